Source: an optimization exercise on an open RTL-to-GDS flow (aim: small area, a short achievable clock period and few clock cycles per item). Production flows keep margins and buffers that such runs may drop. At most, simulation tests tie the RTL to the original design; equivalence was not proved. The runs stand in the order in which they began. Some may have run side by side, so a run need not build on the results above it, and the first need not be the original design. Some runs may be left out. An edit can pass the tests and still lose a function that they never use. No functional check of the RTL was part of runs 3 to 9, 14 and 15. Power is estimated from default activity; no workload was simulated.

--- flow/config.mk ---
export PLATFORM = sky130hd
export DESIGN_NAME = smash_noc
export DESIGN_NICKNAME = smash_noc
export VERILOG_FILES = /design/flow/design.v
export SDC_FILE = /design/flow/constraint.sdc
export NUM_CORES = 4
export LEC_CHECK = 0
export CAP_MARGIN = 20
export CORE_MARGIN = 2
export CORE_UTILIZATION = 30
export PLACE_DENSITY = 0.5
export SLEW_MARGIN = 20
--- flow/constraint.sdc ---
create_clock -name core_clock -period 6.0 [get_ports {i_clk}]
set_input_delay 1.2000 -clock core_clock [delete_from_list [all_inputs] [get_ports {i_clk}]]
set_output_delay 1.2000 -clock core_clock [all_outputs]
set_load 0.01 [all_outputs]
--- flow/design.v ---
`timescale 1 ns / 1 ps
module smash_fifo #(
	parameter ADDR_SIZE = 1,
	parameter DATA_SIZE = 32
) (
	input i_clk, i_rst,
	input  [DATA_SIZE - 1:0] i_data,
	output [DATA_SIZE - 1:0] o_data,
	input                    i_read,
	input                    i_write,
	output                   o_full,
	output                   o_empty
);
	reg [DATA_SIZE - 1:0] mem[0:2 ** ADDR_SIZE - 1];
	reg [ADDR_SIZE - 1:0] read_ptr;
	reg [ADDR_SIZE - 1:0] write_ptr;
	reg empty;
	wire do_write = i_write && !o_full;
	wire do_read  = i_read && !empty;
	wire [ADDR_SIZE - 1:0] read_next = read_ptr + 'd1;
	assign o_empty = empty;
	assign o_full  = !empty && (read_ptr == write_ptr);
	assign o_data  = mem[read_ptr];
	always @(posedge i_clk) begin
		if (do_write) begin
			mem[write_ptr] <= i_data;
		end
	end
	always @(posedge i_clk) begin
		if (i_rst) begin
			read_ptr  <= 'd0;
			write_ptr <= 'd0;
			empty     <= 'b1;
		end else begin
			if (do_write) begin
				write_ptr <= write_ptr + 'd1;
			end
			if (do_read) begin
				read_ptr <= read_ptr + 'd1;
			end
			if (do_write) begin
				empty <= 'b0;
			end else if (do_read && (read_next == write_ptr)) begin
				empty <= 'b1;
			end
		end
	end
endmodule
`timescale 1 ns / 1 ps
module smash_noc #(
	parameter ADDR_SIZE       = 4,
	parameter DATA_SIZE       = 32,
	parameter NUM_ROWS        = 16,
	parameter NUM_COLUMNS     = 16,
	parameter ROUTER_ROW_ADDR = 6,
	parameter ROUTER_COL_ADDR = 9
) (
	input 					 i_clk, i_rst,
	input 					 i_ready_up,
	input [ADDR_SIZE - 1:0]  i_addr_row_up,
	input [ADDR_SIZE - 1:0]  i_addr_col_up,
	input [DATA_SIZE - 1:0]  i_data_up,
	input 					 i_valid_up,
	output reg 				 o_ready_up,
	output 					 o_valid_up,
	output [ADDR_SIZE - 1:0] o_addr_row_up,
	output [ADDR_SIZE - 1:0] o_addr_col_up,
	output [DATA_SIZE - 1:0] o_data_up,
	input 					 i_ready_down,
	input [ADDR_SIZE - 1:0]  i_addr_row_down,
	input [ADDR_SIZE - 1:0]  i_addr_col_down,
	input [DATA_SIZE - 1:0]  i_data_down,
	input 					 i_valid_down,
	output reg 				 o_ready_down,
	output 					 o_valid_down,
	output [ADDR_SIZE - 1:0] o_addr_row_down,
	output [ADDR_SIZE - 1:0] o_addr_col_down,
	output [DATA_SIZE - 1:0] o_data_down,
	input 					 i_ready_left,
	input [ADDR_SIZE - 1:0]  i_addr_row_left,
	input [ADDR_SIZE - 1:0]  i_addr_col_left,
	input [DATA_SIZE - 1:0]  i_data_left,
	input 					 i_valid_left,
	output reg 				 o_ready_left,
	output 					 o_valid_left,
	output [ADDR_SIZE - 1:0] o_addr_row_left,
	output [ADDR_SIZE - 1:0] o_addr_col_left,
	output [DATA_SIZE - 1:0] o_data_left,
	input 					 i_ready_right,
	input [ADDR_SIZE - 1:0]  i_addr_row_right,
	input [ADDR_SIZE - 1:0]  i_addr_col_right,
	input [DATA_SIZE - 1:0]  i_data_right,
	input 					 i_valid_right,
	output reg 				 o_ready_right,
	output 					 o_valid_right,
	output [ADDR_SIZE - 1:0] o_addr_row_right,
	output [ADDR_SIZE - 1:0] o_addr_col_right,
	output [DATA_SIZE - 1:0] o_data_right,
	input 					 pcpi_valid,
	input [31:0] 			 pcpi_insn,
	input [31:0] 			 pcpi_rs1,
	input [31:0] 			 pcpi_rs2,
	output reg 				 pcpi_wr,
	output [31:0] 			 pcpi_rd,
	output 					 pcpi_wait,
	output reg				 pcpi_ready
);
	localparam [2:0] DIR_UP     = 3'd0;
	localparam [2:0] DIR_RIGHT  = 3'd1;
	localparam [2:0] DIR_DOWN   = 3'd2;
	localparam [2:0] DIR_LEFT   = 3'd3;
	localparam [2:0] DIR_CENTER = 3'd4;
	localparam FIFO_WIDTH = 2 * ADDR_SIZE + DATA_SIZE;
	reg  [2:0] lane_direction;
	wire [FIFO_WIDTH - 1:0] o_fifo_data_up;
	wire [FIFO_WIDTH - 1:0] o_fifo_data_down;
	wire [FIFO_WIDTH - 1:0] o_fifo_data_right;
	wire [FIFO_WIDTH - 1:0] o_fifo_data_left;
	wire [FIFO_WIDTH - 1:0] o_fifo_data_center;
	wire full_up, full_down, full_left, full_right, full_center;
	wire empty_up, empty_down, empty_left, empty_right, empty_center;
	assign o_valid_up    = ~empty_up;
	assign o_valid_right = ~empty_right;
	assign o_valid_down  = ~empty_down;
	assign o_valid_left  = ~empty_left;
	assign o_data_up    = o_fifo_data_up[DATA_SIZE - 1:0];
	assign o_data_right = o_fifo_data_right[DATA_SIZE - 1:0];
	assign o_data_down  = o_fifo_data_down[DATA_SIZE - 1:0];
	assign o_data_left  = o_fifo_data_left[DATA_SIZE - 1:0];
	assign pcpi_rd      = o_fifo_data_center[DATA_SIZE - 1:0];
	assign o_addr_row_up    = o_fifo_data_up[ADDR_SIZE + DATA_SIZE - 1:DATA_SIZE];
	assign o_addr_row_right = o_fifo_data_right[ADDR_SIZE + DATA_SIZE - 1:DATA_SIZE];
	assign o_addr_row_down  = o_fifo_data_down[ADDR_SIZE + DATA_SIZE - 1:DATA_SIZE];
	assign o_addr_row_left  = o_fifo_data_left[ADDR_SIZE + DATA_SIZE - 1:DATA_SIZE];
	assign o_addr_col_up    = o_fifo_data_up[FIFO_WIDTH - 1:ADDR_SIZE + DATA_SIZE];
	assign o_addr_col_right = o_fifo_data_right[FIFO_WIDTH - 1:ADDR_SIZE + DATA_SIZE];
	assign o_addr_col_down  = o_fifo_data_down[FIFO_WIDTH - 1:ADDR_SIZE + DATA_SIZE];
	assign o_addr_col_left  = o_fifo_data_left[FIFO_WIDTH - 1:ADDR_SIZE + DATA_SIZE];
	assign pcpi_wait = pcpi_valid && !pcpi_ready;
	wire read_up     = i_ready_up;
	wire read_down   = i_ready_down;
	wire read_left   = i_ready_left;
	wire read_right  = i_ready_right;
	reg  read_center;
	reg write_up, write_down, write_left, write_right, write_center;
	wire [ADDR_SIZE - 1:0] row_addr = pcpi_rs2[ADDR_SIZE - 1:0];
	wire [ADDR_SIZE - 1:0] col_addr = pcpi_rs2[2 * ADDR_SIZE - 1:ADDR_SIZE];
	always @(posedge i_clk) begin
		if (i_rst) begin
			lane_direction <= DIR_UP;
		end else begin
			case (lane_direction)
				DIR_UP:     lane_direction <= DIR_RIGHT;
				DIR_RIGHT:  lane_direction <= DIR_DOWN;
				DIR_DOWN:   lane_direction <= DIR_LEFT;
				DIR_LEFT:   lane_direction <= DIR_CENTER;
				default:    lane_direction <= DIR_UP;
			endcase
		end
	end
	reg                    sel_valid;
	reg [ADDR_SIZE - 1:0]  sel_row;
	reg [ADDR_SIZE - 1:0]  sel_col;
	reg [DATA_SIZE - 1:0]  sel_data;
	always @(*) begin
		sel_valid = 1'b0;
		sel_row   = i_addr_row_up;
		sel_col   = i_addr_col_up;
		sel_data  = i_data_up;
		case (lane_direction)
			DIR_UP: begin
				sel_valid = i_valid_up;
			end
			DIR_RIGHT: begin
				sel_valid = i_valid_right;
				sel_row   = i_addr_row_right;
				sel_col   = i_addr_col_right;
				sel_data  = i_data_right;
			end
			DIR_DOWN: begin
				sel_valid = i_valid_down;
				sel_row   = i_addr_row_down;
				sel_col   = i_addr_col_down;
				sel_data  = i_data_down;
			end
			DIR_LEFT: begin
				sel_valid = i_valid_left;
				sel_row   = i_addr_row_left;
				sel_col   = i_addr_col_left;
				sel_data  = i_data_left;
			end
			DIR_CENTER: begin
				sel_valid = pcpi_valid && pcpi_insn[31];
				sel_row   = row_addr;
				sel_col   = col_addr;
				sel_data  = pcpi_rs1;
			end
			default: begin
			end
		endcase
	end
	wire [FIFO_WIDTH - 1:0] i_fifo_data = {sel_col, sel_row, sel_data};
	reg accept;
	always @(*) begin
		write_up     = 1'b0;
		write_down   = 1'b0;
		write_left   = 1'b0;
		write_right  = 1'b0;
		write_center = 1'b0;
		accept       = 1'b0;
		if (sel_valid) begin
			if (sel_col > ROUTER_COL_ADDR) begin
				write_right = 1'b1;
				accept      = !full_right;
			end else if (sel_col < ROUTER_COL_ADDR) begin
				write_left = 1'b1;
				accept     = !full_left;
			end else if (sel_row > ROUTER_ROW_ADDR) begin
				write_up = 1'b1;
				accept   = !full_up;
			end else if (sel_row < ROUTER_ROW_ADDR) begin
				write_down = 1'b1;
				accept     = !full_down;
			end else if (lane_direction != DIR_CENTER) begin
				write_center = 1'b1;
				accept       = !full_center;
			end else begin
				accept = 1'b1;
			end
		end
	end
	always @(*) begin
		o_ready_up    = 1'b0;
		o_ready_right = 1'b0;
		o_ready_down  = 1'b0;
		o_ready_left  = 1'b0;
		pcpi_ready    = 1'b0;
		pcpi_wr       = 1'b0;
		read_center   = 1'b0;
		case (lane_direction)
			DIR_UP:    o_ready_up    = accept;
			DIR_RIGHT: o_ready_right = accept;
			DIR_DOWN:  o_ready_down  = accept;
			DIR_LEFT:  o_ready_left  = accept;
			DIR_CENTER: begin
				if (pcpi_valid) begin
					if (pcpi_insn[31]) begin
						pcpi_ready = accept;
					end else if (!empty_center) begin
						pcpi_ready  = 1'b1;
						pcpi_wr     = 1'b1;
						read_center = 1'b1;
					end
				end
			end
			default: begin
			end
		endcase
	end
	smash_fifo #(1, FIFO_WIDTH) lane_fifo_up (
		.i_clk   (i_clk),
		.i_rst   (i_rst),
		.i_write (write_up),
		.i_read  (read_up),
		.i_data  (i_fifo_data),
		.o_data  (o_fifo_data_up),
		.o_full  (full_up),
		.o_empty (empty_up)
	);
	smash_fifo #(1, FIFO_WIDTH) lane_fifo_down (
		.i_clk   (i_clk),
		.i_rst   (i_rst),
		.i_write (write_down),
		.i_read  (read_down),
		.i_data  (i_fifo_data),
		.o_data  (o_fifo_data_down),
		.o_full  (full_down),
		.o_empty (empty_down)
	);
	smash_fifo #(1, FIFO_WIDTH) lane_fifo_left (
		.i_clk   (i_clk),
		.i_rst   (i_rst),
		.i_write (write_left),
		.i_read  (read_left),
		.i_data  (i_fifo_data),
		.o_data  (o_fifo_data_left),
		.o_full  (full_left),
		.o_empty (empty_left)
	);
	smash_fifo #(1, FIFO_WIDTH) lane_fifo_right (
		.i_clk   (i_clk),
		.i_rst   (i_rst),
		.i_write (write_right),
		.i_read  (read_right),
		.i_data  (i_fifo_data),
		.o_data  (o_fifo_data_right),
		.o_full  (full_right),
		.o_empty (empty_right)
	);
	smash_fifo #(1, FIFO_WIDTH) lane_fifo_center (
		.i_clk   (i_clk),
		.i_rst   (i_rst),
		.i_write (write_center),
		.i_read  (read_center),
		.i_data  (i_fifo_data),
		.o_data  (o_fifo_data_center),
		.o_full  (full_center),
		.o_empty (empty_center)
	);
endmodule
--- flow/run.sh ---
#!/bin/bash
# synth_recipe.tcl (not shown) runs the flow's synth.tcl, then flattens the netlist and writes it again
# the make line also repeats each setting of config.mk as NAME=value (left out here)
make -C /OpenROAD-flow-scripts/flow DESIGN_CONFIG=/design/flow/config.mk WORK_HOME=/design/flow/orfs CLKGATE_MAP_FILE= SYNTH_SCRIPT=/design/flow/synth_recipe.tcl finish
==> summary.txt, run 1 <==
Routed vias/inst: 4.69
Core ar.: 55,400 um^2
Placed Instances: 2,144
Fmax: 182 MHz
Global Route Usage Sum: 0.184
IO buf count: 414
Row count: 86
Yosys cell types: 60
Slew @ Worst Pin: 1070 ps
Synth area leader: edfxtp_1
Initial antenna violation count: 2
Slowest-stage cell, CP: dfxtp_4
Hold_buf cts: 0
H-Tree Depth: 2
Syn avg cell area: 17.0 um^2
Largest net degree at the start of global routing: 53
Critical path class: flop to primary output
Vias in the first global route: 10,600
Min-delay worst type: flop to flop
Final ANT Viol Nets: 0
Worst slew margin: 0.285
CP max stage delay: 890 ps
# clock sinks: 407
Commonest cells post-synth: 384 x edfxtp_1, 204 x mux2_2, 76 x nor2_1
Maximum fanout along the worst path: 45
#FFs+latches synth: 407
Drt wl/cell: 24.7 um
CTS tree: done
Post CTS Setup Buffer Count: 0
Worst Setup End Kind: primary output
WP data required: 4800 ps
Share of total power in combinational logic: 0.147
Post-layout util: 0.424
Seq pwr share: 0.482
Area of the die: 58,200 um^2
Hold Fails Final Rpt: 0
Final Max Slew Viols: 0
DRT Pass-1 Iters: 4
Switching power: 1.68 mW
Residual DRC: 0
Hold path startpoint: lane_fifo_up.empty
Synthesized area: 16,900 um^2
Critical Path Source: lane_direction[1]
Yosys Warn Count: 2
Post-CTS Resized: 0
EDFF count, synth: 384
Async S/R FF share, synth: 0
Total of max-cap violations: 0
Hpwl dp: 37.2 mm
Die X: 241 um
Mapped Nets: 1,261
Antenna diodes: 0
Min Tclk post-route: 5510 ps
Share of the synthesized area in the top cell type: 0.683
# IOs: 470
Clock transition at the registers of the reported paths: 60 ps
Total number of vias: 10,400
Final-stage net count: 1,710
Final period utilization: 0.918
Clock latency on the worst-skew pair: 560 ps
Setup violations, final: 0
Startpoint Class: flop
Pint: 5.36 mW
Status: finished clean
Post-synthesis cell count: 994
CTS Buf Count: 44
Layout Skew: 15.6 ps
Setup_tns: 0 ps
Lkg Pwr: 7.81 nW
Top post-synthesis cells by area: edfxtp_1 68%, mux2_2 14%, dfxtp_1 2.7%, mux2i_1 2.7%, mux4_2 2.0%
WL final: 54.9 mm
Cell Count, Final, Fillers Out: 2,222
Layout cells sized above 1: 0.234
Initial Util: 0.305
Pwr/cell area: 299 nW/um^2
Initial DRC count: 498
Die height: 241 um
Placer Congestion: 0.748
First-pass GRT wire length: 75.1 mm
Fill count: 5,063
Sequential fraction of the synthesis area: 0.710
Grt ovf: 0
Count leader, synth: edfxtp_1
Net Sw Frac: 0.239
Worst path arrival time: 4310 ps
P&R area growth vs syn: 39.3%
Root Driver: clkbuf_16
Unrepaired setup endpoints after global routing: no
Max clock buf depth: 3
Worst r2r src: lane_direction[1]
Power share of the clock group: 0.371
Top FF cell, synth: edfxtp_1
Peak supply drop: 0.188 mV
Worst-path cell chain: or3b_1 > nor2_1 > o22a_1 > or4_4 > o221a_1 > o21ai_1 > nor3_1 > clkdlybuf4s50_1
-- flip-flops by register name, indices dropped and copies added (netlist names), named ones only --
| name | count |
|---|---|
| lane_fifo_up.write_ptr | 1 |
| lane_fifo_center.read_ptr | 1 |
| lane_fifo_down.read_ptr | 1 |
| lane_fifo_up.empty | 1 |
| lane_fifo_left.write_ptr | 1 |
| lane_fifo_center.empty | 1 |
| lane_fifo_left.empty | 1 |
| lane_fifo_up.read_ptr | 1 |
| lane_fifo_down.write_ptr | 1 |
| lane_fifo_right.empty | 1 |
| lane_fifo_left.read_ptr | 1 |
| lane_fifo_left.mem | 80 |
| lane_fifo_right.read_ptr | 1 |
| lane_fifo_right.write_ptr | 1 |
| lane_direction | 3 |
| lane_fifo_right.mem | 80 |
| lane_fifo_center.write_ptr | 1 |
| lane_fifo_up.mem | 80 |
| lane_fifo_down.mem | 80 |
| lane_fifo_center.mem | 64 |
| lane_fifo_down.empty | 1 |
-- worst max-delay path: cells and delay by family (launching register included) --
kind / cells / cell delay [ps]
compound gates: 3 / 970
flops: 1 / 890
buf+inv: 1 / 590
simple gates: 4 / 1260
-- final timing paths --
check                                  to  slack, ps  cells after the start
setup / recovery               o_ready_up        490                      8
hold / removal         lane_fifo_up.empty        560                      2
setup reg to reg  lane_fifo_up.mem[0][25]       1790                      8
hold reg to reg        lane_fifo_up.empty        560                      2
-- cells by family after synthesis --
family                    synth area share
and+or+nand+nor                     0.0402
DFF                                  0.710
muxes                                0.185
buffers and inverters               0.0152
xor gates and xnor gates           0.00875
AOI/OAI and AO/OA                   0.0408
-- per-layer routing --
| layer | vias to the layer above | track usage | wire length [um] |
|---|---|---|---|
| li1 | 4756 | - | - |
| met2 | 295 | 0.311 | 26700 |
| met1 | 5312 | 0.241 | 23900 |
| met3 | 58 | 0.0420 | 3280 |
| met5 | - | 0 | 0 |
| met4 | 0 | 0.0395 | 962 |
-- power groups by stage --
stage / Sequential, mW / Clock (mW) / Combinational (mW)
3_3_place_gp: 3.45 / 0 / 1.04
3_5_place_dp: 3.45 / 0 / 1.05
4_1_cts: 3.39 / 2.69 / 1.06
2_1_floorplan: 3.40 / 0 / 0.480
5_1_grt: 3.40 / 2.78 / 1.11
6_report: 3.39 / 2.61 / 1.03
-- per-stage QoR --
step	power [mW]	cell area, um^2	worst slack, ps	hold WS [ps]
floorplan	3.88	16900	1040	510
global placement	4.49	22100	547	533
detailed placement	4.50	22100	533	547
CTS	7.14	23500	408	556
global route	7.30	23500	277	593
finish	7.03	23500	491	556
-- cell type report --
type	instances	area, um^2	area share
repair buffers	454	4470	0.190
inverters	10	37.5	0.00160
multi-input cells	526	4690	0.199
clock inverters	23	213	0.00905
flip-flops and latches	407	12000	0.511
clock buffers	54	1160	0.0493
well taps	748	936	0.0398
-- cell usage in the layout (no fill, tap or decap), types with 7 or more instances in the layout --
cell type	netlist	layout
a21oi_1	45	45
a22oi_1	13	13
buf_4	2	37
clkbuf_1	20	9
clkbuf_16	0	45
clkdlybuf4s50_1	0	414
clkinv_1	0	12
dfxtp_1	23	15
edfxtp_1	384	384
inv_1	10	9
mux2_2	204	204
mux2i_1	46	46
mux4_2	15	15
nand2_1	10	10
nor2_1	76	74
o21ai_0	12	7
o22ai_1	7	7
xnor2_1	10	10
Testbench counts, summed over its fixed seeds: cycles 10,289, items 8,000.
==> inputs of run 2 (changes only) <==
==> flow/design.v (replaced) <==
`timescale 1 ns / 1 ps
module smash_fifo #(
	parameter ADDR_SIZE = 0,
	parameter DATA_SIZE = 32
) (
	input i_clk, i_rst,
	input  [DATA_SIZE - 1:0] i_data,
	output [DATA_SIZE - 1:0] o_data,
	input                    i_read,
	input                    i_write,
	output                   o_full,
	output                   o_empty
);
	reg [DATA_SIZE - 1:0] mem;
	reg full;
	assign o_data  = mem;
	assign o_full  = full;
	assign o_empty = !full;
	always @(posedge i_clk) begin
		if (i_write && !full) begin
			mem <= i_data;
		end
	end
	always @(posedge i_clk) begin
		if (i_rst) begin
			full <= 1'b0;
		end else if (i_write && !full) begin
			full <= 1'b1;
		end else if (i_read) begin
			full <= 1'b0;
		end
	end
endmodule
`timescale 1 ns / 1 ps
module smash_noc #(
	parameter ADDR_SIZE       = 4,
	parameter DATA_SIZE       = 32,
	parameter NUM_ROWS        = 16,
	parameter NUM_COLUMNS     = 16,
	parameter ROUTER_ROW_ADDR = 6,
	parameter ROUTER_COL_ADDR = 9
) (
	input 					 i_clk, i_rst,
	input 					 i_ready_up,
	input [ADDR_SIZE - 1:0]  i_addr_row_up,
	input [ADDR_SIZE - 1:0]  i_addr_col_up,
	input [DATA_SIZE - 1:0]  i_data_up,
	input 					 i_valid_up,
	output 	 				 o_ready_up,
	output 					 o_valid_up,
	output [ADDR_SIZE - 1:0] o_addr_row_up,
	output [ADDR_SIZE - 1:0] o_addr_col_up,
	output [DATA_SIZE - 1:0] o_data_up,
	input 					 i_ready_down,
	input [ADDR_SIZE - 1:0]  i_addr_row_down,
	input [ADDR_SIZE - 1:0]  i_addr_col_down,
	input [DATA_SIZE - 1:0]  i_data_down,
	input 					 i_valid_down,
	output 	 				 o_ready_down,
	output 					 o_valid_down,
	output [ADDR_SIZE - 1:0] o_addr_row_down,
	output [ADDR_SIZE - 1:0] o_addr_col_down,
	output [DATA_SIZE - 1:0] o_data_down,
	input 					 i_ready_left,
	input [ADDR_SIZE - 1:0]  i_addr_row_left,
	input [ADDR_SIZE - 1:0]  i_addr_col_left,
	input [DATA_SIZE - 1:0]  i_data_left,
	input 					 i_valid_left,
	output 	 				 o_ready_left,
	output 					 o_valid_left,
	output [ADDR_SIZE - 1:0] o_addr_row_left,
	output [ADDR_SIZE - 1:0] o_addr_col_left,
	output [DATA_SIZE - 1:0] o_data_left,
	input 					 i_ready_right,
	input [ADDR_SIZE - 1:0]  i_addr_row_right,
	input [ADDR_SIZE - 1:0]  i_addr_col_right,
	input [DATA_SIZE - 1:0]  i_data_right,
	input 					 i_valid_right,
	output 	 				 o_ready_right,
	output 					 o_valid_right,
	output [ADDR_SIZE - 1:0] o_addr_row_right,
	output [ADDR_SIZE - 1:0] o_addr_col_right,
	output [DATA_SIZE - 1:0] o_data_right,
	input 					 pcpi_valid,
	input [31:0] 			 pcpi_insn,
	input [31:0] 			 pcpi_rs1,
	input [31:0] 			 pcpi_rs2,
	output 	 				 pcpi_wr,
	output [31:0] 			 pcpi_rd,
	output 					 pcpi_wait,
	output 	 				 pcpi_ready
);
	localparam FW = 2 * ADDR_SIZE + DATA_SIZE;
	wire [4:0] src_valid;
	wire [ADDR_SIZE - 1:0] src_row [0:4];
	wire [ADDR_SIZE - 1:0] src_col [0:4];
	wire [FW - 1:0] src_flit [0:4];
	assign src_valid = {pcpi_valid && pcpi_insn[31], i_valid_left, i_valid_down,
	                    i_valid_right, i_valid_up};
	assign src_row[0] = i_addr_row_up;    assign src_col[0] = i_addr_col_up;
	assign src_row[1] = i_addr_row_right; assign src_col[1] = i_addr_col_right;
	assign src_row[2] = i_addr_row_down;  assign src_col[2] = i_addr_col_down;
	assign src_row[3] = i_addr_row_left;  assign src_col[3] = i_addr_col_left;
	assign src_row[4] = pcpi_rs2[ADDR_SIZE - 1:0];
	assign src_col[4] = pcpi_rs2[2 * ADDR_SIZE - 1:ADDR_SIZE];
	assign src_flit[0] = {i_addr_col_up,    i_addr_row_up,    i_data_up};
	assign src_flit[1] = {i_addr_col_right, i_addr_row_right, i_data_right};
	assign src_flit[2] = {i_addr_col_down,  i_addr_row_down,  i_data_down};
	assign src_flit[3] = {i_addr_col_left,  i_addr_row_left,  i_data_left};
	assign src_flit[4] = {src_col[4], src_row[4], pcpi_rs1};
	reg [4:0] req [0:3];
	reg [4:0] req_loc;
	integer s;
	always @(*) begin
		for (s = 0; s < 5; s = s + 1) begin
			req[0][s]  = src_valid[s] && src_col[s] == ROUTER_COL_ADDR && src_row[s] > ROUTER_ROW_ADDR;
			req[1][s]  = src_valid[s] && src_col[s] > ROUTER_COL_ADDR;
			req[2][s]  = src_valid[s] && src_col[s] == ROUTER_COL_ADDR && src_row[s] < ROUTER_ROW_ADDR;
			req[3][s]  = src_valid[s] && src_col[s] < ROUTER_COL_ADDR;
			req_loc[s] = src_valid[s] && src_col[s] == ROUTER_COL_ADDR && src_row[s] == ROUTER_ROW_ADDR;
		end
	end
	wire [4:0]  gnt [0:3];
	reg  [4:0]  lock [0:3];
	wire [3:0]  out_ready = {i_ready_left, i_ready_down, i_ready_right, i_ready_up};
	wire [3:0]  out_valid;
	wire [FW - 1:0] out_flit [0:3];
	genvar o;
	generate
		for (o = 0; o < 4; o = o + 1) begin : g_out
			wire [4:0] r = req[o];
			wire [4:0] rr = {r[0],r[1],r[2],r[3],r[4]};
			wire [4:0] pr = rr & ~(rr - 5'd1);
			wire [4:0] pri = {pr[0],pr[1],pr[2],pr[3],pr[4]};
			assign gnt[o] = (|lock[o]) ? lock[o] : pri;
			assign out_valid[o] = |r;
			reg [FW - 1:0] f;
			integer k;
			always @(*) begin
				f = {FW{1'b0}};
				for (k = 0; k < 5; k = k + 1)
					f = f | ({FW{gnt[o][k]}} & src_flit[k]);
			end
			assign out_flit[o] = f;
			always @(posedge i_clk) begin
				if (i_rst || out_ready[o])
					lock[o] <= 5'd0;
				else
					lock[o] <= gnt[o];
			end
		end
	endgenerate
	assign o_valid_up    = out_valid[0];
	assign o_valid_right = out_valid[1];
	assign o_valid_down  = out_valid[2];
	assign o_valid_left  = out_valid[3];
	assign {o_addr_col_up,    o_addr_row_up,    o_data_up}    = out_flit[0];
	assign {o_addr_col_right, o_addr_row_right, o_data_right} = out_flit[1];
	assign {o_addr_col_down,  o_addr_row_down,  o_data_down}  = out_flit[2];
	assign {o_addr_col_left,  o_addr_row_left,  o_data_left}  = out_flit[3];
	wire loc_full, loc_empty;
	wire [DATA_SIZE - 1:0] loc_data;
	wire [3:0] gnt_loc = req_loc[3:0] & ~(req_loc[3:0] - 4'd1);
	wire loc_take = !loc_full;
	wire pcpi_recv = pcpi_valid && !pcpi_insn[31];
	reg  [DATA_SIZE - 1:0] loc_in;
	integer m;
	always @(*) begin
		loc_in = {DATA_SIZE{1'b0}};
		for (m = 0; m < 4; m = m + 1)
			loc_in = loc_in | ({DATA_SIZE{gnt_loc[m]}} & src_flit[m][DATA_SIZE - 1:0]);
	end
	smash_fifo #(0, DATA_SIZE) lane_fifo_center (
		.i_clk   (i_clk),
		.i_rst   (i_rst),
		.i_write (|req_loc[3:0]),
		.i_read  (pcpi_recv),
		.i_data  (loc_in),
		.o_data  (loc_data),
		.o_full  (loc_full),
		.o_empty (loc_empty)
	);
	wire [4:0] taken = (gnt[0] & {5{i_ready_up}}) | (gnt[1] & {5{i_ready_right}})
	                 | (gnt[2] & {5{i_ready_down}}) | (gnt[3] & {5{i_ready_left}})
	                 | ({1'b0, gnt_loc} & {5{loc_take}});
	assign o_ready_up    = taken[0];
	assign o_ready_right = taken[1];
	assign o_ready_down  = taken[2];
	assign o_ready_left  = taken[3];
	assign pcpi_ready = pcpi_valid && (pcpi_insn[31] ? (taken[4] || req_loc[4]) : loc_full);
	assign pcpi_wr    = !pcpi_insn[31];
	assign pcpi_rd    = loc_data;
	assign pcpi_wait  = pcpi_valid && !pcpi_ready;
endmodule
==> run 2 against run 1 <==
  * Combinational power about the same
  * Synthesized area shrank 43%
  * Design area fell by 39%
  * Power shrank 74%
  * Largest power group is now combinational cells
==> summary.txt, run 2 <==
Status: finished clean
WP data required: 4800 ps
Initial antenna violation count: 3
Top flop regs: lane_fifo_center.mem: 32 flops, lock: 20 flops, lane_fifo_center.full: 1 flops
# IOs: 470
Post-route cell area: 14,300 um^2
Vias in the first global route: 13,700
Root Driver: clkbuf_16
Commonest non-fill, non-tap cell in the layout: clkdlybuf4s50_1
Most frequent cells in the layout: 414 x clkdlybuf4s50_1, 171 x a22oi_1, 163 x nand2_1
Min-Delay Endpoint: lock[1][4]
Placed Instances: 1,930
First-pass GRT wire length: 93.4 mm
Min Tclk post-route: 5670 ps
Share of the synthesized area in the top cell type: 0.149
Total of max-cap violations: 0
Unrepaired setup endpoints after global routing: no
Largest net degree at the start of global routing: 43
Critical path class: primary input to primary output
Drt wl/cell: 33.6 um
Synth area leader: a222oi_1
Yosys cell types: 69
CTS tree: done
Hold path startpoint: lock[1][4]
Layout cells sized above 1: 0.104
Post-synthesis cell count: 1,267
Die X: 183 um
Cell Count, Final, Fillers Out: 1,940
Routed vias/inst: 7.32
IO buf count: 414
Final Max Slew Viols: 0
Placer Congestion: 0.928
Post CTS Setup Buffer Count: 0
Startpoint Class: primary input
Synthesized area: 9560 um^2
Layout Skew: 10.9 ps
DRT Pass-1 Iters: 13
Clock transition at the registers of the reported paths: 100 ps
Lkg Pwr: 4.90 nW
FF/Latch Area: 1390 um^2
Async S/R FF share, synth: 0
Area of the die: 33,300 um^2
WL final: 65.2 mm
#FFs+latches synth: 53
R2r worst-path depth: 6
Yosys Warn Count: 4
Min-delay worst type: flop to flop
Sequential fraction of the synthesis area: 0.144
Pwr/cell area: 126 nW/um^2
Top FF cell, synth: edfxtp_1
P&R area growth vs syn: 49.3%
Hold_buf cts: 0
Total Power: 1.80 mW
Reg2reg setup slack: 3110 ps
Worst r2r src: lock[2][0]
Core ar.: 31,500 um^2
Final worst setup slack: 327 ps
Fill count: 3,162
Pre-CTS setup slack: 370 ps
Worst slew margin: 0.239
Post-CTS Resized: 0
Clock latency on the worst-skew pair: 320 ps
Setup violations, final: 0
CTS Buf Count: 5
Final period utilization: 0.946
H-Tree Depth: 2
Hpwl dp: 41.4 mm
Slew @ Worst Pin: 1140 ps
Total number of vias: 14,200
DP Area: 14,100 um^2
Global Route Usage Sum: 0.370
Post-layout util: 0.454
Max clock buf depth: 2
Worst path arrival time: 4470 ps
Maximum fanout along the worst path: 19
Final ANT Viol Nets: 0
Die height: 183 um
Reg2reg end: lock[2][0]
Commonest cells post-synth: 171 x a22oi_1, 163 x nand2_1, 160 x clkbuf_1
Fmax: 176 MHz
Peak supply drop: 0.118 mV
Residual DRC: 0
# clock sinks: 53
Row count: 65
Syn avg cell area: 7.55 um^2
Hold_ws: 571 ps
EDFF count, synth: 32
Grt ovf: 0
Hold Fails Final Rpt: 0
Initial Util: 0.304
Count leader, synth: a22oi_1
Initial DRC count: 2,909
Top post-synthesis cells by area: a222oi_1 15%, a22oi_1 13%, edfxtp_1 10%, nand2_1 6.4%, clkbuf_1 6.3%
Hold-critical path depth: 2
Register name with the most flops: lane_fifo_center.mem
Mapped Nets: 1,534
Area of the multi-input gates: 7150 um^2
Setup_tns: 0 ps
Worst Setup End Kind: primary output
Max reg flops: 32
Final-stage net count: 1,802
==> run 2: where the power goes <==
| group | switching [mW] | internal, mW | leakage, nW |
|---|---|---|---|
| registers | 0.00282 | 0.386 | 0.402 |
| clock network | 0.195 | 0.161 | 0.0752 |
| logic | 0.567 | 0.484 | 4.43 |
| total | 0.765 | 1.03 | 4.90 |
==> run 2: kinds of logic after synthesis <==
kind of cell           Yosys count  share of synthesized area
buffers and inverters          278                      0.122
DFF                             53                      0.144
AOI/OAI and AO/OA              584                      0.542
and+or+nand+nor                352                      0.191
==> run 2: final cells by class <==
| class | instances | area share |
|---|---|---|
| multi-input combinational | 936 | 0.500 |
| timing repair buffer | 491 | 0.344 |
| sequential | 53 | 0.0973 |
| tap | 402 | 0.0352 |
| inverter | 48 | 0.0126 |
| clock buffer | 5 | 0.00876 |
| clock inverter | 3 | 0.00166 |
| antenna | 2 | 0.000350 |
==> run 2: worst max-delay path, stage by stage <==
cell and delay [ps]:
clkdlybuf4s50_1 600, a31oi_1 370, and4b_1 320, or4b_2 730
buf_4 290, o211ai_1 350, clkdlybuf4s50_1 610
==> run 2: how the worst max path moves through the flow <==
stage	from	to	slack, ps	cells after the start
floorplan	i_addr_col_up[2]	lane_fifo_center.mem[0]	1490	5
global placement	i_addr_row_left[2]	o_data_up[12]	340	7
detailed placement	i_addr_row_left[2]	o_data_up[12]	370	7
CTS	i_addr_row_left[2]	o_data_up[12]	360	7
global route	i_addr_col_down[2]	o_data_down[21]	210	7
finish	i_addr_row_left[2]	o_data_up[12]	330	7
==> run 2: layer usage <==
metal / wire length [um] / vias up / global-route usage
met2: 29500 / 1317 / 0.594
met1: 24800 / 6837 / 0.465
met4: 2690 / 2 / 0.165
met5: 13 / - / 0
met3: 8170 / 174 / 0.0948
li1: - / 5878 / -
Testbench counts for the RTL of run 2, summed over its fixed seeds: cycles 3,518, items 8,000.
==> inputs of run 3 (changes only) <==
--- a/flow/design.v
+++ b/flow/design.v
@@ -123,3 +123,3 @@
 	wire [4:0]  gnt [0:3];
-	reg  [4:0]  lock [0:3];
+	reg  [4:0]  grant [0:3];
 	wire [3:0]  out_ready = {i_ready_left, i_ready_down, i_ready_right, i_ready_up};
@@ -131,7 +131,9 @@
 			wire [4:0] r = req[o];
-			wire [4:0] rr = {r[0],r[1],r[2],r[3],r[4]};
-			wire [4:0] pr = rr & ~(rr - 5'd1);
-			wire [4:0] pri = {pr[0],pr[1],pr[2],pr[3],pr[4]};
-			assign gnt[o] = (|lock[o]) ? lock[o] : pri;
-			assign out_valid[o] = |r;
+			wire [4:0] cur = grant[o] & r;
+			wire [4:0] oth = r & ~grant[o];
+			wire [4:0] ro = {oth[0],oth[1],oth[2],oth[3],oth[4]};
+			wire [4:0] po = ro & ~(ro - 5'd1);
+			wire [4:0] pri = {po[0],po[1],po[2],po[3],po[4]};
+			assign gnt[o] = cur;
+			assign out_valid[o] = |cur;
 			reg [FW - 1:0] f;
@@ -141,3 +143,3 @@
 				for (k = 0; k < 5; k = k + 1)
-					f = f | ({FW{gnt[o][k]}} & src_flit[k]);
+					f = f | ({FW{grant[o][k]}} & src_flit[k]);
 			end
@@ -145,6 +147,8 @@
 			always @(posedge i_clk) begin
-				if (i_rst || out_ready[o])
-					lock[o] <= 5'd0;
+				if (i_rst)
+					grant[o] <= 5'b10000;
+				else if ((|cur && !out_ready[o]) || !(|oth))
+					grant[o] <= grant[o];
 				else
-					lock[o] <= gnt[o];
+					grant[o] <= pri;
 			end
==> flow/flow/run.sh (new file) <==
#!/bin/bash
# Standard ORFS flow, with small buffers on the ports instead of the
# delay cells buffer_ports picks by default.
set -o pipefail
bash standard.sh BUFFER_PORTS_ARGS="-buffer_cell sky130_fd_sc_hd__buf_1" finish > flow.log 2>&1
==> flow/standard.sh (new file) <==
#!/bin/bash
# synth_recipe.tcl (not shown) runs the flow's synth.tcl, then flattens the netlist and writes it again
# the make line also repeats each setting of config.mk as NAME=value (left out here)
make -C /OpenROAD-flow-scripts/flow DESIGN_CONFIG=/design/flow/config.mk WORK_HOME=/design/flow/orfs CLKGATE_MAP_FILE= SYNTH_SCRIPT=/design/flow/synth_recipe.tcl "${@:-finish}"
removed: flow/run.sh
==> run 3 against run 2 <==
  * Critical endpoint is now o_ready_left
  * Utilization shrank 7.0 points
  * Hold slack gained 88 ps
  * Sequential cell count did not move
  * Highest routed layer is now met4
  * Synthesized cell count is 25% lower
  * Final cell count fell by 18%
  * Sequential power rose by 15%
  * Clock power is 14% lower
  * Synthesized area shrank 24%
  * Power shrank 23%
  * Clock skew rose by 1.4 ps
  * Combinational power shrank about 40%
==> summary.txt, run 3 <==
Status: finished clean
Min-Delay Endpoint: lane_fifo_center.full
Most frequent cells in the layout: 414 x buf_1, 216 x nand2_1, 175 x a222oi_1
CTS tree: done
Maximum fanout along the worst path: 8
Die height: 159 um
IO buf count: 414
Post-layout util: 0.384
Setup violations, final: 0
Max clock buf depth: 2
Grt ovf: 0
Share of the synthesized area in the top cell type: 0.242
Lkg Pwr: 3.23 nW
Unrepaired setup endpoints after global routing: no
Top flop regs: lane_fifo_center.mem: 32 flops, grant: 20 flops, lane_fifo_center.full: 1 flops
Mapped Nets: 1,220
Global Route Usage Sum: 0.324
Final worst setup slack: 1590 ps
Row count: 56
Layout cells sized above 1: 0.0538
Layout Skew: 12.4 ps
Yosys Warn Count: 4
Commonest cells post-synth: 216 x nand2_1, 175 x a222oi_1, 161 x a22oi_1
Clock transition at the registers of the reported paths: 70 ps
Cell Count, Final, Fillers Out: 1,585
# clock sinks: 53
Total of max-cap violations: 0
Initial DRC count: 2,469
Routed vias/inst: 7.04
Hold path startpoint: lane_fifo_center.full
Final Max Slew Viols: 0
Critical path class: primary input to primary output
Worst slew margin: 0.187
Register name with the most flops: lane_fifo_center.mem
# IOs: 470
Top post-synthesis cells by area: a222oi_1 24%, a22oi_1 17%, edfxtp_1 13%, nand2_1 11%, clkbuf_1 6.2%
Initial Util: 0.307
Residual DRC: 0
Slew @ Worst Pin: 1220 ps
Hold_ws: 659 ps
Min-delay worst type: flop to flop
Fmax: 227 MHz
Sequential fraction of the synthesis area: 0.191
Drt wl/cell: 28.0 um
Startpoint Class: primary input
EDFF count, synth: 32
Seq pwr share: 0.323
FF/Latch Area: 1410 um^2
#FFs+latches synth: 53
Share of total power in combinational logic: 0.455
Post-route cell area: 9070 um^2
Largest net degree at the start of global routing: 45
Switching power: 0.626 mW
Synth area leader: a222oi_1
Min Tclk post-route: 4410 ps
Yosys cell types: 66
Reg2reg end: grant[3][3]
Pint: 0.753 mW
Pre-CTS setup slack: 1620 ps
Post CTS Setup Buffer Count: 0
Syn avg cell area: 7.60 um^2
Top FF cell, synth: edfxtp_1
CTS Buf Count: 5
Count leader, synth: nand2_1
R2r worst-path depth: 6
H-Tree Depth: 2
Area of the die: 25,400 um^2
DRT Pass-1 Iters: 11
Vias in the first global route: 10,500
P&R area growth vs syn: 25.1%
Worst path arrival time: 3210 ps
Pwr/cell area: 152 nW/um^2
Worst Setup End Kind: primary output
Hold Fails Final Rpt: 0
Hold_buf cts: 0
Net Sw Frac: 0.454
Setup_tns: 0 ps
First-pass GRT wire length: 65.6 mm
Die X: 159 um
Async S/R FF share, synth: 0
Hpwl dp: 29.5 mm
Total Power: 1.38 mW
Placed Instances: 1,575
Hold-critical path depth: 2
Post-CTS Resized: 0
Root Driver: clkbuf_16
Placer Congestion: 0.935
Fill count: 2,561
Max reg flops: 32
Total number of vias: 11,200
Area of the multi-input gates: 5330 um^2
DP Area: 8890 um^2
Worst r2r src: grant[3][3]
WP data required: 4800 ps
Final period utilization: 0.736
Initial antenna violation count: 1
Clock latency on the worst-skew pair: 310 ps
Synthesized area: 7240 um^2
Final-stage net count: 1,531
Post-synthesis cell count: 953
Peak supply drop: 0.102 mV
WL final: 44.4 mm
Reg2reg setup slack: 3500 ps
Commonest non-fill, non-tap cell in the layout: buf_1
Final ANT Viol Nets: 0
Power share of the clock group: 0.222
Core ar.: 23,600 um^2
==> run 3: worst max-delay path by stage <==
stage	end	from	depth (start not counted)
2_1_floorplan	lane_fifo_center.mem[0]	i_addr_col_up[1]	6
4_1_cts	o_ready_left	i_addr_col_left[3]	7
5_1_grt	o_ready_left	i_addr_col_left[3]	7
3_5_place_dp	o_ready_left	i_addr_col_up[3]	8
3_3_place_gp	o_ready_left	i_addr_col_up[3]	8
6_report	o_ready_left	i_addr_col_left[3]	7
==> run 3: critical path, cell delays in order <==
cell and delay [ps]:
buf_1 270, and4bb_2 350, nand3b_1 130, or3_1 500
nor4_4 340, a221o_1 250, buf_1 170
==> run 3: logic make-up after synthesis <==
group	after synthesis	synth area share
flip-flops	53	0.191
AO/OA/AOI/OAI	435	0.518
multiplexers	6	0.00829
AND/OR/NAND/NOR	315	0.206
buffers and inverters	144	0.0774
==> run 3: power groups by stage <==
| stage | Combinational, mW | Sequential (mW) | Clock, mW |
|---|---|---|---|
| floorplan | 0.343 | 0.400 | 0 |
| global placement | 0.599 | 0.459 | 0 |
| detailed placement | 0.599 | 0.459 | 0 |
| CTS | 0.601 | 0.450 | 0.318 |
| global route | 0.674 | 0.446 | 0.327 |
| finish | 0.628 | 0.446 | 0.306 |
==> run 3: area by class of cell <==
type / instances / share of cell area
Inverter: 12 / 0.00497
Antenna cell: 1 / 0.000276
Clock inverter: 3 / 0.00235
Clock buffer: 5 / 0.0138
Tap cell: 319 / 0.0440
Multi-Input combinational cell: 756 / 0.588
Sequential cell: 53 / 0.156
Timing Repair Buffer: 436 / 0.191
==> run 3: metal layers <==
layer	wire length [um]	share of wire	vias to the layer above	global-route usage
met3	5370	0.12	152	0.0638
met5	0	0	-	0
met1	17000	0.38	5223	0.414
met2	20400	0.46	1054	0.529
met4	1670	0.038	0	0.148
li1	-	-	4724	-
==> inputs of run 4 (changes only) <==
--- a/flow/design.v
+++ b/flow/design.v
@@ -93,3 +93,4 @@
 	localparam FW = 2 * ADDR_SIZE + DATA_SIZE;
-	wire [4:0] src_valid;
+	wire [4:0] src_valid = {pcpi_valid && pcpi_insn[31], i_valid_left, i_valid_down,
+	                        i_valid_right, i_valid_up};
 	wire [ADDR_SIZE - 1:0] src_row [0:4];
@@ -97,4 +98,2 @@
 	wire [FW - 1:0] src_flit [0:4];
-	assign src_valid = {pcpi_valid && pcpi_insn[31], i_valid_left, i_valid_down,
-	                    i_valid_right, i_valid_up};
 	assign src_row[0] = i_addr_row_up;    assign src_col[0] = i_addr_col_up;
@@ -110,4 +109,3 @@
 	assign src_flit[4] = {src_col[4], src_row[4], pcpi_rs1};
-	reg [4:0] req [0:3];
-	reg [4:0] req_loc;
+	reg [4:0] dir [0:4];
 	integer s;
@@ -115,40 +113,41 @@
 		for (s = 0; s < 5; s = s + 1) begin
-			req[0][s]  = src_valid[s] && src_col[s] == ROUTER_COL_ADDR && src_row[s] > ROUTER_ROW_ADDR;
-			req[1][s]  = src_valid[s] && src_col[s] > ROUTER_COL_ADDR;
-			req[2][s]  = src_valid[s] && src_col[s] == ROUTER_COL_ADDR && src_row[s] < ROUTER_ROW_ADDR;
-			req[3][s]  = src_valid[s] && src_col[s] < ROUTER_COL_ADDR;
-			req_loc[s] = src_valid[s] && src_col[s] == ROUTER_COL_ADDR && src_row[s] == ROUTER_ROW_ADDR;
-		end
-	end
-	wire [4:0]  gnt [0:3];
-	reg  [4:0]  grant [0:3];
-	wire [3:0]  out_ready = {i_ready_left, i_ready_down, i_ready_right, i_ready_up};
-	wire [3:0]  out_valid;
-	wire [FW - 1:0] out_flit [0:3];
+			dir[s][0] = src_col[s] == ROUTER_COL_ADDR && src_row[s] > ROUTER_ROW_ADDR;
+			dir[s][1] = src_col[s] > ROUTER_COL_ADDR;
+			dir[s][2] = src_col[s] == ROUTER_COL_ADDR && src_row[s] < ROUTER_ROW_ADDR;
+			dir[s][3] = src_col[s] < ROUTER_COL_ADDR;
+			dir[s][4] = src_col[s] == ROUTER_COL_ADDR && src_row[s] == ROUTER_ROW_ADDR;
+		end
+	end
+	reg [4:0] req [0:4];
+	integer a, b;
+	always @(*) begin
+		for (a = 0; a < 5; a = a + 1)
+			for (b = 0; b < 5; b = b + 1)
+				req[a][b] = src_valid[b] && dir[b][a];
+		req[4][4] = 1'b0;
+	end
+	wire [4:0] out_ready;
+	reg  [4:0] grant [0:4];
+	wire [4:0] out_valid;
+	wire [4:0] out_take;
+	wire loc_full, loc_empty;
+	wire pcpi_recv = pcpi_valid && !pcpi_insn[31];
+	assign out_ready = {!loc_full, i_ready_left, i_ready_down, i_ready_right, i_ready_up};
 	genvar o;
 	generate
-		for (o = 0; o < 4; o = o + 1) begin : g_out
-			wire [4:0] r = req[o];
-			wire [4:0] cur = grant[o] & r;
-			wire [4:0] oth = r & ~grant[o];
-			wire [4:0] ro = {oth[0],oth[1],oth[2],oth[3],oth[4]};
-			wire [4:0] po = ro & ~(ro - 5'd1);
-			wire [4:0] pri = {po[0],po[1],po[2],po[3],po[4]};
-			assign gnt[o] = cur;
-			assign out_valid[o] = |cur;
-			reg [FW - 1:0] f;
-			integer k;
-			always @(*) begin
-				f = {FW{1'b0}};
-				for (k = 0; k < 5; k = k + 1)
-					f = f | ({FW{grant[o][k]}} & src_flit[k]);
-			end
-			assign out_flit[o] = f;
+		for (o = 0; o < 5; o = o + 1) begin : g_out
+			wire [4:0] oth = req[o] & ~grant[o];
+			wire [4:0] pick;
+			assign pick[4] = oth[4];
+			assign pick[3] = oth[3] && !oth[4];
+			assign pick[2] = oth[2] && !(|oth[4:3]);
+			assign pick[1] = oth[1] && !(|oth[4:2]);
+			assign pick[0] = oth[0] && !(|oth[4:1]);
+			assign out_valid[o] = |(grant[o] & req[o]);
+			assign out_take[o]  = out_valid[o] && out_ready[o];
 			always @(posedge i_clk) begin
 				if (i_rst)
-					grant[o] <= 5'b10000;
-				else if ((|cur && !out_ready[o]) || !(|oth))
-					grant[o] <= grant[o];
-				else
-					grant[o] <= pri;
+					grant[o] <= 5'd1 << (o == 4 ? 0 : (o + 2) % 4);
+				else if (!(out_valid[o] && !out_ready[o]) && |oth)
+					grant[o] <= pick;
 			end
@@ -156,2 +155,28 @@
 	endgenerate
+	reg [FW - 1:0] out_flit [0:3];
+	integer x, k;
+	always @(*) begin
+		for (x = 0; x < 4; x = x + 1) begin
+			out_flit[x] = {FW{1'b0}};
+			for (k = 0; k < 5; k = k + 1)
+				out_flit[x] = out_flit[x] | ({FW{grant[x][k]}} & src_flit[k]);
+		end
+	end
+	reg [DATA_SIZE - 1:0] loc_in;
+	integer m;
+	always @(*) begin
+		loc_in = {DATA_SIZE{1'b0}};
+		for (m = 0; m < 4; m = m + 1)
+			loc_in = loc_in | ({DATA_SIZE{grant[4][m]}} & src_flit[m][DATA_SIZE - 1:0]);
+	end
+	smash_fifo #(0, DATA_SIZE) lane_fifo_center (
+		.i_clk   (i_clk),
+		.i_rst   (i_rst),
+		.i_write (out_valid[4]),
+		.i_read  (pcpi_recv),
+		.i_data  (loc_in),
+		.o_data  (pcpi_rd),
+		.o_full  (loc_full),
+		.o_empty (loc_empty)
+	);
 	assign o_valid_up    = out_valid[0];
@@ -164,34 +189,17 @@
 	assign {o_addr_col_left,  o_addr_row_left,  o_data_left}  = out_flit[3];
-	wire loc_full, loc_empty;
-	wire [DATA_SIZE - 1:0] loc_data;
-	wire [3:0] gnt_loc = req_loc[3:0] & ~(req_loc[3:0] - 4'd1);
-	wire loc_take = !loc_full;
-	wire pcpi_recv = pcpi_valid && !pcpi_insn[31];
-	reg  [DATA_SIZE - 1:0] loc_in;
-	integer m;
-	always @(*) begin
-		loc_in = {DATA_SIZE{1'b0}};
-		for (m = 0; m < 4; m = m + 1)
-			loc_in = loc_in | ({DATA_SIZE{gnt_loc[m]}} & src_flit[m][DATA_SIZE - 1:0]);
-	end
-	smash_fifo #(0, DATA_SIZE) lane_fifo_center (
-		.i_clk   (i_clk),
-		.i_rst   (i_rst),
-		.i_write (|req_loc[3:0]),
-		.i_read  (pcpi_recv),
-		.i_data  (loc_in),
-		.o_data  (loc_data),
-		.o_full  (loc_full),
-		.o_empty (loc_empty)
-	);
-	wire [4:0] taken = (gnt[0] & {5{i_ready_up}}) | (gnt[1] & {5{i_ready_right}})
-	                 | (gnt[2] & {5{i_ready_down}}) | (gnt[3] & {5{i_ready_left}})
-	                 | ({1'b0, gnt_loc} & {5{loc_take}});
-	assign o_ready_up    = taken[0];
-	assign o_ready_right = taken[1];
-	assign o_ready_down  = taken[2];
-	assign o_ready_left  = taken[3];
-	assign pcpi_ready = pcpi_valid && (pcpi_insn[31] ? (taken[4] || req_loc[4]) : loc_full);
+	reg [4:0] src_take;
+	integer y, z;
+	always @(*) begin
+		for (y = 0; y < 5; y = y + 1) begin
+			src_take[y] = 1'b0;
+			for (z = 0; z < 5; z = z + 1)
+				src_take[y] = src_take[y] | (dir[y][z] && grant[z][y] && out_ready[z]);
+		end
+	end
+	assign o_ready_up    = src_take[0];
+	assign o_ready_right = src_take[1];
+	assign o_ready_down  = src_take[2];
+	assign o_ready_left  = src_take[3];
+	assign pcpi_ready = pcpi_insn[31] ? (src_take[4] || dir[4][4]) : loc_full;
 	assign pcpi_wr    = !pcpi_insn[31];
-	assign pcpi_rd    = loc_data;
 	assign pcpi_wait  = pcpi_valid && !pcpi_ready;
==> run 4 against run 3 <==
  * Still clean on timing, DRC and antenna
  * Sequential power is 14% higher
  * Die area rose by 3.8%
  * First-iteration DRC count rose by 13%
  * Combinational power shrank 2%
  * Setup slack better by 260 ps
  * Global-route usage down 1.9 points
  * Power grew 20%
  * Count of clock-buffer cells in the layout increased by 11
  * Synthesized cell count is 6.3% higher
  * Critical endpoint is now o_ready_right
==> summary.txt, run 4 <==
DP Area: 9120 um^2
Synth area leader: a22oi_1
Commonest cells post-synth: 224 x a22oi_1, 220 x nand2_1, 159 x a222oi_1
Fmax: 241 MHz
Post-route cell area: 9470 um^2
#FFs+latches synth: 57
Crit-path leading delay family: simple AND/OR/NAND/NOR gates
Top post-synthesis cells by area: a22oi_1 22%, a222oi_1 21%, edfxtp_1 13%, nand2_1 11%, dfxtp_1 6.6%
Global Route Usage Sum: 0.306
CP max stage delay: 710 ps
Final worst setup slack: 1840 ps
Met3 WL: 5.51 mm
Post-CTS Resized: 0
Share of the synthesized area in the top cell type: 0.223
Routed vias/inst: 6.96
Post CTS Setup Buffer Count: 0
CTS tree: done
Hold_buf cts: 0
Startpoint Class: primary input
Placed Instances: 1,633
Yosys Warn Count: 6
Status: finished clean
Core ar.: 24,500 um^2
Fill count: 2,634
First-pass GRT wire length: 63.3 mm
Placer Congestion: 0.922
Clock latency on the worst-skew pair: 330 ps
# clock sinks: 57
Register name with the most flops: lane_fifo_center.mem
WL final: 43.8 mm
Maximum fanout along the worst path: 7
Drt wl/cell: 26.5 um
Lkg Pwr: 3.16 nW
Final period utilization: 0.693
Synthesized area: 7530 um^2
Root Driver: clkbuf_16
Hpwl dp: 28.0 mm
Die X: 162 um
Worst path arrival time: 2960 ps
Async S/R FF share, synth: 0
Cell Count, Final, Fillers Out: 1,652
Clock transition at the registers of the reported paths: 50 ps
Top Metal Used: met4
Sequential fraction of the synthesis area: 0.194
Layout cells sized above 1: 0.0475
Post-synthesis cell count: 1,013
Grt ovf: 0
Count leader, synth: a22oi_1
Top flop regs: lane_fifo_center.mem: 32 flops, grant: 24 flops, lane_fifo_center.full: 1 flops
Top FF cell, synth: edfxtp_1
Peak supply drop: 0.107 mV
Unrepaired setup endpoints after global routing: no
Hold Fails Final Rpt: 0
Syn avg cell area: 7.43 um^2
Pre-CTS setup slack: 1790 ps
Initial DRC count: 2,779
Die height: 162 um
Commonest non-fill, non-tap cell in the layout: buf_1
Slew @ Worst Pin: 1270 ps
DRT Pass-1 Iters: 11
Mapped Nets: 1,280
Largest net degree at the start of global routing: 46
Total length of routed met2 wires: 20.1 mm
M1 WL: 16.8 mm
Most frequent cells in the layout: 414 x buf_1, 224 x a22oi_1, 220 x nand2_1
Pwr/cell area: 175 nW/um^2
# IOs: 470
Final ANT Viol Nets: 0
EDFF count, synth: 32
Worst slew margin: 0.152
Total number of vias: 11,500
Hold_ws: 517 ps
Slowest-stage cell, CP: nor4bb_1
Total of max-cap violations: 0
H-Tree Depth: 3
Min Tclk post-route: 4160 ps
P&R area growth vs syn: 25.8%
Worst Setup End Kind: primary output
Final Max Slew Viols: 0
IO buf count: 414
Yosys cell types: 65
CTS Buf Count: 9
Min-delay worst type: flop to flop
Critical path buffer and inverter count: 2
Residual DRC: 0
Vias in the first global route: 10,500
Max clock buf depth: 2
Setup violations, final: 0
WP data required: 4800 ps
Critical path class: primary input to primary output
Setup_tns: 0 ps
Max reg flops: 32
Initial antenna violation count: 2
Final-stage net count: 1,588
Initial Util: 0.308
Row count: 57
Layout Skew: 11.4 ps
Area of the die: 26,400 um^2
Worst-path cell chain: buf_1 > nor4bb_1 > nand2_1 > o21ai_0 > o21ai_0 > o311ai_0 > buf_1
-- run 4: cell types whose count changed after synthesis, sizes merged, moves of 7 or more --
cell	change
nor2	+7
o21ai	+14
a222oi	-16
a21oi	+7
a22o	-16
a221o	-18
a22oi	+63
nand3	+9
a31oi	+7
-- run 4: path summary, 6_finish.rpt --
kind,startpoint,endpoint,slack (ps),depth (start not counted)
worst min register to register,grant[2][3],grant[2][3],520,2
worst max-delay path,i_addr_row_right[1],o_ready_right,1840,7
worst min-delay path,grant[2][3],grant[2][3],520,2
worst max register to register,grant[4][3],lane_fifo_center.mem[18],3020,5
-- run 4: metrics by stage --
stage,total power [mW],util
after floorplan,0.801,-
after global placement,1.11,0.373
after detailed placement,1.11,0.373
after CTS,1.66,0.386
after global routing,1.74,0.387
final,1.66,0.387
-- run 4: report_power, final --
part	switching, mW	internal, mW
Combinational	0.386	0.228
Sequential	0.0905	0.419
Clock	0.185	0.353
-- run 4: kinds of logic (layout without fill, tap and decap cells) --
logic type | after synthesis | after routing | synth area share
other cells | 0 | 2 | 0
compound gates | 469 | 469 | 0.513
buf+inv | 138 | 451 | 0.0698
flops | 57 | 57 | 0.194
mux | 1 | 1 | 0.00133
simple gates | 348 | 348 | 0.222
-- run 4: worst reg2reg max path, stage by stage (launching register included) --
cell and delay [ps]:
dfxtp_2 1000, nand4b_1 200, or3_1 370, o2111ai_1 220
nor2b_4 610, buf_16 250
-- run 4: layer usage --
metal,GRT usage,vias up
li1,-,4925
met1,0.401,5428
met2,0.498,1024
met3,0.0519,125
met4,0.126,0
met5,0,-
-- run 4: final cells by class --
class,instances,area [um^2],share of cell area
Tap cell,324,405,0.0428
Inverter,9,33.8,0.00357
Antenna cell,2,5.00,0.000529
Timing Repair Buffer,426,1660,0.176
Multi-Input combinational cell,818,5550,0.586
Clock buffer,16,314,0.0332
Sequential cell,57,1500,0.158
==> inputs of run 5 (changes only) <==
--- a/flow/config.mk
+++ b/flow/config.mk
@@ -11,2 +11,3 @@
 export PLACE_DENSITY = 0.5
+export SETUP_SLACK_MARGIN = 2.6
 export SLEW_MARGIN = 20
==> run 5 against run 4 <==
  * Highest routed layer unchanged
  * Clock skew is 4.5 ps lower
  * Sequential share of layout area fell by 1.4 points
  * Design area rose by 11%
  * Power up 7.3%
  * Sequential power is 2% lower
  * Utilization is 4.2 points higher
  * Clock power is about 10% higher
  * Critical path depth shrank 1
  * Global-route usage grew 0.87 points
  * Via count rose by 1.2%
  * Die area did not move
  * Critical path type unchanged
  * Hold slack gained 150 ps
==> summary.txt, run 5 <==
Post-synthesis cell count: 1,013
Critical path class: primary input to primary output
Final ANT Viol Nets: 0
# IOs: 470
Layout Skew: 6.95 ps
Fill count: 2,598
Final-stage net count: 1,624
Worst slew margin: 0.205
First-pass GRT wire length: 64.5 mm
Setup violations, final: 0
Core ar.: 24,500 um^2
DRT Pass-1 Iters: 14
Grt ovf: 0
Drt wl/cell: 26.4 um
Maximum fanout along the worst path: 6
Final Max Slew Viols: 0
Syn avg cell area: 7.43 um^2
GRT busiest layer: met2
Slowest-stage cell, CP: o311ai_2
Commonest non-fill, non-tap cell in the layout: buf_1
Yosys cell types: 65
Status: finished clean
Worst-path cell chain: buf_12 > nand4bb_4 > o311ai_2 > o32a_1 > nor2b_1 > buf_2
Startpoint Class: primary input
Worst path arrival time: 2360 ps
Total of max-cap violations: 0
Top FF cell, synth: edfxtp_1
Row count: 57
Residual DRC: 0
CTS tree: done
Final period utilization: 0.593
Hold_buf cts: 0
Mapped Nets: 1,280
Pwr/cell area: 170 nW/um^2
Worst r2r src: grant[4][0]
Unrepaired setup endpoints after global routing: yes
EDFF count, synth: 32
Largest net degree at the start of global routing: 45
Met2 Usage GRT: 0.512
Clock latency on the worst-skew pair: 340 ps
Initial DRC count: 2,473
Critical path buffer and inverter count: 2
H-Tree Depth: 3
Root Driver: clkbuf_16
Global Route Usage Sum: 0.314
Die X: 162 um
Routed vias/inst: 6.89
Min-delay worst type: flop to flop
Max clock buf depth: 2
Register name with the most flops: lane_fifo_center.mem
Async S/R FF share, synth: 0
Die height: 162 um
Hpwl dp: 28.2 mm
Layout cells sized above 1: 0.141
CP max stage delay: 300 ps
Cell Count, Final, Fillers Out: 1,690
Fmax: 281 MHz
P&R area growth vs syn: 39.4%
Commonest cells post-synth: 224 x a22oi_1, 220 x nand2_1, 159 x a222oi_1
Slew @ Worst Pin: 1190 ps
Most frequent cells in the layout: 360 x buf_1, 224 x a22oi_1, 215 x nand2_1
IO buf count: 414
Total Power: 1.78 mW
Post-route cell area: 10,500 um^2
WP data required: 4800 ps
Count leader, synth: a22oi_1
Critical Path Source: pcpi_rs2[5]
Synth area leader: a22oi_1
Yosys Warn Count: 6
Post-layout util: 0.429
Crit-path leading delay family: compound AO/OA/AOI/OAI gates
Setup_tns: 0 ps
Placed Instances: 1,636
DP Area: 9140 um^2
GR Layer Usage met1: 0.403
Met3 usage: 0.0634
Top flop regs: lane_fifo_center.mem: 32 flops, grant: 24 flops, lane_fifo_center.full: 1 flops
Synthesized area: 7530 um^2
Worst Setup End Kind: primary output
Hold Fails Final Rpt: 0
CTS Buf Count: 9
#FFs+latches synth: 57
Top post-synthesis cells by area: a22oi_1 22%, a222oi_1 21%, edfxtp_1 13%, nand2_1 11%, dfxtp_1 6.6%
Share of the synthesized area in the top cell type: 0.223
Initial Util: 0.308
Min Tclk post-route: 3560 ps
Hold path startpoint: grant[2][4]
Area of the die: 26,400 um^2
Sequential fraction of the synthesis area: 0.194
Clock transition at the registers of the reported paths: 60 ps
Initial antenna violation count: 3
WL final: 44.6 mm
Peak supply drop: 0.107 mV
Total number of vias: 11,600
Vias in the first global route: 10,800
# clock sinks: 57
Max reg flops: 32
Placer Congestion: 0.927
Lkg Pwr: 3.70 nW
-- run 5: cell types whose count changed in the layout (fill, tap and decap cells not counted), sizes merged --
cell    before  now
diode        2    4
clkbuf      16   21
bufinv       0    1
nor2b        2    3
inv          8    9
buf        426  454
-- run 5: final timing paths --
check,endpoint,slack [ps],cells past startpoint
max,pcpi_wait,2440,6
min,grant[2][4],670,2
max reg2reg,lane_fifo_center.mem[14],3370,3
min reg2reg,grant[2][4],670,2
-- run 5: report_power, final --
part           internal [mW]  switching, mW
Clock                  0.396          0.196
Sequential             0.418         0.0794
Combinational          0.276          0.418
Total                   1.09          0.693
-- run 5: cell type report --
class	count	area (um^2)	area share
multi-input combinational	819	5890	0.562
timing repair buffer	461	2290	0.219
sequential	57	1510	0.144
tap	324	405	0.0386
clock buffer	14	307	0.0292
clock inverter	2	38.8	0.00370
inverter	9	33.8	0.00322
antenna	4	10.0	0.000954
-- run 5: metrics by stage --
stage | setup slack, ps | hold WS (ps)
finish | 2440 | 670
global route | 2410 | 703
CTS | 2460 | 676
detailed placement | 1820 | 663
global placement | 1890 | 660
floorplan | 2610 | 577
-- run 5: routing by layer --
metal | part of all wire | wire, um
met1 | 0.38 | 16800
met4 | 0.034 | 1510
met5 | 0 | 0
met3 | 0.12 | 5270
met2 | 0.47 | 21000
-- run 5: logic make-up (layout without fill, tap and decap cells) --
family / after synthesis / after routing / share of synthesized area
buffers and inverters: 138 / 486 / 0.0698
muxes: 1 / 1 / 0.00133
and+or+nand+nor: 348 / 349 / 0.222
AOI/OAI and AO/OA: 469 / 469 / 0.513
DFF: 57 / 57 / 0.194
other: 0 / 4 / 0
-- run 5: timing repair --
item                                    in CTS  in global routing
gates cloned                                 1                  0
endpoints found under the setup margin      42                 10
endpoints found under the hold margin        0                  0
pin swaps                                   32                 33
setup buffers                               15                 18
resized for setup                          166                 59
-- run 5: worst min-delay path, stage by stage, from the launching register on --
cell,delay [ps]
dfxtp_4,440
o21ai_0,120
a21oi_1,70
==> inputs of run 6 (changes only) <==
--- a/flow/design.v
+++ b/flow/design.v
@@ -132,5 +132,7 @@
 	wire [4:0] out_take;
-	wire loc_full, loc_empty;
+	reg  loc_full;
 	wire pcpi_recv = pcpi_valid && !pcpi_insn[31];
 	assign out_ready = {!loc_full, i_ready_left, i_ready_down, i_ready_right, i_ready_up};
+	wire [4:0] cpu_win;
+	wire [4:0] sel [0:4];
 	genvar o;
@@ -138,16 +140,24 @@
 		for (o = 0; o < 5; o = o + 1) begin : g_out
-			wire [4:0] oth = req[o] & ~grant[o];
-			wire [4:0] pick;
-			assign pick[4] = oth[4];
-			assign pick[3] = oth[3] && !oth[4];
-			assign pick[2] = oth[2] && !(|oth[4:3]);
-			assign pick[1] = oth[1] && !(|oth[4:2]);
-			assign pick[0] = oth[0] && !(|oth[4:1]);
-			assign out_valid[o] = |(grant[o] & req[o]);
+			reg nb_lock;
+			wire cpu = o < 4 && req[o][4] && !nb_lock;
+			wire [3:0] oth = req[o][3:0] & ~grant[o][3:0];
+			wire [3:0] pick;
+			assign pick[3] = oth[3];
+			assign pick[2] = oth[2] && !oth[3];
+			assign pick[1] = oth[1] && !(|oth[3:2]);
+			assign pick[0] = oth[0] && !(|oth[3:1]);
+			wire nb_shown = !cpu && |(grant[o][3:0] & req[o][3:0]);
+			assign cpu_win[o] = cpu;
+			assign sel[o] = {cpu, grant[o][3:0] & {4{!cpu}}};
+			assign out_valid[o] = cpu || nb_shown;
 			assign out_take[o]  = out_valid[o] && out_ready[o];
 			always @(posedge i_clk) begin
-				if (i_rst)
+				if (i_rst) begin
 					grant[o] <= 5'd1 << (o == 4 ? 0 : (o + 2) % 4);
-				else if (!(out_valid[o] && !out_ready[o]) && |oth)
-					grant[o] <= pick;
+					nb_lock  <= 1'b0;
+				end else begin
+					nb_lock <= nb_shown && !out_ready[o];
+					if (!(nb_shown && !out_ready[o]) && |oth)
+						grant[o] <= {1'b0, pick};
+				end
 			end
@@ -161,22 +171,26 @@
 			for (k = 0; k < 5; k = k + 1)
-				out_flit[x] = out_flit[x] | ({FW{grant[x][k]}} & src_flit[k]);
-		end
-	end
-	reg [DATA_SIZE - 1:0] loc_in;
+				out_flit[x] = out_flit[x] | ({FW{sel[x][k]}} & src_flit[k]);
+		end
+	end
+	reg  [DATA_SIZE - 1:0] loc_data;
+	wire [3:0] loc_load = grant[4][3:0] & {4{!loc_full}};
+	reg  [DATA_SIZE - 1:0] loc_next;
 	integer m;
 	always @(*) begin
-		loc_in = {DATA_SIZE{1'b0}};
+		loc_next = loc_data & {DATA_SIZE{loc_full}};
 		for (m = 0; m < 4; m = m + 1)
-			loc_in = loc_in | ({DATA_SIZE{grant[4][m]}} & src_flit[m][DATA_SIZE - 1:0]);
-	end
-	smash_fifo #(0, DATA_SIZE) lane_fifo_center (
-		.i_clk   (i_clk),
-		.i_rst   (i_rst),
-		.i_write (out_valid[4]),
-		.i_read  (pcpi_recv),
-		.i_data  (loc_in),
-		.o_data  (pcpi_rd),
-		.o_full  (loc_full),
-		.o_empty (loc_empty)
-	);
+			loc_next = loc_next | ({DATA_SIZE{loc_load[m]}} & src_flit[m][DATA_SIZE - 1:0]);
+	end
+	always @(posedge i_clk) begin
+		loc_data <= loc_next;
+	end
+	always @(posedge i_clk) begin
+		if (i_rst)
+			loc_full <= 1'b0;
+		else if (out_take[4])
+			loc_full <= 1'b1;
+		else if (pcpi_recv)
+			loc_full <= 1'b0;
+	end
+	assign pcpi_rd = loc_data;
 	assign o_valid_up    = out_valid[0];
@@ -195,3 +209,3 @@
 			for (z = 0; z < 5; z = z + 1)
-				src_take[y] = src_take[y] | (dir[y][z] && grant[z][y] && out_ready[z]);
+				src_take[y] = src_take[y] | (dir[y][z] && sel[z][y] && out_ready[z]);
 		end
==> run 6 against run 5 <==
  * Non-clock buffer count is 66 higher
  * Clock power is 1% higher
  * Power is 22% higher
  * Design area is 37% higher
  * Sequential power is 9.6% lower
  * Combinational power is 61% higher
  * Via count is 19% higher
  * Wire length is 35% higher
  * Critical path depth is 2 higher
  * Utilization is 12 points higher
  * Sequential share of layout area is 6.3 points lower
  * Critical path type unchanged
==> summary.txt, run 6 <==
Status: finished clean
Layout Skew: 13.5 ps
Syn avg cell area: 6.66 um^2
Peak supply drop: 0.120 mV
Synthesized area: 8010 um^2
Commonest non-fill, non-tap cell in the layout: a22oi_1
Mapped Nets: 1,470
Hold_buf cts: 0
Maximum fanout along the worst path: 6
Max reg flops: 32
Total of max-cap violations: 0
Most used cell, CP: buf_2
Pre-CTS setup slack: 1330 ps
Hpwl dp: 34.5 mm
Die X: 167 um
H-Tree Depth: 3
Pint: 1.28 mW
First-pass GRT wire length: 83.8 mm
CTS Buf Count: 9
P&R area growth vs syn: 79.5%
Layout cells sized above 1: 0.363
Unrepaired setup endpoints after global routing: yes
Largest net degree at the start of global routing: 38
Most frequent cells in the layout: 379 x a22oi_1, 251 x buf_1, 90 x buf_2
Worst Setup End Kind: primary output
Core ar.: 26,100 um^2
Count leader, synth: a22oi_1
Grt ovf: 0
Worst path arrival time: 2900 ps
Final worst setup slack: 1900 ps
Initial DRC count: 2,156
Max clock buf depth: 2
Pwr/cell area: 151 nW/um^2
Slowest-stage cell, CP: or4_4
Row count: 59
Slew @ Worst Pin: 1140 ps
Final Max Slew Viols: 0
Routed vias/inst: 7.16
Critical path class: primary input to primary output
Crit-path leading delay family: simple AND/OR/NAND/NOR gates
# clock sinks: 57
Synth area leader: a22oi_1
Final period utilization: 0.683
Final ANT Viol Nets: 0
#FFs+latches synth: 57
Post-synthesis cell count: 1,203
WL final: 60.2 mm
Top post-synthesis cells by area: a22oi_1 36%, dfxtp_1 14%, a31oi_1 12%, nor2_1 8.3%, clkbuf_1 5.8%
Die height: 167 um
EDFF count, synth: 0
Fmax: 244 MHz
# IOs: 470
Post-layout util: 0.550
Commonest cells post-synth: 379 x a22oi_1, 178 x nor2_1, 152 x a31oi_1
Setup violations, final: 0
Worst slew margin: 0.241
Worst-path cell chain: buf_2 > a31oi_4 > or4_4 > nand2_4 > o22ai_2 > o21ai_2 > o311ai_2 > buf_2
Clock transition at the registers of the reported paths: 50 ps
Yosys cell types: 64
Seq pwr share: 0.207
Critical path buffer and inverter count: 2
Startpoint Class: primary input
Switching power: 0.896 mW
Final-stage net count: 1,867
Top FF cell, synth: dfxtp_1
Min Tclk post-route: 4100 ps
Top flop regs: loc_data: 32 flops, grant: 20 flops, g_out.nb_lock: 4 flops
Vias in the first global route: 12,800
Register name with the most flops: loc_data
Clock latency on the worst-skew pair: 350 ps
CTS tree: done
Global Route Usage Sum: 0.394
Drt wl/cell: 31.0 um
Share of total power in combinational logic: 0.517
Min-delay worst type: flop to flop
Lkg Pwr: 4.85 nW
Placer Congestion: 0.937
CP max stage delay: 550 ps
IO buf count: 414
Initial Util: 0.306
Share of the synthesized area in the top cell type: 0.355
Power share of the clock group: 0.276
WP data required: 4800 ps
Async S/R FF share, synth: 0
Initial antenna violation count: 0
Total number of vias: 13,900
Net Sw Frac: 0.412
Setup_tns: 0 ps
Sequential fraction of the synthesis area: 0.143
Residual DRC: 0
DRT Pass-1 Iters: 30
Root Driver: clkbuf_16
Yosys Warn Count: 5
Area of the die: 28,000 um^2
Hold Fails Final Rpt: 0
Hold_ws: 508 ps
-- run 6: worst paths after layout --
check	start	endpoint	slack (ps)	cells after the start
worst max register to register	grant[1][3]	grant[1][2]	3560	7
worst min register to register	loc_data[25]	loc_data[25]	510	2
worst min-delay path	loc_data[25]	loc_data[25]	510	2
worst max-delay path	pcpi_rs2[0]	o_ready_left	1900	8
-- run 6: cells by family after synthesis --
logic type / count (synthesis) / share of synthesized area
mux: 8 / 0.0100
buf+inv: 159 / 0.0783
compound gates: 610 / 0.547
simple gates: 369 / 0.223
flops: 57 / 0.142
-- run 6: worst register-to-register path: stages, from the launching register on --
cell and delay, ps:
dfxtp_2 570, buf_6 420, nand2_1 210, or3_1 360, a311o_1 380, o21ai_2 130
mux2i_1 210, nor2_1 50
-- run 6: power groups by stage --
stage | Combinational [mW] | Clock, mW | Sequential (mW)
floorplan | 0.499 | 0 | 0.419
finish | 1.12 | 0.599 | 0.450
global route | 1.17 | 0.618 | 0.451
detailed placement | 0.823 | 0 | 0.455
CTS | 0.993 | 0.608 | 0.447
global placement | 0.821 | 0 | 0.455
-- run 6: final cells by class --
class | instances | area, um^2
multi-input cells | 995 | 8550
inverters | 10 | 37.5
diodes | 1 | 2.50
flip-flops and latches | 57 | 1160
clock buffers | 11 | 253
fillers | 2538 | 11800
well taps | 335 | 419
repair buffers | 527 | 3870
clock inverters | 5 | 77.6
-- run 6: metrics by stage --
stage | cell area, um^2 | cells | power [mW]
global route | 14400 | 1940 | 2.24
floorplan | 9210 | 1203 | 0.917
global placement | 10800 | 1831 | 1.28
detailed placement | 10800 | 1831 | 1.28
finish | 14400 | 1941 | 2.17
CTS | 13100 | 1913 | 2.05
-- run 6: layer usage --
layer	GRT usage	routed length, um
met5	0	0
met4	0.216	3860
met3	0.0905	7260
met2	0.639	27500
met1	0.483	21600
-- run 6: timing repair --
| item | in CTS | in global routing |
|---|---|---|
| endpoints found under the setup margin | 170 | 169 |
| setup buffers | 44 | 16 |
| gates cloned | 22 | 10 |
| pin swaps | 28 | 17 |
| gates resized for setup | 354 | 215 |
==> inputs of run 7 (changes only) <==
--- a/flow/design.v
+++ b/flow/design.v
@@ -135,4 +135,2 @@
 	assign out_ready = {!loc_full, i_ready_left, i_ready_down, i_ready_right, i_ready_up};
-	wire [4:0] cpu_win;
-	wire [4:0] sel [0:4];
 	genvar o;
@@ -140,24 +138,16 @@
 		for (o = 0; o < 5; o = o + 1) begin : g_out
-			reg nb_lock;
-			wire cpu = o < 4 && req[o][4] && !nb_lock;
-			wire [3:0] oth = req[o][3:0] & ~grant[o][3:0];
-			wire [3:0] pick;
-			assign pick[3] = oth[3];
-			assign pick[2] = oth[2] && !oth[3];
-			assign pick[1] = oth[1] && !(|oth[3:2]);
-			assign pick[0] = oth[0] && !(|oth[3:1]);
-			wire nb_shown = !cpu && |(grant[o][3:0] & req[o][3:0]);
-			assign cpu_win[o] = cpu;
-			assign sel[o] = {cpu, grant[o][3:0] & {4{!cpu}}};
-			assign out_valid[o] = cpu || nb_shown;
+			wire [4:0] oth = req[o] & ~grant[o];
+			wire [4:0] pick;
+			assign pick[4] = oth[4];
+			assign pick[3] = oth[3] && !oth[4];
+			assign pick[2] = oth[2] && !(|oth[4:3]);
+			assign pick[1] = oth[1] && !(|oth[4:2]);
+			assign pick[0] = oth[0] && !(|oth[4:1]);
+			assign out_valid[o] = |(grant[o] & req[o]);
 			assign out_take[o]  = out_valid[o] && out_ready[o];
 			always @(posedge i_clk) begin
-				if (i_rst) begin
+				if (i_rst)
 					grant[o] <= 5'd1 << (o == 4 ? 0 : (o + 2) % 4);
-					nb_lock  <= 1'b0;
-				end else begin
-					nb_lock <= nb_shown && !out_ready[o];
-					if (!(nb_shown && !out_ready[o]) && |oth)
-						grant[o] <= {1'b0, pick};
-				end
+				else if (!(out_valid[o] && !out_ready[o]) && |oth)
+					grant[o] <= pick;
 			end
@@ -171,3 +161,3 @@
 			for (k = 0; k < 5; k = k + 1)
-				out_flit[x] = out_flit[x] | ({FW{sel[x][k]}} & src_flit[k]);
+				out_flit[x] = out_flit[x] | ({FW{grant[x][k]}} & src_flit[k]);
 		end
@@ -209,3 +199,3 @@
 			for (z = 0; z < 5; z = z + 1)
-				src_take[y] = src_take[y] | (dir[y][z] && sel[z][y] && out_ready[z]);
+				src_take[y] = src_take[y] | (dir[y][z] && grant[z][y] && out_ready[z]);
 		end
--- a/flow/config.mk
+++ b/flow/config.mk
@@ -10,2 +10,5 @@
 export CORE_UTILIZATION = 30
+export CTS_BUF_LIST = sky130_fd_sc_hd__clkbuf_8
+export CTS_CLUSTER_DIAMETER = 60
+export CTS_CLUSTER_SIZE = 20
 export PLACE_DENSITY = 0.5
==> run 7 against run 6 <==
  * Non-clock buffer count down 61
  * Power down 24%
  * Critical path depth down 2
  * First-iteration DRC count up 33%
  * Clock power down 26%
  * Critical path type unchanged
  * Critical endpoint is now o_valid_up
==> summary.txt, run 7 <==
Total of max-cap violations: 0
IO buf count: 414
Worst r2r src: grant[1][3]
Count leader, synth: a22oi_1
Peak supply drop: 0.0716 mV
Root Driver: clkbuf_8
Post-synthesis cell count: 1,044
Area of the die: 26,200 um^2
Commonest non-fill, non-tap cell in the layout: buf_1
Critical Path Source: i_addr_row_left[2]
Sequential fraction of the synthesis area: 0.153
WL final: 49.9 mm
Pwr/cell area: 160 nW/um^2
Placed Instances: 1,668
# IOs: 470
Hold path startpoint: loc_data[12]
Pint: 0.930 mW
Fmax: 278 MHz
Top post-synthesis cells by area: a22oi_1 22%, a222oi_1 21%, dfxtp_1 15%, nand2_1 11%, clkbuf_1 5.8%
Unrepaired setup endpoints after global routing: yes
Final ANT Viol Nets: 0
CTS Buf Count: 9
Cell Count, Final, Fillers Out: 1,726
Final Max Slew Viols: 0
Grt ovf: 0
Synthesized area: 7470 um^2
CP max stage delay: 310 ps
Layout cells sized above 1: 0.148
Row count: 57
#FFs+latches synth: 57
Worst path arrival time: 2400 ps
Total number of vias: 12,300
Die X: 162 um
Hold_buf cts: 0
Status: finished clean
Top FF cell, synth: dfxtp_1
CTS tree: done
Critical path class: primary input to primary output
Placer Congestion: 0.979
Maximum fanout along the worst path: 6
Slew @ Worst Pin: 1130 ps
Seq pwr share: 0.279
Die height: 162 um
Clock latency on the worst-skew pair: 370 ps
Final worst setup slack: 2400 ps
EDFF count, synth: 0
Setup violations, final: 0
Top flop regs: loc_data: 32 flops, grant: 24 flops, loc_full: 1 flops
DRT Pass-1 Iters: 12
# clock sinks: 57
Drt wl/cell: 28.9 um
Pre-CTS setup slack: 1680 ps
Synth area leader: a22oi_1
Max clock buf depth: 2
Yosys Warn Count: 5
Startpoint Class: primary input
Min-delay worst type: flop to flop
Mapped Nets: 1,311
Layout Skew: 18.5 ps
Syn avg cell area: 7.16 um^2
Share of total power in combinational logic: 0.452
Global Route Usage Sum: 0.357
Async S/R FF share, synth: 0
Final-stage net count: 1,662
Worst slew margin: 0.246
Setup_tns: 0 ps
Largest net degree at the start of global routing: 45
Core ar.: 24,400 um^2
Max reg flops: 32
Switching power: 0.726 mW
Initial antenna violation count: 4
Share of the synthesized area in the top cell type: 0.225
Register name with the most flops: loc_data
Power share of the clock group: 0.269
WP data required: 4800 ps
Final period utilization: 0.601
Yosys cell types: 70
First-pass GRT wire length: 72.3 mm
Worst-path cell chain: buf_12 > a31oi_4 > and2b_2 > a2111oi_4 > nand2_1 > buf_2
P&R area growth vs syn: 38.6%
Routed vias/inst: 7.11
H-Tree Depth: 3
Net Sw Frac: 0.439
Lkg Pwr: 3.71 nW
Commonest cells post-synth: 224 x a22oi_1, 211 x nand2_1, 159 x a222oi_1
Slowest-stage cell, CP: a2111oi_4
Hpwl dp: 31.0 mm
Initial DRC count: 2,857
Vias in the first global route: 11,600
Worst Setup End Kind: primary output
Hold Fails Final Rpt: 0
Residual DRC: 0
Clock transition at the registers of the reported paths: 70 ps
Min Tclk post-route: 3600 ps
Most frequent cells in the layout: 361 x buf_1, 224 x a22oi_1, 207 x nand2_1
Initial Util: 0.306
==> run 7: worst paths after layout <==
path | end | slack [ps] | cells past startpoint
max | o_valid_up | 2400 | 6
min | loc_data[12] | 510 | 2
max reg2reg | grant[1][2] | 3500 | 6
min reg2reg | loc_data[12] | 510 | 2
==> run 7: routing by layer <==
metal | vias to the layer above | GRT usage | part of all wire
met5 | - | 0 | 0.00026
met4 | 2 | 0.191 | 0.050
met3 | 236 | 0.0963 | 0.13
met2 | 1174 | 0.569 | 0.45
met1 | 5749 | 0.439 | 0.36
li1 | 5115 | - | -
==> run 7: repair_timing <==
action                                  4_1_cts  5_1_grt
pin swaps                                    29       23
setup buffers                                25        9
endpoints found under the setup margin       11       12
resized for setup                           162       40
gates cloned                                  4        0
==> run 7: kinds of logic after synthesis <==
family / count (synthesis) / synth area share
AO/OA/AOI/OAI: 475 / 0.525
buffers and inverters: 142 / 0.0793
flip-flops: 57 / 0.153
multiplexers: 2 / 0.00268
AND/OR/NAND/NOR: 368 / 0.240
==> run 7: layout make-up <==
class / instances / area, um^2
sequential: 57 / 1190
clock buffer: 11 / 151
tap: 324 / 405
inverter: 12 / 45.0
timing repair buffer: 466 / 2360
fill: 2619 / 14000
clock inverter: 4 / 76.3
multi-input combinational: 849 / 6130
antenna: 3 / 7.51
==> run 7: stage by stage <==
step	utilization	power [mW]	instance area, um^2	hold slack (ps)
global placement	0.371	1.13	9050	493
floorplan	-	0.788	7480	475
CTS	0.414	1.63	10100	516
detailed placement	0.373	1.13	9110	495
global route	0.425	1.73	10400	533
finish	0.425	1.66	10400	513
==> run 7: power groups by stage <==
| stage | Combinational (mW) | Sequential [mW] | Clock [mW] |
|---|---|---|---|
| after detailed placement | 0.652 | 0.477 | 0 |
| after CTS | 0.700 | 0.467 | 0.460 |
| after global routing | 0.797 | 0.462 | 0.472 |
| final | 0.748 | 0.462 | 0.446 |
| after floorplan | 0.369 | 0.419 | 0 |
| after global placement | 0.649 | 0.478 | 0 |
==> run 7: worst max-delay path: cells and delay by family <==
kind,cells,cell delay [ps]
buf+inv,2,270
simple gates,2,410
compound gates,2,520
==> inputs of run 8 (changes only) <==
--- a/flow/design.v
+++ b/flow/design.v
@@ -150,4 +150,8 @@
 					grant[o] <= 5'd1 << (o == 4 ? 0 : (o + 2) % 4);
-				else if (!(out_valid[o] && !out_ready[o]) && |oth)
-					grant[o] <= pick;
+				else if (!(out_valid[o] && !out_ready[o])) begin
+					if (|oth)
+						grant[o] <= pick;
+					else if (o < 4 && !out_valid[o])
+						grant[o] <= 5'b10000;
+				end
 			end
--- a/flow/config.mk
+++ b/flow/config.mk
@@ -10,7 +10,4 @@
 export CORE_UTILIZATION = 30
-export CTS_BUF_LIST = sky130_fd_sc_hd__clkbuf_8
-export CTS_CLUSTER_DIAMETER = 60
-export CTS_CLUSTER_SIZE = 20
 export PLACE_DENSITY = 0.5
-export SETUP_SLACK_MARGIN = 2.6
+export SETUP_SLACK_MARGIN = 2.3
 export SLEW_MARGIN = 20
==> run 8 against run 7 <==
  * Still clean on timing, DRC and antenna
  * Wire length decreased by 3.9%
  * Final cell count decreased by 1.1%
  * Hold slack worse by 34 ps
  * Sequential share of layout area is 0.56 points higher
  * Critical path depth increased by 1
  * Design area shrank 5.9%
  * Synthesized area increased by 0.28%
  * First-iteration DRC count is 8.3% higher
  * Synthesized cell count up 1.5%
  * Register-to-register slack lost 110 ps
  * Critical endpoint is now o_valid_down
==> summary.txt, run 8 <==
Status: finished clean
Unrepaired setup endpoints after global routing: yes
Initial DRC count: 3,094
Setup_tns: 0 ps
WL final: 48.0 mm
Total number of vias: 12,200
# IOs: 470
Final ANT Viol Nets: 0
Slew @ Worst Pin: 1210 ps
Routed vias/inst: 7.13
Max clock buf depth: 2
Setup violations, final: 0
Die X: 162 um
P&R area growth vs syn: 30.1%
DRT Pass-1 Iters: 12
Fmax: 271 MHz
Yosys Warn Count: 5
Hold_buf cts: 0
Layout Skew: 10.1 ps
Area of the die: 26,300 um^2
#FFs+latches synth: 57
IO buf count: 414
Worst-path cell chain: buf_4 > and4bb_2 > nand2_2 > o211ai_1 > a311oi_2 > inv_2 > buf_6
Final-stage net count: 1,645
Yosys cell types: 69
Post-synthesis cell count: 1,060
WP data required: 4800 ps
Min Tclk post-route: 3690 ps
First-pass GRT wire length: 69.6 mm
Register name with the most flops: loc_data
Commonest non-fill, non-tap cell in the layout: buf_1
Crit-path leading delay family: compound AO/OA/AOI/OAI gates
Fill count: 2,696
Synth area leader: a22oi_1
Top flop regs: loc_data: 32 flops, grant: 24 flops, loc_full: 1 flops
Core ar.: 24,400 um^2
Total of max-cap violations: 0
Row count: 57
Max reg flops: 32
Hold Fails Final Rpt: 0
Pwr/cell area: 181 nW/um^2
Sequential fraction of the synthesis area: 0.152
Die height: 162 um
Post-route cell area: 9750 um^2
Initial antenna violation count: 2
CTS tree: done
DP Area: 9140 um^2
Post-layout util: 0.400
Min-delay worst type: flop to flop
Drt wl/cell: 28.1 um
Slowest-stage cell, CP: a311oi_2
Top post-synthesis cells by area: a22oi_1 23%, a222oi_1 21%, dfxtp_1 15%, nand2_1 11%, clkbuf_1 6.2%
Synthesized area: 7500 um^2
Count leader, synth: a22oi_1
Peak supply drop: 0.0987 mV
Maximum fanout along the worst path: 10
Pre-CTS setup slack: 1810 ps
Largest net degree at the start of global routing: 45
H-Tree Depth: 3
Grt ovf: 0
Commonest cells post-synth: 225 x a22oi_1, 218 x nand2_1, 160 x a222oi_1
Initial Util: 0.307
Worst path arrival time: 2490 ps
Hpwl dp: 31.3 mm
Worst Setup End Kind: primary output
Final period utilization: 0.614
Worst slew margin: 0.193
Share of the synthesized area in the top cell type: 0.225
CP max stage delay: 350 ps
Startpoint Class: primary input
Top FF cell, synth: dfxtp_1
Critical path buffer and inverter count: 3
Critical path class: primary input to primary output
Mapped Nets: 1,327
# clock sinks: 57
Vias in the first global route: 11,400
Residual DRC: 0
Layout cells sized above 1: 0.104
Global Route Usage Sum: 0.340
Async S/R FF share, synth: 0
Clock transition at the registers of the reported paths: 60 ps
Lkg Pwr: 3.56 nW
Hold_ws: 479 ps
EDFF count, synth: 0
Placer Congestion: 0.979
Most frequent cells in the layout: 377 x buf_1, 225 x a22oi_1, 216 x nand2_1
Final worst setup slack: 2310 ps
Syn avg cell area: 7.07 um^2
Clock latency on the worst-skew pair: 330 ps
CTS Buf Count: 9
Final Max Slew Viols: 0
Root Driver: clkbuf_16
## run 8: cell count changes after synthesis, moves of 5 or more
| cell | delta |
|---|---|
| nand2_1 | +7 |
| nand4b_1 | +7 |
| nor4b_1 | -6 |
| clkbuf_1 | +7 |
| nand3b_1 | -6 |
| mux2i_1 | +5 |
| o21ai_0 | -8 |
| a21oi_1 | -9 |
| buf_6 | -5 |
| or3_1 | -8 |
## run 8: final cells by class
cell class	count	area (um^2)	share of cell area
Clock buffer	10	229	0.0235
Clock inverter	4	70.1	0.00719
Inverter	15	56.3	0.00577
Timing Repair Buffer	444	1860	0.190
Multi-Input combinational cell	851	5960	0.611
Antenna cell	2	5.00	0.000513
Tap cell	324	405	0.0416
Sequential cell	57	1170	0.120
## run 8: logic make-up after synthesis
kind of cell | after synthesis | share of synthesized area
compound gates | 469 | 0.522
buf+inv | 152 | 0.0796
flops | 57 | 0.152
mux | 8 | 0.0108
simple gates | 374 | 0.236
## run 8: path summary, 6_finish.rpt
check / end / slack [ps] / from / depth (start not counted)
setup / recovery: o_valid_down / 2310 / i_addr_col_up[2] / 7
hold / removal: loc_full / 480 / loc_full / 1
setup reg to reg: grant[2][3] / 3390 / grant[2][0] / 7
hold reg to reg: loc_full / 480 / loc_full / 1
## run 8: repair_timing
| item | in CTS | in global routing |
|---|---|---|
| pin swaps | 6 | 5 |
| hold endpoints to repair | 0 | 0 |
| buffers inserted | 5 | 3 |
| resized for setup | 41 | 43 |
| setup endpoints to repair | 9 | 9 |
## run 8: power breakdown
group,internal (mW),total [mW],switching [mW]
Sequential,0.400,0.469,0.0686
Clock,0.358,0.547,0.189
Combinational,0.257,0.752,0.495
## run 8: through the flow
step	cells	power, mW
after floorplan	1060	0.826
after global placement	1683	1.18
after detailed placement	1683	1.18
after CTS	1702	1.75
after global routing	1707	1.85
final	1707	1.77
## run 8: metal layers
layer,GRT usage,vias up,share of wire
met5,0,-,0
met1,0.434,5781,0.38
li1,-,5097,-
met3,0.0669,164,0.12
met2,0.559,1134,0.46
met4,0.148,0,0.036
## run 8: worst register-to-register path, stage by stage (launching register included)
cell and delay, ps:
dfxtp_2 1120, nand2_1 260, o211ai_1 310, a311oi_2 100, buf_4 190, buf_4 130
nor2_1 210, mux2i_1 210
==> inputs of run 9 (changes only) <==
--- a/flow/config.mk
+++ b/flow/config.mk
@@ -9,4 +9,4 @@
 export CORE_MARGIN = 2
-export CORE_UTILIZATION = 30
-export PLACE_DENSITY = 0.5
+export CORE_UTILIZATION = 45
+export PLACE_DENSITY = 0.65
 export SETUP_SLACK_MARGIN = 2.3
==> run 9 against run 8 <==
  * Global-route usage rose by 12 points
  * Largest cell class unchanged
  * Still clean
  * Setup slack worse by 69 ps
  * Clock skew up 1.2 ps
  * Register-to-register slack got worse by 40 ps
  * Critical path depth unchanged
  * Synthesized area unchanged
  * Design area shrank 2.0%
  * First-iteration DRC count decreased by 1.3%
==> summary.txt, run 9 <==
WP data required: 4800 ps
Startpoint Class: primary input
Residual DRC: 0
Hold path startpoint: loc_data[9]
FF/Latch Area: 1170 um^2
IO buf count: 414
Initial DRC count: 3,053
Worst r2r src: grant[3][4]
Maximum fanout along the worst path: 7
Top post-synthesis cells by area: a22oi_1 23%, a222oi_1 21%, dfxtp_1 15%, nand2_1 11%, clkbuf_1 6.2%
Slew @ Worst Pin: 1250 ps
CTS tree: done
Count leader, synth: a22oi_1
Yosys Warn Count: 5
Layout cells sized above 1: 0.0982
Largest net degree at the start of global routing: 46
Row count: 47
Total number of vias: 12,300
Sequential fraction of the synthesis area: 0.152
Setup_tns: 0 ps
Hold Fails Final Rpt: 0
P&R area growth vs syn: 27.4%
Post-synthesis cell count: 1,060
Placer Congestion: 1.01
Die height: 133 um
Max clock buf depth: 2
Max reg flops: 32
Fmax: 266 MHz
Min-delay worst type: flop to flop
Root Driver: clkbuf_16
H-Tree Depth: 3
Initial Util: 0.457
EDFF count, synth: 0
Top flop regs: loc_data: 32 flops, grant: 24 flops, loc_full: 1 flops
Grt ovf: 0
Synth area leader: a22oi_1
Yosys cell types: 69
Fill count: 1,649
Unrepaired setup endpoints after global routing: yes
Die X: 133 um
Final ANT Viol Nets: 0
Total of max-cap violations: 0
Lkg Pwr: 3.52 nW
Critical path class: primary input to primary output
Drt wl/cell: 27.5 um
Status: finished clean
Area of the die: 17,700 um^2
Async S/R FF share, synth: 0
Worst path arrival time: 2550 ps
Clock transition at the registers of the reported paths: 50 ps
Peak supply drop: 0.167 mV
WL final: 44.1 mm
Most frequent cells in the layout: 378 x buf_1, 225 x a22oi_1, 217 x nand2_1
DRT Pass-1 Iters: 22
Worst Setup End Kind: primary output
Final Max Slew Viols: 0
Hold_buf cts: 0
First-pass GRT wire length: 63.6 mm
Commonest non-fill, non-tap cell in the layout: buf_1
Final-stage net count: 1,637
Clock latency on the worst-skew pair: 340 ps
Min Tclk post-route: 3750 ps
Setup violations, final: 0
Syn avg cell area: 7.07 um^2
CTS Buf Count: 9
Top FF cell, synth: dfxtp_1
Pwr/cell area: 187 nW/um^2
Core ar.: 16,400 um^2
Hpwl dp: 26.8 mm
Initial antenna violation count: 6
Final period utilization: 0.626
# clock sinks: 57
Vias in the first global route: 11,300
Post-route cell area: 9550 um^2
Register name with the most flops: loc_data
Mapped Nets: 1,327
#FFs+latches synth: 57
DP Area: 8900 um^2
Commonest cells post-synth: 225 x a22oi_1, 218 x nand2_1, 160 x a222oi_1
Area of the multi-input gates: 5950 um^2
Worst slew margin: 0.166
Share of the synthesized area in the top cell type: 0.225
Routed vias/inst: 7.66
# IOs: 470
Critical Path Source: i_addr_row_up[3]
Layout Skew: 11.3 ps
Synthesized area: 7500 um^2
Global Route Usage Sum: 0.457
-- run 9: cell counts after synthesis --
Identical to the previous run, type by type.
-- run 9: worst paths after layout --
kind / to / slack [ps] / cells after the start
max: o_ready_up / 2250 / 7
min: loc_data[9] / 510 / 2
max reg2reg: grant[3][3] / 3350 / 5
min reg2reg: loc_data[9] / 510 / 2
-- run 9: final cells by class --
cell class                      count  area share
Antenna cell                        5     0.00131
Clock buffer                        9      0.0236
Clock inverter                      7      0.0107
Inverter                           15     0.00589
Multi-Input combinational cell    854       0.623
Sequential cell                    57       0.122
Tap cell                          220      0.0288
Timing Repair Buffer              433       0.185
-- run 9: timing repair --
action | CTS | global route
gates cloned | 2 | 1
endpoints found under the setup margin | 10 | 9
pin swaps | 6 | 8
gates resized for setup | 31 | 35
setup buffers | 6 | 4
hold endpoints to repair | 0 | 0
-- run 9: metal layers --
metal / global-route usage / share of wire / vias up
met3: 0.138 / 0.16 / 311
met5: 0 / 0.00054 / -
met2: 0.698 / 0.43 / 1389
met1: 0.549 / 0.33 / 5454
met4: 0.318 / 0.073 / 2
li1: - / - / 5096
-- run 9: cells by family after synthesis --
| logic type | synth area share |
|---|---|
| compound gates | 0.522 |
| simple gates | 0.236 |
| buf+inv | 0.0796 |
| flops | 0.152 |
| mux | 0.0108 |
-- run 9: metrics by stage --
stage / hold slack (ps) / worst slack (ps) / power [mW] / utilization / cells
2_1_floorplan: 474 / 2500 / 0.826 / - / 1060
3_3_place_gp: 493 / 1870 / 1.16 / 0.543 / 1565
3_5_place_dp: 494 / 1860 / 1.16 / 0.543 / 1565
4_1_cts: 510 / 2210 / 1.75 / 0.572 / 1589
5_1_grt: 530 / 2210 / 1.85 / 0.582 / 1600
6_report: 513 / 2250 / 1.78 / 0.582 / 1600
-- run 9: power breakdown --
part	switching (mW)	internal (mW)	leakage [nW]
Combinational	0.444	0.252	2.88
Clock	0.209	0.367	0.156
Sequential	0.110	0.400	0.482
-- run 9: critical path, cell delays in order --
cell,delay (ps)
buf_2,140
nand4bb_4,240
or3b_2,450
o221ai_1,110
nand2_1,110
o311ai_1,100
buf_2,200
==> inputs of run 10 (changes only) <==
--- a/flow/design.v
+++ b/flow/design.v
@@ -2,3 +2,3 @@
 module smash_fifo #(
-	parameter ADDR_SIZE = 0,
+	parameter NUM_SRCS  = 4,
 	parameter DATA_SIZE = 32
@@ -6,8 +6,8 @@
 	input i_clk, i_rst,
-	input  [DATA_SIZE - 1:0] i_data,
-	output [DATA_SIZE - 1:0] o_data,
-	input                    i_read,
-	input                    i_write,
-	output                   o_full,
-	output                   o_empty
+	input  [NUM_SRCS * DATA_SIZE - 1:0] i_data,
+	input  [NUM_SRCS - 1:0]             i_sel,
+	output [DATA_SIZE - 1:0]            o_data,
+	input                               i_read,
+	input                               i_write,
+	output                              o_full
 );
@@ -15,19 +15,23 @@
 	reg full;
-	assign o_data  = mem;
-	assign o_full  = full;
-	assign o_empty = !full;
+	wire [NUM_SRCS - 1:0] load = i_sel & {NUM_SRCS{!full}};
+	reg  [DATA_SIZE - 1:0] mem_next;
+	integer k;
+	always @(*) begin
+		mem_next = mem & {DATA_SIZE{full}};
+		for (k = 0; k < NUM_SRCS; k = k + 1)
+			mem_next = mem_next | ({DATA_SIZE{load[k]}} & i_data[k * DATA_SIZE +: DATA_SIZE]);
+	end
 	always @(posedge i_clk) begin
-		if (i_write && !full) begin
-			mem <= i_data;
-		end
+		mem <= mem_next;
 	end
 	always @(posedge i_clk) begin
-		if (i_rst) begin
+		if (i_rst)
 			full <= 1'b0;
-		end else if (i_write && !full) begin
+		else if (i_write && !full)
 			full <= 1'b1;
-		end else if (i_read) begin
+		else if (i_read)
 			full <= 1'b0;
-		end
-	end
+	end
+	assign o_data = mem;
+	assign o_full = full;
 endmodule
@@ -132,3 +136,3 @@
 	wire [4:0] out_take;
-	reg  loc_full;
+	wire loc_full;
 	wire pcpi_recv = pcpi_valid && !pcpi_insn[31];
@@ -168,23 +172,12 @@
 	end
-	reg  [DATA_SIZE - 1:0] loc_data;
-	wire [3:0] loc_load = grant[4][3:0] & {4{!loc_full}};
-	reg  [DATA_SIZE - 1:0] loc_next;
-	integer m;
-	always @(*) begin
-		loc_next = loc_data & {DATA_SIZE{loc_full}};
-		for (m = 0; m < 4; m = m + 1)
-			loc_next = loc_next | ({DATA_SIZE{loc_load[m]}} & src_flit[m][DATA_SIZE - 1:0]);
-	end
-	always @(posedge i_clk) begin
-		loc_data <= loc_next;
-	end
-	always @(posedge i_clk) begin
-		if (i_rst)
-			loc_full <= 1'b0;
-		else if (out_take[4])
-			loc_full <= 1'b1;
-		else if (pcpi_recv)
-			loc_full <= 1'b0;
-	end
-	assign pcpi_rd = loc_data;
+	smash_fifo #(4, DATA_SIZE) lane_fifo_center (
+		.i_clk   (i_clk),
+		.i_rst   (i_rst),
+		.i_data  ({i_data_left, i_data_down, i_data_right, i_data_up}),
+		.i_sel   (grant[4][3:0]),
+		.o_data  (pcpi_rd),
+		.i_read  (pcpi_recv),
+		.i_write (out_valid[4]),
+		.o_full  (loc_full)
+	);
 	assign o_valid_up    = out_valid[0];
--- a/flow/config.mk
+++ b/flow/config.mk
@@ -9,4 +9,4 @@
 export CORE_MARGIN = 2
-export CORE_UTILIZATION = 45
-export PLACE_DENSITY = 0.65
+export CORE_UTILIZATION = 30
+export PLACE_DENSITY = 0.5
 export SETUP_SLACK_MARGIN = 2.3
==> run 10 against run 9 <==
  * Still clean
  * Sequential cell count stayed put
  * Critical path depth down 1
  * Via count down 1.6%
  * Sequential power decreased by 8.6%
  * Clock power decreased by 6.9%
  * First-iteration DRC count grew 2.6%
  * Synthesized area is 0.45% higher
  * Largest power group unchanged
  * Final cell count increased by 6.5%
  * Highest routed layer is now met4
  * Setup slack better by 54 ps
==> summary.txt, run 10 <==
Initial DRC count: 3,131
Placer Congestion: 0.987
WL final: 48.6 mm
Worst r2r src: grant[3][2]
Row count: 57
Yosys cell types: 76
Largest net degree at the start of global routing: 45
# clock sinks: 57
Initial antenna violation count: 3
Power share of the clock group: 0.306
Commonest non-fill, non-tap cell in the layout: buf_1
Grt ovf: 0
Die height: 162 um
IO buf count: 414
First-pass GRT wire length: 71.6 mm
Area of the die: 26,400 um^2
Die X: 162 um
Final period utilization: 0.617
CTS Buf Count: 9
Root Driver: clkbuf_16
Final ANT Viol Nets: 0
Min Tclk post-route: 3700 ps
Setup violations, final: 0
Total number of vias: 12,100
P&R area growth vs syn: 30.3%
Routed vias/inst: 7.07
Setup_tns: 0 ps
Layout Skew: 7.23 ps
Worst slew margin: 0.201
Maximum fanout along the worst path: 8
Slew @ Worst Pin: 1190 ps
Fill count: 2,674
Clock latency on the worst-skew pair: 330 ps
Hold_ws: 511 ps
Total of max-cap violations: 0
Vias in the first global route: 11,500
Share of total power in combinational logic: 0.428
Synth area leader: a22oi_1
Clock transition at the registers of the reported paths: 60 ps
CTS tree: done
Core ar.: 24,500 um^2
Residual DRC: 0
Count leader, synth: a22oi_1
Most frequent cells in the layout: 374 x buf_1, 225 x a22oi_1, 216 x nand2_1
Unrepaired setup endpoints after global routing: yes
Startpoint Class: primary input
Syn avg cell area: 7.11 um^2
Final Max Slew Viols: 0
Mapped Nets: 1,326
WP data required: 4800 ps
Hpwl dp: 31.9 mm
H-Tree Depth: 3
Worst path arrival time: 2500 ps
Share of the synthesized area in the top cell type: 0.224
Sequential fraction of the synthesis area: 0.152
Post-synthesis cell count: 1,059
Max reg flops: 32
Final-stage net count: 1,638
Yosys Warn Count: 10
Critical path class: primary input to primary output
FF/Latch Area: 1170 um^2
Synthesized area: 7530 um^2
Net Sw Frac: 0.436
Total Power: 1.75 mW
Worst Setup End Kind: primary output
Fmax: 270 MHz
Commonest cells post-synth: 225 x a22oi_1, 219 x nand2_1, 159 x a222oi_1
Critical Path Source: i_addr_col_up[1]
Area of the multi-input gates: 5970 um^2
Top flop regs: lane_fifo_center.mem: 32 flops, grant: 24 flops, lane_fifo_center.full: 1 flops
Pwr/cell area: 179 nW/um^2
Top post-synthesis cells by area: a22oi_1 22%, a222oi_1 21%, dfxtp_1 15%, nand2_1 11%, clkbuf_1 6.5%
Max clock buf depth: 2
DRT Pass-1 Iters: 14
Register name with the most flops: lane_fifo_center.mem
Status: finished clean
Hold path startpoint: lane_fifo_center.mem[21]
# IOs: 470
Async S/R FF share, synth: 0
Min-delay worst type: flop to flop
Peak supply drop: 0.102 mV
Hold_buf cts: 0
EDFF count, synth: 0
Seq pwr share: 0.266
Lkg Pwr: 3.59 nW
Drt wl/cell: 28.5 um
Layout cells sized above 1: 0.109
Global Route Usage Sum: 0.350
Hold Fails Final Rpt: 0
Initial Util: 0.308
Pint: 0.988 mW
#FFs+latches synth: 57
Top FF cell, synth: dfxtp_1
Switching power: 0.764 mW
-- run 10: changes by cell type after synthesis, sizes merged, moves of 5 or more --
| cell | change |
|---|---|
| nand3 | -8 |
| nand3b | +5 |
| clkbuf | +7 |
| nor3 | -7 |
| or4b | +6 |
-- run 10: critical path, stage by stage --
cell and delay [ps]:
buf_6 120, or3b_4 400, or3_4 340, o22a_1 250
nand2_4 80, buf_6 110
-- run 10: layout make-up --
class	count	area share
flip-flops and latches	57	0.120
inverters	12	0.00459
clock buffers	10	0.0244
diodes	4	0.00102
repair buffers	443	0.193
clock inverters	6	0.00689
multi-input cells	848	0.609
well taps	324	0.0413
-- run 10: cells by family (layout without fill, tap and decap cells) --
logic type             after synthesis  in the layout  synth area share
buffers and inverters              155            471            0.0791
flip-flops                          57             57             0.152
other                                0              4                 0
AO/OA/AOI/OAI                      470            470             0.523
AND/OR/NAND/NOR                    374            375             0.242
multiplexers                         3              3           0.00399
-- run 10: path summary, 6_finish.rpt --
path / endpoint / slack, ps / depth (start not counted)
max reg2reg: grant[3][1] / 3510 / 6
min: lane_fifo_center.mem[21] / 510 / 2
max: o_valid_down / 2300 / 6
min reg2reg: lane_fifo_center.mem[21] / 510 / 2
-- run 10: through the flow --
stage,setup WS [ps],instance area (um^2),std cells,util
floorplan,2280,7540,1059,-
global placement,1790,9170,1676,0.375
detailed placement,1770,9170,1676,0.375
CTS,2270,9720,1699,0.397
global route,2270,9810,1703,0.401
finish,2300,9810,1704,0.401
-- run 10: timing repair --
item	CTS	global route
resized for setup	60	28
setup buffers	6	1
pin swaps	8	10
gates cloned	1	0
endpoints found under the setup margin	8	8
-- run 10: per-layer routing --
layer / up-vias / track usage / share of wire
met3: 210 / 0.0891 / 0.13
met1: 5613 / 0.438 / 0.37
li1: 5089 / - / -
met2: 1138 / 0.555 / 0.45
met5: - / 0 / 0
met4: 0 / 0.184 / 0.051
-- run 10: power groups by stage --
stage | clock (mW) | combinational [mW] | sequential (mW)
finish | 0.536 | 0.750 | 0.466
global route | 0.567 | 0.804 | 0.467
CTS | 0.552 | 0.724 | 0.463
detailed placement | 0 | 0.710 | 0.471
global placement | 0 | 0.710 | 0.471
floorplan | 0 | 0.402 | 0.421
Testbench counts for the RTL of run 10, summed over its fixed seeds: cycles 3,730, items 8,000.
==> inputs of run 11 (changes only) <==
--- a/flow/config.mk
+++ b/flow/config.mk
@@ -11,3 +11,3 @@
 export PLACE_DENSITY = 0.5
-export SETUP_SLACK_MARGIN = 2.3
+export SETUP_SLACK_MARGIN = 2.0
 export SLEW_MARGIN = 20
==> run 11 against run 10 <==
  * First-iteration DRC count decreased by 5.1%
  * Global-route usage shrank 1.1 points
  * Clock skew increased by 3.1 ps
  * Sequential share of layout area rose by 0.37 points
  * Synthesized cell count did not move
  * Wire length shrank 1.7%
  * Hold slack hardly changed
  * Highest routed layer unchanged
  * Largest cell class unchanged
  * Final cell count down 0.23%
  * Die area unchanged
==> summary.txt, run 11 <==
Row count: 57
Placer Congestion: 0.964
Clock latency on the worst-skew pair: 340 ps
Core ar.: 24,500 um^2
Pint: 0.934 mW
Final ANT Viol Nets: 0
Total of max-cap violations: 0
Mapped Nets: 1,326
Slew @ Worst Pin: 868 ps
Worst Setup End Kind: primary output
Synth area leader: a22oi_1
Setup violations, final: 0
Vias in the first global route: 11,300
CTS tree: done
Top FF cell, synth: dfxtp_1
Sequential fraction of the synthesis area: 0.152
EDFF count, synth: 0
Initial DRC count: 2,972
Grt ovf: 0
Switching power: 0.766 mW
H-Tree Depth: 3
Power share of the clock group: 0.291
Share of total power in combinational logic: 0.433
Register name with the most flops: lane_fifo_center.mem
Root Driver: clkbuf_16
Clock transition at the registers of the reported paths: 50 ps
Max clock buf depth: 2
Yosys cell types: 76
Min Tclk post-route: 3970 ps
Synthesized area: 7530 um^2
Die height: 162 um
Total Power: 1.70 mW
Unrepaired setup endpoints after global routing: yes
Hold_ws: 512 ps
Count leader, synth: a22oi_1
Worst slew margin: 0.421
Worst setup path end: o_valid_down
Residual DRC: 0
Layout Skew: 10.3 ps
Global Route Usage Sum: 0.339
Yosys Warn Count: 10
Post-synthesis cell count: 1,059
Initial antenna violation count: 2
Seq pwr share: 0.276
IO buf count: 414
Most frequent cells in the layout: 404 x buf_1, 225 x a22oi_1, 217 x nand2_1
Setup_tns: 0 ps
Reg2reg setup slack: 3470 ps
Reg2reg end: grant[3][2]
Lkg Pwr: 3.41 nW
Fill count: 2,716
DRT Pass-1 Iters: 12
Final worst setup slack: 2030 ps
Share of the synthesized area in the top cell type: 0.224
Cell Count, Final, Fillers Out: 1,700
Pre-CTS setup slack: 1780 ps
Peak supply drop: 0.108 mV
Fmax: 252 MHz
Pwr/cell area: 179 nW/um^2
Hold_buf cts: 0
Placed Instances: 1,678
Initial Util: 0.308
Worst r2r src: grant[3][1]
Area of the die: 26,400 um^2
# clock sinks: 57
Final-stage net count: 1,633
WL final: 47.8 mm
Routed vias/inst: 7.11
Drt wl/cell: 28.1 um
Final Max Slew Viols: 0
Top post-synthesis cells by area: a22oi_1 22%, a222oi_1 21%, dfxtp_1 15%, nand2_1 11%, clkbuf_1 6.5%
Async S/R FF share, synth: 0
First-pass GRT wire length: 69.4 mm
Net Sw Frac: 0.451
R2r worst-path depth: 6
Status: finished clean
CTS Buf Count: 9
Min-delay worst type: flop to flop
Critical Path Source: i_addr_col_up[1]
#FFs+latches synth: 57
Commonest non-fill, non-tap cell in the layout: buf_1
Startpoint Class: primary input
Commonest cells post-synth: 225 x a22oi_1, 219 x nand2_1, 159 x a222oi_1
Layout cells sized above 1: 0.0744
Die X: 162 um
Syn avg cell area: 7.11 um^2
Maximum fanout along the worst path: 11
Total number of vias: 12,100
P&R area growth vs syn: 26.4%
Hpwl dp: 31.7 mm
Max reg flops: 32
# IOs: 470
Hold Fails Final Rpt: 0
Largest net degree at the start of global routing: 45
Worst path arrival time: 2770 ps
WP data required: 4800 ps
Critical path class: primary input to primary output
Final period utilization: 0.662
Top flop regs: lane_fifo_center.mem: 32 flops, grant: 24 flops, lane_fifo_center.full: 1 flops
## run 11: final cells by class
cell class                 count  area, um^2  area share
timing repair buffer         439        1750       0.184
clock buffer                  10         239      0.0251
inverter                      12        45.0     0.00473
tap                          324         405      0.0426
antenna                        5        12.5     0.00131
clock inverter                 6        43.8     0.00460
sequential                    57        1170       0.123
multi-input combinational    847        5840       0.614
## run 11: metrics by stage
stage / area [um^2] / util
5_1_grt: 9510 / 0.389
3_5_place_dp: 9180 / 0.375
2_1_floorplan: 7530 / -
6_report: 9520 / 0.389
4_1_cts: 9490 / 0.388
3_3_place_gp: 9180 / 0.375
## run 11: what timing repair did
item,in CTS,in global routing
setup buffers,1,0
endpoints found under the setup margin,2,3
resized for setup,12,3
## run 11: worst min path at each step
stage | cells after the start | start | endpoint | slack (ps)
global route | 2 | lane_fifo_center.mem[8] | lane_fifo_center.mem[8] | 530
global placement | 2 | lane_fifo_center.mem[20] | lane_fifo_center.mem[20] | 500
finish | 2 | lane_fifo_center.mem[2] | lane_fifo_center.mem[2] | 510
detailed placement | 2 | lane_fifo_center.mem[17] | lane_fifo_center.mem[17] | 500
CTS | 2 | lane_fifo_center.mem[2] | lane_fifo_center.mem[2] | 510
floorplan | 2 | grant[4][1] | grant[4][1] | 470
## run 11: power groups by stage
stage | clock, mW | sequential, mW | combinational [mW]
6_report | 0.494 | 0.469 | 0.736
5_1_grt | 0.525 | 0.470 | 0.783
4_1_cts | 0.511 | 0.467 | 0.711
3_5_place_dp | 0 | 0.475 | 0.706
3_3_place_gp | 0 | 0.475 | 0.705
2_1_floorplan | 0 | 0.421 | 0.402
## run 11: metal layers
| metal | global-route usage | wire, um | up-vias | part of all wire |
|---|---|---|---|---|
| met1 | 0.432 | 17500 | 5565 | 0.37 |
| met4 | 0.162 | 2370 | 0 | 0.050 |
| met5 | 0 | 0 | - | 0 |
| met3 | 0.0782 | 6460 | 207 | 0.14 |
| met2 | 0.540 | 21500 | 1240 | 0.45 |
| li1 | - | - | 5076 | - |
## run 11: critical path, stage by stage
cell and delay [ps]:
buf_2 160, or3b_4 420, or3_4 390, o22a_1 260, nand2_4 140, buf_1 190
## run 11: kinds of logic (layout without fill, tap and decap cells)
group                  count (synthesis)  in the layout  share of synthesized area
buffers and inverters                155            467                     0.0791
other                                  0              5                          0
DFF                                   57             57                      0.152
muxes                                  3              3                    0.00399
AOI/OAI and AO/OA                    470            470                      0.523
and+or+nand+nor                      374            374                      0.242
==> inputs of run 12 (changes only) <==
--- a/flow/config.mk
+++ b/flow/config.mk
@@ -9,5 +9,5 @@
 export CORE_MARGIN = 2
-export CORE_UTILIZATION = 30
-export PLACE_DENSITY = 0.5
-export SETUP_SLACK_MARGIN = 2.0
+export CORE_UTILIZATION = 20
+export PLACE_DENSITY = 0.4
+export SETUP_SLACK_MARGIN = 2.3
 export SLEW_MARGIN = 20
==> run 12 against run 11 <==
  * Design area grew 5.6%
  * Setup slack gained 250 ps
  * Maximum frequency grew 6.7%
  * Count of clock-buffer cells in the layout is the same
  * Die area grew 49%
  * Largest power group unchanged
  * Clock power grew 11%
  * Via count shrank 0.84%
==> summary.txt, run 12 <==
EDFF count, synth: 0
Status: finished clean
Clock transition at the registers of the reported paths: 60 ps
Most used cell, CP: buf_6
Global Route Usage Sum: 0.254
Lkg Pwr: 3.61 nW
Area of the die: 39,200 um^2
Top post-synthesis cells by area: a22oi_1 22%, a222oi_1 21%, dfxtp_1 15%, nand2_1 11%, clkbuf_1 6.5%
Pre-CTS setup slack: 1700 ps
Fmax: 269 MHz
Commonest non-fill, non-tap cell in the layout: buf_1
Critical path class: primary input to primary output
XOR/XNOR share of the synthesized area: 0
Hold Fails Final Rpt: 0
Post-synthesis cell count: 1,059
Startpoint Class: primary input
Root Driver: clkbuf_16
First-pass GRT wire length: 74.7 mm
Total of max-cap violations: 0
Pwr/cell area: 177 nW/um^2
GRT busiest layer: met2
Met2 Usage GRT: 0.415
R2r worst-path depth: 6
DRT Pass-1 Iters: 10
Slew @ Worst Pin: 957 ps
Placed Instances: 1,867
# clock sinks: 57
Register name with the most flops: lane_fifo_center.mem
Setup_tns: 0 ps
Antenna diodes: 0
Setup violations, final: 0
Worst-path cell chain: buf_6 > or3b_4 > or3_4 > o22a_1 > nand2_4 > buf_6
Commonest cells post-synth: 225 x a22oi_1, 219 x nand2_1, 159 x a222oi_1
CTS tree: done
CTS Buf Count: 9
Die X: 198 um
GR Layer Usage met1: 0.323
Mapped Nets: 1,326
Final period utilization: 0.620
Yosys Warn Count: 10
Most frequent cells in the layout: 375 x buf_1, 225 x a22oi_1, 217 x nand2_1
Initial antenna violation count: 1
Synth area leader: a22oi_1
Min-Delay Endpoint: lane_fifo_center.mem[5]
CP max stage delay: 410 ps
Hold_buf cts: 0
Row count: 71
Final worst setup slack: 2280 ps
IO buf count: 414
Final Max Slew Viols: 0
Maximum fanout along the worst path: 7
Initial DRC count: 2,135
# IOs: 470
Routed vias/inst: 6.33
Share of the synthesized area in the top cell type: 0.224
Synth Area in Compound Gates: 0.523
Max clock buf depth: 2
Cell Count, Final, Fillers Out: 1,894
Hpwl dp: 35.2 mm
Count leader, synth: a22oi_1
Hold-critical path depth: 2
Largest family of logic cells by synthesized area: compound AO/OA/AOI/OAI gates
Vias in the first global route: 11,400
Min Tclk post-route: 3720 ps
Synth Area in Adders: 0
Synth Area in Simple Gates: 0.242
WP data required: 4800 ps
H-Tree Depth: 3
Final ANT Viol Nets: 0
Worst Setup End Kind: primary output
Grt ovf: 0
Clock latency on the worst-skew pair: 340 ps
Peak supply drop: 0.120 mV
Final-stage net count: 1,645
Met3 usage: 0.0583
Synthesized area: 7530 um^2
Post-synthesis mux area share: 0.00399
DP Area: 9430 um^2
Total number of vias: 12,000
Drt wl/cell: 27.8 um
Top flop regs: lane_fifo_center.mem: 32 flops, grant: 24 flops, lane_fifo_center.full: 1 flops
#FFs+latches synth: 57
Worst path arrival time: 2520 ps
Placer Congestion: 0.906
Sequential fraction of the synthesis area: 0.152
Syn avg cell area: 7.11 um^2
Core ar.: 37,400 um^2
Async S/R FF share, synth: 0
Worst r2r src: grant[0][3]
Layout Skew: 16.7 ps
Reg2reg setup slack: 3400 ps
Worst slew margin: 0.362
Largest net degree at the start of global routing: 45
Post-route cell area: 10,000 um^2
Max reg flops: 32
Top FF cell, synth: dfxtp_1
Initial Util: 0.201
Min-delay worst type: flop to flop
Die height: 198 um
WL final: 52.7 mm
Residual DRC: 0
Layout cells sized above 1: 0.111
Hold path startpoint: lane_fifo_center.mem[5]
Unrepaired setup endpoints after global routing: yes
P&R area growth vs syn: 33.4%
Post-layout util: 0.269
Yosys cell types: 76
Slowest-stage cell, CP: or3b_4
Reg2reg end: grant[0][3]
[run 12: logic make-up (layout without fill, tap and decap cells)]
group | count (synthesis) | in the layout
AO/OA/AOI/OAI | 470 | 470
buffers and inverters | 155 | 479
flip-flops | 57 | 57
multiplexers | 3 | 3
AND/OR/NAND/NOR | 374 | 374
[run 12: stage by stage]
step / hold WS, ps / power [mW]
finish: 514 / 1.77
global route: 529 / 1.87
CTS: 512 / 1.77
detailed placement: 496 / 1.19
global placement: 495 / 1.20
floorplan: 466 / 0.823
[run 12: power by group]
| group | internal (mW) | total [mW] | switching (mW) |
|---|---|---|---|
| logic | 0.256 | 0.760 | 0.504 |
| registers | 0.400 | 0.465 | 0.0646 |
| clock network | 0.324 | 0.549 | 0.226 |
[run 12: timing repair]
item	4_1_cts	5_1_grt
setup endpoints to repair	8	9
pin swaps	8	9
setup buffers	8	3
gates resized for setup	58	26
[run 12: how the worst max path moves through the flow]
stage	from	end	cells after the start
6_report	i_addr_col_right[0]	o_valid_down	6
3_5_place_dp	i_addr_col_down[1]	o_valid_up	7
5_1_grt	i_addr_row_up[1]	o_ready_up	8
3_3_place_gp	i_addr_col_down[1]	o_valid_up	7
2_1_floorplan	i_addr_col_up[1]	o_valid_down	6
4_1_cts	i_addr_row_down[3]	o_valid_up	7
[run 12: area by class of cell]
cell class                 instances  area [um^2]
clock buffer                      10          229
clock inverter                     6         68.8
fill                            4228        27400
inverter                          12         45.0
multi-input combinational        847         5960
sequential                        57         1170
tap                              511          639
timing repair buffer             451         1940
[run 12: metal layers]
| layer | wire length, um | part of all wire |
|---|---|---|
| met1 | 20600 | 0.39 |
| met2 | 25000 | 0.48 |
| met3 | 5700 | 0.11 |
| met4 | 1390 | 0.026 |
| met5 | 0 | 0 |
[run 12: worst max-delay path, delay by kind of cell]
kind,cells,cell delay (ps)
simple gates,3,890
buf+inv,2,220
compound gates,1,200
==> inputs of run 13 (changes only) <==
--- a/flow/config.mk
+++ b/flow/config.mk
@@ -9,5 +9,5 @@
 export CORE_MARGIN = 2
-export CORE_UTILIZATION = 20
-export PLACE_DENSITY = 0.4
-export SETUP_SLACK_MARGIN = 2.3
+export CORE_UTILIZATION = 30
+export PLACE_DENSITY = 0.5
+export SETUP_SLACK_MARGIN = 2.45
 export SLEW_MARGIN = 20
==> run 13 against run 12 <==
  * Maximum frequency grew 0.45%
  * Register-to-register slack gained 190 ps
  * Global-route usage grew 9.1 points
  * Die area shrank 33%
  * Critical path depth is the same
  * Utilization grew 14 points
  * Non-clock buffer count grew 6
  * Design area shrank 0.83%
  * Critical endpoint unchanged
==> summary.txt, run 13 <==
Min Tclk post-route: 3700 ps
Maximum fanout along the worst path: 4
Hold path startpoint: lane_fifo_center.mem[19]
Die height: 162 um
Worst Setup End Kind: primary output
Status: finished clean
DRT Pass-1 Iters: 13
Pwr/cell area: 177 nW/um^2
Reg2reg end: grant[2][1]
Hpwl dp: 32.3 mm
Global Route Usage Sum: 0.345
Worst-path cell chain: buf_8 > or3b_4 > or3_4 > o22a_1 > nand2_4 > buf_6
Total number of vias: 12,100
Routed vias/inst: 7.07
CTS Buf Count: 9
EDFF count, synth: 0
Final ANT Viol Nets: 0
Layout Skew: 7.86 ps
Worst r2r src: grant[2][3]
Top post-synthesis cells by area: a22oi_1 22%, a222oi_1 21%, dfxtp_1 15%, nand2_1 11%, clkbuf_1 6.5%
Worst slew margin: 0.413
Setup violations, final: 0
Critical path class: primary input to primary output
Vias in the first global route: 11,400
Post-synthesis cell count: 1,059
CP max stage delay: 420 ps
Top FF cell, synth: dfxtp_1
Root Driver: clkbuf_16
Hold-critical path depth: 2
Yosys Warn Count: 10
Max clock buf depth: 2
# clock sinks: 57
Final-stage net count: 1,651
Hold_ws: 506 ps
Startpoint Class: primary input
Slowest-stage cell, CP: or3b_4
H-Tree Depth: 3
Layout cells sized above 1: 0.126
Share of the synthesized area in the top cell type: 0.224
Commonest cells post-synth: 225 x a22oi_1, 219 x nand2_1, 159 x a222oi_1
Sequential fraction of the synthesis area: 0.152
Final Max Slew Viols: 0
IO buf count: 414
Hold_buf cts: 0
Total of max-cap violations: 0
Top flop regs: lane_fifo_center.mem: 32 flops, grant: 24 flops, lane_fifo_center.full: 1 flops
Initial DRC count: 2,988
Initial Util: 0.308
Worst path arrival time: 2500 ps
Crit-path leading delay family: simple AND/OR/NAND/NOR gates
Grt ovf: 0
Residual DRC: 0
# IOs: 470
R2r worst-path depth: 6
Reg2reg setup slack: 3590 ps
Lkg Pwr: 3.68 nW
Slew @ Worst Pin: 880 ps
Async S/R FF share, synth: 0
Yosys cell types: 76
Synthesized area: 7530 um^2
Mapped Nets: 1,326
Placer Congestion: 0.956
Largest net degree at the start of global routing: 44
Commonest non-fill, non-tap cell in the layout: buf_1
CTS tree: done
Final period utilization: 0.617
Synth area leader: a22oi_1
Core ar.: 24,500 um^2
Setup_tns: 0 ps
Register name with the most flops: lane_fifo_center.mem
Peak supply drop: 0.0946 mV
WL final: 48.6 mm
Fmax: 270 MHz
Count leader, synth: a22oi_1
#FFs+latches synth: 57
Clock latency on the worst-skew pair: 340 ps
Most frequent cells in the layout: 371 x buf_1, 224 x a22oi_1, 215 x nand2_1
Critical path buffer and inverter count: 2
Min-Delay Endpoint: lane_fifo_center.mem[19]
First-pass GRT wire length: 70.3 mm
P&R area growth vs syn: 32.3%
Syn avg cell area: 7.11 um^2
Row count: 57
Hold Fails Final Rpt: 0
WP data required: 4800 ps
Max reg flops: 32
Clock transition at the registers of the reported paths: 60 ps
Unrepaired setup endpoints after global routing: yes
Drt wl/cell: 28.4 um
Initial antenna violation count: 2
Min-delay worst type: flop to flop
Die X: 162 um
Area of the die: 26,400 um^2
## run 13: through the flow
stage	setup slack (ps)	total power, mW	utilization	cell area, um^2	std cells
floorplan	2310	0.824	-	7560	1059
global placement	1770	1.18	0.376	9200	1681
finish	2300	1.76	0.407	9960	1714
global route	2230	1.85	0.407	9960	1714
CTS	2290	1.74	0.401	9800	1707
detailed placement	1760	1.18	0.376	9200	1681
## run 13: how the worst max path moves through the flow
stage	startpoint	to	slack (ps)	cells after the start
detailed placement	i_addr_col_down[2]	o_valid_up	1760	7
finish	i_addr_col_right[2]	o_valid_down	2300	6
global route	i_addr_col_down[2]	o_valid_up	2230	7
floorplan	i_addr_col_up[1]	o_valid_down	2310	6
global placement	i_addr_col_down[2]	o_valid_up	1770	7
CTS	i_addr_col_right[2]	o_valid_up	2290	7
## run 13: area by class of cell
type / count / area, um^2
Antenna cell: 1 / 2.50
Clock buffer: 10 / 239
Clock inverter: 6 / 67.6
Fill cell: 2700 / 14500
Inverter: 12 / 45.0
Multi-Input combinational cell: 847 / 6030
Sequential cell: 57 / 1170
Tap cell: 324 / 405
Timing Repair Buffer: 457 / 2000
## run 13: timing repair
action | in CTS | in global routing
pin swaps | 16 | 8
endpoints found under the setup margin | 10 | 10
buffers inserted | 10 | 6
gates resized for setup | 77 | 29
hold endpoints to repair | 0 | 0
## run 13: routing by layer
layer | GRT usage | share of wire | vias up
met3 | 0.0779 | 0.13 | 220
met2 | 0.565 | 0.46 | 1130
met1 | 0.424 | 0.36 | 5659
met5 | 0 | 0.00027 | -
met4 | 0.179 | 0.047 | 2
li1 | - | - | 5109
## run 13: cells by family (layout without fill, tap and decap cells)
kind of cell | Yosys count | count (layout) | share of synthesized area
multiplexers | 3 | 3 | 0.00399
AO/OA/AOI/OAI | 470 | 470 | 0.523
AND/OR/NAND/NOR | 374 | 374 | 0.242
buffers and inverters | 155 | 485 | 0.0791
flip-flops | 57 | 57 | 0.152
other | 0 | 1 | 0
## run 13: tightest hold or removal path: cells and delay by family, from the launching register on
family / cells / cell delay (ps)
and+or+nand+nor: 1 / 80
AOI/OAI and AO/OA: 1 / 80
DFF: 1 / 320
## run 13: where the power goes
group	total [mW]	internal (mW)	leakage (nW)	switching, mW
clock network	0.538	0.333	0.145	0.205
logic	0.761	0.262	3.05	0.499
registers	0.465	0.400	0.482	0.0653
total	1.76	0.995	3.68	0.769
==> inputs of run 14 (changes only) <==
--- a/flow/design.v
+++ b/flow/design.v
@@ -132,2 +132,16 @@
 	end
+	reg [FW - 1:0] out_flit [0:3];
+	reg [3:0] out_dir;
+	integer x, k;
+	always @(*) begin
+		for (x = 0; x < 4; x = x + 1) begin
+			out_flit[x] = {FW{1'b0}};
+			for (k = 0; k < 5; k = k + 1)
+				out_flit[x] = out_flit[x] | ({FW{grant[x][k]}} & src_flit[k]);
+		end
+		out_dir[0] = out_flit[0][FW - 1:FW - ADDR_SIZE] == ROUTER_COL_ADDR && out_flit[0][FW - ADDR_SIZE - 1:DATA_SIZE] > ROUTER_ROW_ADDR;
+		out_dir[1] = out_flit[1][FW - 1:FW - ADDR_SIZE] > ROUTER_COL_ADDR;
+		out_dir[2] = out_flit[2][FW - 1:FW - ADDR_SIZE] == ROUTER_COL_ADDR && out_flit[2][FW - ADDR_SIZE - 1:DATA_SIZE] < ROUTER_ROW_ADDR;
+		out_dir[3] = out_flit[3][FW - 1:FW - ADDR_SIZE] < ROUTER_COL_ADDR;
+	end
 	wire [4:0] out_ready;
@@ -149,3 +163,3 @@
 			assign pick[0] = oth[0] && !(|oth[4:1]);
-			assign out_valid[o] = |(grant[o] & req[o]);
+			assign out_valid[o] = o < 4 ? (|(grant[o] & src_valid)) && out_dir[o] : |(grant[o] & req[o]);
 			assign out_take[o]  = out_valid[o] && out_ready[o];
@@ -163,11 +177,2 @@
 	endgenerate
-	reg [FW - 1:0] out_flit [0:3];
-	integer x, k;
-	always @(*) begin
-		for (x = 0; x < 4; x = x + 1) begin
-			out_flit[x] = {FW{1'b0}};
-			for (k = 0; k < 5; k = k + 1)
-				out_flit[x] = out_flit[x] | ({FW{grant[x][k]}} & src_flit[k]);
-		end
-	end
 	smash_fifo #(4, DATA_SIZE) lane_fifo_center (
--- a/flow/config.mk
+++ b/flow/config.mk
@@ -11,3 +11,3 @@
 export PLACE_DENSITY = 0.5
-export SETUP_SLACK_MARGIN = 2.45
+export SETUP_SLACK_MARGIN = 2.3
 export SLEW_MARGIN = 20
==> run 14 against run 13 <==
  * Still clean
  * Power grew 0.25%
  * Largest power group unchanged
  * Maximum frequency shrank 6.0%
  * Via count decreased by 0.71%
  * Die area down 1.6%
  * Design area down 2.6%
==> summary.txt, run 14 <==
Status: finished clean
Cell Count, Final, Fillers Out: 1,711
Final Max Slew Viols: 0
WL final: 47.4 mm
Top post-synthesis cells by area: a22oi_1 24%, a222oi_1 22%, dfxtp_1 15%, nand2_1 11%, clkbuf_1 4.9%
M1 WL: 18.4 mm
Root Driver: clkbuf_16
Layout Skew: 4.23 ps
Largest net degree at the start of global routing: 47
# IOs: 470
Final period utilization: 0.657
Hpwl dp: 30.4 mm
Worst path arrival time: 2740 ps
Placer Congestion: 0.923
Drt wl/cell: 27.7 um
Slew @ Worst Pin: 1150 ps
Fill count: 2,660
Die X: 161 um
Commonest non-fill, non-tap cell in the layout: buf_1
Min Tclk post-route: 3940 ps
Vias in the first global route: 11,200
Critical path class: primary input to primary output
Mapped Nets: 1,307
First-pass GRT wire length: 69.2 mm
IO buf count: 414
Commonest cells post-synth: 232 x a22oi_1, 218 x nand2_1, 160 x a222oi_1
Routed vias/inst: 7.03
Setup violations, final: 0
Residual DRC: 0
Area of the die: 26,000 um^2
Yosys cell types: 63
Initial DRC count: 2,934
EDFF count, synth: 0
Max reg flops: 32
Synthesized area: 7410 um^2
Synth area leader: a22oi_1
Core ar.: 24,300 um^2
Total length of routed met2 wires: 21.1 mm
P&R area growth vs syn: 31.0%
Sequential fraction of the synthesis area: 0.154
H-Tree Depth: 3
Post-route cell area: 9710 um^2
Yosys Warn Count: 10
Final ANT Viol Nets: 0
Maximum fanout along the worst path: 2
Unrepaired setup endpoints after global routing: yes
Post-synthesis cell count: 1,040
#FFs+latches synth: 57
Async S/R FF share, synth: 0
Global Route Usage Sum: 0.343
Max clock buf depth: 2
Setup_tns: 0 ps
Clock latency on the worst-skew pair: 340 ps
Clock transition at the registers of the reported paths: 50 ps
Initial Util: 0.305
Min-delay worst type: flop to flop
Syn avg cell area: 7.12 um^2
Top flop regs: lane_fifo_center.mem: 32 flops, grant: 24 flops, lane_fifo_center.full: 1 flops
DRT Pass-1 Iters: 11
Share of the synthesized area in the top cell type: 0.235
Top FF cell, synth: dfxtp_1
Die height: 161 um
# clock sinks: 57
Grt ovf: 0
Met3 WL: 6.10 mm
CP max stage delay: 520 ps
Pwr/cell area: 182 nW/um^2
DP Area: 9040 um^2
Total number of vias: 12,000
Placed Instances: 1,667
Hold Fails Final Rpt: 0
Top Metal Used: met4
Worst slew margin: 0.233
Worst Setup End Kind: primary output
Worst-path cell chain: buf_8 > a222oi_1 > nand2_1 > a31o_1 > or4_4 > clkinv_4 > buf_6
Peak supply drop: 0.115 mV
Final-stage net count: 1,645
Fmax: 254 MHz
CTS tree: done
Row count: 57
WP data required: 4800 ps
Total of max-cap violations: 0
Initial antenna violation count: 3
Count leader, synth: a22oi_1
Most frequent cells in the layout: 378 x buf_1, 232 x a22oi_1, 218 x nand2_1
Register name with the most flops: lane_fifo_center.mem
CTS Buf Count: 9
Layout cells sized above 1: 0.106
Slowest-stage cell, CP: or4_4
Lkg Pwr: 3.57 nW
Startpoint Class: primary input
==> run 14: area by class of cell <==
cell class / count / area, um^2 / share of cell area
Clock inverter: 5 / 30.0 / 0.00309
Clock buffer: 11 / 253 / 0.0260
Tap cell: 324 / 405 / 0.0418
Multi-Input combinational cell: 845 / 5820 / 0.599
Timing Repair Buffer: 457 / 1980 / 0.204
Sequential cell: 57 / 1170 / 0.121
Antenna cell: 4 / 10.0 / 0.00103
Inverter: 8 / 35.0 / 0.00361
==> run 14: power by group <==
| part | switching [mW] | leakage (nW) | total, mW | internal [mW] |
|---|---|---|---|---|
| Clock | 0.202 | 0.137 | 0.502 | 0.300 |
| Sequential | 0.0750 | 0.483 | 0.476 | 0.401 |
| Combinational | 0.511 | 2.95 | 0.792 | 0.280 |
==> run 14: final timing paths <==
path | start | end | slack (ps) | cells past startpoint
worst max register to register | grant[0][4] | grant[0][2] | 3170 | 9
worst max-delay path | i_addr_col_left[2] | o_valid_up | 2060 | 7
worst min register to register | lane_fifo_center.mem[13] | lane_fifo_center.mem[13] | 510 | 2
worst min-delay path | lane_fifo_center.mem[13] | lane_fifo_center.mem[13] | 510 | 2
==> run 14: worst max-delay path, delay by kind of cell <==
family	cells	cell delay, ps
AOI/OAI and AO/OA	2	600
and+or+nand+nor	2	680
buffers and inverters	3	250
==> run 14: kinds of logic (layout without fill, tap and decap cells) <==
group,Yosys count,after routing,synth area share
buf+inv,140,481,0.0773
mux,8,8,0.0108
flops,57,57,0.154
simple gates,363,365,0.227
other cells,0,4,0
compound gates,472,472,0.531
==> run 14: per-stage QoR <==
stage	util	hold WS [ps]	setup slack, ps	total power [mW]
global route	0.399	546	1990	1.86
global placement	0.372	491	2000	1.21
finish	0.399	511	2060	1.77
detailed placement	0.372	497	1980	1.21
CTS	0.392	511	2160	1.74
floorplan	-	467	2350	0.845
==> run 14: timing repair <==
| action | 4_1_cts | 5_1_grt |
|---|---|---|
| buffers inserted | 14 | 8 |
| gates cloned | 2 | 0 |
| pin swaps | 12 | 15 |
| hold buffers | 0 | 0 |
| endpoints found under the hold margin | 0 | 0 |
| endpoints found under the setup margin | 8 | 11 |
| resized for setup | 31 | 37 |
==> run 14: per-layer routing <==
metal,global-route usage,vias up
met5,0,-
met2,0.525,1122
met4,0.151,0
met3,0.0860,161
li1,-,5084
met1,0.455,5667
==> inputs of run 15 (changes only) <==
--- a/flow/config.mk
+++ b/flow/config.mk
@@ -11,3 +11,3 @@
 export PLACE_DENSITY = 0.5
-export SETUP_SLACK_MARGIN = 2.3
+export SETUP_SLACK_MARGIN = 2.15
 export SLEW_MARGIN = 20
==> run 15 against run 14 <==
  * Still clean on timing, DRC and antenna
  * Clock skew grew 1.3 ps
  * Die area is the same
  * Sequential share of layout area grew 0.22 points
  * Non-clock buffer count shrank 11
  * Final cell count shrank 0.64%
  * Critical path depth shrank 1
  * Utilization shrank 0.72 points
  * Count of clock-buffer cells in the layout is the same
  * Sequential cell count is the same
  * Synthesized cell count is the same
  * Via count shrank 0.29%
  * Largest cell class unchanged
  * Highest routed layer unchanged
==> summary.txt, run 15 <==
Status: finished clean
Setup violations, final: 0
Reg2reg setup slack: 3200 ps
Slowest-stage cell, CP: or4_4
Critical path buffer and inverter count: 3
Placer Congestion: 0.923
Core ar.: 24,300 um^2
Global Route Usage Sum: 0.336
Pwr/cell area: 184 nW/um^2
Initial DRC count: 2,788
Crit-path leading delay family: buffers and inverters
Top post-synthesis cells by area: a22oi_1 24%, a222oi_1 22%, dfxtp_1 15%, nand2_1 11%, clkbuf_1 4.9%
Die height: 161 um
Total length of routed met2 wires: 20.7 mm
Critical Path Source: i_valid_right
DRT Pass-1 Iters: 12
Share of the synthesized area in the top cell type: 0.235
Fmax: 256 MHz
Final-stage net count: 1,634
Commonest non-fill, non-tap cell in the layout: buf_1
WL final: 47.4 mm
Top flop regs: lane_fifo_center.mem: 32 flops, grant: 24 flops, lane_fifo_center.full: 1 flops
Commonest cells post-synth: 232 x a22oi_1, 218 x nand2_1, 160 x a222oi_1
Critical path class: primary input to primary output
Drt wl/cell: 27.9 um
Root Driver: clkbuf_16
Worst path arrival time: 2710 ps
Yosys cell types: 63
Final ANT Viol Nets: 0
Post-synthesis cell count: 1,040
Unrepaired setup endpoints after global routing: yes
Placed Instances: 1,667
Initial Util: 0.305
Top FF cell, synth: dfxtp_1
Area of the die: 26,000 um^2
Synthesized area: 7410 um^2
Lkg Pwr: 3.43 nW
Row count: 57
Slew @ Worst Pin: 1170 ps
Met3 WL: 6.54 mm
Peak supply drop: 0.110 mV
Worst setup path end: o_valid_up
Routed vias/inst: 7.06
Cell Count, Final, Fillers Out: 1,700
# IOs: 470
Worst-path cell chain: buf_1 > a22oi_1 > a31o_1 > or4_4 > clkinv_4 > buf_6
Initial antenna violation count: 3
First-pass GRT wire length: 68.2 mm
Largest net degree at the start of global routing: 47
Clock latency on the worst-skew pair: 340 ps
Min Tclk post-route: 3910 ps
Maximum fanout along the worst path: 8
# clock sinks: 57
Layout Skew: 5.57 ps
Startpoint Class: primary input
Sequential fraction of the synthesis area: 0.154
Layout cells sized above 1: 0.0773
Top Metal Used: met4
CP max stage delay: 520 ps
Grt ovf: 0
EDFF count, synth: 0
#FFs+latches synth: 57
P&R area growth vs syn: 28.7%
Worst r2r src: grant[0][2]
Hpwl dp: 30.4 mm
Count leader, synth: a22oi_1
Register name with the most flops: lane_fifo_center.mem
R2r worst-path depth: 9
Vias in the first global route: 11,100
Max clock buf depth: 2
CTS tree: done
Number of cells on the critical path: 6
Most frequent cells in the layout: 399 x buf_1, 232 x a22oi_1, 218 x nand2_1
Min-delay worst type: flop to flop
Reg2reg end: grant[0][2]
H-Tree Depth: 3
Setup_tns: 0 ps
Total number of vias: 12,000
Hold_ws: 511 ps
Die X: 161 um
Residual DRC: 0
Worst slew margin: 0.215
CTS Buf Count: 9
Synth area leader: a22oi_1
IO buf count: 414
Total of max-cap violations: 0
Final period utilization: 0.652
Max reg flops: 32
Worst Setup End Kind: primary output
Syn avg cell area: 7.12 um^2
Mapped Nets: 1,307
Yosys Warn Count: 10
Final Max Slew Viols: 0
WP data required: 4800 ps
Async S/R FF share, synth: 0
Clock transition at the registers of the reported paths: 50 ps
M1 WL: 18.2 mm
Hold Fails Final Rpt: 0
==> run 15: routing by layer <==
metal  GRT usage  up-vias
met4       0.149        0
met2       0.512     1208
met3      0.0801      156
met5           0        -
li1            -     5069
met1       0.451     5566
==> run 15: area by class of cell <==
cell class	instances	area (um^2)
Multi-Input combinational cell	845	5760
Tap cell	324	405
Sequential cell	57	1170
Antenna cell	4	10.0
Fill cell	2674	14800
Inverter	8	35.0
Clock inverter	5	30.0
Timing Repair Buffer	446	1860
Clock buffer	11	253
==> run 15: kinds of logic after synthesis <==
kind of cell	Yosys count	share of synthesized area
AO/OA/AOI/OAI	472	0.531
multiplexers	8	0.0108
flip-flops	57	0.154
AND/OR/NAND/NOR	363	0.227
buffers and inverters	140	0.0773
==> run 15: how the worst min path moves through the flow <==
stage / startpoint / endpoint / slack [ps] / depth (start not counted)
after floorplan: grant[4][3] / grant[4][3] / 470 / 2
after global placement: lane_fifo_center.mem[9] / lane_fifo_center.mem[9] / 490 / 2
after detailed placement: lane_fifo_center.mem[18] / lane_fifo_center.mem[18] / 500 / 2
after CTS: lane_fifo_center.mem[18] / lane_fifo_center.mem[18] / 510 / 2
after global routing: lane_fifo_center.mem[27] / lane_fifo_center.mem[27] / 550 / 2
final: lane_fifo_center.mem[13] / lane_fifo_center.mem[13] / 510 / 2
==> run 15: worst register-to-register path: cells and delay by family, from the launching register on <==
| kind | cells | cell delay (ps) |
|---|---|---|
| flip-flops | 1 | 690 |
| buffers and inverters | 3 | 670 |
| AO/OA/AOI/OAI | 3 | 550 |
| AND/OR/NAND/NOR | 3 | 790 |
==> run 15: where the power goes <==
| group | switching [mW] | total [mW] | leakage [nW] | internal, mW |
|---|---|---|---|---|
| sequential | 0.0756 | 0.476 | 0.483 | 0.400 |
| combinational | 0.508 | 0.775 | 2.81 | 0.267 |
| clock | 0.202 | 0.502 | 0.137 | 0.300 |
| total | 0.786 | 1.75 | 3.43 | 0.967 |
==> run 15: what timing repair did <==
item                       4_1_cts  5_1_grt
setup endpoints to repair        3        9
hold buffers                     0        0
pin swaps                        4        9
resized for setup                7       29
gates cloned                     0        2
setup buffers                    9        2
==> run 15: through the flow <==
step	utilization	total power [mW]	setup WS (ps)	instance area, um^2
floorplan	-	0.845	2350	7410
CTS	0.387	1.73	2080	9410
global route	0.392	1.84	2080	9530
detailed placement	0.372	1.21	1980	9040
finish	0.392	1.75	2090	9530
global placement	0.372	1.21	2000	9040

## what the ideal ports hide
No port has a modelled driver above. Below, the same layouts with a new extraction and two added sets of constraints. Step 1: set_driving_cell puts a clkbuf_16 on i_clk and a buf_2 on each other input, an assumption about the parent block. Step 2 moves the port delays by t, midway between the first and last clock arrival at a register: inputs arrive t later, outputs are due t later. That takes back most of the time a late clock gives input paths. a / b / c = no drivers / after step 1 / after step 2; a / b = the first two.
run	t (ns)	setup WS [ns]	latest minus earliest clock arrival (ns)	worst data-port slew with drivers (ns)
run 1	0.605	0.491 / 0.437 / 0.539	0.017 / 0.017	0.10
run 2	0.376	0.327 / 0.294 / 0.294	0.017 / 0.017	0.09
run 3	0.337	1.585 / 1.563 / 1.563	0.013 / 0.012	0.08
run 4	0.377	1.843 / 1.820 / 1.820	0.012 / 0.012	0.09
run 5	0.378	2.442 / 2.395 / 2.395	0.010 / 0.010	0.09
run 6	0.392	1.902 / 1.865 / 1.865	0.014 / 0.013	0.08
run 7	0.400	2.397 / 2.346 / 2.346	0.026 / 0.025	0.13
run 8	0.372	2.314 / 2.280 / 2.280	0.011 / 0.011	0.10
run 9	0.378	2.245 / 2.224 / 2.224	0.012 / 0.012	0.10
run 10	0.363	2.299 / 2.256 / 2.256	0.010 / 0.011	0.13
run 11	0.366	2.028 / 2.011 / 2.011	0.010 / 0.010	0.10
run 12	0.382	2.279 / 2.231 / 2.231	0.018 / 0.017	0.09
run 13	0.380	2.295 / 2.256 / 2.256	0.010 / 0.010	0.10
run 14	0.383	2.057 / 2.015 / 2.015	0.010 / 0.009	0.10
run 15	0.382	2.091 / 2.063 / 2.063	0.011 / 0.011	0.10
After both steps every run listed still meets setup and hold. The setup slack of run 7, which loses most, moves by -0.051 ns with the drivers and by -0.051 ns with both steps.
